What follows belongs to an exercise in optimizing a design on an open flow for small area; a production flow would make more cautious choices.
RTL that was checked went through simulation tests only; none was proved equivalent to the original.
Order is by start time. A run may have started before the one above it ended, and the first run may already hold edits.
The series may have gaps, and a smaller design here may also do less where the tests do not look.
Only the layout flow was run in runs 2 to 7; the RTL was not checked for function there.
The clock cells of runs 9 to 15 come from the design's own scripts or RTL, not from TritonCTS.
The flow treats the clock pin as an ideal source. Dropping or thinning the clock tree relies on that and would not hold on a real chip.
Power is estimated from default activity; no workload was simulated.

--- flow/run.sh ---
#!/bin/bash
# synth_recipe.tcl (not shown) runs the flow's synth.tcl, then flattens the netlist and writes it again
# the make line also repeats each setting of config.mk as NAME=value (left out here)
make -C /OpenROAD-flow-scripts/flow DESIGN_CONFIG=/design/flow/config.mk WORK_HOME=/design/flow/orfs CLKGATE_MAP_FILE= SYNTH_SCRIPT=/design/flow/synth_recipe.tcl finish
--- flow/config.mk ---
export PLATFORM = sky130hd
export DESIGN_NAME = top
export DESIGN_NICKNAME = top
export VERILOG_FILES = /design/flow/design.v
export SDC_FILE = /design/flow/constraint.sdc
export NUM_CORES = 4
export LEC_CHECK = 0
export CAP_MARGIN = 20
export CORE_MARGIN = 2
export CORE_UTILIZATION = 40
export SLEW_MARGIN = 20
--- flow/constraint.sdc ---
create_clock -name core_clock -period 12.0 [get_ports {clk}]
set_input_delay 2.4000 -clock core_clock [delete_from_list [all_inputs] [get_ports {clk}]]
set_output_delay 2.4000 -clock core_clock [all_outputs]
set_load 0.01 [all_outputs]
--- flow/design.v ---
module DeBounce (
    input  logic clk,
    input  logic n_reset,
    input  logic button_in,
    input  logic [3:0] columnas,            
    output logic DB_out,                    
    output logic [3:0] columna_presionada   
);
    parameter N = 6;
    parameter integer MAX_COUNT = 15_000;  
    reg [N-1:0] q_reg, q_next;
    reg DFF1, DFF2;
    wire q_reset = (DFF1 ^ DFF2);
    wire q_add   = ~q_reg[N-1];
    logic [31:0] counter;
    logic active;
    always @(*) begin
        case ({q_reset, q_add})
            2'b00: q_next = q_reg;
            2'b01: q_next = q_reg + 1;
            default: q_next = {N{1'b0}};
        endcase
    end
    always_ff @(posedge clk or negedge n_reset) begin
        if (!n_reset) begin
            DFF1               <= 0;
            DFF2               <= 0;
            q_reg              <= 0;
            DB_out             <= 0;
            active             <= 0;
            counter            <= 0;
            columna_presionada <= 4'b0000;
        end else begin
            DFF1  <= button_in;
            DFF2  <= DFF1;
            q_reg <= q_next;
            if (q_reg[N-1] && DFF2 && !active) begin
                DB_out             <= 1;
                active             <= 1;
                counter            <= 0;
                columna_presionada <= columnas;  
            end
            else if (active) begin
                if (counter < MAX_COUNT) begin
                    counter <= counter + 1;
                end else begin
                    DB_out  <= 0;
                    active  <= 0;
                    columna_presionada <= 4'b0000;  
                end
            end
        end
    end
endmodule
`timescale 1ns/1ns
module disp_dec(
    input logic [3:0] w, 
    output logic [6:0] d
);
    always_comb begin
        case (w)
            4'h0: d = 7'b1111110;
            4'h1: d = 7'b0110000;
            4'h2: d = 7'b1101101;
            4'h3: d = 7'b1111001;
            4'h4: d = 7'b0110011;
            4'h5: d = 7'b1011011;
            4'h6: d = 7'b1011111;
            4'h7: d = 7'b1110000;
            4'h8: d = 7'b1111111;
            4'h9: d = 7'b1111011;
            4'hA: d = 7'b1110111;
            4'hB: d = 7'b0011111;
            4'hC: d = 7'b1001110;
            4'hD: d = 7'b0111101;
            4'hE: d = 7'b1001111;
            4'hF: d = 7'b1000111;
            default: d = 7'b0000000;
        endcase
    end
endmodule
`timescale 1ns/1ps
module mux(
    input logic [3:0] a,     
    input logic [15:0] cdu,     
    output logic [3:0] w     
);
    always_comb begin
        case (a)
            4'b0001: w = cdu[3:0];       
            4'b0010: w = cdu[7:4];       
            4'b0100: w = cdu[11:8];      
            4'b1000: w = cdu[15:12];     
            default: w = 4'b0000;
        endcase
    end
endmodule
`timescale 1ns/1ps
module disp_controller(
    input logic clk,
    input logic n_reset,
    output logic [3:0] a
);
    parameter int frequency = 2_700_000;                
    parameter int max_count = frequency * 1/1000;  
    logic [24:0] count;   
    always_ff @(posedge clk or negedge n_reset) begin
        if (!n_reset) begin
            count <= 0;
            a <= 4'b0001;  
        end
        else if (count == max_count - 1) begin
            case (a)
                4'b0001: a <= 4'b0010;
                4'b0010: a <= 4'b0100;
                4'b0100: a <= 4'b1000;
                4'b1000: a <= 4'b0001;
                default: a <= 4'b1000;
            endcase
            count <= 0;
        end 
        else begin
            count <= count + 1;
        end
    end
endmodule
`timescale 1 ns / 1 ns
module lecture (
    input logic clk,
    input logic n_reset,
    input logic [3:0] filas_raw,         
    output logic [3:0] columnas,
    output logic [3:0] sample            
);
    logic [3:0] columna_presionada0;  
    logic [3:0] columna_presionada1;
    logic [3:0] columna_presionada2;
    logic [3:0] columna_presionada3;
    logic [3:0] columna_presionada_total;
    logic [3:0] filas_db;  
    columnas_fsm fsm (
        .clk(clk),
        .n_reset(n_reset),
        .columnas(columnas)
    );
    DeBounce db0 (
        .clk(clk),
        .n_reset(n_reset),
        .button_in(filas_raw[0]),
        .columnas(columnas),
        .DB_out(filas_db[0]),
        .columna_presionada(columna_presionada0)
    );
    DeBounce db1 (
        .clk(clk),
        .n_reset(n_reset),
        .button_in(filas_raw[1]),
        .columnas(columnas),
        .DB_out(filas_db[1]),
        .columna_presionada(columna_presionada1)
    );
    DeBounce db2 (
        .clk(clk),
        .n_reset(n_reset),
        .button_in(filas_raw[2]),
        .columnas(columnas),
        .DB_out(filas_db[2]),
        .columna_presionada(columna_presionada2)
    );
    DeBounce db3 (
        .clk(clk),
        .n_reset(n_reset),
        .button_in(filas_raw[3]),
        .columnas(columnas),
        .DB_out(filas_db[3]),
        .columna_presionada(columna_presionada3)
    );
    assign columna_presionada_total = columna_presionada0 | columna_presionada1 | columna_presionada2 | columna_presionada3;  
    always @(posedge clk or negedge n_reset) begin
        if (!n_reset)
            sample <= 4'b1111;
        else
        case({columna_presionada_total, filas_db})
            8'b1000_1000 : sample <= 4'b0001;  
            8'b0100_1000 : sample <= 4'b0010;  
            8'b0010_1000 : sample <= 4'b0011;  
            8'b0001_1000 : sample <= 4'b1010;  
            8'b1000_0100 : sample <= 4'b0100;  
            8'b0100_0100 : sample <= 4'b0101;  
            8'b0010_0100 : sample <= 4'b0110;  
            8'b0001_0100 : sample <= 4'b1011;  
            8'b1000_0010 : sample <= 4'b0111;  
            8'b0100_0010 : sample <= 4'b1000;  
            8'b0010_0010 : sample <= 4'b1001;  
            8'b0001_0010 : sample <= 4'b1100;  
            8'b1000_0001 : sample <= 4'b1101;  
            8'b0100_0001 : sample <= 4'b0000;  
            8'b0010_0001 : sample <= 4'b1110;  
            default: sample <= 4'b1111;  
        endcase
    end
endmodule
module columnas_fsm(
    input  logic clk,
    input  logic n_reset,
    output logic [3:0] columnas
);
    parameter int N = 10;  
    logic [N-1:0] count;
    always_ff @(posedge clk or negedge n_reset) begin
        if (!n_reset) begin
            count <= '0;
            columnas <= 4'b0000;
        end
        else if (count[N-1]) begin  
            count <= '0;  
            case (columnas)
                4'b1000: columnas <= 4'b0100;
                4'b0100: columnas <= 4'b0010;
                4'b0010: columnas <= 4'b0001;
                4'b0001: columnas <= 4'b1000;
                default: columnas <= 4'b1000;
            endcase
        end else begin
            count <= count + 1;
        end
    end
endmodule
module sume (
    input  logic clk,
    input  logic n_reset,
    input  logic [3:0] sample,   
    output logic [15:0] cdu,     
    output logic [3:0] debug
);
    typedef enum logic [2:0] {S0, S1, S2, S3, S4, S5, S6} statetype;
    statetype state;
    logic [9:0] w1, w2;
    logic [3:0] sample_A;
    logic flag;
    logic [11:0] sum;
    assign debug = ~state;
    logic [3:0] unidades1, unidades2, decenas1, decenas2;
    logic [3:0] centenas1, centenas2;
    always_comb begin
        w1 = (centenas1 * 100) +
             (decenas1  * 10) +
             unidades1;
        w2 = (centenas2 * 100) +
             (decenas2  * 10) +
             unidades2;  
    end
    always_ff @(posedge clk or negedge n_reset) begin
        if (!n_reset)
            sample_A <= 4'b1111;
        else
            sample_A <= sample;
    end
    assign flag = (sample_A != sample);
    always_ff @(posedge clk or negedge n_reset) begin
        if (!n_reset) begin
            state <= S0;
            centenas1 <= 4'd0;
            decenas1  <= 4'd0;
            unidades1 <= 4'd0;
            centenas2 <= 4'd0;
            decenas2  <= 4'd0;
            unidades2 <= 4'd0;
            sum <= 12'd0;
        end
        else if (flag && sample != 4'b1111) begin
            case (state)
                S0: centenas1 <= sample;
                S1: decenas1  <= sample;
                S2: unidades1  <= sample;
                S3: centenas2 <= sample;
                S4: decenas2  <= sample;
                S5: unidades2  <= sample;
                S6: sum <= w1 + w2;
            endcase
            case (state)
                S0: state <= S1;
                S1: state <= S2;
                S2: state <= S3;
                S3: state <= S4;
                S4: state <= S5;
                S5: state <= S6;
                S6: state <= S0;
                default: state <= S0;
            endcase
        end
    end
    bin_to_bcd conv_bcd (
        .i_bin(sum),
        .o_bcd(cdu)
    );
endmodule
module bin_to_bcd (
    input  logic [11:0] i_bin,   
    output logic [15:0] o_bcd    
);
    logic [11:0] bin_shift;   
    logic [15:0] bcd;         
    integer i;
    always @(*) begin
        bcd = 16'd0;   
        bin_shift = i_bin;
        for (i = 0; i < 12; i = i + 1) begin
            if (bcd[3:0] > 4)
                bcd[3:0] = bcd[3:0] + 3;
            if (bcd[7:4] > 4)
                bcd[7:4] = bcd[7:4] + 3;
            if (bcd[11:8] > 4)
                bcd[11:8] = bcd[11:8] + 3;
            if (bcd[15:12] > 4)
                bcd[15:12] = bcd[15:12] + 3;
            bcd = {bcd[14:0], bin_shift[11]};
            bin_shift = bin_shift << 1;
        end
        o_bcd = bcd;
    end
endmodule
`timescale 1ns/1ps
module top(
    input logic clk,
    input logic n_reset,  
    input logic [3:0] filas_raw,  
    output logic [6:0] d,   
    output logic [3:0] a,  
    output logic [3:0] columnas,  
    output logic [3:0] led   
    );      
    logic [3:0] w;
    logic [3:0] sample;  
    logic [15:0] cdu;
    disp_dec decoder (.w(w), .d(d));
    disp_controller controller (.clk(clk), .n_reset(n_reset), .a(a));
    mux mux (.a(a), .cdu(cdu), .w(w));
    sume suma (
    .clk(clk),              
    .n_reset(n_reset),
    .sample(sample),       
    .cdu(cdu),
    .debug(led)              
    );
    lecture lect (
        .clk(clk),
        .n_reset(n_reset),
        .filas_raw(filas_raw),
        .columnas(columnas),
        .sample(sample)
    );
endmodule
==> results.txt, run 1 <==
- CTS tree: done
- Core Rows: 73
- Via count: 11,580
- Initial antenna violation count: 0
- Root buffer cell: clkbuf_16
- Synth top area cells: dfrtp_1 (42%), ha_1 (7.5%), nor2_1 (3.7%)
- Period utilisation layout: 94.97%
- Detailed Route WL: 30.48 mm
- Post-synth EDFFs: 0
- R2R cell count: 14
- Max Cap Viol: 0
- Setup Crit Path Kind: register to output pin
- Htree depth: 1
- Post-DR vias/cell: 5.245
- Worst-path clk slew: 0.07 ns
- Drt pass-1 iters: 5
- Synth Area per Inst: 9.724 um2
- Peak fanout along the critical path: 14
- Worst hold path startpoint: lect.db0.DFF1
- Core box area: 39,550 um2
- Reg2reg end: suma.sum[9]
- Fin nets: 1,772
- Slowest stage delay, CP: 0.57 ns
- Distinct cells, synth: 94
- Worst Skew: 0.02741 ns
- Area Growth Syn to Fin: 12.67%
- Post-synth top area cell: dfrtp_1
- ANT cells: 0
- Most used cell, CP: ha_1
- DP Wirelength: 21.48 mm
- CTS buffer count: 31
- DR iter-0 viols: 516
- Status: complete, no violations
- Post-synthesis register bit count: 273
- Seq/Total Area, Yosys: 42.99%
- Top-count cell post-synth: dfrtp_1
- Critical Path RT: 9.60 ns
- Slew Limit Headroom: 42.19%
- Worst Hold Class: register to register
- Clk latency of the worst-skew pair: 0.57 ns
- Min Hold Slack: 0.3917 ns
- # DRC: 0
- Global-route wire length before repair: 53.42 mm
- Maximum vdd drop: 0.0001225 V
- Hold path depth: 0
- Initial cell density of the core: 40.25%
- Post-synth top area share: 41.50%
- Die Span X: 203.5 um
- Slew Limit Fails: 0
- Hold_buf cts: 0
- Total power: 1979 uW
- Final Wtd Congestion: 0.8376
- Ports: 25
- Number of global-route vias before repair: 11,353
- Total die area: 41,410 um2
- Top_reg_cell synth: dfrtp_1
- Lkg Pwr: 0.008383 uW
- FF-to-FF Start: suma.decenas2[1]
- Async set-reset flop share out of synthesis: 100.0%
- Clock sinks: 273
- # setup viols final: 0
- Least-Margin Pin Slew: 0.8671 ns
- Port buffer count: 23
- Gr ovfl total: 0
- Fmax: 87.75 MHz
- Syn_nets: 1,750
- CP Launch Type: register
- Post-route minimum period: 11.40 ns
- Pwr/cell area: 110.3 nW/um2
- Final ANT Viol Nets: 0
- Min-Delay Endpoint: lect.db0.DFF2
- All-layer global routing usage: 14.89%
- Share of post-route cells with drive strength above 1: 9.566%
- Chip height: 203.5 um
- Routed WL per cell: 13.81 um
- Largest net degree at the start of global routing: 136
- Yosys warnings: 8
- Final hold vios: 0
- Commonest cells post-synth: dfrtp_1 (264), nor2_1 (159), nand2_1 (140)
- Setup tns final: 0 ns
- Cells after synthesis: 1,637
- Maximum buffer depth of the clock tree: 3
- R2R setup slack: 8.36 ns
- Mapped cell area: 15,920 um2
- Slowest CP cell: clkdlybuf4s50_1
- Worst EP arrival: 9.00 ns
- CP Capture Type: output pin
-- where the power goes --
part           switching, uW  leakage (uW)  internal, uW
logic                   26.2       0.00410          11.2
registers               6.36       0.00373           929
clock network            374      0.000553           633
total                    406       0.00838          1570
-- metal layers --
metal  track usage, %  routed length (um)  up-vias
met4            3.441                 470        0
met3            2.013                1005       48
met5                0                   0        -
li1                 -                   -     5850
met1            20.44               14710     5517
met2            25.02               14290      165
-- cell families after synthesis --
| kind of cell | share of synthesized area [%] |
|---|---|
| buffers and inverters | 3.341 |
| and+or+nand+nor | 20.45 |
| DFF | 42.99 |
| AOI/OAI and AO/OA | 12.81 |
| xor gates and xnor gates | 7.122 |
| adders and majority gates | 8.929 |
| other | 0.02356 |
| muxes | 4.331 |
-- layout by cell type, fill, tap and decap left out, types with 30 or more instances in the layout --
cell       instances
xor2_1            57
and2_1            68
nor2_1           158
nor4_1            31
clkbuf_16         31
a21oi_1           58
nand2_1          139
o21ai_0           74
xnor2_1           68
inv_1             83
ha_1              94
mux2_2            36
nand3_1           57
dfrtp_1          263
nor3_1            30
-- critical path, delay by kind of cell (launching register included) --
family | cells | cell delay [ns]
flops | 1 | 0.47
fa+ha+maj | 6 | 1.67
simple gates | 5 | 1.12
compound gates | 13 | 3.07
mux | 2 | 0.76
buf+inv | 5 | 1.05
xor+xnor | 1 | 0.27
-- timing repair --
item | 4_1_cts | 5_1_grt
pin swaps | 0 | 3
hold endpoints to repair | 0 | 0
setup endpoints to repair | 7 | 7
buffers inserted | 0 | 3
gates resized for setup | 3 | 20
-- cell type report --
class	count	area [um2]
flip-flops and latches	273	6844
clock inverters	14	220.2
inverters	83	311.5
well taps	525	656.9
fillers	3732	21610
repair buffers	36	352.8
clock buffers	43	900.9
multi-input cells	1234	8648
-- through the flow --
| stage | utilization (%) | area [um2] | worst slack (ns) | cells |
|---|---|---|---|---|
| 6_report | 45.35 | 17930 | 0.6039 | 2208 |
| 5_1_grt | 45.35 | 17930 | -0.03885 | 2208 |
| 4_1_cts | 44.98 | 17790 | 0.03656 | 2204 |
| 3_5_place_dp | 42.12 | 16660 | 0.3521 | 2147 |
| 3_3_place_gp | 42.12 | 16660 | 0.7083 | 2147 |
| 2_1_floorplan | - | 15920 | 1.879 | 1637 |
-- worst max path at each step --
stage                           start  endpoint  slack [ns]  cells past startpoint
after floorplan           suma.sum[8]      d[0]        1.88                     37
after detailed placement  suma.sum[8]      d[0]        0.35                     34
after global routing      suma.sum[8]      d[0]       -0.04                     35
after CTS                 suma.sum[8]      d[2]        0.04                     32
final                     suma.sum[8]      d[2]        0.60                     32
after global placement    suma.sum[8]      d[0]        0.71                     34
==> run 2: changes to the inputs <==
==> flow/design.v (replaced) <==
module DeBounce (
    input  logic       clk,
    input  logic       n_reset,
    input  logic       button_in,
    input  logic       cvalid,      
    input  logic [1:0] cidx,        
    output logic       DB_out,
    output logic       col_v,       
    output logic [1:0] col_i        
);
    logic       DFF1, DFF2;
    logic [4:0] qL;
    logic       q5;
    logic [13:0] hc;               
    wire q_reset = DFF1 ^ DFF2;
    wire start   = q5 & DFF2 & ~DB_out;
    wire hc_end  = (hc == 14'b01101100110111);
    wire [13:0] hc_step = {hc[12:0], ~(hc[13] ^ hc[1] ^ hc[0])};
    always_ff @(posedge clk or negedge n_reset) begin
        if (!n_reset) begin
            DFF1   <= 1'b0;
            DFF2   <= 1'b0;
            qL     <= 5'd0;
            q5     <= 1'b0;
            DB_out <= 1'b0;
        end else begin
            DFF1 <= button_in;
            DFF2 <= DFF1;
            if (q_reset) begin
                qL <= 5'd0;
                q5 <= 1'b0;
            end else begin
                qL <= qL + 5'd1;
                q5 <= q5 | (&qL);
            end
            if (start)
                DB_out <= 1'b1;
            else if (hc_end)
                DB_out <= 1'b0;
        end
    end
    always_ff @(posedge clk) begin
        if (start) begin
            hc    <= 14'd0;
            col_v <= cvalid;
            col_i <= cidx;
        end else begin
            hc    <= hc_step;
        end
    end
endmodule
module disp_dec (
    input  logic [3:0] w,
    output logic [6:0] d
);
    always_comb begin
        case (w)
            4'h0: d = 7'b1111110;
            4'h1: d = 7'b0110000;
            4'h2: d = 7'b1101101;
            4'h3: d = 7'b1111001;
            4'h4: d = 7'b0110011;
            4'h5: d = 7'b1011011;
            4'h6: d = 7'b1011111;
            4'h7: d = 7'b1110000;
            4'h8: d = 7'b1111111;
            4'h9: d = 7'b1111011;
            default: d = 7'bxxxxxxx;
        endcase
    end
endmodule
module mux (
    input  logic [1:0]  ai,
    input  logic [15:0] cdu,
    output logic [3:0]  w
);
    always_comb begin
        case (ai)
            2'd0: w = cdu[3:0];
            2'd1: w = cdu[7:4];
            2'd2: w = cdu[11:8];
            default: w = cdu[15:12];
        endcase
    end
endmodule
module disp_controller (
    input  logic       clk,
    input  logic       n_reset,
    output logic [1:0] ai,
    output logic [3:0] a
);
    logic [11:0] count;   
    wire d_end = (count == 12'b110101010011);
    always_ff @(posedge clk or negedge n_reset) begin
        if (!n_reset) begin
            count <= 12'd0;
            ai    <= 2'd0;
        end else if (d_end) begin
            count <= 12'd0;
            ai    <= ai + 2'd1;
        end else begin
            count <= {count[10:0], ~(count[11] ^ count[0])};
        end
    end
    assign a = 4'b0001 << ai;
endmodule
module lecture (
    input  logic       clk,
    input  logic       n_reset,
    input  logic [3:0] filas_raw,
    output logic [3:0] columnas,
    output logic [3:0] sample,
    output logic       ev           
);
    logic       cvalid;
    logic [1:0] cidx;
    logic [3:0] db;
    logic [3:0] cv;
    logic [1:0] ci [4];
    columnas_fsm fsm (.clk(clk), .n_reset(n_reset), .cvalid(cvalid), .cidx(cidx), .columnas(columnas));
    genvar g;
    generate
        for (g = 0; g < 4; g++) begin : row
            DeBounce db_i (
                .clk(clk), .n_reset(n_reset), .button_in(filas_raw[g]),
                .cvalid(cvalid), .cidx(cidx),
                .DB_out(db[g]), .col_v(cv[g]), .col_i(ci[g])
            );
        end
    endgenerate
    logic       one;
    logic [1:0] r;
    logic       v;
    logic [1:0] c;
    logic [3:0] key;
    always_comb begin
        one = 1'b0; r = 2'd0; v = 1'b0; c = 2'd0;
        case (db)
            4'b1000: begin one = 1'b1; r = 2'd0; v = cv[3]; c = ci[3]; end
            4'b0100: begin one = 1'b1; r = 2'd1; v = cv[2]; c = ci[2]; end
            4'b0010: begin one = 1'b1; r = 2'd2; v = cv[1]; c = ci[1]; end
            4'b0001: begin one = 1'b1; r = 2'd3; v = cv[0]; c = ci[0]; end
            default: ;
        endcase
        key = 4'b1111;
        if (one && v) begin
            case ({r, c})
                4'b00_00: key = 4'd1;
                4'b00_01: key = 4'd2;
                4'b00_10: key = 4'd3;
                4'b00_11: key = 4'd10;
                4'b01_00: key = 4'd4;
                4'b01_01: key = 4'd5;
                4'b01_10: key = 4'd6;
                4'b01_11: key = 4'd11;
                4'b10_00: key = 4'd7;
                4'b10_01: key = 4'd8;
                4'b10_10: key = 4'd9;
                4'b10_11: key = 4'd12;
                4'b11_00: key = 4'd13;
                4'b11_01: key = 4'd0;
                4'b11_10: key = 4'd14;
                default:  key = 4'b1111;
            endcase
        end
    end
    always_ff @(posedge clk or negedge n_reset) begin
        if (!n_reset) begin
            sample <= 4'b1111;
            ev     <= 1'b0;
        end else begin
            sample <= key;
            ev     <= (key != sample) && (key != 4'b1111);
        end
    end
endmodule
module columnas_fsm (
    input  logic       clk,
    input  logic       n_reset,
    output logic       cvalid,
    output logic [1:0] cidx,
    output logic [3:0] columnas
);
    logic [9:0] count;    
    wire c_end = (count == 10'b1001111110);
    always_ff @(posedge clk or negedge n_reset) begin
        if (!n_reset) begin
            count  <= 10'd0;
            cvalid <= 1'b0;
            cidx   <= 2'd0;
        end else if (c_end) begin
            count  <= 10'd0;
            cvalid <= 1'b1;
            cidx   <= cidx + {1'b0, cvalid};
        end else begin
            count  <= {count[8:0], ~(count[9] ^ count[0])};
        end
    end
    assign columnas = cvalid ? (4'b1000 >> cidx) : 4'b0000;
endmodule
module sume (
    input  logic        clk,
    input  logic        n_reset,
    input  logic [3:0]  sample,
    input  logic        ev,
    output logic [10:0] sum,
    output logic [3:0]  debug
);
    logic [2:0]  state;
    logic [11:0] acc;
    logic [1:0]  cls;    
    assign debug = {1'b1, ~state};
    wire [3:0] s = sample;
    logic [11:0] term;
    logic [11:0] base;
    logic [1:0]  cls_n;
    logic        ovf;
    always_comb begin
        case (state)
            3'd0, 3'd3: term = s * 7'd100;
            3'd1, 3'd4: term = s * 4'd10;
            default:    term = {8'd0, s};
        endcase
        base = (state == 3'd0) ? 12'd0 : acc;
        ovf = (cls == 2'b11) || (cls == 2'b01 && s >= 4'd4) || (cls == 2'b10 && s >= 4'd14);
        if (state == 3'd3)
            cls_n = (s >= 4'd11) ? 2'b11 : (s == 4'd10) ? 2'b10 : (s == 4'd9) ? 2'b01 : 2'b00;
        else if (cls == 2'b01)
            cls_n = (s >= 4'd13) ? 2'b11 : (s == 4'd12) ? 2'b01 : (s == 4'd11) ? 2'b10 : 2'b00;
        else if (cls == 2'b10)
            cls_n = (s >= 4'd3) ? 2'b11 : (s == 4'd2) ? 2'b01 : (s == 4'd1) ? 2'b10 : 2'b00;
        else
            cls_n = cls;
    end
    wire [11:0] acc_add = base + term;
    always_ff @(posedge clk or negedge n_reset) begin
        if (!n_reset) begin
            state <= 3'd0;
            sum   <= 11'd0;
        end else if (ev) begin
            state <= (state == 3'd6) ? 3'd0 : state + 3'd1;
            if (state == 3'd6)
                sum <= acc[10:0];
        end
    end
    always_ff @(posedge clk) begin
        if (ev) begin
            case (state)
                3'd2:    acc <= {2'b00, acc_add[9:0]};
                3'd5:    acc <= acc_add - {ovf, 11'd0} - {ovf, 10'd0};
                3'd6:    acc <= acc;
                default: acc <= acc_add;
            endcase
            if (state == 3'd3 || state == 3'd4)
                cls <= cls_n;
        end
    end
endmodule
module bin_to_bcd (
    input  logic [10:0] i_bin,
    output logic [15:0] o_bcd
);
    logic [15:0] bcd;
    integer i;
    always_comb begin
        bcd = 16'd0;
        for (i = 10; i >= 0; i = i - 1) begin
            if (bcd[3:0] > 4)   bcd[3:0]   = bcd[3:0] + 4'd3;
            if (bcd[7:4] > 4)   bcd[7:4]   = bcd[7:4] + 4'd3;
            if (bcd[11:8] > 4)  bcd[11:8]  = bcd[11:8] + 4'd3;
            bcd = {bcd[14:0], i_bin[i]};
        end
        o_bcd = bcd;
    end
endmodule
module top (
    input  logic       clk,
    input  logic       n_reset,
    input  logic [3:0] filas_raw,
    output logic [6:0] d,
    output logic [3:0] a,
    output logic [3:0] columnas,
    output logic [3:0] led
);
    logic [3:0]  sample;
    logic        ev;
    logic [10:0] sum;
    logic [15:0] cdu;
    logic [1:0]  ai;
    logic [3:0]  w;
    lecture lect (.clk(clk), .n_reset(n_reset), .filas_raw(filas_raw),
                  .columnas(columnas), .sample(sample), .ev(ev));
    sume suma (.clk(clk), .n_reset(n_reset), .sample(sample), .ev(ev),
               .sum(sum), .debug(led));
    bin_to_bcd conv (.i_bin(sum), .o_bcd(cdu));
    disp_controller controller (.clk(clk), .n_reset(n_reset), .ai(ai), .a(a));
    mux mux (.ai(ai), .cdu(cdu), .w(w));
    disp_dec decoder (.w(w), .d(d));
endmodule
==> results.txt, run 2 <==
- Status: complete, no violations
- Slowest stage delay, CP: 0.73 ns (+0.16 ns)
- Root buffer cell: clkbuf_16
- Synth Area per Inst: 9.383 um2 (-3.5%)
- Drt pass-1 iters: 6 (+1)
- Worst-path clk slew: 0.07 ns (about the same)
- # setup viols final: 0 (unchanged)
- Top-count cell post-synth: nor2_1
- Via count: 7,600 (-34%)
- Post-synth EDFFs: 25 (+25)
- R2R setup slack: 7.61 ns (-0.75 ns)
- Maximum vdd drop: 0.00008759 V (-29%)
- Setup tns final: 0 ns (unchanged)
- Final hold vios: 0 (unchanged)
- Post-route minimum period: 11.19 ns (-0.2100 ns)
- Lkg Pwr: 0.004774 uW (-43%)
- All-layer global routing usage: 15.14% (+0.25 points)
- Least-Margin Pin Slew: 0.9553 ns (+0.08820 ns)
- Slew Limit Fails: 0 (unchanged)
- Area Growth Syn to Fin: 10.23%
- Mapped cell area: 10,190 um2 (-36%)
- Clk latency of the worst-skew pair: 0.42 ns (-0.15 ns)
- Distinct cells, synth: 108 (+15%)
- Largest registers: lect.row.db_i.hc (56), lect.row.db_i.qL (20), controller.count (12)
- Initial antenna violation count: 0 (unchanged)
- Peak fanout along the critical path: 11 (-3)
- FF-to-FF Start: suma.state[0]
- RSZ-0062 raised after global routing: no
- Reg2reg end: suma.acc[10]
- Chip height: 163.6 um (-20%)
- Commonest non-fill, non-tap cell in the layout: nor2_1
- Fin nets: 1,167 (-34%)
- Final ANT Viol Nets: 0 (unchanged)
- Seq/Total Area, Yosys: 38.56% (-4.4 points)
- Critical Path RT: 9.60 ns (about the same)
- Post-synthesis register bit count: 163 (-40%)
- Max reg flops: 56
- Largest net degree at the start of global routing: 73 (-46%)
- Top_reg_cell synth: dfrtp_1
- Post-synth top area cell: dfrtp_1
- CP Launch Type: register
- CP bufs+invs: 4 (-1)
- Crit path launch: suma.sum[8]
- Worst Hold Class: register to register
- Core Rows: 58 (-21%)
- Post-synth top area share: 19.16% (-22 points)
- Fmax: 89.40 MHz (+1.9%)
- Synth top area cells: dfrtp_1 (19%), dfxtp_1 (11%), ha_1 (9.2%)
- Post-cts repair resize count: 0 (-3)
- # DRC: 0 (unchanged)
- Period utilisation layout: 93.22% (-1.7 points)
- Worst Skew: 0.008534 ns (-0.01887 ns)
- Gr ovfl total: 0 (unchanged)
- Post-DR vias/cell: 5.330 (+1.6%)
- Ports: 25 (unchanged)
- Postcts setup bufs: 0 (unchanged)
- Slowest CP cell: o2bb2ai_1
- CTS buffer count: 17 (-45%)
- Number of global-route vias before repair: 7,043 (-38%)
- DP Wirelength: 14.05 mm (-35%)
- Htree depth: 4 (+3)
- Hold path depth: 0 (unchanged)
- Async set-reset flop share out of synthesis: 50.31% (-50 points)
- ANT cells: 0 (unchanged)
- Port buffer count: 23 (unchanged)
- Clock sinks: 163 (-40%)
- Slew Limit Headroom: 36.31% (-5.9 points)
- CTS tree: done
- Yosys warnings: 9 (+1)
- CP Capture Type: output pin
- Delay-heaviest family, CP: compound AO/OA/AOI/OAI gates
- End of the critical path: d[3]
- Pwr/cell area: 106.2 nW/um2 (-3.8%)
- Global-route wire length before repair: 33.54 mm (-37%)
- Largest reg by FF count: lect.row.db_i.hc
- R2R cell count: 18 (+4)
- Most used cell, CP: ha_1
- Total die area: 26,770 um2 (-35%)
- Most frequent cells in the layout: nor2_1 (90), dfrtp_1 (78), ha_1 (75)
- Core box area: 25,110 um2 (-37%)
- Setup Crit Path Kind: register to output pin
- Crit. path cell count: 29 (-9.4%)
- Final Wtd Congestion: 0.8356 (-0.24%)
- Worst EP arrival: 8.79 ns (-0.21 ns)
- Syn_nets: 1,170 (-33%)
- Total power: 1193 uW (-40%)
- Initial cell density of the core: 40.58% (+0.33 points)
- Commonest cells post-synth: nor2_1 (90), dfrtp_1 (78), ha_1 (75)
- Max Cap Viol: 0 (unchanged)
- Maximum buffer depth of the clock tree: 2 (-1)
- Detailed Route WL: 19.75 mm (-35%)
- Hold_buf cts: 0 (unchanged)
- Die Span X: 163.6 um (-20%)
- Routed WL per cell: 13.85 um (+0.34%)
- DR iter-0 viols: 499 (-3.3%)
- Share of post-route cells with drive strength above 1: 8.303% (-1.3 points)
- Cells after synthesis: 1,086 (-34%)
[run 2: cell types whose count changed after synthesis, moves of 28 or more]
cell and change:
xor2_1 -41, xnor2_1 -28, dfrtp_1 -186, o21ai_0 -29
nand2_1 -72, dfxtp_1 +56, nor2_1 -69
[run 2: cell families (layout without fill, tap and decap cells)]
logic type               after synthesis  count (layout)  synth area share [%]
AND/OR/NAND/NOR                      404             404                 21.39
buffers and inverters                116             126                 4.813
other                                  1               1               0.03680
multiplexers                          28              28                 3.045
XOR/XNOR                              59              59                 5.415
flip-flops                           163             163                 38.56
AO/OA/AOI/OAI                        236             236                 16.85
adder cells (fa/ha/maj)               79              79                 9.897
[run 2: where the power goes]
part / total, uW / switching (uW) / internal, uW / leakage, uW
clock: 561 / 243 / 318 / 0.000304
combinational: 41.0 / 20.0 / 21.0 / 0.00271
sequential: 590 / 13.1 / 577 / 0.00176
[run 2: final cells by class]
| class | instances | area (um2) |
|---|---|---|
| tap | 330 | 412.9 |
| timing repair buffer | 24 | 235.2 |
| multi-input combinational | 807 | 5771 |
| fill | 2462 | 13880 |
| clock inverter | 15 | 196.4 |
| inverter | 70 | 262.8 |
| clock buffer | 17 | 425.4 |
| sequential | 163 | 3929 |
[run 2: worst min-delay path by stage]
stage / from / end
2_1_floorplan: lect.row[0].db_i.DFF1 / lect.row[0].db_i.DFF2
3_3_place_gp: controller.count[3] / controller.count[4]
3_5_place_dp: controller.count[5] / controller.count[6]
4_1_cts: controller.count[3] / controller.count[4]
5_1_grt: controller.count[2] / controller.count[3]
6_report: controller.count[2] / controller.count[3]
[run 2: worst reg2reg max path: cells and delay by family (launching register included)]
family | cells | cell delay (ns)
AND/OR/NAND/NOR | 2 | 0.29
XOR/XNOR | 2 | 0.33
AO/OA/AOI/OAI | 11 | 2.05
flip-flops | 1 | 0.54
adder cells (fa/ha/maj) | 2 | 0.67
buffers and inverters | 1 | 0.24
[run 2: stage by stage]
step / hold WS (ns) / utilization (%) / instance area [um2] / instances / setup slack [ns]
6_report: 0.3817 / 44.73 / 11230 / 1426 / 0.8138
5_1_grt: 0.3997 / 44.73 / 11230 / 1426 / 0.1111
2_1_floorplan: 0.3718 / - / 10190 / 1086 / 2.782
3_5_place_dp: 0.3625 / 42.26 / 10610 / 1394 / 1.297
3_3_place_gp: 0.3617 / 42.26 / 10610 / 1394 / 1.606
4_1_cts: 0.3898 / 44.73 / 11230 / 1426 / 0.8159
[run 2: layer usage]
metal  vias up  track usage, %  wire, um
met2       111           24.96      9392
met1      3602           20.33      9704
li1       3865               -         -
met4         0           5.263       289
met5         -               0         0
met3        22           2.133       368
==> run 3: changes to the inputs <==
--- a/flow/design.v
+++ b/flow/design.v
@@ -204,25 +204,59 @@
     input  logic [3:0]  sample,
     input  logic        ev,
-    output logic [10:0] sum,
+    output logic [15:0] cdu,
     output logic [3:0]  debug
 );
-    logic [2:0]  state;
-    logic [11:0] acc;
-    logic [1:0]  cls;    
+    logic [2:0] state;
+    logic [1:0] M;
+    logic [3:0] H, T, U;
+    logic [1:0] cls;    
+    logic [1:0] sM;
+    logic [3:0] sH, sT, sU;
     assign debug = {1'b1, ~state};
     wire [3:0] s = sample;
-    logic [11:0] term;
-    logic [11:0] base;
-    logic [1:0]  cls_n;
-    logic        ovf;
+    wire first = (state == 3'd0);
+    wire p_h = (state == 3'd0) || (state == 3'd3);
+    wire p_t = (state == 3'd1) || (state == 3'd4);
+    wire p_u = (state == 3'd2) || (state == 3'd5);
+    function automatic logic [5:0] dadd(input logic [3:0] x, input logic [3:0] y);
+        logic [4:0] t;
+        t = {1'b0, x} + {1'b0, y};
+        if (t >= 5'd20)      dadd = {2'd2, 4'(t - 5'd20)};
+        else if (t >= 5'd10) dadd = {2'd1, 4'(t - 5'd10)};
+        else                 dadd = {2'd0, t[3:0]};
+    endfunction
+    logic [3:0] bU, bT, bH;
+    logic [1:0] bM;
+    logic [5:0] ru, rt, rh;
+    logic [1:0] m1;
+    logic [3:0] u2, t2, h2;
+    logic [3:0] u3, t3, h3;
+    logic [1:0] m3;
+    logic       r, b0, b1, b2;
+    logic [1:0] cls_n;
     always_comb begin
-        case (state)
-            3'd0, 3'd3: term = s * 7'd100;
-            3'd1, 3'd4: term = s * 4'd10;
-            default:    term = {8'd0, s};
-        endcase
-        base = (state == 3'd0) ? 12'd0 : acc;
-        ovf = (cls == 2'b11) || (cls == 2'b01 && s >= 4'd4) || (cls == 2'b10 && s >= 4'd14);
-        if (state == 3'd3)
+        bU = first ? 4'd0 : U;
+        bT = first ? 4'd0 : T;
+        bH = first ? 4'd0 : H;
+        bM = first ? 2'd0 : M;
+        ru = dadd(bU, p_u ? s : 4'd0);
+        rt = dadd(bT, (p_t ? s : 4'd0) | {2'b00, ru[5:4]});
+        rh = dadd(bH, (p_h ? s : 4'd0) | {2'b00, rt[5:4]});
+        m1 = bM + rh[5:4];
+        u2 = ru[3:0];
+        t2 = rt[3:0];
+        h2 = rh[3:0];
+        r = p_u && ((cls == 2'b11) || (cls == 2'b01 && s >= 4'd4) || (cls == 2'b10 && s >= 4'd14));
+        b0 = u2 < 4'd4;
+        u3 = b0 ? u2 + 4'd6 : u2 - 4'd4;
+        b1 = t2 < 4'd2 + {3'd0, b0};
+        t3 = b1 ? t2 + 4'd8 - {3'd0, b0} : t2 - 4'd2 - {3'd0, b0};
+        b2 = (h2 == 4'd0) && b1;
+        h3 = b2 ? 4'd9 : h2 - {3'd0, b1};
+        m3 = m1 - 2'd1 - {1'b0, b2};
+        if (!r) begin
+            u3 = u2; t3 = t2; h3 = h2; m3 = m1;
+        end
+        if (p_h)
             cls_n = (s >= 4'd11) ? 2'b11 : (s == 4'd10) ? 2'b10 : (s == 4'd9) ? 2'b01 : 2'b00;
         else if (cls == 2'b01)
@@ -233,44 +267,32 @@
             cls_n = cls;
     end
-    wire [11:0] acc_add = base + term;
     always_ff @(posedge clk or negedge n_reset) begin
         if (!n_reset) begin
             state <= 3'd0;
-            sum   <= 11'd0;
+            sM <= 2'd0;
+            sH <= 4'd0;
+            sT <= 4'd0;
+            sU <= 4'd0;
         end else if (ev) begin
             state <= (state == 3'd6) ? 3'd0 : state + 3'd1;
-            if (state == 3'd6)
-                sum <= acc[10:0];
+            if (state == 3'd6) begin
+                sM <= M;
+                sH <= H;
+                sT <= T;
+                sU <= U;
+            end
         end
     end
     always_ff @(posedge clk) begin
-        if (ev) begin
-            case (state)
-                3'd2:    acc <= {2'b00, acc_add[9:0]};
-                3'd5:    acc <= acc_add - {ovf, 11'd0} - {ovf, 10'd0};
-                3'd6:    acc <= acc;
-                default: acc <= acc_add;
-            endcase
-            if (state == 3'd3 || state == 3'd4)
-                cls <= cls_n;
-        end
-    end
-endmodule
-module bin_to_bcd (
-    input  logic [10:0] i_bin,
-    output logic [15:0] o_bcd
-);
-    logic [15:0] bcd;
-    integer i;
-    always_comb begin
-        bcd = 16'd0;
-        for (i = 10; i >= 0; i = i - 1) begin
-            if (bcd[3:0] > 4)   bcd[3:0]   = bcd[3:0] + 4'd3;
-            if (bcd[7:4] > 4)   bcd[7:4]   = bcd[7:4] + 4'd3;
-            if (bcd[11:8] > 4)  bcd[11:8]  = bcd[11:8] + 4'd3;
-            bcd = {bcd[14:0], i_bin[i]};
+        if (ev && state != 3'd6) begin
+            M <= m3;
+            H <= h3;
+            T <= t3;
+            U <= u3;
         end
-        o_bcd = bcd;
+        if (ev && (p_h || p_t))
+            cls <= cls_n;
     end
+    assign cdu = {2'b00, sM, sH, sT, sU};
 endmodule
 module top (
@@ -285,5 +307,4 @@
     logic [3:0]  sample;
     logic        ev;
-    logic [10:0] sum;
     logic [15:0] cdu;
     logic [1:0]  ai;
@@ -292,6 +313,5 @@
                   .columnas(columnas), .sample(sample), .ev(ev));
     sume suma (.clk(clk), .n_reset(n_reset), .sample(sample), .ev(ev),
-               .sum(sum), .debug(led));
-    bin_to_bcd conv (.i_bin(sum), .o_bcd(cdu));
+               .cdu(cdu), .debug(led));
     disp_controller controller (.clk(clk), .n_reset(n_reset), .ai(ai), .a(a));
     mux mux (.ai(ai), .cdu(cdu), .w(w));
==> flow/flow/run.sh (new file) <==
#!/bin/bash
# Layout flow: the standard synthesis, then the combinational logic of
# the synthesized netlist is re-mapped by ABC for area (flip-flops untouched,
# same names and cell types), then the standard layout from floorplan on.
set -euo pipefail
HERE=$(pwd)
RES=$HERE/orfs/results/sky130hd/top/base
LIB=$FLOW_HOME/platforms/sky130hd/lib/sky130_fd_sc_hd__tt_025C_1v80.lib

# 1. standard synthesis (netlist only)
bash standard.sh $RES/1_2_yosys.v > synth_standard.log 2>&1
cp $RES/1_2_yosys.v $HERE/std_netlist.v

# 2. re-map combinational logic
SEQ=$(tr '\n' ' ' < flow/seq_cells.txt)
cat > resynth.ys <<EOY
read_liberty -ignore_miss_func $LIB
blackbox $SEQ
read_verilog $HERE/std_netlist.v
hierarchy -top top
flatten
opt -full
abc -liberty $LIB -script $HERE/flow/resynth.abc -dont_use *lpflow* -dont_use *probe* -dont_use *diode* -dont_use *clkdly* -dont_use *dlygate*
opt_clean -purge
hilomap -singleton -hicell sky130_fd_sc_hd__conb_1 HI -locell sky130_fd_sc_hd__conb_1 LO
stat -liberty $LIB
write_verilog -noattr -nohex -nodec $RES/1_2_yosys.v
EOY
yosys -s resynth.ys > resynth.log 2>&1

# 3. standard layout on the re-mapped netlist
bash standard.sh > layout.log 2>&1
==> flow/flow/resynth.abc (new file) <==
strash; &get -n; &deepsyn -T 60; &put; strash; &get -n; &dch -f; &nf -R 1000; &put
==> flow/flow/seq_cells.txt (new file) <==
sky130_fd_sc_hd__dfbbn_1
sky130_fd_sc_hd__dfbbn_2
sky130_fd_sc_hd__dfbbp_1
sky130_fd_sc_hd__dfrbp_1
sky130_fd_sc_hd__dfrbp_2
sky130_fd_sc_hd__dfrtn_1
sky130_fd_sc_hd__dfrtp_1
sky130_fd_sc_hd__dfrtp_2
sky130_fd_sc_hd__dfrtp_4
sky130_fd_sc_hd__dfsbp_1
sky130_fd_sc_hd__dfsbp_2
sky130_fd_sc_hd__dfstp_1
sky130_fd_sc_hd__dfstp_2
sky130_fd_sc_hd__dfstp_4
sky130_fd_sc_hd__dfxbp_1
sky130_fd_sc_hd__dfxbp_2
sky130_fd_sc_hd__dfxtp_1
sky130_fd_sc_hd__dfxtp_2
sky130_fd_sc_hd__dfxtp_4
sky130_fd_sc_hd__dlrbn_1
sky130_fd_sc_hd__dlrbn_2
sky130_fd_sc_hd__dlrbp_1
sky130_fd_sc_hd__dlrbp_2
sky130_fd_sc_hd__dlrtn_1
sky130_fd_sc_hd__dlrtn_2
sky130_fd_sc_hd__dlrtn_4
sky130_fd_sc_hd__dlrtp_1
sky130_fd_sc_hd__dlrtp_2
sky130_fd_sc_hd__dlrtp_4
sky130_fd_sc_hd__dlxbn_1
sky130_fd_sc_hd__dlxbn_2
sky130_fd_sc_hd__dlxbp_1
sky130_fd_sc_hd__dlxtn_1
sky130_fd_sc_hd__dlxtn_2
sky130_fd_sc_hd__dlxtn_4
sky130_fd_sc_hd__dlxtp_1
sky130_fd_sc_hd__edfxbp_1
sky130_fd_sc_hd__edfxtp_1
sky130_fd_sc_hd__lpflow_inputisolatch_1
sky130_fd_sc_hd__sdfbbn_1
sky130_fd_sc_hd__sdfbbn_2
sky130_fd_sc_hd__sdfbbp_1
sky130_fd_sc_hd__sdfrbp_1
sky130_fd_sc_hd__sdfrbp_2
sky130_fd_sc_hd__sdfrtn_1
sky130_fd_sc_hd__sdfrtp_1
sky130_fd_sc_hd__sdfrtp_2
sky130_fd_sc_hd__sdfrtp_4
sky130_fd_sc_hd__sdfsbp_1
sky130_fd_sc_hd__sdfsbp_2
sky130_fd_sc_hd__sdfstp_1
sky130_fd_sc_hd__sdfstp_2
sky130_fd_sc_hd__sdfstp_4
sky130_fd_sc_hd__sdfxbp_1
sky130_fd_sc_hd__sdfxbp_2
sky130_fd_sc_hd__sdfxtp_1
sky130_fd_sc_hd__sdfxtp_2
sky130_fd_sc_hd__sdfxtp_4
sky130_fd_sc_hd__sedfxbp_1
sky130_fd_sc_hd__sedfxbp_2
sky130_fd_sc_hd__sedfxtp_1
sky130_fd_sc_hd__sedfxtp_2
sky130_fd_sc_hd__sedfxtp_4
==> flow/standard.sh (new file) <==
#!/bin/bash
# synth_recipe.tcl (not shown) runs the flow's synth.tcl, then flattens the netlist and writes it again
# the make line also repeats each setting of config.mk as NAME=value (left out here)
make -C /OpenROAD-flow-scripts/flow DESIGN_CONFIG=/design/flow/config.mk WORK_HOME=/design/flow/orfs CLKGATE_MAP_FILE= SYNTH_SCRIPT=/design/flow/synth_recipe.tcl "${@:-finish}"
--- a/flow/config.mk
+++ b/flow/config.mk
@@ -8,4 +8,4 @@
 export CAP_MARGIN = 20
 export CORE_MARGIN = 2
-export CORE_UTILIZATION = 40
+export CORE_UTILIZATION = 70
 export SLEW_MARGIN = 20
removed: flow/run.sh
==> results.txt, run 3 <==
- # DRC: 0 (unchanged)
- Cells after synthesis: 647 (-40%)
- Worst Hold Class: register to register
- Least-Margin Pin Slew: 0.9498 ns (-0.005444 ns)
- Slew Limit Headroom: 36.19% (-0.12 points)
- Ports: 25 (unchanged)
- Most used cell, CP: a21oi_1
- Postcts setup bufs: 0 (unchanged)
- CTS tree: done
- Drt pass-1 iters: 5 (-1)
- Number of global-route vias before repair: 4,755 (-32%)
- Most frequent cells in the layout: dfrtp_1 (81), nand2_1 (68), dfxtp_1 (56)
- R2R cell count: 46 (+28)
- Met2 Wirelength: 7.040 mm (-25%)
- CP Capture Type: register
- Area Growth Syn to Fin: 14.18%
- CTS buffer count: 17 (unchanged)
- Largest reg by FF count: lect.row.db_i.hc
- Clk latency of the worst-skew pair: 0.54 ns (+0.12 ns)
- Worst-path clk slew: 0.07 ns (about the same)
- Synth Area per Inst: 10.67 um2 (+14%)
- Max Cap Viol: 0 (unchanged)
- Worst hold path startpoint: controller.count[9]
- Maximum buffer depth of the clock tree: 2 (unchanged)
- Syn_nets: 653 (-44%)
- Pwr/cell area: 149.3 nW/um2 (+41%)
- FF-to-FF Start: suma.state[1]
- Detailed Route WL: 13.64 mm (-31%)
- All-layer global routing usage: 27.78% (+13 points)
- Worst Skew: 0.009756 ns (+0.001221 ns)
- Routed WL per cell: 16.30 um (+18%)
- Initial cell density of the core: 71.25% (+31 points)
- Setup Crit Path Kind: register to register
- Final ANT Viol Nets: 0 (unchanged)
- Setup tns final: 0 ns (unchanged)
- Hold_buf cts: 0 (unchanged)
- Fmax: 117.1 MHz (+31%)
- Mapped cell area: 6900 um2 (-32%)
- Htree depth: 4 (unchanged)
- Commonest non-fill, non-tap cell in the layout: dfrtp_1
- R2R setup slack: 3.46 ns (-4.15 ns)
- Hold path depth: 0 (unchanged)
- Period utilisation layout: 71.19% (-22 points)
- RSZ-0062 raised after global routing: no
- Port buffer count: 23 (unchanged)
- Yosys warnings: 8 (-1)
- Slowest stage delay, CP: 0.44 ns (-0.29 ns)
- Min-Delay Endpoint: controller.count[10]
- Via count: 4,868 (-36%)
- # setup viols final: 0 (unchanged)
- Clock sinks: 169 (+3.7%)
- Fin nets: 697 (-40%)
- Post-route minimum period: 8.542 ns (-2.644 ns)
- Slew Limit Fails: 0 (unchanged)
- Lkg Pwr: 0.003333 uW (-30%)
- Largest net degree at the start of global routing: 86 (+18%)
- Maximum vdd drop: 0.0001353 V (+54%)
- Highest Signal Layer: met4
- Reg2reg end: suma.M[1]
- Worst EP arrival: 8.82 ns (+0.03 ns)
- Share of post-route cells with drive strength above 1: 5.256% (-3.0 points)
- CP Launch Type: register
- Chip height: 103.3 um (-37%)
- Post-DR vias/cell: 5.816 (+9.1%)
- Global-route wire length before repair: 22.25 mm (-34%)
- Met1 Wirelength: 5.571 mm (-43%)
- Final Wtd Congestion: 0.8446 (+1.1%)
- DP Area: 7310 um2 (-31%)
- Total die area: 10,670 um2 (-60%)
- Min Hold Slack: 0.3705 ns (-0.01115 ns)
- Core Rows: 36 (-38%)
- Post-cts repair resize count: 0 (unchanged)
- Core box area: 9684 um2 (-61%)
- Die Span X: 103.3 um (-37%)
- Wire length on met3: 738 um (+100%)
- Slowest CP cell: dfrtp_1
- Status: complete, no violations
- Peak fanout along the critical path: 7 (-4)
- Max reg flops: 56 (unchanged)
- DP Wirelength: 8.591 mm (-39%)
- DR iter-0 viols: 241 (-52%)
- ANT cells: 0 (unchanged)
- Root buffer cell: clkbuf_8
- Final hold vios: 0 (unchanged)
- Gr ovfl total: 0 (unchanged)
- Critical Path RT: 12.28 ns (+2.68 ns)
- Initial antenna violation count: 0 (unchanged)
- Largest registers: lect.row.db_i.hc (56), lect.row.db_i.qL (20), controller.count (12)
- Fin area: 7879 um2 (-30%)
## run 3: layer usage
metal  global-route usage, %  vias up
met5                       0        -
met4                   12.25        0
met3                   8.199       29
met2                   46.90      147
met1                   33.21     2348
li1                        -     2344
## run 3: worst max path at each step
stage | start | endpoint | slack (ns)
2_1_floorplan | suma.state[1] | suma.M[1] | 4.75
3_3_place_gp | suma.state[1] | suma.M[1] | 4.41
3_5_place_dp | suma.state[1] | suma.M[1] | 3.77
4_1_cts | suma.state[1] | suma.M[1] | 3.60
5_1_grt | suma.state[1] | suma.M[1] | 2.34
6_report | suma.state[1] | suma.M[1] | 3.46
## run 3: per-stage QoR
step	total power, uW	setup slack (ns)	std cells	utilization, %
finish	1176	3.458	837	81.36
global route	1215	2.342	837	81.36
CTS	1183	3.604	837	81.32
detailed placement	670.6	3.770	805	75.48
global placement	665.6	4.413	805	75.48
floorplan	653.7	4.745	647	-
## run 3: layout make-up
type                       instances  area, um2
sequential                       169       4094
multi-input combinational        457       2728
fill                             584       1805
clock buffer                      21      470.5
timing repair buffer              25      246.5
tap                              133      166.4
clock inverter                    11      95.09
inverter                          21      78.83
## run 3: worst max-delay path, delay by kind of cell (launching register included)
family                 cells  cell delay (ns)
AND/OR/NAND/NOR           17             2.35
AO/OA/AOI/OAI             25             4.64
flip-flops                 1             0.44
buffers and inverters      1             0.19
XOR/XNOR                   3             0.66
## run 3: power breakdown
group          switching (uW)  internal (uW)
Sequential               15.9            601
Clock                     217            298
Combinational            24.6           19.3
==> run 4: changes to the inputs <==
--- a/flow/config.mk
+++ b/flow/config.mk
@@ -9,3 +9,4 @@
 export CORE_MARGIN = 2
 export CORE_UTILIZATION = 70
+export CTS_BUF_LIST = sky130_fd_sc_hd__clkbuf_8
 export SLEW_MARGIN = 20
==> results.txt, run 4 <==
- Status: complete, no violations
- R2R cell count: 46 (unchanged)
- Crit path launch: suma.state[1]
- Via count: 4,800 (-1.4%)
- Lkg Pwr: 0.003257 uW (-2.3%)
- DR iter-0 viols: 222 (-7.9%)
- Detailed Route WL: 12.60 mm (-7.7%)
- Reg2reg end: suma.M[1]
- Drt pass-1 iters: 5 (unchanged)
- Core box area: 9684 um2 (unchanged)
- Most used cell, CP: a21oi_1
- Slew Limit Headroom: 35.36% (-0.83 points)
- Least-Margin Pin Slew: 0.9622 ns (+0.01236 ns)
- Period utilisation layout: 71.39% (+0.20 points)
- Final hold vios: 0 (unchanged)
- P_sw: 233.6 uW (-9.4%)
- Most frequent cells in the layout: dfrtp_1 (81), nand2_1 (68), dfxtp_1 (56)
- Initial antenna violation count: 0 (unchanged)
- Largest net degree at the start of global routing: 86 (unchanged)
- Layout Cells excl Fill: 837 (unchanged)
- Post-DR vias/cell: 5.735 (-1.4%)
- Port buffer count: 23 (unchanged)
- CTS buffer count: 17 (unchanged)
- Synth Area per Inst: 10.67 um2 (unchanged)
- Switching Fraction: 22.30% (+0.39 points)
- Ports: 25 (unchanged)
- Largest registers: lect.row.db_i.hc (56), lect.row.db_i.qL (20), controller.count (12)
- Max reg flops: 56 (unchanged)
- Internal power: 813.8 uW (-11%)
- FF-to-FF Start: suma.state[1]
- Postcts setup bufs: 0 (unchanged)
- Final Wtd Congestion: 0.8446 (unchanged)
- Share of post-route cells with drive strength above 1: 5.256% (unchanged)
- Clk network pwr share: 37.1% (-6.7 points)
- Post-cts repair resize count: 0 (unchanged)
- Worst-path clk slew: 0.08 ns (about the same)
- Total die area: 10,670 um2 (unchanged)
- Global-route wire length before repair: 21.09 mm (-5.2%)
- Fin nets: 697 (unchanged)
- CP Capture Type: register
- Hold_buf cts: 0 (unchanged)
- Pwr/cell area: 136.0 nW/um2 (-8.9%)
- Fin area: 7704 um2 (-2.2%)
- Final ANT Viol Nets: 0 (unchanged)
- RSZ-0062 raised after global routing: no
- Area Growth Syn to Fin: 11.64%
- Commonest non-fill, non-tap cell in the layout: dfrtp_1
- Slowest stage delay, CP: 0.45 ns (about the same)
- # setup viols final: 0 (unchanged)
- DP Area: 7310 um2 (unchanged)
- DP Wirelength: 8.591 mm (unchanged)
- Cells after synthesis: 647 (unchanged)
- Htree depth: 4 (unchanged)
- Gr ovfl total: 0 (unchanged)
- Worst Hold Class: register to register
- Max Cap Viol: 0 (unchanged)
- Worst Skew: 0.01054 ns (+0.0007862 ns)
- End of the critical path: suma.M[1]
- Sequential Power Share: 58.8% (+6.3 points)
- Maximum buffer depth of the clock tree: 2 (unchanged)
- Fillers: 631 (+8.0%)
- Number of global-route vias before repair: 4,625 (-2.7%)
- Mapped cell area: 6900 um2 (unchanged)
- Peak fanout along the critical path: 7 (unchanged)
- Yosys warnings: 8 (unchanged)
- Pre-CTS setup slack: 3.770 ns (unchanged)
- Worst EP arrival: 8.76 ns (-0.06 ns)
- Critical Path RT: 12.20 ns (-0.08 ns)
- Fmax: 116.7 MHz (-0.28%)
- Setup Crit Path Kind: register to register
- Slowest CP cell: dfrtp_1
- Initial cell density of the core: 71.25% (unchanged)
- Gate power share: 4.1% (+0.4 points)
- Root buffer cell: clkbuf_8
- Cells after DPL: 805 (unchanged)
- ANT cells: 0 (unchanged)
- Post-route minimum period: 8.566 ns (+0.02391 ns)
- Syn_nets: 653 (unchanged)
- Clock sinks: 169 (unchanged)
- Slew Limit Fails: 0 (unchanged)
- CP Launch Type: register
- Chip height: 103.3 um (unchanged)
- Routed WL per cell: 15.05 um (-7.7%)
- CTS tree: done
- Setup tns final: 0 ns (unchanged)
- Clk latency of the worst-skew pair: 0.45 ns (-0.09 ns)
- Die Span X: 103.3 um (unchanged)
- Final WS setup: 3.434 ns (-0.02391 ns)
- Core Rows: 36 (unchanged)
- R2R setup slack: 3.43 ns (-0.02 ns)
- Largest reg by FF count: lect.row.db_i.hc
- All-layer global routing usage: 25.99% (-1.8 points)
- Maximum vdd drop: 0.0001344 V (-0.67%)
- # DRC: 0 (unchanged)
-- run 4: layout make-up --
type / instances / area, um2 / area share, %
tap: 133 / 166.4 / 2.160
timing repair buffer: 25 / 246.5 / 3.200
clock inverter: 13 / 128.9 / 1.673
inverter: 21 / 78.83 / 1.023
multi-input combinational: 457 / 2728 / 35.41
sequential: 169 / 4094 / 53.14
clock buffer: 19 / 261.5 / 3.395
-- run 4: metal layers --
| metal | up-vias | wire length (um) | track usage [%] | share of wire, % |
|---|---|---|---|---|
| li1 | 2338 | - | - | - |
| met1 | 2341 | 5449 | 32.36 | 43 |
| met2 | 98 | 6424 | 43.76 | 51 |
| met3 | 23 | 507 | 6.653 | 4.0 |
| met4 | 0 | 218 | 10.43 | 1.7 |
| met5 | - | 0 | 0 | 0 |
-- run 4: worst min path at each step --
stage	to	start	slack (ns)	cells past startpoint
final	controller.count[6]	controller.count[5]	0.37	0
after detailed placement	controller.count[10]	controller.count[9]	0.36	0
after global routing	controller.count[6]	controller.count[5]	0.39	0
after CTS	controller.count[6]	controller.count[5]	0.37	0
after floorplan	controller.count[10]	controller.count[9]	0.35	0
after global placement	controller.count[3]	controller.count[2]	0.35	0
-- run 4: per-stage QoR --
step                power [uW]  hold slack [ns]  util [%]
floorplan                653.7           0.3454         -
global placement         665.6           0.3537     75.48
detailed placement       670.6           0.3618     75.48
CTS                       1057           0.3734     79.51
global route              1090           0.3917     79.55
finish                    1047           0.3740     79.55
-- run 4: power groups by stage --
stage | Sequential [uW] | Combinational, uW | Clock, uW
floorplan | 624 | 29.8 | 0
detailed placement | 628 | 42.6 | 0
finish | 616 | 43.0 | 388
global route | 619 | 50.2 | 420
global placement | 627 | 39.0 | 0
CTS | 616 | 44.0 | 397
-- run 4: critical path, delay by kind of cell, from the launching register on --
family / cells / cell delay [ns]
buffers and inverters: 1 / 0.18
and+or+nand+nor: 17 / 2.36
AOI/OAI and AO/OA: 25 / 4.68
DFF: 1 / 0.45
xor gates and xnor gates: 3 / 0.66
==> run 5: changes to the inputs <==
--- a/flow/design.v
+++ b/flow/design.v
@@ -1,3 +1,5 @@
-module DeBounce (
+module DeBounce #(
+    parameter bit LAST_ROW = 1'b0    
+) (
     input  logic       clk,
     input  logic       n_reset,
@@ -6,15 +8,15 @@
     input  logic [1:0] cidx,        
     output logic       DB_out,
-    output logic       col_v,       
-    output logic [1:0] col_i        
+    output logic [2:0] col          
 );
-    logic       DFF1, DFF2;
-    logic [4:0] qL;
-    logic       q5;
-    logic [13:0] hc;               
+    logic        DFF1, DFF2;
+    logic [4:0]  qL;
+    logic        q5;
+    logic [13:0] hc;
     wire q_reset = DFF1 ^ DFF2;
     wire start   = q5 & DFF2 & ~DB_out;
-    wire hc_end  = (hc == 14'b01101100110111);
-    wire [13:0] hc_step = {hc[12:0], ~(hc[13] ^ hc[1] ^ hc[0])};
+    wire hc_end  = (hc == 14'b10000011110110);
+    wire [13:0] hc_step = {~hc[12:0], hc[0] ^ hc[4] ^ hc[13]};
+    wire [4:0] q_step = {~qL[3:0], qL[1] ^ qL[4] ^ (qL[3:0] == 4'b0101)};
     always_ff @(posedge clk or negedge n_reset) begin
         if (!n_reset) begin
@@ -31,5 +33,5 @@
                 q5 <= 1'b0;
             end else begin
-                qL <= qL + 5'd1;
+                qL <= q_step;
                 q5 <= q5 | (&qL);
             end
@@ -40,12 +42,22 @@
         end
     end
-    always_ff @(posedge clk) begin
-        if (start) begin
-            hc    <= 14'd0;
-            col_v <= cvalid;
-            col_i <= cidx;
-        end else begin
-            hc    <= hc_step;
+    generate
+        if (LAST_ROW) begin : g_last
+            logic [1:0] cc;
+            always_ff @(posedge clk)
+                if (start) cc <= cvalid ? cidx : 2'd3;
+            assign col = {cc != 2'd3, cc};
+        end else begin : g_row
+            logic [2:0] cc;
+            always_ff @(posedge clk)
+                if (start) cc <= {cvalid, cidx};
+            assign col = cc;
         end
+    endgenerate
+    always_ff @(posedge clk) begin
+        if (start)
+            hc <= 14'd0;
+        else
+            hc <= hc_step;
     end
 endmodule
@@ -90,6 +102,6 @@
     output logic [3:0] a
 );
-    logic [11:0] count;   
-    wire d_end = (count == 12'b110101010011);
+    logic [11:0] count;
+    wire d_end = (count == 12'b011001100010);
     always_ff @(posedge clk or negedge n_reset) begin
         if (!n_reset) begin
@@ -100,5 +112,5 @@
             ai    <= ai + 2'd1;
         end else begin
-            count <= {count[10:0], ~(count[11] ^ count[0])};
+            count <= {~count[10:0], count[11] ^ count[0]};
         end
     end
@@ -116,14 +128,13 @@
     logic [1:0] cidx;
     logic [3:0] db;
-    logic [3:0] cv;
-    logic [1:0] ci [4];
+    logic [2:0] cl [4];
     columnas_fsm fsm (.clk(clk), .n_reset(n_reset), .cvalid(cvalid), .cidx(cidx), .columnas(columnas));
     genvar g;
     generate
         for (g = 0; g < 4; g++) begin : row
-            DeBounce db_i (
+            DeBounce #(.LAST_ROW(g == 0)) db_i (
                 .clk(clk), .n_reset(n_reset), .button_in(filas_raw[g]),
                 .cvalid(cvalid), .cidx(cidx),
-                .DB_out(db[g]), .col_v(cv[g]), .col_i(ci[g])
+                .DB_out(db[g]), .col(cl[g])
             );
         end
@@ -137,8 +148,8 @@
         one = 1'b0; r = 2'd0; v = 1'b0; c = 2'd0;
         case (db)
-            4'b1000: begin one = 1'b1; r = 2'd0; v = cv[3]; c = ci[3]; end
-            4'b0100: begin one = 1'b1; r = 2'd1; v = cv[2]; c = ci[2]; end
-            4'b0010: begin one = 1'b1; r = 2'd2; v = cv[1]; c = ci[1]; end
-            4'b0001: begin one = 1'b1; r = 2'd3; v = cv[0]; c = ci[0]; end
+            4'b1000: begin one = 1'b1; r = 2'd0; {v, c} = cl[3]; end
+            4'b0100: begin one = 1'b1; r = 2'd1; {v, c} = cl[2]; end
+            4'b0010: begin one = 1'b1; r = 2'd2; {v, c} = cl[1]; end
+            4'b0001: begin one = 1'b1; r = 2'd3; {v, c} = cl[0]; end
             default: ;
         endcase
@@ -182,6 +193,6 @@
     output logic [3:0] columnas
 );
-    logic [9:0] count;    
-    wire c_end = (count == 10'b1001111110);
+    logic [9:0] count;
+    wire c_end = (count == 10'b1110101011);
     always_ff @(posedge clk or negedge n_reset) begin
         if (!n_reset) begin
@@ -194,5 +205,5 @@
             cidx   <= cidx + {1'b0, cvalid};
         end else begin
-            count  <= {count[8:0], ~(count[9] ^ count[0])};
+            count  <= {~count[8:0], count[9] ^ count[0]};
         end
     end
--- a/flow/flow/run.sh
+++ b/flow/flow/run.sh
@@ -29,4 +29,7 @@
 yosys -s resynth.ys > resynth.log 2>&1
 
-# 3. standard layout on the re-mapped netlist
-bash standard.sh > layout.log 2>&1
+# 3. standard layout on the re-mapped netlist; clock tree and port buffer
+#    choices from flow/cts_args.txt and flow/port_buf.txt
+CTS_ARGS_V=$(cat flow/cts_args.txt)
+PORT_BUF=$(cat flow/port_buf.txt)
+bash standard.sh "CTS_ARGS=$CTS_ARGS_V" "BUFFER_PORTS_ARGS=-buffer_cell $PORT_BUF" finish > layout.log 2>&1
==> flow/flow/cts_args.txt (new file) <==
-sink_clustering_enable -repair_clock_nets -dont_use_dummy_load -buf_list sky130_fd_sc_hd__clkbuf_8
==> flow/flow/port_buf.txt (new file) <==
sky130_fd_sc_hd__buf_1
--- a/flow/config.mk
+++ b/flow/config.mk
@@ -9,4 +9,3 @@
 export CORE_MARGIN = 2
 export CORE_UTILIZATION = 70
-export CTS_BUF_LIST = sky130_fd_sc_hd__clkbuf_8
 export SLEW_MARGIN = 20
==> results.txt, run 5 <==
- Status: complete, no violations
- Slowest stage delay, CP: 0.48 ns (+0.03 ns)
- Routed WL per cell: 15.23 um (+1.2%)
- Die Span X: 100.7 um (-2.5%)
- Largest reg by FF count: lect.row.db_i.hc
- Clock sinks: 168 (-0.59%)
- Root buffer cell: clkbuf_8
- Critical Path RT: 12.18 ns (-0.02 ns)
- Core Rows: 35 (-2.8%)
- Slew Limit Fails: 0 (unchanged)
- Initial cell density of the core: 71.55% (+0.30 points)
- Final Wtd Congestion: 0.9322 (+10%)
- Ports: 25 (unchanged)
- Initial antenna violation count: 0 (unchanged)
- Syn_nets: 630 (-3.5%)
- ANT cells: 0 (unchanged)
- Core box area: 9153 um2 (-5.5%)
- Via count: 4,631 (-3.5%)
- Global-route wire length before repair: 19.85 mm (-5.9%)
- Least-Margin Pin Slew: 1.055 ns (+0.09307 ns)
- FF+latch area: 4064 um2 (-0.73%)
- Largest net degree at the start of global routing: 86 (unchanged)
- Maximum buffer depth of the clock tree: 2 (unchanged)
- Final ANT Viol Nets: 0 (unchanged)
- Hold_buf cts: 0 (unchanged)
- Mapped cell area: 6549 um2 (-5.1%)
- CP Capture Type: register
- Peak fanout along the critical path: 9 (+2)
- Period utilisation layout: 66.68% (-4.7 points)
- Gr ovfl total: 0 (unchanged)
- Fillers: 634 (+0.48%)
- Commonest non-fill, non-tap cell in the layout: nor2_1
- Final hold vios: 0 (unchanged)
- Chip height: 100.7 um (-2.5%)
- Number of global-route vias before repair: 4,401 (-4.8%)
- Worst Hold Class: register to register
- Layout Cells excl Fill: 777 (-7.2%)
- DP Wirelength: 8.354 mm (-2.8%)
- Met1 Wirelength: 5.234 mm (-3.9%)
- Yosys warnings: 9 (+1)
- DR iter-0 viols: 187 (-16%)
- Largest registers: lect.row.db_i.hc (56), lect.row.db_i.qL (20), controller.count (12)
- Cells after synthesis: 624 (-3.6%)
- Highest Signal Layer: met4
- Cells after DPL: 760 (-5.6%)
- Synth Area per Inst: 10.49 um2 (-1.6%)
- CP Launch Type: register
- Port buffer count: 23 (unchanged)
- Most used cell, CP: a21oi_1
- Post-cts repair resize count: 0 (unchanged)
- Area of the multi-input gates: 2395 um2 (-12%)
- Met2 Wirelength: 5.796 mm (-9.8%)
- Most frequent cells in the layout: nor2_1 (112), dfrtp_1 (81), nand2_1 (60)
- Setup tns final: 0 ns (unchanged)
- Drt pass-1 iters: 5 (unchanged)
- Post-DR vias/cell: 5.960 (+3.9%)
- Share of post-route cells with drive strength above 1: 3.604% (-1.7 points)
- # setup viols final: 0 (unchanged)
- All-layer global routing usage: 25.37% (-0.62 points)
- CTS buffer count: 17 (unchanged)
- Slew Limit Headroom: 29.39% (-6.0 points)
- RSZ-0062 raised after global routing: no
- Area Growth Syn to Fin: 7.356%
- CTS tree: done
- Setup Crit Path Kind: register to register
- Post-route minimum period: 8.002 ns (-0.5648 ns)
- Max reg flops: 56 (unchanged)
- Worst-path clk slew: 0.09 ns (about the same)
- Clk latency of the worst-skew pair: 0.45 ns (about the same)
- Slowest CP cell: dfrtp_1
- Postcts setup bufs: 0 (unchanged)
- Worst Skew: 0.03551 ns (+0.02497 ns)
- # DRC: 0 (unchanged)
- Worst EP arrival: 8.19 ns (-0.57 ns)
- Detailed Route WL: 11.83 mm (-6.1%)
- Wire length on met3: 592 um (+17%)
- Fmax: 125.0 MHz (+7.1%)
- Min Hold Slack: 0.3901 ns (+0.01608 ns)
- Total die area: 10,150 um2 (-4.9%)
- Max Cap Viol: 0 (unchanged)
- Htree depth: 4 (unchanged)
- Fin nets: 674 (-3.3%)
[run 5: cell count changes in the layout (fill, tap and decap cells not counted), sizes merged, moves of 8 or more]
| cell | before | now |
|---|---|---|
| clkdlybuf4s50 | 22 | 0 |
| nor4 | 0 | 8 |
| nand2 | 68 | 60 |
| buf | 3 | 24 |
| and2 | 52 | 6 |
| xnor2 | 28 | 16 |
| nor2b | 26 | 10 |
| nor2 | 55 | 112 |
[run 5: path summary, 6_finish.rpt]
| kind | from | endpoint | slack, ns | depth (start not counted) |
|---|---|---|---|---|
| max | suma.state[0] | suma.M[1] | 4.00 | 39 |
| min | lect.row[1].db_i.hc[6] | lect.row[1].db_i.hc[7] | 0.39 | 1 |
| max reg2reg | suma.state[0] | suma.M[1] | 4.00 | 39 |
| min reg2reg | lect.row[1].db_i.hc[6] | lect.row[1].db_i.hc[7] | 0.39 | 1 |
| max in group asynchronous | n_reset | lect.row[1].db_i.DB_out | 9.36 | 2 |
| min in group asynchronous | n_reset | suma.sM[0] | 2.12 | 2 |
[run 5: final cells by class]
| type | instances | area share, % |
|---|---|---|
| inverters | 24 | 1.281 |
| flip-flops and latches | 168 | 57.80 |
| repair buffers | 25 | 1.548 |
| multi-input cells | 432 | 34.06 |
| well taps | 111 | 1.975 |
| clock buffers | 17 | 3.328 |
[run 5: stage by stage]
step	instance area [um2]	util [%]	worst slack, ns
3_5_place_dp	6793	74.22	4.266
6_report	7030	76.81	3.998
3_3_place_gp	6793	74.22	4.769
4_1_cts	7027	76.77	4.182
2_1_floorplan	6549	-	5.303
5_1_grt	7030	76.81	3.052
[run 5: worst max-delay path, delay by kind of cell (launching register included)]
family	cells	cell delay (ns)
compound gates	24	4.85
xor+xnor	2	0.52
flops	1	0.48
mux	1	0.26
simple gates	12	1.58
[run 5: routing by layer]
metal / vias up / global-route usage, %
met4: 0 / 10.85
met3: 21 / 6.657
li1: 2261 / -
met2: 143 / 41.13
met1: 2206 / 32.51
met5: - / 0
Power of run 5 is not shown: the default activity estimate is doubtful for this run.
==> run 6: changes to the inputs <==
==> flow/flow/cts_args.txt (replaced) <==
-sink_clustering_enable -repair_clock_nets -dont_use_dummy_load -buf_list sky130_fd_sc_hd__clkbuf_8 -sink_clustering_size 20 -sink_clustering_max_diameter 60
--- a/flow/config.mk
+++ b/flow/config.mk
@@ -8,4 +8,4 @@
 export CAP_MARGIN = 20
 export CORE_MARGIN = 2
-export CORE_UTILIZATION = 70
+export CORE_UTILIZATION = 85
 export SLEW_MARGIN = 20
==> results.txt, run 6 <==
- Status: complete, no violations
- Core Rows: 32 (-8.6%)
- Initial cell density of the core: 86.09% (+15 points)
- DP Area: 6774 um2 (-0.28%)
- # setup viols final: 0 (unchanged)
- Setup Crit Path Kind: register to register
- All-layer global routing usage: 40.64% (+15 points)
- Yosys warnings: 9 (unchanged)
- Hold_buf cts: 0 (unchanged)
- Cells after synthesis: 624 (unchanged)
- Clk latency of the worst-skew pair: 0.46 ns (about the same)
- CP Capture Type: register
- Layout Cells excl Fill: 768 (-1.2%)
- Ports: 25 (unchanged)
- Via count: 5,179 (+12%)
- R2R setup slack: 3.49 ns (-0.51 ns)
- Slowest stage delay, CP: 0.47 ns (about the same)
- DP Wirelength: 10.24 mm (+23%)
- Postcts setup bufs: 0 (unchanged)
- Worst Hold Class: register to register
- DR iter-0 viols: 623 (+230%)
- Final Wtd Congestion: 0.9018 (-3.3%)
- Largest reg by FF count: lect.row.db_i.hc
- Fin nets: 674 (unchanged)
- Number of global-route vias before repair: 5,214 (+18%)
- Mapped cell area: 6549 um2 (unchanged)
- Synth Area per Inst: 10.49 um2 (unchanged)
- Final hold vios: 0 (unchanged)
- Clock sinks: 168 (unchanged)
- Global-route wire length before repair: 25.76 mm (+30%)
- Chip height: 91.78 um (-8.9%)
- Worst Skew: 0.03172 ns (-0.003790 ns)
- ANT cells: 0 (unchanged)
- Worst-path clk slew: 0.08 ns (about the same)
- Syn_nets: 630 (unchanged)
- CTS tree: done
- Slowest CP cell: dfrtp_1
- Post-DR vias/cell: 6.743 (+13%)
- Cells after DPL: 750 (-1.3%)
- Area Growth Syn to Fin: 7.222%
- Detailed Route WL: 16.03 mm (+35%)
- Most used cell, CP: a21oi_1
- Most frequent cells in the layout: nor2_1 (111), dfrtp_1 (81), nand2_1 (60)
- Total die area: 8423 um2 (-17%)
- Max reg flops: 56 (unchanged)
- Largest registers: lect.row.db_i.hc (56), lect.row.db_i.qL (20), controller.count (12)
- Gr ovfl total: 0 (unchanged)
- Commonest non-fill, non-tap cell in the layout: nor2_1
- Fin area: 7022 um2 (-0.12%)
- Drt pass-1 iters: 6 (+1)
- Routed WL per cell: 20.87 um (+37%)
- Post-route minimum period: 8.512 ns (+0.5104 ns)
- Maximum buffer depth of the clock tree: 2 (unchanged)
- Period utilisation layout: 70.93% (+4.3 points)
- Max Cap Viol: 0 (unchanged)
- Root buffer cell: clkbuf_8
- Setup tns final: 0 ns (unchanged)
- Initial antenna violation count: 0 (unchanged)
- Htree depth: 4 (unchanged)
- RSZ-0062 raised after global routing: no
- Post-cts repair resize count: 0 (unchanged)
- Peak fanout along the critical path: 9 (unchanged)
- Least-Margin Pin Slew: 1.080 ns (+0.02467 ns)
- Final ANT Viol Nets: 0 (unchanged)
- # DRC: 0 (unchanged)
- Critical Path RT: 12.18 ns (about the same)
- CTS buffer count: 17 (unchanged)
- Die Span X: 91.78 um (-8.9%)
- Port buffer count: 23 (unchanged)
- Core box area: 7607 um2 (-17%)
- Share of post-route cells with drive strength above 1: 3.754% (+0.15 points)
- Slew Limit Fails: 0 (unchanged)
- Slew Limit Headroom: 27.96% (-1.4 points)
- Min Hold Slack: 0.4045 ns (+0.01434 ns)
- Worst EP arrival: 8.69 ns (+0.50 ns)
- Largest net degree at the start of global routing: 86 (unchanged)
- Fmax: 117.5 MHz (-6.0%)
- CP Launch Type: register
==> run 6: routing by layer <==
metal | vias up | global-route usage, % | share of wire [%]
met1 | 2404 | 46.79 | 34
met3 | 122 | 7.313 | 8.3
li1 | 2253 | - | -
met4 | 0 | 22.51 | 5.6
met5 | - | 0 | 0
met2 | 400 | 72.00 | 52
==> run 6: area by class of cell <==
type	instances	area, um2
clock buffer	17	234.0
fill	266	585.6
inverter	24	90.09
multi-input combinational	432	2397
sequential	168	4064
tap	102	127.6
timing repair buffer	25	108.9
==> run 6: worst max-delay path, delay by kind of cell, from the launching register on <==
kind | cells | cell delay (ns)
xor+xnor | 2 | 0.58
simple gates | 11 | 1.67
flops | 1 | 0.47
compound gates | 24 | 5.18
mux | 1 | 0.33
==> run 6: path summary, 6_finish.rpt <==
check                                        start                       to  depth (start not counted)
setup reg to reg                     suma.state[0]                suma.M[1]                         38
min in group asynchronous                  n_reset               suma.sU[3]                          1
setup / recovery                     suma.state[0]                suma.M[1]                         38
hold reg to reg            lect.row[0].db_i.hc[10]  lect.row[0].db_i.hc[11]                          1
max in group asynchronous                  n_reset  lect.row[0].db_i.DB_out                          1
hold / removal             lect.row[0].db_i.hc[10]  lect.row[0].db_i.hc[11]                          1
==> run 6: per-stage QoR <==
step / setup slack, ns / utilization [%]
finish: 3.488 / 92.30
CTS: 3.803 / 92.12
detailed placement: 4.031 / 89.05
global route: 2.541 / 92.30
floorplan: 5.303 / -
global placement: 4.863 / 89.05
Power of run 6 is not shown: default switching activity piles up to over one toggle a cycle in this logic, so the estimate is an artifact.
==> run 7: changes to the inputs <==
==> flow/flow/cts_args.txt (replaced) <==
-sink_clustering_enable -repair_clock_nets -dont_use_dummy_load -buf_list sky130_fd_sc_hd__clkbuf_8 -sink_clustering_size 30 -sink_clustering_max_diameter 100
--- a/flow/config.mk
+++ b/flow/config.mk
@@ -8,4 +8,4 @@
 export CAP_MARGIN = 20
 export CORE_MARGIN = 2
-export CORE_UTILIZATION = 85
+export CORE_UTILIZATION = 70
 export SLEW_MARGIN = 20
==> results.txt, run 7 <==
- Worst Skew: 0.03551 ns (+0.003790 ns)
- Yosys warnings: 9 (unchanged)
- Hold_buf cts: 0 (unchanged)
- Worst Hold Class: register to register
- Port buffer count: 23 (unchanged)
- Chip height: 100.7 um (+9.8%)
- CTS tree: done
- Setup Crit Path Kind: register to register
- Setup tns final: 0 ns (unchanged)
- Core Rows: 35 (+9.4%)
- Commonest non-fill, non-tap cell in the layout: nor2_1
- Post-cts repair resize count: 0 (unchanged)
- Final ANT Viol Nets: 0 (unchanged)
- Global-route wire length before repair: 19.85 mm (-23%)
- Largest reg by FF count: lect.row.db_i.hc
- Area Growth Syn to Fin: 7.356%
- # setup viols final: 0 (unchanged)
- Fillers: 634 (+140%)
- Post-route minimum period: 8.002 ns (-0.5104 ns)
- Slew Limit Headroom: 29.39% (+1.4 points)
- FF+latch area: 4064 um2 (unchanged)
- Final hold vios: 0 (unchanged)
- Number of global-route vias before repair: 4,401 (-16%)
- CTS buffer count: 17 (unchanged)
- Initial antenna violation count: 0 (unchanged)
- Clk latency of the worst-skew pair: 0.45 ns (about the same)
- Synth Area per Inst: 10.49 um2 (unchanged)
- Max Cap Viol: 0 (unchanged)
- Largest net degree at the start of global routing: 86 (unchanged)
- Initial cell density of the core: 71.55% (-15 points)
- Slowest CP cell: dfrtp_1
- All-layer global routing usage: 25.37% (-15 points)
- Detailed Route WL: 11.83 mm (-26%)
- Most frequent cells in the layout: nor2_1 (112), dfrtp_1 (81), nand2_1 (60)
- Routed WL per cell: 15.23 um (-27%)
- Root buffer cell: clkbuf_8
- Slew Limit Fails: 0 (unchanged)
- Via count: 4,631 (-11%)
- Htree depth: 4 (unchanged)
- Share of post-route cells with drive strength above 1: 3.604% (-0.15 points)
- RSZ-0062 raised after global routing: no
- Maximum buffer depth of the clock tree: 2 (unchanged)
- Status: complete, no violations
- Total die area: 10,150 um2 (+20%)
- Post-DR vias/cell: 5.960 (-12%)
- Clock sinks: 168 (unchanged)
- Final Wtd Congestion: 0.9322 (+3.4%)
- Fmax: 125.0 MHz (+6.4%)
- Worst EP arrival: 8.19 ns (-0.50 ns)
- Mapped cell area: 6549 um2 (unchanged)
- DP Wirelength: 8.354 mm (-18%)
- # DRC: 0 (unchanged)
- Peak fanout along the critical path: 9 (unchanged)
- Least-Margin Pin Slew: 1.055 ns (-0.02467 ns)
- Die Span X: 100.7 um (+9.8%)
- Postcts setup bufs: 0 (unchanged)
- Syn_nets: 630 (unchanged)
- Period utilisation layout: 66.68% (-4.3 points)
- Ports: 25 (unchanged)
- Largest registers: lect.row.db_i.hc (56), lect.row.db_i.qL (20), controller.count (12)
- CP Capture Type: register
- Cells after synthesis: 624 (unchanged)
- CP Launch Type: register
- DR iter-0 viols: 187 (-70%)
- Worst-path clk slew: 0.09 ns (about the same)
- Drt pass-1 iters: 5 (-1)
- Area of the multi-input gates: 2395 um2 (-0.10%)
- Max reg flops: 56 (unchanged)
- Most used cell, CP: a21oi_1
- Critical Path RT: 12.18 ns (about the same)
- Core box area: 9153 um2 (+20%)
- Gr ovfl total: 0 (unchanged)
- ANT cells: 0 (unchanged)
- Slowest stage delay, CP: 0.48 ns (about the same)
- Fin nets: 674 (unchanged)
## run 7: per-layer routing
layer / global-route usage, % / vias up / wire (um)
li1: - / 2261 / -
met3: 6.657 / 21 / 592
met2: 41.13 / 143 / 5796
met1: 32.51 / 2206 / 5234
met5: 0 / - / 0
met4: 10.85 / 0 / 207
## run 7: final cells by class
cell class / instances / area share (%)
sequential: 168 / 57.80
multi-input combinational: 432 / 34.06
clock buffer: 17 / 3.328
tap: 111 / 1.975
timing repair buffer: 25 / 1.548
inverter: 24 / 1.281
## run 7: path summary, 6_finish.rpt
check | slack, ns | cells past startpoint | to | start
worst max register to register | 4.00 | 39 | suma.M[1] | suma.state[0]
max in group asynchronous | 9.36 | 2 | lect.row[1].db_i.DB_out | n_reset
worst max-delay path | 4.00 | 39 | suma.M[1] | suma.state[0]
min in group asynchronous | 2.12 | 2 | suma.sM[0] | n_reset
worst min-delay path | 0.39 | 1 | lect.row[1].db_i.hc[7] | lect.row[1].db_i.hc[6]
worst min register to register | 0.39 | 1 | lect.row[1].db_i.hc[7] | lect.row[1].db_i.hc[6]
## run 7: stage by stage
stage / cell area [um2] / std cells / util [%] / worst slack, ns / hold WS (ns)
floorplan: 6549 / 624 / - / 5.303 / 0.3718
global placement: 6793 / 760 / 74.22 / 4.769 / 0.3803
detailed placement: 6793 / 760 / 74.22 / 4.266 / 0.3852
CTS: 7027 / 777 / 76.77 / 4.182 / 0.3928
global route: 7030 / 777 / 76.81 / 3.052 / 0.3930
finish: 7030 / 777 / 76.81 / 3.998 / 0.3901
## run 7: worst max-delay path: cells and delay by family (launching register included)
| family | cells | cell delay (ns) |
|---|---|---|
| compound gates | 24 | 4.85 |
| simple gates | 12 | 1.58 |
| xor+xnor | 2 | 0.52 |
| flops | 1 | 0.48 |
| mux | 1 | 0.26 |
Power of run 7 is not shown: the default activity estimate is doubtful for this run.
==> run 8: changes to the inputs <==
--- a/flow/design.v
+++ b/flow/design.v
@@ -96,22 +96,42 @@
     end
 endmodule
+module timebase (
+    input  logic clk,
+    input  logic n_reset,
+    output logic col_move,
+    output logic disp_move
+);
+    logic [4:0] c27;
+    logic [4:0] c19;
+    logic [6:0] c100;
+    wire e27  = (c27  == 5'b00101);     
+    wire e19  = (c19  == 5'b10111);     
+    wire e100 = (c100 == 7'b1111010);   
+    always_ff @(posedge clk or negedge n_reset) begin
+        if (!n_reset) begin
+            c27  <= 5'd0;
+            c19  <= 5'd0;
+            c100 <= 7'd0;
+        end else begin
+            c27  <= e27  ? 5'd0 : {~c27[3:0], c27[1] ^ c27[4]};
+            c19  <= e19  ? 5'd0 : {~c19[3:0], c19[0] ^ c19[4]};
+            c100 <= e100 ? 7'd0 : {~c100[5:0], c100[0] ^ c100[6]};
+        end
+    end
+    assign col_move  = e27 & e19;
+    assign disp_move = e27 & e100;
+endmodule
 module disp_controller (
     input  logic       clk,
     input  logic       n_reset,
+    input  logic       disp_move,
     output logic [1:0] ai,
     output logic [3:0] a
 );
-    logic [11:0] count;
-    wire d_end = (count == 12'b011001100010);
     always_ff @(posedge clk or negedge n_reset) begin
-        if (!n_reset) begin
-            count <= 12'd0;
-            ai    <= 2'd0;
-        end else if (d_end) begin
-            count <= 12'd0;
-            ai    <= ai + 2'd1;
-        end else begin
-            count <= {~count[10:0], count[11] ^ count[0]};
-        end
+        if (!n_reset)
+            ai <= 2'd0;
+        else if (disp_move)
+            ai <= ai + 2'd1;
     end
     assign a = 4'b0001 << ai;
@@ -121,4 +141,5 @@
     input  logic       n_reset,
     input  logic [3:0] filas_raw,
+    input  logic       col_move,
     output logic [3:0] columnas,
     output logic [3:0] sample,
@@ -129,5 +150,5 @@
     logic [3:0] db;
     logic [2:0] cl [4];
-    columnas_fsm fsm (.clk(clk), .n_reset(n_reset), .cvalid(cvalid), .cidx(cidx), .columnas(columnas));
+    columnas_fsm fsm (.clk(clk), .n_reset(n_reset), .col_move(col_move), .cvalid(cvalid), .cidx(cidx), .columnas(columnas));
     genvar g;
     generate
@@ -189,21 +210,16 @@
     input  logic       clk,
     input  logic       n_reset,
+    input  logic       col_move,
     output logic       cvalid,
     output logic [1:0] cidx,
     output logic [3:0] columnas
 );
-    logic [9:0] count;
-    wire c_end = (count == 10'b1110101011);
     always_ff @(posedge clk or negedge n_reset) begin
         if (!n_reset) begin
-            count  <= 10'd0;
             cvalid <= 1'b0;
             cidx   <= 2'd0;
-        end else if (c_end) begin
-            count  <= 10'd0;
+        end else if (col_move) begin
             cvalid <= 1'b1;
             cidx   <= cidx + {1'b0, cvalid};
-        end else begin
-            count  <= {~count[8:0], count[9] ^ count[0]};
         end
     end
@@ -321,9 +337,11 @@
     logic [1:0]  ai;
     logic [3:0]  w;
-    lecture lect (.clk(clk), .n_reset(n_reset), .filas_raw(filas_raw),
+    logic        col_move, disp_move;
+    timebase tb_i (.clk(clk), .n_reset(n_reset), .col_move(col_move), .disp_move(disp_move));
+    lecture lect (.clk(clk), .n_reset(n_reset), .filas_raw(filas_raw), .col_move(col_move),
                   .columnas(columnas), .sample(sample), .ev(ev));
     sume suma (.clk(clk), .n_reset(n_reset), .sample(sample), .ev(ev),
                .cdu(cdu), .debug(led));
-    disp_controller controller (.clk(clk), .n_reset(n_reset), .ai(ai), .a(a));
+    disp_controller controller (.clk(clk), .n_reset(n_reset), .disp_move(disp_move), .ai(ai), .a(a));
     mux mux (.ai(ai), .cdu(cdu), .w(w));
     disp_dec decoder (.w(w), .d(d));
==> flow/flow/cts_args.txt (replaced) <==
-sink_clustering_enable -repair_clock_nets -dont_use_dummy_load -buf_list sky130_fd_sc_hd__clkbuf_8
==> results.txt, run 8 <==
- Status: complete, no violations
- Core box area: 8806 um2 (-3.8%)
- Least-Margin Pin Slew: 1.051 ns (-0.004551 ns)
- Most used cell, CP: nor2_1
- Drt pass-1 iters: 7 (+2)
- Most frequent cells in the layout: nor2_1 (122), dfrtp_1 (76), nand2_1 (60)
- Global-route wire length before repair: 20.48 mm (+3.2%)
- Htree depth: 4 (unchanged)
- Slowest CP cell: a2111oi_0
- FF-to-FF Start: lect.sample[1]
- Slew Limit Fails: 0 (unchanged)
- Mapped cell area: 6435 um2 (-1.7%)
- Fmax: 151.0 MHz (+21%)
- Synth Area per Inst: 10.48 um2 (-0.14%)
- Post-route minimum period: 6.622 ns (-1.380 ns)
- Final hold vios: 0 (unchanged)
- Postcts setup bufs: 0 (unchanged)
- Initial cell density of the core: 73.07% (+1.5 points)
- Total die area: 9976 um2 (-1.7%)
- Setup tns final: 0 ns (unchanged)
- Setup Crit Path Kind: register to register
- Cells after synthesis: 614 (-1.6%)
- Hold_buf cts: 0 (unchanged)
- Core Rows: 34 (-2.9%)
- Critical Path RT: 12.15 ns (-0.03 ns)
- Worst Hold Class: register to register
- Port buffer count: 23 (unchanged)
- CTS tree: done
- Die Span X: 99.88 um (-0.84%)
- Slew Limit Headroom: 29.91% (+0.52 points)
- Clock sinks: 163 (-3.0%)
- Min Hold Slack: 0.3786 ns (-0.01156 ns)
- End of the critical path: suma.M[1]
- Syn_nets: 620 (-1.6%)
- Period utilisation layout: 55.18% (-11 points)
- Reg2reg end: suma.M[1]
- # setup viols final: 0 (unchanged)
- All-layer global routing usage: 26.23% (+0.86 points)
- Clk latency of the worst-skew pair: 0.44 ns (about the same)
- Number of global-route vias before repair: 4,506 (+2.4%)
- Yosys warnings: 10 (+1)
- R2R setup slack: 5.38 ns (+1.38 ns)
- Largest reg by FF count: lect.row.db_i.hc
- Share of post-route cells with drive strength above 1: 4.103% (+0.50 points)
- Max reg flops: 56 (unchanged)
- Peak fanout along the critical path: 9 (unchanged)
- Largest registers: lect.row.db_i.hc (56), lect.row.db_i.qL (20), lect.row.db_i.g_row.cc (9)
- CP Launch Type: register
- Area of the multi-input gates: 2417 um2 (+0.94%)
- Via count: 4,561 (-1.5%)
- Maximum buffer depth of the clock tree: 2 (unchanged)
- Initial antenna violation count: 0 (unchanged)
- Commonest non-fill, non-tap cell in the layout: nor2_1
- ANT cells: 0 (unchanged)
- DP Wirelength: 8.542 mm (+2.3%)
- Root buffer cell: clkbuf_8
- R2R cell count: 29 (-26%)
- Post-cts repair resize count: 0 (unchanged)
- Ports: 25 (unchanged)
- Largest net degree at the start of global routing: 81 (-5.8%)
- Worst-path clk slew: 0.08 ns (about the same)
- FF+latch area: 3939 um2 (-3.1%)
- Fillers: 578 (-8.8%)
- DR iter-0 viols: 239 (+28%)
- Final ANT Viol Nets: 0 (unchanged)
- Fin util: 78.86% (+2.0 points)
- Detailed Route WL: 12.10 mm (+2.3%)
- Post-DR vias/cell: 5.954 (about the same)
- Crit path launch: lect.sample[1]
- CP Capture Type: register
- Chip height: 99.88 um (-0.84%)
- Gr ovfl total: 0 (unchanged)
- Routed WL per cell: 15.80 um (+3.8%)
- Final Wtd Congestion: 0.9204 (-1.3%)
- RSZ-0062 raised after global routing: no
- Worst EP arrival: 6.78 ns (-1.41 ns)
- Slowest stage delay, CP: 0.66 ns (+0.18 ns)
- CTS buffer count: 17 (unchanged)
- Area Growth Syn to Fin: 7.914%
- # DRC: 0 (unchanged)
- Max Cap Viol: 0 (unchanged)
- Worst Skew: 0.03080 ns (-0.004705 ns)
- Fin nets: 666 (-1.2%)
## run 8: layer usage
layer | part of all wire, % | global-route usage (%) | vias up
li1 | - | - | 2220
met3 | 3.6 | 5.014 | 21
met2 | 51 | 44.75 | 110
met1 | 44 | 32.66 | 2210
met5 | 0 | 0 | -
met4 | 1.6 | 12.12 | 0
## run 8: worst min-delay path by stage
stage | from | endpoint | cells after the start
floorplan | lect.row[0].db_i.DFF1 | lect.row[0].db_i.DFF2 | 0
global placement | lect.row[0].db_i.DFF1 | lect.row[0].db_i.DFF2 | 0
detailed placement | lect.row[3].db_i.DFF1 | lect.row[3].db_i.DFF2 | 0
CTS | lect.row[1].db_i.DFF1 | lect.row[1].db_i.DFF2 | 0
global route | lect.row[1].db_i.DFF1 | lect.row[1].db_i.DFF2 | 0
finish | lect.row[1].db_i.DFF1 | lect.row[1].db_i.DFF2 | 0
## run 8: critical path: cells and delay by family, from the launching register on
family                     cells  cell delay, ns
and+or+nand+nor               15            2.34
AOI/OAI and AO/OA             10            2.27
adders and majority gates      2            0.64
DFF                            1            0.63
xor gates and xnor gates       2            0.47
## run 8: area by class of cell
class	instances	area share, %
clock buffers	17	3.369
inverters	21	1.135
multi-input cells	430	34.81
flip-flops and latches	163	56.72
well taps	108	1.946
repair buffers	27	2.018
## run 8: metrics by stage
| stage | instance area [um2] | cells | setup WS [ns] |
|---|---|---|---|
| detailed placement | 6668 | 746 | 5.562 |
| global placement | 6668 | 746 | 5.878 |
| finish | 6944 | 766 | 5.378 |
| floorplan | 6435 | 614 | 6.277 |
| global route | 6944 | 766 | 4.626 |
| CTS | 6902 | 763 | 5.517 |
Power of run 8 is not shown: the default activity estimate is doubtful for this run.
==> run 9: changes to the inputs <==
--- a/flow/design.v
+++ b/flow/design.v
@@ -83,15 +83,13 @@
 endmodule
 module mux (
-    input  logic [1:0]  ai,
-    input  logic [15:0] cdu,
-    output logic [3:0]  w
+    input  logic [1:0] ai,
+    input  logic [4:0] hm,
+    input  logic [6:0] l,
+    output logic [3:0] w
 );
+    logic [6:0] v;
     always_comb begin
-        case (ai)
-            2'd0: w = cdu[3:0];
-            2'd1: w = cdu[7:4];
-            2'd2: w = cdu[11:8];
-            default: w = cdu[15:12];
-        endcase
+        v = ai[1] ? {2'b00, hm} : l;
+        w = ai[0] ? 4'(v / 7'd10) : 4'(v % 7'd10);
     end
 endmodule
@@ -231,13 +229,14 @@
     input  logic [3:0]  sample,
     input  logic        ev,
-    output logic [15:0] cdu,
+    output logic [4:0]  hm,      
+    output logic [6:0]  l,
     output logic [3:0]  debug
 );
     logic [2:0] state;
-    logic [1:0] M;
-    logic [3:0] H, T, U;
+    logic [4:0] HM;
+    logic [6:0] L;
     logic [1:0] cls;    
-    logic [1:0] sM;
-    logic [3:0] sH, sT, sU;
+    logic [4:0] sHM;
+    logic [6:0] sL;
     assign debug = {1'b1, ~state};
     wire [3:0] s = sample;
@@ -246,43 +245,25 @@
     wire p_t = (state == 3'd1) || (state == 3'd4);
     wire p_u = (state == 3'd2) || (state == 3'd5);
-    function automatic logic [5:0] dadd(input logic [3:0] x, input logic [3:0] y);
-        logic [4:0] t;
-        t = {1'b0, x} + {1'b0, y};
-        if (t >= 5'd20)      dadd = {2'd2, 4'(t - 5'd20)};
-        else if (t >= 5'd10) dadd = {2'd1, 4'(t - 5'd10)};
-        else                 dadd = {2'd0, t[3:0]};
-    endfunction
-    logic [3:0] bU, bT, bH;
-    logic [1:0] bM;
-    logic [5:0] ru, rt, rh;
-    logic [1:0] m1;
-    logic [3:0] u2, t2, h2;
-    logic [3:0] u3, t3, h3;
-    logic [1:0] m3;
-    logic       r, b0, b1, b2;
+    logic [6:0] bL;
+    logic [4:0] bHM;
+    logic [7:0] l1;
+    logic [6:0] l2, l3;
+    logic [1:0] c;
+    logic [4:0] hm2, hm3;
+    logic       r, b;
     logic [1:0] cls_n;
     always_comb begin
-        bU = first ? 4'd0 : U;
-        bT = first ? 4'd0 : T;
-        bH = first ? 4'd0 : H;
-        bM = first ? 2'd0 : M;
-        ru = dadd(bU, p_u ? s : 4'd0);
-        rt = dadd(bT, (p_t ? s : 4'd0) | {2'b00, ru[5:4]});
-        rh = dadd(bH, (p_h ? s : 4'd0) | {2'b00, rt[5:4]});
-        m1 = bM + rh[5:4];
-        u2 = ru[3:0];
-        t2 = rt[3:0];
-        h2 = rh[3:0];
+        bL  = first ? 7'd0 : L;
+        bHM = first ? 5'd0 : HM;
+        l1 = {1'b0, bL} + (p_t ? {s, 3'b000} + {3'b000, s, 1'b0} : p_u ? {4'd0, s} : 8'd0);
+        if (l1 >= 8'd200)      begin c = 2'd2; l2 = 7'(l1 - 8'd200); end
+        else if (l1 >= 8'd100) begin c = 2'd1; l2 = 7'(l1 - 8'd100); end
+        else                   begin c = 2'd0; l2 = l1[6:0]; end
+        hm2 = bHM + (p_h ? {1'b0, s} : {3'd0, c});
         r = p_u && ((cls == 2'b11) || (cls == 2'b01 && s >= 4'd4) || (cls == 2'b10 && s >= 4'd14));
-        b0 = u2 < 4'd4;
-        u3 = b0 ? u2 + 4'd6 : u2 - 4'd4;
-        b1 = t2 < 4'd2 + {3'd0, b0};
-        t3 = b1 ? t2 + 4'd8 - {3'd0, b0} : t2 - 4'd2 - {3'd0, b0};
-        b2 = (h2 == 4'd0) && b1;
-        h3 = b2 ? 4'd9 : h2 - {3'd0, b1};
-        m3 = m1 - 2'd1 - {1'b0, b2};
-        if (!r) begin
-            u3 = u2; t3 = t2; h3 = h2; m3 = m1;
-        end
+        b = l2 < 7'd24;
+        l3  = b ? l2 + 7'd76 : l2 - 7'd24;
+        hm3 = hm2 - 5'd10 - {4'd0, b};
+        if (!r) begin l3 = l2; hm3 = hm2; end
         if (p_h)
             cls_n = (s >= 4'd11) ? 2'b11 : (s == 4'd10) ? 2'b10 : (s == 4'd9) ? 2'b01 : 2'b00;
@@ -297,15 +278,11 @@
         if (!n_reset) begin
             state <= 3'd0;
-            sM <= 2'd0;
-            sH <= 4'd0;
-            sT <= 4'd0;
-            sU <= 4'd0;
+            sHM <= 5'd0;
+            sL  <= 7'd0;
         end else if (ev) begin
             state <= (state == 3'd6) ? 3'd0 : state + 3'd1;
             if (state == 3'd6) begin
-                sM <= M;
-                sH <= H;
-                sT <= T;
-                sU <= U;
+                sHM <= HM;
+                sL  <= L;
             end
         end
@@ -313,13 +290,12 @@
     always_ff @(posedge clk) begin
         if (ev && state != 3'd6) begin
-            M <= m3;
-            H <= h3;
-            T <= t3;
-            U <= u3;
+            HM <= hm3;
+            L  <= l3;
         end
         if (ev && (p_h || p_t))
             cls <= cls_n;
     end
-    assign cdu = {2'b00, sM, sH, sT, sU};
+    assign hm = sHM;
+    assign l  = sL;
 endmodule
 module top (
@@ -334,5 +310,6 @@
     logic [3:0]  sample;
     logic        ev;
-    logic [15:0] cdu;
+    logic [4:0]  hm;
+    logic [6:0]  l;
     logic [1:0]  ai;
     logic [3:0]  w;
@@ -342,7 +319,7 @@
                   .columnas(columnas), .sample(sample), .ev(ev));
     sume suma (.clk(clk), .n_reset(n_reset), .sample(sample), .ev(ev),
-               .cdu(cdu), .debug(led));
+               .hm(hm), .l(l), .debug(led));
     disp_controller controller (.clk(clk), .n_reset(n_reset), .disp_move(disp_move), .ai(ai), .a(a));
-    mux mux (.ai(ai), .cdu(cdu), .w(w));
+    mux mux (.ai(ai), .hm(hm), .l(l), .w(w));
     disp_dec decoder (.w(w), .d(d));
 endmodule
--- a/flow/flow/run.sh
+++ b/flow/flow/run.sh
@@ -29,7 +29,6 @@
 yosys -s resynth.ys > resynth.log 2>&1
 
-# 3. standard layout on the re-mapped netlist; clock tree and port buffer
-#    choices from flow/cts_args.txt and flow/port_buf.txt
-CTS_ARGS_V=$(cat flow/cts_args.txt)
+# 3. standard layout on the re-mapped netlist, with the port buffer cell
+#    from flow/port_buf.txt and the clock tree of flow/cts_hook.tcl
 PORT_BUF=$(cat flow/port_buf.txt)
-bash standard.sh "CTS_ARGS=$CTS_ARGS_V" "BUFFER_PORTS_ARGS=-buffer_cell $PORT_BUF" finish > layout.log 2>&1
+bash standard.sh "PRE_CTS_TCL=$HERE/flow/cts_hook.tcl" "BUFFER_PORTS_ARGS=-buffer_cell $PORT_BUF" finish > layout.log 2>&1
==> flow/flow/cts_cfg.txt (new file) <==
7 sky130_fd_sc_hd__clkbuf_16 sky130_fd_sc_hd__clkbuf_4
==> flow/flow/cts_hook.tcl (new file) <==
# PRE_CTS_TCL hook: builds the clock tree with my_cts_build (my_cts.tcl)
# instead of TritonCTS, then finishes the CTS step as ORFS's cts.tcl does
# (legalize, timing repair, write 4_1_cts.odb / 4_cts.sdc) and exits.
source [file join [file dirname [info script]] my_cts.tcl]
set cfg [split [string trim [read [open [file join [file dirname [info script]] cts_cfg.txt]]]]]
my_cts_build {*}$cfg
set_propagated_clock [all_clocks]
estimate_parasitics -placement
set_placement_padding -global \
  -left $::env(CELL_PAD_IN_SITES_DETAIL_PLACEMENT) \
  -right $::env(CELL_PAD_IN_SITES_DETAIL_PLACEMENT)
detailed_placement
estimate_parasitics -placement
repair_timing_helper
detailed_placement
check_placement -verbose
report_clock_skew
orfs_write_db $::env(RESULTS_DIR)/4_1_cts.odb
orfs_write_sdc $::env(RESULTS_DIR)/4_cts.sdc
exit
==> flow/flow/my_cts.tcl (new file) <==
# Clock tree built here instead of TritonCTS: the flip-flops are split into
# NLEAF groups by position (k-means) and each group gets one clock buffer
# placed at its centre; the clock port drives the NLEAF buffers. Every
# flip-flop is one buffer away from the port.
proc my_cts_build { nleaf master_name {root_name ""} } {
  set block [ord::get_db_block]
  set db [ord::get_db]
  set clk_net [$block findNet clk]
  set master [$db findMaster $master_name]
  set sinks {}
  foreach it [$clk_net getITerms] { lappend sinks $it }
  set n [llength $sinks]
  set xs {}; set ys {}
  foreach it $sinks {
    set b [[$it getInst] getBBox]
    lappend xs [expr {([$b xMin] + [$b xMax]) / 2.0}]
    lappend ys [expr {([$b yMin] + [$b yMax]) / 2.0}]
  }
  # k-means, seeded by sorting along x then y
  set order [lsort -real -indices $xs]
  set cx {}; set cy {}
  for {set k 0} {$k < $nleaf} {incr k} {
    set i [lindex $order [expr {int(($k + 0.5) * $n / $nleaf)}]]
    lappend cx [lindex $xs $i]; lappend cy [lindex $ys $i]
  }
  # balanced k-means: each group takes at most ceil(n/nleaf) flip-flops,
  # points are given to centres in order of increasing distance
  set cap [expr {($n + $nleaf - 1) / $nleaf}]
  for {set iter 0} {$iter < 30} {incr iter} {
    set pairs {}
    for {set i 0} {$i < $n} {incr i} {
      for {set k 0} {$k < $nleaf} {incr k} {
        set dx [expr {[lindex $xs $i] - [lindex $cx $k]}]
        set dy [expr {[lindex $ys $i] - [lindex $cy $k]}]
        lappend pairs [list [expr {$dx*$dx + $dy*$dy}] $i $k]
      }
    }
    set pairs [lsort -real -index 0 $pairs]
    for {set k 0} {$k < $nleaf} {incr k} { set sc($k) 0; set sx($k) 0.0; set sy($k) 0.0 }
    for {set i 0} {$i < $n} {incr i} { set a($i) -1 }
    set left $n
    foreach p $pairs {
      if {$left == 0} break
      lassign $p d i k
      if {$a($i) >= 0 || $sc($k) >= $cap} continue
      set a($i) $k; incr sc($k); incr left -1
      set sx($k) [expr {$sx($k) + [lindex $xs $i]}]
      set sy($k) [expr {$sy($k) + [lindex $ys $i]}]
    }
    set cx {}; set cy {}
    for {set k 0} {$k < $nleaf} {incr k} {
      lappend cx [expr {$sx($k) / max(1, $sc($k))}]; lappend cy [expr {$sy($k) / max(1, $sc($k))}]
    }
  }
  set asg {}
  for {set i 0} {$i < $n} {incr i} { lappend asg $a($i) }
  set drv_net $clk_net
  if {$root_name ne ""} {
    set rinst [odb::dbInst_create $block [$db findMaster $root_name] "clkbuf_root"]
    set rnet [odb::dbNet_create $block "clknet_root"]
    $rnet setSigType CLOCK
    [$rinst findITerm A] connect $clk_net
    [$rinst findITerm X] connect $rnet
    set mx 0.0; set my 0.0
    for {set k 0} {$k < $nleaf} {incr k} { set mx [expr {$mx + [lindex $cx $k] / $nleaf}]; set my [expr {$my + [lindex $cy $k] / $nleaf}] }
    $rinst setLocation [expr {int($mx)}] [expr {int($my)}]
    $rinst setPlacementStatus PLACED
    set drv_net $rnet
  }
  for {set k 0} {$k < $nleaf} {incr k} {
    set inst [odb::dbInst_create $block $master "clkbuf_leaf_$k"]
    set net [odb::dbNet_create $block "clknet_leaf_$k"]
    $net setSigType CLOCK
    [$inst findITerm A] connect $drv_net
    [$inst findITerm X] connect $net
    $inst setLocation [expr {int([lindex $cx $k])}] [expr {int([lindex $cy $k])}]
    $inst setPlacementStatus PLACED
    set leafnet($k) $net
  }
  for {set i 0} {$i < $n} {incr i} {
    set it [lindex $sinks $i]
    $it disconnect
    $it connect $leafnet([lindex $asg $i])
  }
  $clk_net setSigType CLOCK
  for {set k 0} {$k < $nleaf} {incr k} { puts "my_cts: leaf $k sinks $sc($k)" }
}
removed: flow/flow/cts_args.txt
==> results.txt, run 9 <==
- Setup Crit Path Kind: register to register
- Syn_nets: 619 (-0.16%)
- Synth Area per Inst: 10.45 um2 (-0.30%)
- Core Rows: 34 (unchanged)
- Slew Limit Fails: 0 (unchanged)
- Postcts setup bufs: 0 (unchanged)
- # setup viols final: 0 (unchanged)
- Ports: 25 (unchanged)
- Total die area: 9931 um2 (-0.45%)
- Most used cell, CP: a21oi_1
- FF-to-FF Start: suma.state[0]
- Initial antenna violation count: 1 (+1)
- Worst Skew: 0.01034 ns (-0.02046 ns)
- Mapped cell area: 6405 um2 (-0.47%)
- Worst EP arrival: 6.53 ns (-0.25 ns)
- Largest registers: lect.row.db_i.hc (56), lect.row.db_i.qL (20), lect.row.db_i.g_row.cc (9)
- Port buffer count: 23 (unchanged)
- Clk latency of the worst-skew pair: 0.52 ns (+0.08 ns)
- Slew Limit Headroom: 33.03% (+3.1 points)
- RSZ-0062 raised after global routing: no
- Peak fanout along the critical path: 7 (-2)
- Drt pass-1 iters: 5 (-2)
- Yosys warnings: 10 (unchanged)
- CP Capture Type: register
- Least-Margin Pin Slew: 1.001 ns (-0.04983 ns)
- Hold_buf cts: 0 (unchanged)
- Core box area: 8806 um2 (unchanged)
- DP Wirelength: 8.032 mm (-6.0%)
- Fmax: 160.0 MHz (+6.0%)
- Slowest stage delay, CP: 0.45 ns (-0.21 ns)
- DR iter-0 viols: 283 (+18%)
- Period utilisation layout: 52.07% (-3.1 points)
- Final ANT Viol Nets: 0 (unchanged)
- Setup tns final: 0 ns (unchanged)
- CP Launch Type: register
- # DRC: 0 (unchanged)
- Number of global-route vias before repair: 4,286 (-4.9%)
- Area Growth Syn to Fin: 6.525%
- Via count: 4,420 (-3.1%)
- Post-route minimum period: 6.249 ns (-0.3731 ns)
- Final Wtd Congestion: 0.8877 (-3.6%)
- Post-DR vias/cell: 5.862 (-1.5%)
- Crit path launch: suma.state[0]
- Worst Hold Class: register to register
- Worst hold path startpoint: lect.row[1].db_i.DFF1
- Final hold vios: 0 (unchanged)
- Share of post-route cells with drive strength above 1: 2.171% (-1.9 points)
- Gr ovfl total: 0 (unchanged)
- Slowest CP cell: dfrtp_1
- Die Span X: 99.66 um (-0.23%)
- Post-cts repair resize count: 0 (unchanged)
- Fillers: 583 (+0.87%)
- Initial cell density of the core: 72.73% (-0.34 points)
- Fin nets: 653 (-2.0%)
- Commonest non-fill, non-tap cell in the layout: nor2_1
- Most frequent cells in the layout: nor2_1 (117), dfrtp_1 (74), dfxtp_1 (56)
- All-layer global routing usage: 23.43% (-2.8 points)
- Worst-path clk slew: 0.09 ns (about the same)
- Global-route wire length before repair: 19.46 mm (-5.0%)
- Largest net degree at the start of global routing: 79 (-2.5%)
- Chip height: 99.66 um (-0.23%)
- Max reg flops: 56 (unchanged)
- Largest reg by FF count: lect.row.db_i.hc
- Critical Path RT: 12.28 ns (+0.13 ns)
- Cells after synthesis: 613 (-0.16%)
- Max Cap Viol: 0 (unchanged)
- Status: complete, no violations
- Routed WL per cell: 14.89 um (-5.8%)
- Detailed Route WL: 11.22 mm (-7.3%)
-- run 9: path summary, 6_finish.rpt --
path | to | cells past startpoint | slack [ns]
hold / removal | lect.row[1].db_i.DFF2 | 0 | 0.40
max in group asynchronous | lect.row[1].db_i.qL[1] | 1 | 9.36
hold reg to reg | lect.row[1].db_i.DFF2 | 0 | 0.40
setup / recovery | suma.HM[3] | 31 | 5.75
setup reg to reg | suma.HM[3] | 31 | 5.75
min in group asynchronous | tb_i.c100[3] | 1 | 2.02
-- run 9: critical path, delay by kind of cell, from the launching register on --
family | cells | cell delay [ns]
AO/OA/AOI/OAI | 16 | 3.39
XOR/XNOR | 4 | 0.75
buffers and inverters | 2 | 0.20
flip-flops | 1 | 0.45
AND/OR/NAND/NOR | 9 | 1.21
-- run 9: cell type report --
class	count	area, um2	share of cell area (%)
multi-input cells	429	2482	36.38
well taps	108	135.1	1.981
flip-flops and latches	159	3829	56.12
inverters	25	93.84	1.375
plain buffers	8	182.7	2.677
diodes	1	2.502	0.03668
repair buffers	24	97.59	1.430
-- run 9: through the flow --
step / hold slack [ns] / instance area [um2] / utilization, % / instances / setup WS, ns
floorplan: 0.3718 / 6405 / - / 613 / 6.605
global placement: 0.3781 / 6638 / 75.38 / 745 / 6.247
detailed placement: 0.3848 / 6638 / 75.38 / 745 / 5.938
global route: 0.4154 / 6823 / 77.48 / 754 / 4.972
finish: 0.3998 / 6823 / 77.48 / 754 / 5.751
-- run 9: routing by layer --
metal / part of all wire, % / GRT usage [%] / vias to the layer above
li1: - / - / 2171
met3: 2.7 / 1.546 / 21
met1: 45 / 31.82 / 2141
met2: 50 / 41.68 / 87
met5: 0 / 0 / -
met4: 2.2 / 5.690 / 0
Power of run 9 is not shown: the default activity estimate is doubtful for this run.
==> run 10: changes to the inputs <==
--- a/flow/flow/run.sh
+++ b/flow/flow/run.sh
@@ -12,7 +12,10 @@
 cp $RES/1_2_yosys.v $HERE/std_netlist.v
 
-# 2. re-map combinational logic
+# 2. re-map combinational logic: ABC (&deepsyn then &nf) from 4 random
+#    seeds in parallel; the smallest netlist by cell area is kept
 SEQ=$(tr '\n' ' ' < flow/seq_cells.txt)
-cat > resynth.ys <<EOY
+for S in 1 2 3 4; do
+  sed "s/@SEED@/$S/" flow/resynth.abc > resynth_$S.abc
+  cat > resynth_$S.ys <<EOY
 read_liberty -ignore_miss_func $LIB
 blackbox $SEQ
@@ -21,11 +24,21 @@
 flatten
 opt -full
-abc -liberty $LIB -script $HERE/flow/resynth.abc -dont_use *lpflow* -dont_use *probe* -dont_use *diode* -dont_use *clkdly* -dont_use *dlygate*
+abc -liberty $LIB -script $HERE/resynth_$S.abc -dont_use *lpflow* -dont_use *probe* -dont_use *diode* -dont_use *clkdly* -dont_use *dlygate*
 opt_clean -purge
 hilomap -singleton -hicell sky130_fd_sc_hd__conb_1 HI -locell sky130_fd_sc_hd__conb_1 LO
 stat -liberty $LIB
-write_verilog -noattr -nohex -nodec $RES/1_2_yosys.v
+write_verilog -noattr -nohex -nodec $HERE/resynth_$S.v
 EOY
-yosys -s resynth.ys > resynth.log 2>&1
+  yosys -s resynth_$S.ys > resynth_$S.log 2>&1 &
+done
+wait
+BEST=""; BESTA=""
+for S in 1 2 3 4; do
+  A=$(grep "Chip area for module" resynth_$S.log | tail -1 | awk '{print $NF}')
+  echo "seed $S area $A" >> resynth_pick.log
+  if [[ -n "$A" && -s resynth_$S.v ]] && { [[ -z "$BESTA" ]] || awk "BEGIN{exit !($A < $BESTA)}"; }; then BEST=$S; BESTA=$A; fi
+done
+echo "picked seed $BEST area $BESTA" >> resynth_pick.log
+cp resynth_$BEST.v $RES/1_2_yosys.v
 
 # 3. standard layout on the re-mapped netlist, with the port buffer cell
==> flow/flow/cts_cfg.txt (replaced) <==
6 sky130_fd_sc_hd__clkbuf_16 sky130_fd_sc_hd__clkbuf_4
==> flow/flow/resynth.abc (replaced) <==
strash; &get -n; &deepsyn -T 60 -S @SEED@; &put; strash; &get -n; &dch -f; &nf -R 1000; &put
==> results.txt, run 10 <==
- Status: complete, no violations
- Worst EP arrival: 7.78 ns (+1.25 ns)
- Commonest non-fill, non-tap cell in the layout: nor2_1
- R2R setup slack: 4.57 ns (-1.18 ns)
- Max Cap Viol: 0 (unchanged)
- Setup Crit Path Kind: register to register
- Ports: 25 (unchanged)
- Core Rows: 34 (unchanged)
- Routed WL per cell: 14.90 um (+0.13%)
- Final Wtd Congestion: 0.8612 (-3.0%)
- Least-Margin Pin Slew: 0.9870 ns (-0.01391 ns)
- Detailed Route WL: 11.09 mm (-1.2%)
- Fmax: 134.6 MHz (-16%)
- Setup tns final: 0 ns (unchanged)
- Chip height: 99.24 um (-0.42%)
- Layout Cells excl Fill: 744 (-1.3%)
- Largest net degree at the start of global routing: 79 (unchanged)
- CP bufs+invs: 0 (-2)
- Most frequent cells in the layout: nor2_1 (115), dfrtp_1 (74), dfxtp_1 (56)
- RSZ-0062 raised after global routing: no
- Port buffer count: 23 (unchanged)
- DP Area: 6575 um2 (-0.94%)
- Initial antenna violation count: 0 (-1)
- # DRC: 0 (unchanged)
- Slew Limit Fails: 0 (unchanged)
- Area Growth Syn to Fin: 6.148%
- Fin area: 6740 um2 (-1.2%)
- CP Launch Type: register
- Share of post-route cells with drive strength above 1: 2.044% (-0.13 points)
- Largest reg by FF count: lect.row.db_i.hc
- Mapped cell area: 6350 um2 (-0.86%)
- Via count: 4,340 (-1.8%)
- Delay-heaviest family, CP: compound AO/OA/AOI/OAI gates
- Cells after synthesis: 605 (-1.3%)
- Worst Skew: 0.02159 ns (+0.01125 ns)
- Cells after DPL: 736 (-1.2%)
- Final ANT Viol Nets: 0 (unchanged)
- Synth Area per Inst: 10.50 um2 (+0.45%)
- Most used cell, CP: a21oi_1
- Syn_nets: 611 (-1.3%)
- CP Capture Type: register
- DR iter-0 viols: 179 (-37%)
- Yosys warnings: 10 (unchanged)
- All-layer global routing usage: 22.97% (-0.45 points)
- Postcts setup bufs: 0 (unchanged)
- Global-route wire length before repair: 19.09 mm (-1.9%)
- ANT cells: 0 (-1)
- DP Wirelength: 7.825 mm (-2.6%)
- Fin nets: 644 (-1.4%)
- Total die area: 9849 um2 (-0.83%)
- Max reg flops: 56 (unchanged)
- Post-DR vias/cell: 5.833 (-0.49%)
- Drt pass-1 iters: 4 (-1)
- Number of global-route vias before repair: 4,287 (+0.023%)
- Peak fanout along the critical path: 7 (unchanged)
- Slew Limit Headroom: 33.96% (+0.93 points)
- Slowest CP cell: nor3_1
- Largest registers: lect.row.db_i.hc (56), lect.row.db_i.qL (20), lect.row.db_i.g_row.cc (9)
- Core box area: 8763 um2 (-0.48%)
- Initial cell density of the core: 72.46% (-0.28 points)
- Period utilisation layout: 61.91% (+9.8 points)
- Gr ovfl total: 0 (unchanged)
- # setup viols final: 0 (unchanged)
- Slowest stage delay, CP: 0.49 ns (+0.04 ns)
- Critical Path RT: 12.35 ns (+0.07 ns)
- Worst-path clk slew: 0.11 ns (+0.02 ns)
- Post-route minimum period: 7.429 ns (+1.180 ns)
- Hold_buf cts: 0 (unchanged)
- Worst Hold Class: register to register
- Post-cts repair resize count: 0 (unchanged)
- Final hold vios: 0 (unchanged)
- Die Span X: 99.24 um (-0.42%)
- Clk latency of the worst-skew pair: 0.50 ns (-0.02 ns)
==> run 10: stage by stage <==
step                util [%]  hold WS, ns  worst slack (ns)
detailed placement     75.03       0.3826             4.771
floorplan                  -       0.3718             5.481
finish                 76.91       0.3969             4.571
global route           76.91       0.4178             3.896
global placement       75.03       0.3792             5.152
==> run 10: path summary, 6_finish.rpt <==
check                                 startpoint                    end  cells after the start
setup / recovery                   suma.state[2]             suma.HM[4]                     34
hold / removal             lect.row[1].db_i.DFF1  lect.row[1].db_i.DFF2                      0
setup reg to reg                   suma.state[2]             suma.HM[4]                     34
hold reg to reg            lect.row[1].db_i.DFF1  lect.row[1].db_i.DFF2                      0
max in group asynchronous                n_reset  lect.row[1].db_i.DFF1                      1
min in group asynchronous                n_reset           tb_i.c100[5]                      1
==> run 10: per-layer routing <==
metal	vias up	share of wire (%)	wire, um	track usage [%]
met5	-	0	0	0
met4	0	1.8	195	5.058
met3	17	3.9	430	1.476
met2	96	49	5484	41.22
met1	2075	45	4978	31.20
li1	2152	-	-	-
==> run 10: layout make-up <==
cell class	instances	area, um2
tap	108	135.1
buffer	7	157.7
fill	582	2023
sequential	159	3829
inverter	28	105.1
timing repair buffer	24	97.59
multi-input combinational	418	2416
Power of run 10 is not shown: the default activity estimate is doubtful for this run.
==> run 11: changes to the inputs <==
==> flow/flow/cts_cfg.txt (replaced) <==
5 sky130_fd_sc_hd__buf_12 sky130_fd_sc_hd__clkbuf_4
==> results.txt, run 11 <==
- Area Growth Syn to Fin: 5.360%
- Drt pass-1 iters: 4 (unchanged)
- Worst hold path startpoint: lect.row[0].db_i.DFF1
- Worst Hold Class: register to register
- Via count: 4,328 (-0.28%)
- Ports: 25 (unchanged)
- CP bufs+invs: 0 (unchanged)
- Final Wtd Congestion: 0.8612 (unchanged)
- # DRC: 0 (unchanged)
- Largest reg by FF count: lect.row.db_i.hc
- Pre-CTS setup slack: 4.771 ns (unchanged)
- GR peak layer: met2
- Delay-heaviest family, CP: compound AO/OA/AOI/OAI gates
- Least-Margin Pin Slew: 1.019 ns (+0.03217 ns)
- Core box area: 8763 um2 (unchanged)
- Number of global-route vias before repair: 4,291 (+0.093%)
- DR iter-0 viols: 205 (+15%)
- CP Capture Type: register
- Hold_buf cts: 0 (unchanged)
- Period utilisation layout: 61.94% (about the same)
- Final WS setup: 4.567 ns (-0.003830 ns)
- Most used cell, CP: a21oi_1
- Yosys warnings: 10 (unchanged)
- Peak fanout along the critical path: 10 (+3)
- Max Cap Viol: 0 (unchanged)
- Postcts setup bufs: 0 (unchanged)
- Fmax: 134.5 MHz (about the same)
- Met1 Use GR: 30.43% (-0.77 points)
- ANT cells: 0 (unchanged)
- # setup viols final: 0 (unchanged)
- Final ANT Viol Nets: 0 (unchanged)
- Detailed Route WL: 10.82 mm (-2.4%)
- Cells after synthesis: 605 (unchanged)
- Met2 usage: 41.06% (-0.16 points)
- Clk latency of the worst-skew pair: 0.46 ns (-0.04 ns)
- Syn_nets: 611 (unchanged)
- Final hold vios: 0 (unchanged)
- Synth Area per Inst: 10.50 um2 (unchanged)
- Chip height: 99.24 um (unchanged)
- Post-cts repair resize count: 0 (unchanged)
- R2R setup slack: 4.57 ns (about the same)
- Worst EP arrival: 7.75 ns (-0.03 ns)
- Worst Skew: 0.01451 ns (-0.007079 ns)
- Max reg flops: 56 (unchanged)
- Mapped cell area: 6350 um2 (unchanged)
- Setup tns final: 0 ns (unchanged)
- FF-to-FF Start: suma.state[1]
- Status: complete, no violations
- Post-route minimum period: 7.433 ns (+0.003830 ns)
- Die Span X: 99.24 um (unchanged)
- Core Rows: 34 (unchanged)
- Most frequent cells in the layout: nor2_1 (115), dfrtp_1 (74), dfxtp_1 (56)
- Min-Delay Endpoint: lect.row[0].db_i.DFF2
- Hold path depth: 0 (unchanged)
- Reg2reg end: suma.HM[4]
- Routed WL per cell: 14.56 um (-2.3%)
- Initial cell density of the core: 72.46% (unchanged)
- Fin nets: 643 (-0.16%)
- Worst-path clk slew: 0.12 ns (about the same)
- Largest registers: lect.row.db_i.hc (56), lect.row.db_i.qL (20), lect.row.db_i.g_row.cc (9)
- CP Launch Type: register
- Slew Limit Headroom: 31.81% (-2.2 points)
- R2R cell count: 34 (unchanged)
- Port buffer count: 23 (unchanged)
- Layout Cells excl Fill: 743 (-0.13%)
- RSZ-0062 raised after global routing: no
- Slowest CP cell: dfrtp_1
- Post-DR vias/cell: 5.825 (-0.14%)
- Critical Path RT: 12.32 ns (-0.03 ns)
- All-layer global routing usage: 22.64% (-0.33 points)
- Slew Limit Fails: 0 (unchanged)
- Fin util: 76.34% (-0.57 points)
- DP Wirelength: 7.825 mm (unchanged)
- Share of post-route cells with drive strength above 1: 1.890% (-0.15 points)
- GRT met3 Usage: 1.616% (+0.14 points)
- Slowest stage delay, CP: 0.50 ns (about the same)
- Commonest non-fill, non-tap cell in the layout: nor2_1
- Gr ovfl total: 0 (unchanged)
- Total die area: 9849 um2 (unchanged)
- Fillers: 594 (+2.1%)
- Global-route wire length before repair: 18.85 mm (-1.2%)
- Initial antenna violation count: 0 (unchanged)
- Cells after DPL: 736 (unchanged)
- Setup Crit Path Kind: register to register
- Largest net degree at the start of global routing: 79 (unchanged)
-- run 11: per-layer routing --
layer | part of all wire, % | wire, um | vias up
li1 | - | - | 2159
met1 | 45 | 4882 | 2065
met2 | 50 | 5397 | 87
met3 | 3.6 | 386 | 17
met4 | 1.4 | 154 | 0
met5 | 0 | 0 | -
-- run 11: final cells by class --
class | count | area, um2 | share of cell area (%)
timing repair buffer | 24 | 97.59 | 1.459
buffer | 6 | 107.6 | 1.608
tap | 108 | 135.1 | 2.020
inverter | 28 | 105.1 | 1.571
sequential | 159 | 3829 | 57.23
multi-input combinational | 418 | 2416 | 36.11
-- run 11: worst reg2reg max path, delay by kind of cell, from the launching register on --
family	cells	cell delay (ns)
simple gates	13	2.29
xor+xnor	5	1.18
compound gates	13	2.32
flops	1	0.50
fa+ha+maj	3	1.02
-- run 11: how the worst max path moves through the flow --
stage / end / cells past startpoint / start / slack, ns
floorplan: suma.HM[4] / 35 / suma.state[0] / 5.48
global placement: suma.HM[4] / 34 / suma.state[1] / 5.15
detailed placement: suma.HM[4] / 34 / suma.state[1] / 4.77
global route: suma.HM[4] / 34 / suma.state[1] / 3.90
finish: suma.HM[4] / 34 / suma.state[1] / 4.57
-- run 11: stage by stage --
stage | hold WS (ns) | cell area, um2
global route | 0.4301 | 6690
floorplan | 0.3718 | 6350
finish | 0.4054 | 6690
global placement | 0.3792 | 6575
detailed placement | 0.3826 | 6575
Power of run 11 is not shown: the default activity estimate is doubtful for this run.
==> run 12: changes to the inputs <==
==> flow/flow/cts_cfg.txt (replaced) <==
8 sky130_fd_sc_hd__buf_8 sky130_fd_sc_hd__clkbuf_4
==> results.txt, run 12 <==
- Min-Delay Endpoint: lect.row[2].db_i.DFF2
- Peak fanout along the critical path: 9 (-1)
- Largest reg by FF count: lect.row.db_i.hc
- Fin nets: 655 (+1.9%)
- Worst hold path startpoint: lect.row[2].db_i.DFF1
- Routed WL per cell: 14.47 um (-0.62%)
- Max reg flops: 56 (unchanged)
- Final hold vios: 0 (unchanged)
- Most used cell, CP: a21oi_1
- Area of the multi-input gates: 2449 um2 (+1.3%)
- Fmax: 148.3 MHz (+10%)
- Initial cell density of the core: 72.74% (+0.29 points)
- Hold path depth: 0 (unchanged)
- # DRC: 0 (unchanged)
- Hold_buf cts: 0 (unchanged)
- # setup viols final: 0 (unchanged)
- Fillers: 606 (+2.0%)
- Cells after synthesis: 613 (+1.3%)
- Worst EP arrival: 7.09 ns (-0.66 ns)
- Max Cap Viol: 0 (unchanged)
- Reg2reg end: suma.HM[4]
- Core box area: 8763 um2 (unchanged)
- Ports: 25 (unchanged)
- Met1 Wirelength: 5.035 mm (+3.1%)
- Critical Path RT: 12.35 ns (+0.03 ns)
- FF+latch area: 3829 um2 (unchanged)
- Drt pass-1 iters: 5 (+1)
- CP Capture Type: register
- Worst Skew: 0.02216 ns (+0.007649 ns)
- Detailed Route WL: 10.93 mm (+0.99%)
- Port buffer count: 23 (unchanged)
- Synth Area per Inst: 10.40 um2 (-0.92%)
- ANT cells: 0 (unchanged)
- Wire length on met3: 453 um (+17%)
- Gr ovfl total: 0 (unchanged)
- Worst Hold Class: register to register
- Most frequent cells in the layout: nor2_1 (120), dfrtp_1 (74), dfxtp_1 (56)
- R2R setup slack: 5.26 ns (+0.69 ns)
- Met2 Wirelength: 5.288 mm (-2.0%)
- Syn_nets: 619 (+1.3%)
- CP Launch Type: register
- Worst-path clk slew: 0.11 ns (about the same)
- Setup tns final: 0 ns (unchanged)
- Initial antenna violation count: 0 (unchanged)
- Number of global-route vias before repair: 4,192 (-2.3%)
- Highest Signal Layer: met4
- FF-to-FF Start: suma.state[2]
- RSZ-0062 raised after global routing: no
- Period utilisation layout: 56.18% (-5.8 points)
- Slew Limit Headroom: 30.83% (-0.98 points)
- Commonest non-fill, non-tap cell in the layout: nor2_1
- Final ANT Viol Nets: 0 (unchanged)
- DR iter-0 viols: 297 (+45%)
- Largest registers: lect.row.db_i.hc (56), lect.row.db_i.qL (20), lect.row.db_i.g_row.cc (9)
- Setup Crit Path Kind: register to register
- Post-DR vias/cell: 5.811 (-0.25%)
- Slowest CP cell: a21oi_1
- Chip height: 99.43 um (+0.19%)
- DP Wirelength: 7.766 mm (-0.75%)
- Postcts setup bufs: 0 (unchanged)
- Total die area: 9886 um2 (+0.38%)
- R2R cell count: 30 (-12%)
- Core Rows: 34 (unchanged)
- Mapped cell area: 6375 um2 (+0.39%)
- Yosys warnings: 10 (unchanged)
- Status: complete, no violations
- Global-route wire length before repair: 18.86 mm (about the same)
- Post-route minimum period: 6.742 ns (-0.6907 ns)
- Clk latency of the worst-skew pair: 0.51 ns (+0.05 ns)
- Slew Limit Fails: 0 (unchanged)
- Largest net degree at the start of global routing: 79 (unchanged)
- Share of post-route cells with drive strength above 1: 2.473% (+0.58 points)
- Post-cts repair resize count: 0 (unchanged)
- Die Span X: 99.43 um (+0.19%)
- Slowest stage delay, CP: 0.52 ns (+0.02 ns)
- Via count: 4,387 (+1.4%)
- Area Growth Syn to Fin: 5.770%
- All-layer global routing usage: 22.66% (about the same)
- Least-Margin Pin Slew: 1.034 ns (+0.01459 ns)
- Final Wtd Congestion: 0.8480 (-1.5%)
==> run 12: layer usage <==
layer | global-route usage (%) | vias to the layer above
li1 | - | 2197
met5 | 0 | -
met3 | 2.319 | 13
met2 | 39.60 | 85
met1 | 32.01 | 2092
met4 | 3.161 | 0
==> run 12: critical path: cells and delay by family, from the launching register on <==
kind / cells / cell delay (ns)
compound gates: 12 / 2.55
xor+xnor: 3 / 0.61
fa+ha+maj: 2 / 0.78
buf+inv: 2 / 0.23
flops: 1 / 0.46
simple gates: 11 / 1.94
==> run 12: area by class of cell <==
class	instances	area share [%]
sequential	159	56.78
tap	108	2.004
inverter	26	1.447
buffer	9	1.893
multi-input combinational	428	36.31
timing repair buffer	25	1.559
==> run 12: worst max path at each step <==
stage                              from    endpoint  cells after the start  slack, ns
after detailed placement  suma.state[2]  suma.HM[4]                     30       5.32
after floorplan           suma.state[0]  suma.HM[3]                     30       6.12
final                     suma.state[2]  suma.HM[4]                     30       5.26
after global routing      suma.state[2]  suma.HM[3]                     30       4.50
after global placement    suma.state[0]  suma.HM[3]                     30       5.75
==> run 12: stage by stage <==
step | area, um2 | util (%) | hold WS, ns | setup WS (ns) | instances
floorplan | 6375 | - | 0.3718 | 6.118 | 613
global placement | 6608 | 75.40 | 0.3794 | 5.753 | 745
detailed placement | 6608 | 75.40 | 0.3868 | 5.324 | 745
global route | 6743 | 76.94 | 0.4238 | 4.502 | 755
finish | 6743 | 76.94 | 0.4046 | 5.258 | 755
Power of run 12 is not shown: the default activity estimate is doubtful for this run.
==> run 13: changes to the inputs <==
--- a/flow/flow/run.sh
+++ b/flow/flow/run.sh
@@ -12,8 +12,8 @@
 cp $RES/1_2_yosys.v $HERE/std_netlist.v
 
-# 2. re-map combinational logic: ABC (&deepsyn then &nf) from 4 random
-#    seeds in parallel; the smallest netlist by cell area is kept
+# 2. re-map combinational logic: ABC (&deepsyn then &nf) from 8 random
+#    seeds, 4 at a time; the smallest netlist by cell area is kept
 SEQ=$(tr '\n' ' ' < flow/seq_cells.txt)
-for S in 1 2 3 4; do
+for S in 1 2 3 4 5 6 7 8; do
   sed "s/@SEED@/$S/" flow/resynth.abc > resynth_$S.abc
   cat > resynth_$S.ys <<EOY
@@ -31,8 +31,9 @@
 EOY
   yosys -s resynth_$S.ys > resynth_$S.log 2>&1 &
+  if [[ $S == 4 ]]; then wait; fi
 done
 wait
 BEST=""; BESTA=""
-for S in 1 2 3 4; do
+for S in 1 2 3 4 5 6 7 8; do
   A=$(grep "Chip area for module" resynth_$S.log | tail -1 | awk '{print $NF}')
   echo "seed $S area $A" >> resynth_pick.log
==> flow/flow/cts_cfg.txt (replaced) <==
sky130_fd_sc_hd__buf_12 sky130_fd_sc_hd__clkbuf_4 122 5 9
--- a/flow/flow/cts_hook.tcl
+++ b/flow/flow/cts_hook.tcl
@@ -2,8 +2,20 @@
 # instead of TritonCTS, then finishes the CTS step as ORFS's cts.tcl does
 # (legalize, timing repair, write 4_1_cts.odb / 4_cts.sdc) and exits.
+# cts_cfg.txt: leaf buffer, root buffer, slew target (ps, estimated with
+# placement parasitics), fewest and most leaves. The fewest leaves whose
+# estimated worst clock-pin slew meets the target are used.
 source [file join [file dirname [info script]] my_cts.tcl]
-set cfg [split [string trim [read [open [file join [file dirname [info script]] cts_cfg.txt]]]]]
-my_cts_build {*}$cfg
+set f [open [file join [file dirname [info script]] cts_cfg.txt]]
+lassign [split [string trim [read $f]]] leaf_buf root_buf target nl_min nl_max
+close $f
 set_propagated_clock [all_clocks]
+for {set nl $nl_min} {$nl <= $nl_max} {incr nl} {
+  my_cts_build $nl $leaf_buf $root_buf
+  detailed_placement
+  set w [my_cts_worst_slew]
+  puts "my_cts: $nl leaves, estimated worst clock-pin slew $w ps"
+  if {$w <= $target || $nl == $nl_max} break
+  my_cts_undo
+}
 estimate_parasitics -placement
 set_placement_padding -global \
--- a/flow/flow/my_cts.tcl
+++ b/flow/flow/my_cts.tcl
@@ -86,2 +86,38 @@
   for {set k 0} {$k < $nleaf} {incr k} { puts "my_cts: leaf $k sinks $sc($k)" }
 }
+
+# Undo my_cts_build: every flip-flop back on the clock port net, the
+# buffers and their nets removed.
+proc my_cts_undo { } {
+  set block [ord::get_db_block]
+  set clk_net [$block findNet clk]
+  foreach inst [$block getInsts] {
+    set name [$inst getName]
+    if {![string match "clkbuf_leaf_*" $name] && $name ne "clkbuf_root"} continue
+    set onet [[$inst findITerm X] getNet]
+    if {$onet ne "NULL"} {
+      foreach it [$onet getITerms] {
+        if {[$it getInst] eq $inst} continue
+        $it disconnect
+        $it connect $clk_net
+      }
+    }
+    odb::dbInst_destroy $inst
+    if {$onet ne "NULL"} { odb::dbNet_destroy $onet }
+  }
+}
+
+# Worst slew (ps) at any flip-flop clock pin, with placement parasitics.
+proc my_cts_worst_slew { } {
+  estimate_parasitics -placement
+  set worst 0
+  foreach pin [all_registers -clock_pins -edge_triggered] {
+    foreach e {rise fall} {
+      foreach a {min max} {
+        set ps [expr {[sta::time_ui_sta [get_property $pin slew_${a}_$e]] * 1e12}]
+        if {$ps > $worst} { set worst $ps }
+      }
+    }
+  }
+  return $worst
+}
==> results.txt, run 13 <==
- Status: complete, no violations
- Core box area: 8763 um2 (unchanged)
- DR iter-0 viols: 229 (-23%)
- Post-cts repair resize count: 0 (unchanged)
- Commonest non-fill, non-tap cell in the layout: nor2_1
- CP Capture Type: register
- # DRC: 0 (unchanged)
- Final ANT Viol Nets: 0 (unchanged)
- Postcts setup bufs: 0 (unchanged)
- Hold_buf cts: 0 (unchanged)
- Synth Area per Inst: 10.34 um2 (-0.61%)
- Port buffer count: 23 (unchanged)
- Final Wtd Congestion: 0.9031 (+6.5%)
- Number of global-route vias before repair: 4,208 (+0.38%)
- Core Rows: 34 (unchanged)
- Slowest stage delay, CP: 0.52 ns (about the same)
- Slowest CP cell: dfrtp_1
- Max Cap Viol: 0 (unchanged)
- Yosys warnings: 10 (unchanged)
- Worst-path clk slew: 0.10 ns (about the same)
- ANT cells: 0 (unchanged)
- DP Wirelength: 7.948 mm (+2.3%)
- Clk latency of the worst-skew pair: 0.48 ns (-0.03 ns)
- Setup tns final: 0 ns (unchanged)
- Fin nets: 652 (-0.46%)
- Syn_nets: 619 (unchanged)
- Hold path depth: 0 (unchanged)
- Period utilisation layout: 61.13% (+4.9 points)
- All-layer global routing usage: 23.00% (+0.34 points)
- RSZ-0062 raised after global routing: no
- Initial antenna violation count: 0 (unchanged)
- Ports: 25 (unchanged)
- Worst Skew: 0.007634 ns (-0.01453 ns)
- # setup viols final: 0 (unchanged)
- Global-route wire length before repair: 19.06 mm (+1.1%)
- Slew Limit Fails: 0 (unchanged)
- Share of post-route cells with drive strength above 1: 2.174% (-0.30 points)
- Detailed Route WL: 11.25 mm (+3.0%)
- Most used cell, CP: a21oi_1
- Most frequent cells in the layout: nor2_1 (117), dfrtp_1 (74), nand2_1 (59)
- Largest registers: lect.row.db_i.hc (56), lect.row.db_i.qL (20), lect.row.db_i.g_row.cc (9)
- R2R cell count: 34 (+13%)
- Fmax: 136.3 MHz (-8.1%)
- Chip height: 99.14 um (-0.29%)
- Worst Hold Class: register to register
- Max reg flops: 56 (unchanged)
- CP Launch Type: register
- Worst EP arrival: 7.56 ns (+0.47 ns)
- Initial cell density of the core: 72.30% (-0.44 points)
- Largest net degree at the start of global routing: 79 (unchanged)
- Area Growth Syn to Fin: 5.727% (about the same)
- Least-Margin Pin Slew: 1.027 ns (-0.006944 ns)
- Die Span X: 99.14 um (-0.29%)
- Mapped cell area: 6336 um2 (-0.61%)
- Post-DR vias/cell: 5.914 (+1.8%)
- Routed WL per cell: 14.96 um (+3.4%)
- Min Hold Slack: 0.4041 ns (-0.0005580 ns)
- Cells after synthesis: 613 (unchanged)
- Setup Crit Path Kind: register to register
- Peak fanout along the critical path: 10 (+1)
- Slew Limit Headroom: 31.29% (+0.46 points)
- Drt pass-1 iters: 6 (+1)
- Gr ovfl total: 0 (unchanged)
- Largest reg by FF count: lect.row.db_i.hc
- Critical Path RT: 12.23 ns (-0.12 ns)
- Via count: 4,447 (+1.4%)
- Post-route minimum period: 7.336 ns (+0.5934 ns)
- Final hold vios: 0 (unchanged)
- Total die area: 9829 um2 (-0.58%)
[run 13: changes by cell type in the layout (fill, tap and decap cells not counted), moves of 3 or more]
cell / before / now
mux2i_1: 4 / 1
buf_12: 0 / 6
a21oi_1: 40 / 37
a21boi_0: 4 / 1
nor4_1: 5 / 8
nand2_1: 51 / 59
o21ai_0: 20 / 24
nor2_1: 120 / 117
buf_8: 8 / 0
a211oi_1: 0 / 4
[run 13: cell type report]
cell class	count	area (um2)
Timing Repair Buffer	24	97.59
Tap cell	108	135.1
Buffer	7	127.6
Fill cell	590	2064
Inverter	27	101.3
Multi-Input combinational cell	427	2409
Sequential cell	159	3829
[run 13: worst max-delay path, delay by kind of cell (launching register included)]
family,cells,cell delay [ns]
AOI/OAI and AO/OA,17,2.84
xor gates and xnor gates,5,0.91
adders and majority gates,2,0.79
buffers and inverters,2,0.29
DFF,1,0.52
and+or+nand+nor,8,1.73
[run 13: per-layer routing]
metal	up-vias	track usage, %	part of all wire [%]
li1	2165	-	-
met1	2140	31.23	44
met2	114	41.63	50
met3	28	1.476	4.0
met4	0	4.426	1.8
met5	-	0	0
[run 13: stage by stage]
stage	worst slack, ns	instance area (um2)	cells	utilization [%]
after global placement	5.369	6569	745	74.96
after floorplan	5.657	6336	613	-
after detailed placement	4.814	6569	745	74.96
final	4.664	6699	752	76.44
after global routing	3.880	6699	752	76.44
[run 13: worst paths after layout]
check / from / endpoint / slack, ns
worst max-delay path: suma.state[1] / suma.HM[4] / 4.66
worst min-delay path: lect.row[1].db_i.DFF1 / lect.row[1].db_i.DFF2 / 0.40
worst max register to register: suma.state[1] / suma.HM[4] / 4.66
worst min register to register: lect.row[1].db_i.DFF1 / lect.row[1].db_i.DFF2 / 0.40
max in group asynchronous: n_reset / lect.row[3].db_i.DFF1 / 9.21
min in group asynchronous: n_reset / lect.row[0].db_i.qL[2] / 2.17
Power of run 13 is not shown: the default activity estimate is doubtful for this run.
==> run 14: changes to the inputs <==
--- a/flow/design.v
+++ b/flow/design.v
@@ -195,11 +195,13 @@
         end
     end
+    logic [3:0] nsample;
+    assign sample = ~nsample;
     always_ff @(posedge clk or negedge n_reset) begin
         if (!n_reset) begin
-            sample <= 4'b1111;
+            nsample <= 4'b0000;
             ev     <= 1'b0;
         end else begin
-            sample <= key;
-            ev     <= (key != sample) && (key != 4'b1111);
+            nsample <= ~key;
+            ev      <= (key != sample) && (key != 4'b1111);
         end
     end
--- a/flow/flow/run.sh
+++ b/flow/flow/run.sh
@@ -12,8 +12,8 @@
 cp $RES/1_2_yosys.v $HERE/std_netlist.v
 
-# 2. re-map combinational logic: ABC (&deepsyn then &nf) from 8 random
+# 2. re-map combinational logic: ABC (&deepsyn then &nf) from 12 random
 #    seeds, 4 at a time; the smallest netlist by cell area is kept
 SEQ=$(tr '\n' ' ' < flow/seq_cells.txt)
-for S in 1 2 3 4 5 6 7 8; do
+for S in 1 2 3 4 5 6 7 8 9 10 11 12; do
   sed "s/@SEED@/$S/" flow/resynth.abc > resynth_$S.abc
   cat > resynth_$S.ys <<EOY
@@ -31,9 +31,9 @@
 EOY
   yosys -s resynth_$S.ys > resynth_$S.log 2>&1 &
-  if [[ $S == 4 ]]; then wait; fi
+  if (( S % 4 == 0 )); then wait; fi
 done
 wait
 BEST=""; BESTA=""
-for S in 1 2 3 4 5 6 7 8; do
+for S in 1 2 3 4 5 6 7 8 9 10 11 12; do
   A=$(grep "Chip area for module" resynth_$S.log | tail -1 | awk '{print $NF}')
   echo "seed $S area $A" >> resynth_pick.log
==> results.txt, run 14 <==
- Fin nets: 662 (+1.5%)
- Pre-CTS setup slack: 4.987 ns (+0.1724 ns)
- Global-route wire length before repair: 18.45 mm (-3.2%)
- Max Cap Viol: 0 (unchanged)
- Final ANT Viol Nets: 0 (unchanged)
- CP Capture Type: register
- Mapped cell area: 6329 um2 (-0.12%)
- Worst Hold Class: register to register
- Core box area: 8763 um2 (unchanged)
- Drt pass-1 iters: 4 (-2)
- Setup tns final: 0 ns (unchanged)
- Commonest non-fill, non-tap cell in the layout: nor2_1
- Hold_buf cts: 0 (unchanged)
- Period utilisation layout: 59.35% (-1.8 points)
- Worst Skew: 0.01337 ns (+0.005736 ns)
- Core Rows: 34 (unchanged)
- Cells after DPL: 755 (+1.3%)
- Slew Limit Fails: 0 (unchanged)
- Cells after synthesis: 622 (+1.5%)
- ANT cells: 0 (unchanged)
- Status: complete, no violations
- Detailed Route WL: 10.62 mm (-5.6%)
- Post-route minimum period: 7.122 ns (-0.2138 ns)
- Least-Margin Pin Slew: 0.9896 ns (-0.03720 ns)
- Worst-path clk slew: 0.12 ns (+0.02 ns)
- Routed WL per cell: 13.93 um (-6.9%)
- Area of the multi-input gates: 2377 um2 (-1.3%)
- Final WS setup: 4.878 ns (+0.2138 ns)
- Die Span X: 99.09 um (about the same)
- RSZ-0062 raised after global routing: no
- Largest net degree at the start of global routing: 79 (unchanged)
- DP Wirelength: 7.858 mm (-1.1%)
- DR iter-0 viols: 249 (+8.7%)
- Total die area: 9818 um2 (-0.11%)
- Largest reg by FF count: lect.row.db_i.hc
- CP Launch Type: register
- # setup viols final: 0 (unchanged)
- Clk latency of the worst-skew pair: 0.47 ns (about the same)
- Delay-heaviest family, CP: compound AO/OA/AOI/OAI gates
- Max reg flops: 56 (unchanged)
- Synth Area per Inst: 10.17 um2 (-1.6%)
- All-layer global routing usage: 22.19% (-0.81 points)
- Ports: 25 (unchanged)
- Largest registers: lect.row.db_i.hc (56), lect.row.db_i.qL (20), lect.row.db_i.g_row.cc (9)
- Chip height: 99.09 um (about the same)
- Gr ovfl total: 0 (unchanged)
- Initial antenna violation count: 0 (unchanged)
- Setup Crit Path Kind: register to register
- Via count: 4,394 (-1.2%)
- Post-cts repair resize count: 0 (unchanged)
- Area Growth Syn to Fin: 5.931%
- Syn_nets: 628 (+1.5%)
- Number of global-route vias before repair: 4,182 (-0.62%)
- Final Wtd Congestion: 0.8682 (-3.9%)
- Worst EP arrival: 7.35 ns (-0.21 ns)
- Post-DR vias/cell: 5.766 (-2.5%)
- Layout Cells excl Fill: 762 (+1.3%)
- Slew Limit Headroom: 33.78% (+2.5 points)
- Critical Path RT: 12.23 ns (about the same)
- Initial cell density of the core: 72.22% (-0.086 points)
- Slowest stage delay, CP: 0.44 ns (-0.08 ns)
- Fmax: 140.4 MHz (+3.0%)
- Min Hold Slack: 0.4111 ns (+0.007007 ns)
- Share of post-route cells with drive strength above 1: 1.529% (-0.64 points)
- Final hold vios: 0 (unchanged)
- CP bufs+invs: 3 (+1)
- Slowest CP cell: dfrtp_1
- FF+latch area: 3824 um2 (-0.13%)
- Yosys warnings: 10 (unchanged)
- Port buffer count: 23 (unchanged)
- Peak fanout along the critical path: 8 (-2)
- Most used cell, CP: a21oi_1
- Most frequent cells in the layout: nor2_1 (137), dfrtp_1 (78), dfxtp_1 (56)
- Fillers: 600 (+1.7%)
- Postcts setup bufs: 0 (unchanged)
- # DRC: 0 (unchanged)
## run 14: area by class of cell
type                    count  share of cell area [%]
flip-flops and latches    159                   57.04
multi-input cells         429                   35.46
well taps                 108                   2.016
repair buffers             26                   1.978
inverters                  34                   1.904
plain buffers               6                   1.605
## run 14: metrics by stage
step / utilization [%] / area (um2)
6_report: 76.50 / 6704
5_1_grt: 76.50 / 6704
3_5_place_dp: 74.96 / 6569
3_3_place_gp: 74.96 / 6569
2_1_floorplan: - / 6329
## run 14: layer usage
layer  GRT usage, %  up-vias  wire length, um
met5              0        -                0
met4          4.636        0              243
met3          1.418       18              270
met2          38.88       57             5266
met1          31.08     2101             4836
li1               -     2218                -
## run 14: final timing paths
kind	from	to	slack (ns)	cells past startpoint
setup / recovery	suma.state[0]	suma.HM[4]	4.88	32
hold / removal	lect.row[0].db_i.DFF1	lect.row[0].db_i.DFF2	0.41	0
setup reg to reg	suma.state[0]	suma.HM[4]	4.88	32
hold reg to reg	lect.row[0].db_i.DFF1	lect.row[0].db_i.DFF2	0.41	0
max in group asynchronous	n_reset	lect.fsm.cvalid	9.50	3
min in group asynchronous	n_reset	lect.row[0].db_i.qL[4]	1.92	2
Power of run 14 is not shown: the default activity estimate is doubtful for this run.
==> run 15: changes to the inputs <==
--- a/flow/config.mk
+++ b/flow/config.mk
@@ -6,6 +6,6 @@
 export NUM_CORES = 4
 export LEC_CHECK = 0
-export CAP_MARGIN = 20
+export CAP_MARGIN = 0
 export CORE_MARGIN = 2
 export CORE_UTILIZATION = 70
-export SLEW_MARGIN = 20
+export SLEW_MARGIN = 0
==> results.txt, run 15 <==
- DR iter-0 viols: 232 (-6.8%)
- Synth Area per Inst: 10.17 um2 (unchanged)
- Worst-path clk slew: 0.12 ns (about the same)
- Port buffer count: 23 (unchanged)
- Share of post-route cells with drive strength above 1: 1.378% (-0.15 points)
- Setup tns final: 0 ns (unchanged)
- CP Capture Type: register
- Area of the multi-input gates: 2377 um2 (unchanged)
- Chip height: 99.09 um (unchanged)
- Yosys warnings: 10 (unchanged)
- Core box area: 8763 um2 (unchanged)
- Slew Limit Fails: 0 (unchanged)
- FF-to-FF Start: suma.state[0]
- R2R cell count: 32 (unchanged)
- Die Span X: 99.09 um (unchanged)
- Core Rows: 34 (unchanged)
- Mapped cell area: 6329 um2 (unchanged)
- Final ANT Viol Nets: 0 (unchanged)
- Ports: 25 (unchanged)
- Worst Hold Class: register to register
- Slew Limit Headroom: 33.78% (about the same)
- Number of global-route vias before repair: 4,182 (unchanged)
- GR peak layer: met2
- Final hold vios: 0 (unchanged)
- Largest registers: lect.row.db_i.hc (56), lect.row.db_i.qL (20), lect.row.db_i.g_row.cc (9)
- Reg2reg end: suma.HM[4]
- Total die area: 9818 um2 (unchanged)
- ANT cells: 0 (unchanged)
- Fin nets: 661 (-0.15%)
- Fillers: 603 (+0.50%)
- CP Launch Type: register
- Worst EP arrival: 7.34 ns (about the same)
- RSZ-0062 raised after global routing: no
- FF+latch area: 3824 um2 (unchanged)
- # DRC: 0 (unchanged)
- Most used cell, CP: a21oi_1
- Critical Path RT: 12.23 ns (about the same)
- Hold_buf cts: 0 (unchanged)
- Cells after synthesis: 622 (unchanged)
- Initial cell density of the core: 72.22% (unchanged)
- Post-cts repair resize count: 0 (unchanged)
- Drt pass-1 iters: 4 (unchanged)
- End of the critical path: suma.HM[4]
- Syn_nets: 628 (unchanged)
- Routed WL per cell: 13.81 um (-0.86%)
- DP Wirelength: 7.858 mm (unchanged)
- Largest net degree at the start of global routing: 79 (unchanged)
- Postcts setup bufs: 0 (unchanged)
- Gr ovfl total: 0 (unchanged)
- Fmax: 140.6 MHz (+0.12%)
- Via count: 4,393 (-0.023%)
- Met1 Use GR: 31.08% (unchanged)
- Global-route wire length before repair: 18.45 mm (unchanged)
- All-layer global routing usage: 22.19% (unchanged)
- GRT met3 Usage: 1.418% (unchanged)
- Area Growth Syn to Fin: 5.496%
- Largest reg by FF count: lect.row.db_i.hc
- Worst Skew: 0.01257 ns (-0.0007959 ns)
- Peak fanout along the critical path: 8 (unchanged)
- Clk latency of the worst-skew pair: 0.47 ns (about the same)
- Setup Crit Path Kind: register to register
- Most frequent cells in the layout: nor2_1 (137), dfrtp_1 (78), dfxtp_1 (56)
- Crit path launch: suma.state[0]
- Commonest non-fill, non-tap cell in the layout: nor2_1
- Initial antenna violation count: 0 (unchanged)
- Max Cap Viol: 0 (unchanged)
- # setup viols final: 0 (unchanged)
- Post-DR vias/cell: 5.773 (+0.11%)
- Period utilisation layout: 59.27% (-0.073 points)
- Met2 usage: 38.88% (unchanged)
- Slowest stage delay, CP: 0.44 ns (about the same)
- Max reg flops: 56 (unchanged)
- Final Wtd Congestion: 0.8682 (unchanged)
- Least-Margin Pin Slew: 0.9896 ns (-0.000001132 ns)
- Post-route minimum period: 7.113 ns (-0.008780 ns)
- Slowest CP cell: dfrtp_1
- Detailed Route WL: 10.51 mm (-0.99%)
- Status: complete, no violations
- R2R setup slack: 4.89 ns (about the same)
run 15: cell count changes in the layout (fill, tap and decap cells not counted):
cell	change
buf_16	-1
run 15: worst max-delay path: cells and delay by family (launching register included):
family	cells	cell delay (ns)
compound gates	19	3.73
xor+xnor	4	0.84
fa+ha+maj	2	0.80
simple gates	4	0.70
flops	1	0.44
buf+inv	3	0.37
run 15: cell type report:
class / count / share of cell area (%)
flip-flops and latches: 159 / 57.27
multi-input cells: 429 / 35.61
well taps: 108 / 2.024
inverters: 34 / 1.912
plain buffers: 6 / 1.612
repair buffers: 25 / 1.574
run 15: worst min-delay path by stage:
stage | startpoint | to | slack (ns) | depth (start not counted)
after floorplan | lect.row[0].db_i.DFF1 | lect.row[0].db_i.DFF2 | 0.37 | 0
after global placement | lect.row[3].db_i.DFF1 | lect.row[3].db_i.DFF2 | 0.37 | 0
after detailed placement | lect.row[0].db_i.DFF1 | lect.row[0].db_i.DFF2 | 0.38 | 0
after global routing | lect.row[0].db_i.hc[9] | lect.row[0].db_i.hc[10] | 0.43 | 1
final | lect.row[1].db_i.DFF1 | lect.row[1].db_i.DFF2 | 0.41 | 0
run 15: per-stage QoR:
step	setup WS, ns	utilization [%]	hold WS (ns)	area, um2	cells
detailed placement	4.987	74.96	0.3838	6569	755
floorplan	5.929	-	0.3718	6329	622
global route	4.307	76.19	0.4254	6676	761
finish	4.887	76.19	0.4109	6676	761
global placement	5.606	74.96	0.3747	6569	755
run 15: layer usage:
metal | part of all wire (%) | wire, um | vias to the layer above
met5 | 0 | 0 | -
met4 | 2.3 | 243 | 0
met3 | 2.2 | 234 | 18
met2 | 50 | 5275 | 51
met1 | 45 | 4759 | 2111
li1 | - | - | 2213
Power of run 15 is not shown: the default activity estimate is doubtful for this run.

## separate check: timing with driven ports
Ports are ideal in the flow. The routed layouts listed here were re-timed in OpenROAD.
Step 1 assumes that a clkbuf_16 drives the clock port and a buf_2 every other input.
Step 2, shift: input delay + t, output delay - t, t = (earliest + latest rising clock arrival at the registers) / 2. This alone moves slack from input paths to output paths.
Three values: ideal, step 1, step 2; two values: the first two.
| run | t (ns) | slack for setup (ns) | worst hold slack (ns) | worst setup path at the end | cell pins on the clock port's net |
|---|---|---|---|---|---|
| run 1 | 0.603 | 0.604 / 0.555 / 1.158 | 0.392 / 0.392 / 0.392 | register to output | 1 |
| run 2 | 0.461 | 0.814 / 0.773 / 1.234 | 0.382 / 0.382 / 0.382 | register to output | 1 |
| run 3 | 0.569 | 3.458 / 3.458 / 3.458 | 0.371 / 0.371 / 0.371 | register to register | 1 |
| run 4 | 0.480 | 3.434 / 3.434 / 3.434 | 0.374 / 0.374 / 0.374 | register to register | 1 |
| run 5 | 0.469 | 3.998 / 3.998 / 3.998 | 0.390 / 0.390 / 0.390 | register to register | 1 |
| run 6 | 0.482 | 3.488 / 3.488 / 3.488 | 0.404 / 0.404 / 0.404 | register to register | 1 |
| run 7 | 0.469 | 3.998 / 3.998 / 3.998 | 0.390 / 0.390 / 0.390 | register to register | 1 |
| run 8 | 0.457 | 5.378 / 5.378 / 5.378 | 0.379 / 0.379 / 0.379 | register to register | 1 |
| run 9 | 0.551 | 5.751 / 5.751 / 5.751 | 0.400 / 0.400 / 0.400 | register to register | 1 |
| run 10 | 0.518 | 4.571 / 4.571 / 4.571 | 0.397 / 0.397 / 0.397 | register to register | 1 |
| run 11 | 0.477 | 4.567 / 4.567 / 4.567 | 0.405 / 0.405 / 0.405 | register to register | 1 |
| run 12 | 0.533 | 5.258 / 5.258 / 5.258 | 0.405 / 0.405 / 0.405 | register to register | 1 |
| run 13 | 0.504 | 4.664 / 4.664 / 4.664 | 0.404 / 0.404 / 0.404 | register to register | 1 |
| run 14 | 0.490 | 4.878 / 4.878 / 4.878 | 0.411 / 0.411 / 0.411 | register to register | 1 |
| run 15 | 0.491 | 4.887 / 4.887 / 4.887 | 0.411 / 0.411 / 0.411 | register to register | 1 |
After both steps every run listed still meets setup and hold.
